Source: an optimization exercise on an open RTL-to-GDS flow (aim: small area). Production flows keep margins and buffers that such runs may drop. At most, simulation tests tie the RTL to the original design; equivalence was not proved. The runs stand in the order in which they began. Some may have run side by side, so a run need not build on the results above it, and the first need not be the original design. Some runs may be left out. An edit can pass the tests and still lose a function that they never use. The RTL of runs 2 to 4 was laid out without a check of its function. The flow treats the clock pin as an ideal source, which a real chip does not have. Power is estimated from default activity; no workload was simulated.

==> design.v <==
module main_wrapper
   (btn_pin,
    rst,
    seg_cs_pin,
    seg_data_0_pin,
    seg_data_1_pin,
    sw_pin,
    sys_clk_in);
  input [4:0]btn_pin;
  input rst;
  output [7:0]seg_cs_pin;
  output [7:0]seg_data_0_pin;
  output [7:0]seg_data_1_pin;
  input [3:0]sw_pin;
  input sys_clk_in;
  wire clk = sys_clk_in;
  reg [3:0] sw1, sw2, sw3;
  reg [2:0] bt1, bt2, bt3;
  reg [3:0] aim;      
  reg [2:0] btr;      
  wire [3:0] swd = sw1 & sw2 & sw3;
  wire [2:0] btd = bt1 & bt2 & bt3;
  always @(posedge clk)
    if (rst) begin
      sw1 <= 0; sw2 <= 0; sw3 <= 0;
      bt1 <= 0; bt2 <= 0; bt3 <= 0;
      aim <= 0; btr <= 0;
    end else begin
      sw1 <= sw_pin; sw2 <= sw1; sw3 <= sw2;
      bt1 <= btn_pin[2:0]; bt2 <= bt1; bt3 <= bt2;
      aim <= swd; btr <= btd;
    end
  wire test = btr[0];
  wire rf   = btr[1];
  wire mf   = btr[2];
  reg [8:0] q;
  reg [3:0] r;
  always @(posedge clk)
    if (rst || (q == 9'd500 && r == 4'd1)) begin
      q <= 0; r <= 0;
    end else if (r == 4'd9) begin
      q <= q + 9'd1; r <= 0;
    end else
      r <= r + 4'd1;
  reg [2:0] s4;
  reg [3:0] s3, s2, s1, s0;
  reg game;
  wire s_hi = (s4 != 0) || (s3 != 0) || (s2 != 0);
  wire le10 = (s1 == 0) || (s1 == 1 && s0 == 0);
  wire le25 = (s1 < 2) || (s1 == 2 && s0 <= 5);
  wire le35 = (s1 < 3) || (s1 == 3 && s0 <= 5);
  wire le45 = (s1 < 4) || (s1 == 4 && s0 <= 5);
  wire le50 = (s1 < 5) || (s1 == 5 && s0 == 0);
  reg [8:0] qth;   
  always @(*) begin
    qth = 9'd499;
    if (game && !s_hi) begin
      if (le10) qth = 9'd399;
      else if (le25) qth = 9'd299;
      else if (le35) qth = 9'd199;
      else if (le45) qth = 9'd159;
      else if (le50) qth = 9'd99;
    end
  end
  wire hit_nx = rst || (r == 4'd9 && q == qth);
  reg hit;
  always @(posedge clk) hit <= hit_nx;
  reg [63:0] lfsr;
  wire fb = ~(lfsr[63] ^ lfsr[62] ^ lfsr[60] ^ lfsr[59]);
  always @(posedge clk)
    if (rst || btd[1]) lfsr <= 64'd0;
    else lfsr <= {lfsr[62:0], fb};
  reg [3:0] dec;
  wire nib_ok = (lfsr[3:0] != 4'd0) && (lfsr[3:0] <= 4'd9);
  always @(posedge clk)
    if (rst) dec <= 0;
    else if (nib_ok && !hit_nx) dec <= lfsr[3:0];
  reg [27:0] b;
  wire [7:0] nz;
  wire [6:0] top;
  genvar k;
  generate for (k = 0; k < 7; k = k + 1) begin : g_nz
    assign nz[k] = |b[4*k+3:4*k];
  end endgenerate
  assign nz[7] = 1'b0;
  generate for (k = 0; k < 7; k = k + 1) begin : g_top
    assign top[k] = nz[k] & ~nz[k+1];
  end endgenerate
  reg [3:0] lead;
  integer j;
  always @(*) begin
    lead = 4'd0;
    for (j = 0; j < 7; j = j + 1)
      lead = lead | (b[4*j +: 4] & {4{top[j]}});
  end
  wire remove = !rf && mf && game && (r == 4'd0) && (aim == lead);
  wire entry  = !rf && hit && game;
  reg [27:0] brm;
  always @(*)
    for (j = 0; j < 7; j = j + 1)
      brm[4*j +: 4] = b[4*j +: 4] & {4{~(remove & top[j])}};
  wire s_max = (s4 == 3'd6) && (s3 == 4'd5) && (s2 == 4'd5) && (s1 == 4'd3) && (s0 == 4'd5);
  always @(posedge clk)
    if (rst) begin
      b <= 0; game <= 1'b1;
      s4 <= 0; s3 <= 0; s2 <= 0; s1 <= 0; s0 <= 0;
    end else begin
      if (rf || !game) b <= 0;
      else if (entry) b <= {brm[23:0], dec};
      else b <= brm;
      if (rf) game <= 1'b1;
      else if (nz[6]) game <= 1'b0;
      if (rf) begin
        s4 <= 0; s3 <= 0; s2 <= 0; s1 <= 0; s0 <= 0;
      end else if (remove) begin
        if (s_max) begin
          s4 <= 0; s3 <= 0; s2 <= 0; s1 <= 0; s0 <= 0;
        end else if (s0 != 4'd9) s0 <= s0 + 4'd1;
        else begin
          s0 <= 0;
          if (s1 != 4'd9) s1 <= s1 + 4'd1;
          else begin
            s1 <= 0;
            if (s2 != 4'd9) s2 <= s2 + 4'd1;
            else begin
              s2 <= 0;
              if (s3 != 4'd9) s3 <= s3 + 4'd1;
              else begin
                s3 <= 0;
                s4 <= s4 + 3'd1;
              end
            end
          end
        end
      end
    end
  reg [1:0] p;
  always @(posedge clk)
    if (rst) p <= 0;
    else p <= p + 2'd1;
  function [6:0] seg7(input [3:0] v);
    case (v)
      4'd0: seg7 = 7'b0111111;
      4'd1: seg7 = 7'b0000110;
      4'd2: seg7 = 7'b1011011;
      4'd3: seg7 = 7'b1001111;
      4'd4: seg7 = 7'b1100110;
      4'd5: seg7 = 7'b1101101;
      4'd6: seg7 = 7'b1111101;
      4'd7: seg7 = 7'b0000111;
      4'd8: seg7 = 7'b1111111;
      4'd9: seg7 = 7'b1101111;
      default: seg7 = 7'b0000000;
    endcase
  endfunction
  reg [3:0] v1, v2;
  always @(*) begin
    case (p)
      2'd0: v1 = game ? aim : 4'd0;
      2'd1: v1 = 4'd0;
      2'd2: v1 = game ? b[23:20] : 4'd0;
      default: v1 = game ? b[19:16] : {1'b0, s4};
    endcase
    case (p)
      2'd0: v2 = game ? b[15:12] : s3;
      2'd1: v2 = game ? b[11:8] : s2;
      2'd2: v2 = game ? b[7:4] : s1;
      default: v2 = game ? b[3:0] : s0;
    endcase
  end
  reg [7:0] o1, o2;
  always @(*) begin
    o1 = {1'b0, seg7(v1)};
    if (game && v1 == 4'd0) o1 = 8'b00000000;
    if (game && p == 2'd1) o1 = 8'b01001001;
    if (test) o1 = 8'b11111111;
    o2 = {1'b0, seg7(v2)};
    if (game && v2 == 4'd0) o2 = 8'b00000000;
    if (test) o2 = 8'b11111111;
  end
  assign seg_data_0_pin = o1;
  assign seg_data_1_pin = o2;
  wire [3:0] cs = {p == 2'd3, p == 2'd2, p == 2'd1, p == 2'd0};
  assign seg_cs_pin = {cs, cs};
endmodule
==> run.sh <==
#!/bin/bash
# synth_recipe.tcl (not shown) runs the flow's synth.tcl, then flattens the netlist and writes it again
# the make line also repeats each setting of config.mk as NAME=value (left out here)
make -C /OpenROAD-flow-scripts/flow DESIGN_CONFIG=/design/flow/config.mk WORK_HOME=/design/flow/orfs CLKGATE_MAP_FILE= SYNTH_SCRIPT=/design/flow/synth_recipe.tcl finish
==> config.mk <==
export PLATFORM = sky130hd
export DESIGN_NAME = main_wrapper
export DESIGN_NICKNAME = main_wrapper
export VERILOG_FILES = /design/flow/design.v
export SDC_FILE = /design/flow/constraint.sdc
export NUM_CORES = 4
export LEC_CHECK = 0
export CAP_MARGIN = 20
export CORE_MARGIN = 2
export CORE_UTILIZATION = 40
export SLEW_MARGIN = 20
==> constraint.sdc <==
create_clock -name core_clock -period 60.0 [get_ports {sys_clk_in}]
set_input_delay 12.0000 -clock core_clock [delete_from_list [all_inputs] [get_ports {sys_clk_in}]]
set_output_delay 12.0000 -clock core_clock [all_outputs]
set_load 0.01 [all_outputs]
==> results of run 1 <==
## Yosys cell counts, types with 3 or more instances
cell	number
inv_1	28
ha_1	23
o22ai_1	7
xnor2_1	8
nor3_1	12
a222oi_1	8
nor4_1	4
nor4b_1	4
nand2b_1	20
or4_1	7
o211ai_1	3
and3_1	12
buf_4	6
a21o_1	15
nand4_1	10
o21ai_1	10
o21bai_1	4
a31oi_1	5
mux4_2	3
a22oi_1	11
nand2_1	66
a21oi_1	37
or2_2	5
mux2i_1	12
dfxtp_1	160
nor4_4	4
o21ai_0	19
and2_1	69
a211oi_1	6
nor2_1	47
o221a_2	3
nor4bb_1	3
nor2b_1	28
xor2_1	16
or3_1	4
clkbuf_1	37
nand3_1	18
## stage by stage
stage,hold slack (ns),total power [mW],setup slack (ns)
2_1_floorplan,0.406,0.127,45.44
3_3_place_gp,0.411,0.136,44.54
3_5_place_dp,0.412,0.136,44.46
4_1_cts,0.431,0.243,44.01
5_1_grt,0.436,0.251,43.68
6_report,0.428,0.242,44.19
## registers in the layout, summed over array words and instances (netlist names), 4 cells and up
| name | cells |
|---|---|
| sw1 | 4 |
| b | 28 |
| dec | 4 |
| s0 | 4 |
| s3 | 4 |
| s2 | 4 |
| sw3 | 4 |
| sw2 | 4 |
| r | 4 |
| s1 | 4 |
| q | 9 |
| aim | 4 |
| lfsr | 64 |
## path summary, 6_finish.rpt
check                                         end  cells after the start  slack, ns      from
worst min-delay path                     lfsr[49]                      1       0.43  lfsr[48]
worst min register to register           lfsr[49]                      1       0.43  lfsr[48]
worst max register to register              s4[0]                      6      56.71      game
worst max-delay path            seg_data_0_pin[1]                     12      44.19      p[0]
## power by group through the flow
stage / sequential [mW] / clock, mW / combinational [mW]
after CTS: 0.111 / 0.110 / 0.0230
after floorplan: 0.112 / 0 / 0.0156
after detailed placement: 0.113 / 0 / 0.0228
final: 0.111 / 0.108 / 0.0232
after global routing: 0.111 / 0.115 / 0.0256
after global placement: 0.113 / 0 / 0.0224
## cells by family (layout without fill, tap and decap cells)
logic type,after synthesis,after routing,share of synthesized area
AND/OR/NAND/NOR,328,328,0.264
flip-flops,160,160,0.454
AO/OA/AOI/OAI,148,148,0.141
buffers and inverters,74,96,0.0429
XOR/XNOR,24,24,0.0298
adder cells (fa/ha/maj),23,23,0.0408
multiplexers,15,15,0.0266
## final cells by class
type                       instances  area share
multi-input combinational        538       0.439
sequential                       160       0.394
clock buffer                      18      0.0540
timing repair buffer              35      0.0454
tap                              225      0.0346
clock inverter                    14      0.0202
inverter                          29      0.0134
## layer usage
layer | global-route usage | part of all wire | up-vias
met5 | 0 | 0 | -
met4 | 0.0735 | 0.021 | 0
met3 | 0.0333 | 0.053 | 33
met2 | 0.261 | 0.45 | 156
met1 | 0.242 | 0.48 | 2575
li1 | - | - | 2711
## cell usage in the layout, fill, tap and decap left out, types with 11 or more instances in the layout
cell,netlist,routed
nor2b_1,28,28
mux2i_1,12,12
xor2_1,16,16
inv_1,28,28
nand2_1,66,66
nand3_1,18,18
o21ai_0,19,19
nand2b_1,20,20
dfxtp_1,160,160
a21o_1,15,15
ha_1,23,23
clkbuf_16,0,17
nor3_1,12,12
nor2_1,47,47
a22oi_1,11,11
clkdlybuf4s50_1,0,32
a21oi_1,37,37
and3_1,12,12
and2_1,69,69
==> run notes, run 1 <==
status=timing/DRC/antenna clean; area delta synth->final=15.3%; TNS Setup=0 ns; final core occ=0.472; total CTS buffers=17; setup repair bufs after CTS=0; vias in the first global route=5,169; routed vias=5,475; filler instances=1,625; Startpoint Class=register; CP Capture Type=output port; #FFs+latches synth=160; layout cells sized above 1=0.0730; sw frac=0.271; Cell Pwr Density=29.7 mW/mm^2; Unique masters post-synth=66; Starting Density=0.409; CP max stage cell=ha_1; period utilization=0.264; gate count of the mapped netlist=772; DR vias/cell=5.37; syn nets=806; Worst EP arrival=3.81 ns; Switching Power=65.5 uW; wire per inst=14.9 um; Worst VDD drop=0.0253 mV; Ys Warns=1; post-synthesis sequential area ratio=0.454; Max Fanout on Critical Path=13; initial antenna violation count=0; standard-cell row count=48; Post-Syn Area=0.00705 sq mm; CP top delay family=compound AO/OA/AOI/OAI gates; DIE WIDTH=137 um; Clock Skews=0.00858 ns; CTS tree=done; CP cell instances=ha_1 -> clkinv_1 -> o211ai_1 -> o21ai_0 -> inv_1 -> ha_1 -> nor2b_1 -> a21oi_1 -> a21oi_1 -> a21oi_1 -> a21o_1 -> clkdlybuf4s50_1; clock latency on the worst-skew pair=0.43 ns; Area after DPL=0.00748 sq mm; hpwl dp=10,400 um; IO Port Bufs=32; global route total overflow=0; Worst Path Buf+Inv=3; area leader, netlist=dfxtp_1; Slew @ Worst Pin=1.01 ns; DIE AREA=0.0187 sq mm; Multi-input gate area=0.00357 sq mm; area share of the largest cell type after synthesis=0.454; most frequent CP cell=a21oi_1; Synth area leaders=dfxtp_1 (45%), and2_1 (6.1%), ha_1 (4.1%), nand2_1 (3.5%), a21oi_1 (2.6%); final WL=15,200 um; RePlAce Congestion=0.868; nets@finish=815; core box area=0.0172 sq mm; final setup fails=0; leakage power=3.18 nW; unrepaired setup endpoints after global routing=no; Clock Path Buffers=2; final cell count without fillers=1,019; CTS Hold Buffers Added=0; top_reg_cell synth=dfxtp_1; cts repair resizes=0; Flop pwr share=0.459; CTS Sinks=160; FMAX=63.2 MHz; DRC Markers=0; Mapped Avg Cell Area=9.13 sq um; DRT iter0 DRCs=394; post-route cell area=0.00813 sq mm; asr flop ratio synth=0; die height=137 um; gr usage total=0.173; # IOs=35; Reg area=0.00320 sq mm; worst setup path class=register to output port; # H-tree levels=4; clock root cell=clkbuf_16; fin. max-slew vios=0; diode count=0; Clock Power Share=0.446; Pint=176 uW; largest net degree at the start of global routing=65; placed insts=985; Comb pwr share=0.096; EDFF count, synth=0; slew margin rel.=0.327; Final min period=15.81 ns; first-pass GRT wire length=25,600 um; post-route antenna net violation count=0; max-cap viol count=0; min-delay worst type=register to register; clock slew at reported path FFs=0.07 ns; CP max stage delay=0.46 ns; DRT Pass-1 Iters=6; Critical Path RT=48.00 ns; final hold viol count=0
==> run 2: changes to the inputs <==
==> design.v (replaced) <==
module Debounce(
  input clk,
  input rst,
  input [3:0] sw_pin,
  input [2:0] btn_pin,
  output [3:0] aim,    
  output [2:0] btr,    
  output [2:0] btd     
);
  reg [3:0] sws1, swc0, swc1;
  reg [2:0] bts1, btc0, btc1;
  always @(posedge clk) begin
    sws1 <= sw_pin;
    if (rst) begin
      swc0 <= 0; swc1 <= 0;
      bts1 <= 0; btc0 <= 0; btc1 <= 0;
    end else begin
      swc0 <= sws1 & ~swc1;
      swc1 <= sws1 & (swc0 | swc1);
      bts1 <= btn_pin;
      btc0 <= bts1 & ~btc1;
      btc1 <= bts1 & (btc0 | btc1);
    end
  end
  assign aim = swc1 & ~swc0;
  assign btr = btc1 & ~btc0;
  assign btd = bts1 & btc1;
endmodule
module Random_gen(
  input clk,
  input rst,
  input clr_btn,
  input hold,
  output reg [3:0] dec
);
  reg [63:0] ls;
  wire clr = rst | clr_btn;
  wire fb = ~(ls[63] ^ ls[62] ^ ls[60] ^ ls[59]);
  integer j;
  always @(posedge clk) begin
    ls[0] <= ~clr & fb;
    for (j = 1; j < 64; j = j + 1)
      if (j % 2 == 1) ls[j] <= ~(~clr & ls[j-1]);
      else ls[j] <= ~(clr | ls[j-1]);
  end
  wire [3:0] nib = {~ls[3], ls[2], ~ls[1], ls[0]};
  wire nib_ok = (nib != 4'd0) && (nib <= 4'd9);
  always @(posedge clk)
    if (rst) dec <= 0;
    else if (nib_ok && !hold) dec <= nib;
endmodule
module Control(
  input clk,
  input rst,
  input [3:0] aim,
  input rf,             
  input mf,             
  input [3:0] dec,
  output hit_nx,        
  output reg game,
  output [23:0] b,      
  output [18:0] s       
);
  wire r0, r9, wrap;
  wire [8:0] q;
  Counter counter_i (.clk(clk), .rst(rst), .q(q), .r0(r0), .r9(r9));
  wire [1:0] lvl;
  wire remove, entry;
  Score score_i (.clk(clk), .rst(rst), .rf(rf), .inc(remove), .s(s));
  Hit hit_i (.s(s), .game(game), .q(q), .r9(r9), .rst(rst), .hit_nx(hit_nx));
  reg hit;
  always @(posedge clk) hit <= hit_nx;
  wire seven;
  Board board_i (.clk(clk), .rst(rst), .clrb(rf | ~game), .entry(!rf && hit && game),
                 .fire(!rf && mf && game && r0), .aim(aim), .dec(dec), .b(b), .seven(seven),
                 .remove(remove));
  always @(posedge clk)
    if (rst | rf) game <= 1'b1;
    else if (seven) game <= 1'b0;
endmodule
module Counter(input clk, input rst, output reg [8:0] q, output r0, output r9);
  reg [3:0] r;
  always @(posedge clk)
    if (rst || (q == 9'd500 && r == 4'd1)) begin
      q <= 0; r <= 0;
    end else if (r == 4'd9) begin
      q <= q + 9'd1; r <= 0;
    end else
      r <= r + 4'd1;
  assign r0 = (r == 4'd0);
  assign r9 = (r == 4'd9);
endmodule
module Hit(input [18:0] s, input game, input [8:0] q, input r9, input rst, output hit_nx);
  wire [2:0] s4 = s[18:16];
  wire [3:0] s3 = s[15:12], s2 = s[11:8], s1 = s[7:4], s0 = s[3:0];
  wire s_hi = (s4 != 0) || (s3 != 0) || (s2 != 0);
  wire le10 = (s1 == 0) || (s1 == 1 && s0 == 0);
  wire le25 = (s1 < 2) || (s1 == 2 && s0 <= 5);
  wire le35 = (s1 < 3) || (s1 == 3 && s0 <= 5);
  wire le45 = (s1 < 4) || (s1 == 4 && s0 <= 5);
  wire le50 = (s1 < 5) || (s1 == 5 && s0 == 0);
  reg [8:0] qth;   
  always @(*) begin
    qth = 9'd499;
    if (game && !s_hi) begin
      if (le10) qth = 9'd399;
      else if (le25) qth = 9'd299;
      else if (le35) qth = 9'd199;
      else if (le45) qth = 9'd159;
      else if (le50) qth = 9'd99;
    end
  end
  assign hit_nx = rst || (r9 && q == qth);
endmodule
module Score(input clk, input rst, input rf, input inc, output [18:0] s);
  reg [2:0] s4;
  reg [3:0] s3, s2, s1, s0;
  assign s = {s4, s3, s2, s1, s0};
  wire s_max = (s4 == 3'd6) && (s3 == 4'd5) && (s2 == 4'd5) && (s1 == 4'd3) && (s0 == 4'd5);
  always @(posedge clk)
    if (rst || rf || (inc && s_max)) begin
      s4 <= 0; s3 <= 0; s2 <= 0; s1 <= 0; s0 <= 0;
    end else if (inc) begin
      if (s0 != 4'd9) s0 <= s0 + 4'd1;
      else begin
        s0 <= 0;
        if (s1 != 4'd9) s1 <= s1 + 4'd1;
        else begin
          s1 <= 0;
          if (s2 != 4'd9) s2 <= s2 + 4'd1;
          else begin
            s2 <= 0;
            if (s3 != 4'd9) s3 <= s3 + 4'd1;
            else begin
              s3 <= 0;
              s4 <= s4 + 3'd1;
            end
          end
        end
      end
    end
endmodule
module Board(input clk, input rst, input clrb, input entry, input fire, input [3:0] aim,
             input [3:0] dec, output reg [23:0] b, output reg seven, output remove);
  wire [6:0] nz;
  wire [5:0] top;
  genvar k;
  generate for (k = 0; k < 6; k = k + 1) begin : g_nz
    assign nz[k] = |b[4*k+3:4*k];
  end endgenerate
  assign nz[6] = seven;
  generate for (k = 0; k < 6; k = k + 1) begin : g_top
    assign top[k] = nz[k] & ~nz[k+1];
  end endgenerate
  reg [3:0] lead;
  integer j;
  always @(*) begin
    lead = 4'd0;
    for (j = 0; j < 6; j = j + 1)
      lead = lead | (b[4*j +: 4] & {4{top[j]}});
  end
  assign remove = fire && (aim == lead);
  reg [23:0] brm;
  always @(*)
    for (j = 0; j < 6; j = j + 1)
      brm[4*j +: 4] = b[4*j +: 4] & {4{~(remove & top[j])}};
  always @(posedge clk)
    if (rst || clrb) begin
      b <= 0; seven <= 0;
    end else if (entry) begin
      b <= {brm[19:0], dec}; seven <= nz[5] & ~(remove & top[5]);
    end else
      b <= brm;
endmodule
module ssdisplay(
  input clk,
  input rst,
  input [23:0] b,
  input [18:0] s,
  input [3:0] aim,
  input test,
  input game,
  output [7:0] seg_data_0_pin,
  output [7:0] seg_data_1_pin,
  output [7:0] seg_cs_pin
);
  reg [1:0] p;
  always @(posedge clk)
    if (rst) p <= 0;
    else p <= p + 2'd1;
  function [6:0] seg7(input [3:0] v);
    case (v)
      4'd0: seg7 = 7'b0111111;
      4'd1: seg7 = 7'b0000110;
      4'd2: seg7 = 7'b1011011;
      4'd3: seg7 = 7'b1001111;
      4'd4: seg7 = 7'b1100110;
      4'd5: seg7 = 7'b1101101;
      4'd6: seg7 = 7'b1111101;
      4'd7: seg7 = 7'b0000111;
      4'd8: seg7 = 7'b1111111;
      4'd9: seg7 = 7'b1101111;
      default: seg7 = 7'b0000000;
    endcase
  endfunction
  reg [3:0] v1, v2;
  always @(*) begin
    case (p)
      2'd0: v1 = game ? aim : 4'd0;
      2'd1: v1 = 4'd0;
      2'd2: v1 = game ? b[23:20] : 4'd0;
      default: v1 = game ? b[19:16] : {1'b0, s[18:16]};
    endcase
    case (p)
      2'd0: v2 = game ? b[15:12] : s[15:12];
      2'd1: v2 = game ? b[11:8] : s[11:8];
      2'd2: v2 = game ? b[7:4] : s[7:4];
      default: v2 = game ? b[3:0] : s[3:0];
    endcase
  end
  reg [7:0] o1, o2;
  always @(*) begin
    o1 = {1'b0, seg7(v1)};
    if (game && v1 == 4'd0) o1 = 8'b00000000;
    if (game && p == 2'd1) o1 = 8'b01001001;
    if (test) o1 = 8'b11111111;
    o2 = {1'b0, seg7(v2)};
    if (game && v2 == 4'd0) o2 = 8'b00000000;
    if (test) o2 = 8'b11111111;
  end
  assign seg_data_0_pin = o1;
  assign seg_data_1_pin = o2;
  wire [3:0] cs = {p == 2'd3, p == 2'd2, p == 2'd1, p == 2'd0};
  assign seg_cs_pin = {cs, cs};
endmodule
module main_wrapper
   (btn_pin,
    rst,
    seg_cs_pin,
    seg_data_0_pin,
    seg_data_1_pin,
    sw_pin,
    sys_clk_in);
  input [4:0]btn_pin;
  input rst;
  output [7:0]seg_cs_pin;
  output [7:0]seg_data_0_pin;
  output [7:0]seg_data_1_pin;
  input [3:0]sw_pin;
  input sys_clk_in;
  wire [3:0] aim;
  wire [2:0] btr, btd;
  wire [3:0] dec;
  wire hit_nx, game;
  wire [23:0] b;
  wire [18:0] s;
  Debounce debounce_i (.clk(sys_clk_in), .rst(rst), .sw_pin(sw_pin), .btn_pin(btn_pin[2:0]),
                       .aim(aim), .btr(btr), .btd(btd));
  Random_gen random_i (.clk(sys_clk_in), .rst(rst), .clr_btn(btd[1]), .hold(hit_nx), .dec(dec));
  Control control_i (.clk(sys_clk_in), .rst(rst), .aim(aim), .rf(btr[1]), .mf(btr[2]),
                     .dec(dec), .hit_nx(hit_nx), .game(game), .b(b), .s(s));
  ssdisplay display_i (.clk(sys_clk_in), .rst(rst), .b(b), .s(s), .aim(aim), .test(btr[0]),
                       .game(game), .seg_data_0_pin(seg_data_0_pin),
                       .seg_data_1_pin(seg_data_1_pin), .seg_cs_pin(seg_cs_pin));
endmodule
==> flow/run.sh (new file) <==
#!/bin/bash
# Own layout flow: the standard flow, except that synthesis maps the logic
# with an area-oriented ABC script (flow/area_synth.tcl), the port buffers are
# the smallest buffer and CTS inserts no dummy clock loads.
set -euo pipefail
WORK=$(pwd)
export AREA_ABC_SCRIPT=$WORK/flow/area.abc
bash standard.sh synth "SYNTH_SCRIPT=$WORK/flow/area_synth.tcl" > $WORK/1_synth.log 2>&1
bash standard.sh finish \
  "SYNTH_SCRIPT=$WORK/flow/area_synth.tcl" \
  "BUFFER_PORTS_ARGS=-buffer_cell sky130_fd_sc_hd__buf_1" \
  "CTS_ARGS=-sink_clustering_enable -repair_clock_nets -dont_use_dummy_load" \
  > $WORK/2_layout.log 2>&1
==> flow/area.abc (new file) <==
strash
&get -n
&fraig -x
&put
scorr
dc2
strash
&get -n
&deepsyn -T 60
&put
strash
&get -n
&dch -f
&nf
&put
==> flow/area_synth.tcl (new file) <==
# The standard flow's synthesis script (synth_recipe.tcl) with one change: ABC maps the
# logic with flow/area.abc, an area-oriented script, instead of ORFS's speed
# script. Everything before ABC, and so every register and its name, is the
# same as in the standard synthesis.
proc synth {args} { yosys synth -nofsm -noshare {*}$args }
proc abc {args} {
  set i [lsearch -exact $args -script]
  if { $i >= 0 } { lset args [expr {$i + 1}] $::env(AREA_ABC_SCRIPT) }
  yosys abc {*}$args
}
source $::env(SCRIPTS_DIR)/synth.tcl
# left out here: clear keep_hierarchy, flatten, clean up, hide names made inside functions, write 1_2_yosys.v
==> standard.sh (new file) <==
#!/bin/bash
# synth_recipe.tcl (not shown) runs the flow's synth.tcl, then flattens the netlist and writes it again
# the make line also repeats each setting of config.mk as NAME=value (left out here)
make -C /OpenROAD-flow-scripts/flow DESIGN_CONFIG=/design/flow/config.mk WORK_HOME=/design/flow/orfs CLKGATE_MAP_FILE= SYNTH_SCRIPT=/design/flow/synth_recipe.tcl "${@:-finish}"
removed: run.sh
==> run notes, run 2 <==
status=timing/DRC/antenna clean; CTS Hold Buffers Added=0; Switching Power=43.8 uW; DRT iter0 DRCs=358; TNS Setup=0 ns; CP Capture Type=output port; Comb pwr share=0.064; # H-tree levels=4; Worst EP arrival=3.66 ns; hpwl dp=8820 um; clock slew at reported path FFs=0.06 ns; worst setup path class=register to output port; unrepaired setup endpoints after global routing=no; Cell Pwr Density=30.3 mW/mm^2; max-cap viol count=0; RePlAce Congestion=0.899; Slew @ Worst Pin=0.978 ns; final setup fails=0; setup repair bufs after CTS=0; CP top delay family=compound AO/OA/AOI/OAI gates; Clock Path Buffers=2; area delta synth->final=13.4%; Pint=154 uW; #FFs+latches synth=150; commonest non-fill, non-tap cell in the layout=dfxtp_1; routed vias=4,594; Synth area leaders=dfxtp_1 (52%), nor2_1 (5.8%), ha_1 (4.8%), a22o_1 (4.3%), nand2_1 (4.0%); Final min period=15.66 ns; EDFF count, synth=0; final cell count without fillers=850; area leader, netlist=dfxtp_1; diode count=0; Worst VDD drop=0.0270 mV; core box area=0.0140 sq mm; min-delay worst type=register to register; post-route cell area=0.00654 sq mm; Critical Path RT=48.00 ns; max reg flops=64; Clock Power Share=0.419; leakage power=2.45 nW; largest net degree at the start of global routing=34; post-synthesis sequential area ratio=0.521; FMAX=63.8 MHz; slew margin rel.=0.342; first-pass GRT wire length=20,700 um; global route total overflow=0; wire per inst=14.7 um; Unique masters post-synth=46; top_reg_cell synth=dfxtp_1; Area after DPL=0.00611 sq mm; nets@finish=705; area share of the largest cell type after synthesis=0.521; Fin Hold WS=0.356 ns; fin. max-slew vios=0; gr usage total=0.175; CP max stage cell=nor2_1; total CTS buffers=17; cts repair resizes=0; DRT Pass-1 Iters=5; DRC Markers=0; Starting Density=0.412; DIE AREA=0.0154 sq mm; Flop pwr share=0.517; placed insts=833; CTS Sinks=150; CP cell instances=clkinv_1 -> nor2_1 -> nand2_1 -> o211ai_1 -> clkinv_1 -> ha_1 -> a31oi_1 -> nor2_1 -> a21o_1 -> nor2b_1 -> a21o_1 -> a21oi_1 -> buf_1; Largest regs=random_i.ls x64, control_i.board_i.b x24, control_i.counter_i.q x9; standard-cell row count=43; Mapped Avg Cell Area=9.27 sq um; DIE WIDTH=124 um; CTS tree=done; initial antenna violation count=0; Max Fanout on Critical Path=11; most frequent cells in the layout=dfxtp_1 (150), nor2_1 (89), nand2_1 (62); Post-Syn Area=0.00577 sq mm; DR vias/cell=5.40; syn nets=655; Largest Register=random_i.ls; asr flop ratio synth=0; layout cells sized above 1=0.0358; top-count cell post-synth=dfxtp_1; Clock Skews=0.0168 ns; Ys Warns=8; clock root cell=clkbuf_16; gate count of the mapped netlist=622; Startpoint Class=register; Worst Path Buf+Inv=3; vias in the first global route=4,258; clock latency on the worst-skew pair=0.42 ns; synth cell count leaders=dfxtp_1 (150), nor2_1 (89), nand2_1 (62); sw frac=0.221; post-route antenna net violation count=0; die height=124 um; IO Port Bufs=32; period utilization=0.261; # IOs=35; CP max stage delay=0.57 ns; final WL=12,500 um; final hold viol count=0
run 2: kinds of logic after synthesis:
group | share of synthesized area
flip-flops | 0.521
XOR/XNOR | 0.0152
AND/OR/NAND/NOR | 0.215
adder cells (fa/ha/maj) | 0.0477
buffers and inverters | 0.0254
AO/OA/AOI/OAI | 0.174
multiplexers | 0.00174
run 2: routing by layer:
layer / global-route usage / vias up / wire length [um]
met5: 0 / - / 0
met4: 0.0723 / 0 / 196
met3: 0.0440 / 17 / 589
met2: 0.278 / 98 / 5750
met1: 0.225 / 2166 / 5980
li1: - / 2313 / -
run 2: final cells by class:
| cell class | instances | area [sq um] |
|---|---|---|
| timing repair buffer | 37 | 158 |
| fill | 1377 | 7450 |
| inverter | 27 | 101 |
| clock buffer | 17 | 425 |
| multi-input combinational | 439 | 2630 |
| tap | 180 | 225 |
| sequential | 150 | 3000 |
run 2: worst paths after layout:
path / startpoint / slack [ns] / endpoint / cells past startpoint
hold / removal: random_i.ls[8] / 0.36 / random_i.ls[9] / 1
setup / recovery: control_i.game / 44.34 / seg_data_0_pin[3] / 13
hold reg to reg: random_i.ls[8] / 0.36 / random_i.ls[9] / 1
setup reg to reg: control_i.board_i.b[21] / 55.90 / control_i.score_i.s4[1] / 9
run 2: per-stage QoR:
stage                     utilization  setup slack [ns]  total power [mW]
final                           0.468             44.34             0.198
after global routing            0.468             43.95             0.206
after CTS                       0.467             44.34             0.200
after detailed placement        0.437             44.80             0.117
after global placement          0.437             44.88             0.117
after floorplan                     -             45.39             0.113
run 2: worst reg2reg max path, cell delays in order, from the launching register on:
cell and delay [ns]:
dfxtp_1 0.35, nor4_1 0.86, a22oi_1 0.29, nand4_1 0.16, or4b_1 0.49, nor4b_1 0.49, nand4_1 0.19, nor4_2 0.60
nand3_1 0.27, a211oi_1 0.30
run 2: power groups by stage:
stage	combinational, mW	sequential, mW	clock (mW)
5_1_grt	0.0144	0.103	0.0892
3_3_place_gp	0.0123	0.104	0
2_1_floorplan	0.00903	0.104	0
3_5_place_dp	0.0128	0.104	0
4_1_cts	0.0128	0.102	0.0851
6_report	0.0127	0.102	0.0831
==> run 3: changes to the inputs <==
==> flow/run.sh (replaced) <==
#!/bin/bash
# Own layout flow: the standard flow, except that synthesis maps the logic
# with an area-oriented ABC script (flow/area_synth.tcl), the port buffers are
# the smallest buffer and CTS inserts no dummy clock loads.
set -euo pipefail
WORK=$(pwd)
export AREA_ABC_SCRIPT=$WORK/flow/area.abc
bash standard.sh synth ADDER_MAP_FILE= "SYNTH_SCRIPT=$WORK/flow/area_synth.tcl" > $WORK/1_synth.log 2>&1
bash standard.sh finish ADDER_MAP_FILE= \
  "SYNTH_SCRIPT=$WORK/flow/area_synth.tcl" \
  "BUFFER_PORTS_ARGS=-buffer_cell sky130_fd_sc_hd__buf_1" \
  "CTS_ARGS=-sink_clustering_enable -repair_clock_nets -dont_use_dummy_load -buf_list sky130_fd_sc_hd__clkbuf_4 -sink_clustering_size 10 -sink_clustering_max_diameter 50" \
  > $WORK/2_layout.log 2>&1
==> run notes, run 3 <==
status=timing/DRC/antenna clean; largest net degree at the start of global routing=34; area delta synth->final=8.12%; most frequent cells in the layout=dfxtp_1 (150), nor2_1 (78), nand2_1 (60); first-pass GRT wire length=20,000 um; area share of the largest cell type after synthesis=0.545; standard-cell row count=42; clock root cell=clkbuf_4; Critical Path RT=48.00 ns; slew margin rel.=0.331; min-delay worst type=register to register; # H-tree levels=4; final WL=11,800 um; vias in the first global route=4,264; die height=121 um; #FFs+latches synth=150; CP top delay family=simple AND/OR/NAND/NOR gates; post-route antenna net violation count=0; Starting Density=0.413; top_reg_cell synth=dfxtp_1; gr usage total=0.170; CTS Hold Buffers Added=0; diode count=0; final setup fails=0; total power=153 uW; filler instances=1,328; Final min period=15.63 ns; Clock Path Buffers=2; layout cells sized above 1=0.0332; final hold viol count=0; CP cell instances=and2_0 -> a222oi_1 -> and3_1 -> a31oi_1 -> nor2_1 -> and3_1 -> o21ai_0 -> nor2_1 -> nor3_1 -> buf_1; IO Port Bufs=32; Worst VDD drop=0.0189 mV; EDFF count, synth=0; CTS tree=done; wire per inst=14.6 um; CP max stage delay=0.73 ns; Startpoint Class=register; top-count cell post-synth=dfxtp_1; Unique masters post-synth=46; worst setup path class=register to output port; FMAX=64.0 MHz; commonest non-fill, non-tap cell in the layout=dfxtp_1; unrepaired setup endpoints after global routing=no; global route total overflow=0; DIE WIDTH=121 um; Clock Skews=0.0286 ns; Worst EP arrival=3.63 ns; gate count of the mapped netlist=587; CP max stage cell=and2_0; RePlAce Congestion=0.911; Max Fanout on Critical Path=14; Mapped Avg Cell Area=9.39 sq um; DIE AREA=0.0147 sq mm; initial antenna violation count=0; Largest Register=random_i.ls; core box area=0.0133 sq mm; area leader, netlist=dfxtp_1; DRT Pass-1 Iters=6; setup repair bufs after CTS=0; clock latency on the worst-skew pair=0.52 ns; Worst Path Buf+Inv=1; routed vias=4,478; DR vias/cell=5.54; fin. max-slew vios=0; synth cell count leaders=dfxtp_1 (150), nor2_1 (78), nand2_1 (60); total CTS buffers=17; Cell Pwr Density=25.6 mW/mm^2; hpwl dp=8310 um; Post-Syn Area=0.00551 sq mm; DRC Markers=0; CP Capture Type=output port; Slew @ Worst Pin=0.995 ns; syn nets=598; DRT iter0 DRCs=260; period utilization=0.260; asr flop ratio synth=0; max reg flops=64; Largest regs=random_i.ls x64, control_i.board_i.b x24, control_i.counter_i.q x9; post-synthesis sequential area ratio=0.545; nets@finish=645; Ys Warns=8; Synth area leaders=dfxtp_1 (54%), nor2_1 (5.3%), a22o_1 (4.6%), nand2_1 (4.1%), a21oi_1 (4.0%); # IOs=35; TNS Setup=0 ns; max-cap viol count=0; CTS Sinks=150; leakage power=2.19 nW; cts repair resizes=0; clock slew at reported path FFs=0.11 ns
-- run 3: changes by cell type in the layout (fill, tap and decap cells not counted), sizes merged, moves of 8 or more --
| cell | previous run | this run |
|---|---|---|
| ha | 22 | 0 |
| nor3 | 12 | 20 |
| clkinv | 27 | 19 |
| a222oi | 0 | 9 |
| nand3 | 18 | 6 |
| a211oi | 3 | 11 |
| nor2 | 89 | 78 |
| a22oi | 23 | 10 |
-- run 3: per-layer routing --
| metal | share of wire | track usage | wire length (um) | up-vias |
|---|---|---|---|---|
| li1 | - | - | - | 2232 |
| met3 | 0.050 | 0.0484 | 595 | 12 |
| met5 | 0 | 0 | 0 | - |
| met1 | 0.47 | 0.214 | 5550 | 2111 |
| met4 | 0.014 | 0.0625 | 163 | 0 |
| met2 | 0.47 | 0.277 | 5510 | 123 |
-- run 3: worst paths after layout --
kind / startpoint / end / cells after the start / slack [ns]
setup reg to reg: control_i.board_i.b[21] / control_i.score_i.s2[3] / 9 / 56.42
setup / recovery: display_i.p[1] / seg_data_1_pin[3] / 10 / 44.37
hold reg to reg: random_i.ls[56] / random_i.ls[57] / 1 / 0.36
hold / removal: random_i.ls[56] / random_i.ls[57] / 1 / 0.36
-- run 3: per-stage QoR --
stage / setup WS (ns) / area, sq um / utilization / hold WS [ns] / cells
6_report: 44.37 / 5960 / 0.447 / 0.362 / 808
5_1_grt: 44.01 / 5960 / 0.447 / 0.381 / 808
4_1_cts: 44.37 / 5960 / 0.446 / 0.366 / 808
3_5_place_dp: 44.95 / 5830 / 0.437 / 0.347 / 791
3_3_place_gp: 45.08 / 5830 / 0.437 / 0.345 / 791
2_1_floorplan: 45.28 / 5510 / - / 0.343 / 587
-- run 3: power by group --
part / leakage, nW / switching (mW) / total, mW / internal [mW]
registers: 1.22 / 0.00122 / 0.102 / 0.101
logic: 0.894 / 0.00624 / 0.00951 / 0.00327
clock network: 0.0782 / 0.0280 / 0.0410 / 0.0129
-- run 3: worst reg2reg max path: cells and delay by family, from the launching register on --
kind	cells	cell delay, ns
flops	1	0.36
simple gates	5	2.08
compound gates	4	0.99
-- run 3: kinds of logic (layout without fill, tap and decap cells) --
| kind of cell | Yosys count | in the layout | synth area share |
|---|---|---|---|
| AND/OR/NAND/NOR | 252 | 252 | 0.225 |
| AO/OA/AOI/OAI | 150 | 150 | 0.194 |
| flip-flops | 150 | 150 | 0.545 |
| buffers and inverters | 25 | 70 | 0.0211 |
| XOR/XNOR | 9 | 9 | 0.0143 |
| multiplexers | 1 | 1 | 0.00182 |
-- run 3: cell type report --
type	count	area, sq um	area share
Tap cell	176	220	0.0369
Timing Repair Buffer	34	135	0.0227
Multi-Input combinational cell	412	2400	0.403
Clock buffer	17	128	0.0214
Sequential cell	150	3000	0.504
Inverter	19	71.3	0.0120
==> run 4: changes to the inputs <==
--- a/flow/run.sh
+++ b/flow/run.sh
@@ -9,5 +9,5 @@
 bash standard.sh finish ADDER_MAP_FILE= \
   "SYNTH_SCRIPT=$WORK/flow/area_synth.tcl" \
   "BUFFER_PORTS_ARGS=-buffer_cell sky130_fd_sc_hd__buf_1" \
-  "CTS_ARGS=-sink_clustering_enable -repair_clock_nets -dont_use_dummy_load -buf_list sky130_fd_sc_hd__clkbuf_4 -sink_clustering_size 10 -sink_clustering_max_diameter 50" \
+  "CTS_ARGS=-sink_clustering_enable -repair_clock_nets -dont_use_dummy_load -buf_list sky130_fd_sc_hd__clkbuf_8" \
   > $WORK/2_layout.log 2>&1
--- a/config.mk
+++ b/config.mk
@@ -7,5 +7,6 @@
 export LEC_CHECK = 0
 export CAP_MARGIN = 20
 export CORE_MARGIN = 2
-export CORE_UTILIZATION = 40
+export CORE_UTILIZATION = 65
+export PLACE_DENSITY = 0.75
 export SLEW_MARGIN = 20
==> run notes, run 4 <==
status=timing/DRC/antenna clean; final WL=11,600 um; cts repair resizes=0; core box area=0.00822 sq mm; vias in the first global route=4,018; largest net degree at the start of global routing=34; DIE AREA=0.00924 sq mm; max reg flops=64; standard-cell row count=33; gr usage total=0.262; # IOs=35; Startpoint Class=register; final hold viol count=0; final cell count without fillers=737; CTS Sinks=150; hpwl dp=8020 um; Slew @ Worst Pin=1.04 ns; area delta synth->final=8.44%; #FFs+latches synth=150; first-pass GRT wire length=18,800 um; Clock Path Buffers=2; asr flop ratio synth=0; routed vias=4,564; global route total overflow=0; final worst slack=44.40 ns; top_reg_cell synth=dfxtp_1; Worst EP arrival=3.60 ns; FMAX=64.1 MHz; Post-Syn Area=0.00551 sq mm; TNS Setup=0 ns; synth cell count leaders=dfxtp_1 (150), nor2_1 (78), nand2_1 (60); Unique masters post-synth=46; FF-to-FF path depth=9; Critical Path RT=48.00 ns; # H-tree levels=4; CP Capture Type=output port; EDFF count, synth=0; die height=96.1 um; DRT iter0 DRCs=386; RR Startpoint=control_i.board_i.b[4]; post-synthesis sequential area ratio=0.545; CTS Hold Buffers Added=0; DIE WIDTH=96.1 um; commonest non-fill, non-tap cell in the layout=dfxtp_1; DRC Markers=0; area share of the largest cell type after synthesis=0.545; area leader, netlist=dfxtp_1; initial antenna violation count=0; period utilization=0.260; top-count cell post-synth=dfxtp_1; Worst VDD drop=0.0183 mV; reg2reg end=control_i.score_i.s2[3]; RePlAce Congestion=0.858; diode count=0; Synth area leaders=dfxtp_1 (54%), nor2_1 (5.3%), a22o_1 (4.6%), nand2_1 (4.1%), a21oi_1 (4.0%); Ys Warns=8; total CTS buffers=17; flop-to-flop setup slack=56.37 ns; Mapped Avg Cell Area=9.39 sq um; setup repair bufs after CTS=0; leakage power=2.23 nW; crit path to=seg_data_1_pin[3]; Setup crit start=display_i.p[1]; clock latency on the worst-skew pair=0.44 ns; Max Fanout on Critical Path=12; post-route antenna net violation count=0; wire per inst=15.7 um; Starting Density=0.671; filler instances=643; final setup fails=0; syn nets=598; gate count of the mapped netlist=587; min-delay worst type=register to register; DR vias/cell=6.19; nets@finish=645; CTS tree=done; total power=167 uW; layout cells sized above 1=0.0332; DRT Pass-1 Iters=8; worst setup path class=register to output port; unrepaired setup endpoints after global routing=no; slew margin rel.=0.304; Largest Register=random_i.ls; Cell Pwr Density=27.9 mW/mm^2; IO Port Bufs=32; Final min period=15.60 ns; clock root cell=clkbuf_8; Largest regs=random_i.ls x64, control_i.board_i.b x24, control_i.counter_i.q x9; max-cap viol count=0; placed insts=720; Clock Skews=0.0413 ns; DP Worst Slack=44.94 ns; clock slew at reported path FFs=0.11 ns; most frequent cells in the layout=dfxtp_1 (150), nor2_1 (78), nand2_1 (60); fin. max-slew vios=0
run 4: cell count changes in the layout (fill, tap and decap cells not counted):
cell	delta
clkbuf_8	+17
clkbuf_4	-17
run 4: worst min path at each step:
stage / start / endpoint / slack (ns) / cells past startpoint
3_5_place_dp: random_i.ls[24] / random_i.ls[25] / 0.35 / 1
3_3_place_gp: random_i.ls[56] / random_i.ls[57] / 0.34 / 1
4_1_cts: random_i.ls[18] / random_i.ls[19] / 0.34 / 1
2_1_floorplan: random_i.ls[10] / random_i.ls[11] / 0.34 / 1
5_1_grt: random_i.ls[18] / random_i.ls[19] / 0.35 / 1
6_report: random_i.ls[18] / random_i.ls[19] / 0.33 / 1
run 4: area by class of cell:
class | instances | area [sq um] | share of cell area
flip-flops and latches | 150 | 3000 | 0.502
inverters | 19 | 71.3 | 0.0119
repair buffers | 34 | 135 | 0.0226
multi-input cells | 412 | 2400 | 0.402
well taps | 105 | 131 | 0.0220
clock buffers | 17 | 234 | 0.0391
run 4: worst max-delay path: stages (launching register included):
cell and delay [ns]:
dfxtp_1 0.46, nor2b_1 0.87, a222oi_1 0.30, and3_1 0.30, o31ai_1 0.42, clkinv_1 0.13, o21ai_0 0.30, nor2_1 0.11
nor3_1 0.15, buf_1 0.18
run 4: metrics by stage:
stage,hold slack (ns),area [sq um],util
final,0.333,5980,0.728
after floorplan,0.343,5510,-
after global routing,0.353,5980,0.728
after CTS,0.340,5970,0.727
after detailed placement,0.348,5740,0.698
after global placement,0.344,5740,0.698
run 4: power breakdown:
part           internal [mW]  total, mW  switching [mW]  leakage (nW)
logic                0.00326    0.00963         0.00637         0.894
clock network         0.0250     0.0551          0.0301         0.122
registers              0.101      0.102         0.00117          1.22
total                  0.129      0.167          0.0376          2.23
run 4: cells by family (layout without fill, tap and decap cells):
family,count (synthesis),count (layout),synth area share
buffers and inverters,25,70,0.0211
AND/OR/NAND/NOR,252,252,0.225
multiplexers,1,1,0.00182
XOR/XNOR,9,9,0.0143
AO/OA/AOI/OAI,150,150,0.194
flip-flops,150,150,0.545
run 4: layer usage:
layer	global-route usage	vias up	wire length [um]
met5	0	-	0
met4	0.0976	0	262
met3	0.0587	29	746
met2	0.431	184	5390
met1	0.337	2127	5210
li1	-	2224	-
==> run 5: changes to the inputs <==
--- a/design.v
+++ b/design.v
@@ -61,11 +61,10 @@
   output [23:0] b,      
   output [18:0] s       
 );
-  wire r0, r9, wrap;
+  wire r0, r9;
   wire [8:0] q;
   Counter counter_i (.clk(clk), .rst(rst), .q(q), .r0(r0), .r9(r9));
-  wire [1:0] lvl;
-  wire remove, entry;
+  wire remove;
   Score score_i (.clk(clk), .rst(rst), .rf(rf), .inc(remove), .s(s));
   Hit hit_i (.s(s), .game(game), .q(q), .r9(r9), .rst(rst), .hit_nx(hit_nx));
   reg hit;
@@ -79,96 +78,87 @@
     else if (seven) game <= 1'b0;
 endmodule
 module Counter(input clk, input rst, output reg [8:0] q, output r0, output r9);
-  reg [3:0] r;
-  always @(posedge clk)
-    if (rst || (q == 9'd500 && r == 4'd1)) begin
-      q <= 0; r <= 0;
-    end else if (r == 4'd9) begin
-      q <= q + 9'd1; r <= 0;
-    end else
-      r <= r + 4'd1;
-  assign r0 = (r == 4'd0);
-  assign r9 = (r == 4'd9);
+  reg [4:0] r;
+  assign r0 = ~r[4] & ~r[0];
+  assign r9 = r[4] & ~r[3];
+  wire r1 = ~r[1] & r[0];
+  wire wrap = rst || (q == 9'd500 && r1);
+  always @(posedge clk) begin
+    if (wrap) r <= 0;
+    else r <= {r[3:0], ~r[4]};
+    if (wrap) q <= 0;
+    else if (r9) q <= q + 9'd1;
+  end
 endmodule
 module Hit(input [18:0] s, input game, input [8:0] q, input r9, input rst, output hit_nx);
-  wire [2:0] s4 = s[18:16];
-  wire [3:0] s3 = s[15:12], s2 = s[11:8], s1 = s[7:4], s0 = s[3:0];
-  wire s_hi = (s4 != 0) || (s3 != 0) || (s2 != 0);
-  wire le10 = (s1 == 0) || (s1 == 1 && s0 == 0);
-  wire le25 = (s1 < 2) || (s1 == 2 && s0 <= 5);
-  wire le35 = (s1 < 3) || (s1 == 3 && s0 <= 5);
-  wire le45 = (s1 < 4) || (s1 == 4 && s0 <= 5);
-  wire le50 = (s1 < 5) || (s1 == 5 && s0 == 0);
-  reg [8:0] qth;   
-  always @(*) begin
-    qth = 9'd499;
-    if (game && !s_hi) begin
-      if (le10) qth = 9'd399;
-      else if (le25) qth = 9'd299;
-      else if (le35) qth = 9'd199;
-      else if (le45) qth = 9'd159;
-      else if (le50) qth = 9'd99;
-    end
-  end
-  assign hit_nx = rst || (r9 && q == qth);
+  wire [3:0] s1 = s[7:4], s0 = s[3:0];
+  wire s_hi = |s[18:8];
+  wire s0le5 = ~s0[3] & ~(s0[2] & s0[1]);    
+  wire s0z = (s0 == 4'd0);
+  wire l0 = (s1 == 4'd0) | (s1 == 4'd1 & s0z);
+  wire l1 = (s1 == 4'd1 & ~s0z) | (s1 == 4'd2 & s0le5);
+  wire l2 = (s1 == 4'd2 & ~s0le5) | (s1 == 4'd3 & s0le5);
+  wire l3 = (s1 == 4'd3 & ~s0le5) | (s1 == 4'd4 & s0le5);
+  wire l4 = (s1 == 4'd4 & ~s0le5) | (s1 == 4'd5 & s0z);
+  wire low = game & ~s_hi;
+  wire m = low & l0 ? (q == 9'd399) :
+           low & l1 ? (q == 9'd299) :
+           low & l2 ? (q == 9'd199) :
+           low & l3 ? (q == 9'd159) :
+           low & l4 ? (q == 9'd99) : (q == 9'd499);
+  assign hit_nx = rst | (r9 & m);
 endmodule
 module Score(input clk, input rst, input rf, input inc, output [18:0] s);
   reg [2:0] s4;
   reg [3:0] s3, s2, s1, s0;
   assign s = {s4, s3, s2, s1, s0};
-  wire s_max = (s4 == 3'd6) && (s3 == 4'd5) && (s2 == 4'd5) && (s1 == 4'd3) && (s0 == 4'd5);
+  wire s_max = s4[2] & s4[1] & s3[2] & s3[0] & s2[2] & s2[0] & s1[1] & s1[0] & s0[2] & s0[0];
+  function [3:0] binc(input [3:0] d, input c);   
+    binc = {d[3] ^ (c & d[0] & (d[3] | (d[2] & d[1]))),
+            d[2] ^ (c & d[1] & d[0]),
+            d[1] ^ (c & d[0] & ~d[3]),
+            d[0] ^ c};
+  endfunction
+  wire c1 = inc & s0[3] & s0[0];
+  wire c2 = c1 & s1[3] & s1[0];
+  wire c3 = c2 & s2[3] & s2[0];
+  wire c4 = c3 & s3[3] & s3[0];
   always @(posedge clk)
     if (rst || rf || (inc && s_max)) begin
       s4 <= 0; s3 <= 0; s2 <= 0; s1 <= 0; s0 <= 0;
-    end else if (inc) begin
-      if (s0 != 4'd9) s0 <= s0 + 4'd1;
-      else begin
-        s0 <= 0;
-        if (s1 != 4'd9) s1 <= s1 + 4'd1;
-        else begin
-          s1 <= 0;
-          if (s2 != 4'd9) s2 <= s2 + 4'd1;
-          else begin
-            s2 <= 0;
-            if (s3 != 4'd9) s3 <= s3 + 4'd1;
-            else begin
-              s3 <= 0;
-              s4 <= s4 + 3'd1;
-            end
-          end
-        end
-      end
+    end else begin
+      s0 <= binc(s0, inc);
+      s1 <= binc(s1, c1);
+      s2 <= binc(s2, c2);
+      s3 <= binc(s3, c3);
+      s4 <= s4 + {2'b0, c4};
     end
 endmodule
 module Board(input clk, input rst, input clrb, input entry, input fire, input [3:0] aim,
              input [3:0] dec, output reg [23:0] b, output reg seven, output remove);
   wire [6:0] nz;
-  wire [5:0] top;
   genvar k;
   generate for (k = 0; k < 6; k = k + 1) begin : g_nz
     assign nz[k] = |b[4*k+3:4*k];
   end endgenerate
   assign nz[6] = seven;
-  generate for (k = 0; k < 6; k = k + 1) begin : g_top
-    assign top[k] = nz[k] & ~nz[k+1];
-  end endgenerate
   reg [3:0] lead;
   integer j;
   always @(*) begin
     lead = 4'd0;
     for (j = 0; j < 6; j = j + 1)
-      lead = lead | (b[4*j +: 4] & {4{top[j]}});
+      lead = lead | (b[4*j +: 4] & {4{~nz[j+1]}});
   end
   assign remove = fire && (aim == lead);
   reg [23:0] brm;
   always @(*)
     for (j = 0; j < 6; j = j + 1)
-      brm[4*j +: 4] = b[4*j +: 4] & {4{~(remove & top[j])}};
+      brm[4*j +: 4] = b[4*j +: 4] & {4{~(remove & ~nz[j+1])}};
   always @(posedge clk)
     if (rst || clrb) begin
       b <= 0; seven <= 0;
     end else if (entry) begin
-      b <= {brm[19:0], dec}; seven <= nz[5] & ~(remove & top[5]);
+      b <= {brm[19:0], dec}; seven <= nz[5] & ~remove;
     end else
       b <= brm;
 endmodule
@@ -189,19 +179,13 @@
     if (rst) p <= 0;
     else p <= p + 2'd1;
   function [6:0] seg7(input [3:0] v);
-    case (v)
-      4'd0: seg7 = 7'b0111111;
-      4'd1: seg7 = 7'b0000110;
-      4'd2: seg7 = 7'b1011011;
-      4'd3: seg7 = 7'b1001111;
-      4'd4: seg7 = 7'b1100110;
-      4'd5: seg7 = 7'b1101101;
-      4'd6: seg7 = 7'b1111101;
-      4'd7: seg7 = 7'b0000111;
-      4'd8: seg7 = 7'b1111111;
-      4'd9: seg7 = 7'b1101111;
-      default: seg7 = 7'b0000000;
-    endcase
+    seg7 = {v[3] | (v[2] & ~v[1]) | (~v[2] & v[1]) | (v[1] & ~v[0]),
+            v[3] | (~v[1] & ~v[0]) | (v[2] & ~v[1]) | (v[2] & ~v[0]),
+            (~v[2] & ~v[0]) | (v[1] & ~v[0]),
+            v[3] | (~v[2] & ~v[0]) | (v[1] & ~v[0]) | (~v[2] & v[1]) | (v[2] & ~v[1] & v[0]),
+            v[2] | ~v[1] | v[0],
+            ~v[2] | (v[1] & v[0]) | (~v[1] & ~v[0]),
+            v[3] | v[1] | (v[2] & v[0]) | (~v[2] & ~v[0])};
   endfunction
   reg [3:0] v1, v2;
   always @(*) begin
@@ -218,18 +202,11 @@
       default: v2 = game ? b[3:0] : s[3:0];
     endcase
   end
-  reg [7:0] o1, o2;
-  always @(*) begin
-    o1 = {1'b0, seg7(v1)};
-    if (game && v1 == 4'd0) o1 = 8'b00000000;
-    if (game && p == 2'd1) o1 = 8'b01001001;
-    if (test) o1 = 8'b11111111;
-    o2 = {1'b0, seg7(v2)};
-    if (game && v2 == 4'd0) o2 = 8'b00000000;
-    if (test) o2 = 8'b11111111;
-  end
-  assign seg_data_0_pin = o1;
-  assign seg_data_1_pin = o2;
+  wire blank1 = game & ((v1 == 4'd0) | (v1[3] & (v1[2] | v1[1])));
+  wire blank2 = game & (v2 == 4'd0);
+  wire sym = game & (p == 2'd1);
+  assign seg_data_0_pin = test ? 8'hff : sym ? 8'b01001001 : blank1 ? 8'h00 : {1'b0, seg7(v1)};
+  assign seg_data_1_pin = test ? 8'hff : blank2 ? 8'h00 : {1'b0, seg7(v2)};
   wire [3:0] cs = {p == 2'd3, p == 2'd2, p == 2'd1, p == 2'd0};
   assign seg_cs_pin = {cs, cs};
 endmodule
==> flow/run.sh (replaced) <==
#!/bin/bash
# Own layout flow: the standard flow (standard.sh), except that
#  - synthesis maps the logic with an area-oriented ABC script
#    (flow/area_synth.tcl, flow/area.abc) and without Yosys's adder
#    extraction; everything before ABC, so every register and its name, is
#    as in the standard synthesis;
#  - the port buffers are the smallest buffer;
#  - CTS uses small clock buffers and inserts no dummy clock loads.
# Each step's full output goes to a log file in the work folder.
set -euo pipefail
WORK=$(pwd)
export AREA_ABC_SCRIPT=$WORK/flow/area.abc
CTS="-sink_clustering_enable -repair_clock_nets -dont_use_dummy_load -buf_list sky130_fd_sc_hd__clkbuf_8 -sink_clustering_size 20 -sink_clustering_max_diameter 100"
bash standard.sh synth ADDER_MAP_FILE= "SYNTH_SCRIPT=$WORK/flow/area_synth.tcl" \
  > $WORK/1_synth.log 2>&1
bash standard.sh finish ADDER_MAP_FILE= "SYNTH_SCRIPT=$WORK/flow/area_synth.tcl" \
  "BUFFER_PORTS_ARGS=-buffer_cell sky130_fd_sc_hd__buf_1" \
  "CTS_ARGS=$CTS" \
  > $WORK/2_layout.log 2>&1
==> run notes, run 5 <==
hold worst-path end=random_i.ls[5]; FMAX=65.5 MHz; diode count=0; Mapped Avg Cell Area=9.32 sq um; filler instances=656; post-route antenna net violation count=0; largest net degree at the start of global routing=34; period utilization=0.255; DRC Markers=0; hold path depth=1; final setup fails=0; TNS Setup=0 ns; placed insts=723; Worst Min Path Start=random_i.ls[4]; RR Startpoint=control_i.game; DRT iter0 DRCs=320; post-synthesis sequential area ratio=0.550; max-cap viol count=0; area leader, netlist=dfxtp_1; vias in the first global route=4,334; status=timing/DRC/antenna clean; min-delay worst type=register to register; first-pass GRT wire length=19,400 um; clock root cell=clkbuf_8; Unique masters post-synth=52; Worst VDD drop=0.0260 mV; Critical Path RT=48.00 ns; DR vias/cell=6.19; # IOs=35; unrepaired setup endpoints after global routing=no; Max Fanout on Critical Path=10; Post-Syn Area=0.00550 sq mm; clock latency on the worst-skew pair=0.43 ns; hpwl dp=8080 um; commonest non-fill, non-tap cell in the layout=dfxtp_1; Largest Register=random_i.ls; final cell count without fillers=740; core box area=0.00822 sq mm; Ys Warns=7; top_reg_cell synth=dfxtp_1; FF-to-FF path depth=9; Worst EP arrival=3.28 ns; RePlAce Congestion=0.969; Clock Skews=0.0321 ns; flop-to-flop setup slack=55.90 ns; # H-tree levels=4; total power=167 uW; wire per inst=16.0 um; Synth area leaders=dfxtp_1 (55%), nor2_1 (5.5%), nand2_1 (4.7%), a22o_1 (4.3%), a21oi_1 (4.0%); IO Port Bufs=32; EDFF count, synth=0; die height=96.0 um; worst setup path class=register to output port; leakage power=2.18 nW; gr usage total=0.273; CTS tree=done; clock slew at reported path FFs=0.09 ns; Slew @ Worst Pin=1.01 ns; Starting Density=0.669; gate count of the mapped netlist=590; Multi-input gate area=0.00236 sq mm; slew margin rel.=0.318; Clock Path Buffers=2; final hold viol count=0; Cell Pwr Density=27.9 mW/mm^2; total CTS buffers=17; Startpoint Class=register; #FFs+latches synth=151; CTS Hold Buffers Added=0; most frequent cells in the layout=dfxtp_1 (151), nor2_1 (80), nand2_1 (69); syn nets=601; top-count cell post-synth=dfxtp_1; reg2reg end=random_i.dec[0]; CP Capture Type=output port; DIE WIDTH=96.0 um; CTS Sinks=151; final core occ=0.727; nets@finish=648; Reg area=0.00302 sq mm; area delta synth->final=8.72%; initial antenna violation count=0; area share of the largest cell type after synthesis=0.550; cts repair resizes=0; standard-cell row count=33; final WL=11,800 um; Final min period=15.28 ns; DIE AREA=0.00921 sq mm; DRT Pass-1 Iters=5; synth cell count leaders=dfxtp_1 (151), nor2_1 (80), nand2_1 (69); setup repair bufs after CTS=0; layout cells sized above 1=0.0331; routed vias=4,583; Largest regs=random_i.ls x64, control_i.board_i.b x24, control_i.counter_i.q x9; asr flop ratio synth=0; global route total overflow=0; fin. max-slew vios=0; max reg flops=64
[run 5: changes by cell type after synthesis, moves of 4 or more]
cell / before / now
a211oi_1: 11 / 6
nand2_1: 60 / 69
and3_1: 17 / 9
nor3_1: 20 / 15
and4_1: 8 / 3
xor2_1: 5 / 1
o21ai_0: 8 / 12
nand2b_1: 14 / 4
clkinv_1: 19 / 26
a22oi_1: 10 / 17
[run 5: cell type report]
class | instances | area share
multi-input combinational | 407 | 0.394
sequential | 151 | 0.506
inverter | 26 | 0.0163
timing repair buffer | 34 | 0.0226
clock buffer | 17 | 0.0391
tap | 105 | 0.0220
[run 5: kinds of logic (layout without fill, tap and decap cells)]
family	Yosys count	count (layout)	synth area share
AND/OR/NAND/NOR	242	242	0.209
AO/OA/AOI/OAI	159	159	0.206
flip-flops	151	151	0.550
buffers and inverters	32	77	0.0259
XOR/XNOR	5	5	0.00797
multiplexers	1	1	0.00182
[run 5: routing by layer]
layer  wire, um  part of all wire  track usage  up-vias
met2       5750              0.49        0.467      160
met3        632             0.053       0.0783       27
met4        220             0.019        0.108        0
met1       5240              0.44        0.325     2168
met5          0                 0            0        -
li1           -                 -            -     2228
[run 5: critical path: stages (launching register included)]
cell	delay, ns
dfxtp_1	0.38
nor2_1	0.64
nand2_1	0.14
o21ai_0	0.55
nand3_1	0.21
a32oi_1	0.27
nor2b_1	0.10
o221ai_1	0.21
a21oi_1	0.10
o21ai_0	0.09
buf_1	0.17
[run 5: per-stage QoR]
stage	worst slack, ns	cell area (sq um)	hold slack [ns]
after floorplan	45.74	5500	0.343
after global placement	45.46	5730	0.345
after detailed placement	45.26	5730	0.348
after CTS	44.82	5960	0.356
after global routing	44.52	5980	0.363
final	44.72	5980	0.352
[run 5: report_power, final]
part	switching, mW	internal [mW]
sequential	0.00107	0.102
combinational	0.00584	0.00282
clock	0.0302	0.0250
total	0.0371	0.129
[run 5: how the worst max path moves through the flow]
stage / startpoint / endpoint / slack, ns / depth (start not counted)
CTS: display_i.p[0] / seg_data_0_pin[1] / 44.82 / 10
global route: display_i.p[0] / seg_data_0_pin[1] / 44.52 / 10
global placement: display_i.p[0] / seg_data_0_pin[1] / 45.46 / 10
detailed placement: display_i.p[0] / seg_data_0_pin[1] / 45.26 / 10
finish: display_i.p[0] / seg_data_0_pin[1] / 44.72 / 10
floorplan: display_i.p[0] / seg_data_0_pin[1] / 45.74 / 9
==> run 6: changes to the inputs <==
--- a/flow/run.sh
+++ b/flow/run.sh
@@ -10,7 +10,7 @@
 set -euo pipefail
 WORK=$(pwd)
 export AREA_ABC_SCRIPT=$WORK/flow/area.abc
-CTS="-sink_clustering_enable -repair_clock_nets -dont_use_dummy_load -buf_list sky130_fd_sc_hd__clkbuf_8 -sink_clustering_size 20 -sink_clustering_max_diameter 100"
+CTS="-sink_clustering_enable -repair_clock_nets -dont_use_dummy_load -buf_list {sky130_fd_sc_hd__clkbuf_4 sky130_fd_sc_hd__clkbuf_8} -sink_clustering_size 10 -sink_clustering_max_diameter 50"
 bash standard.sh synth ADDER_MAP_FILE= "SYNTH_SCRIPT=$WORK/flow/area_synth.tcl" \
   > $WORK/1_synth.log 2>&1
 bash standard.sh finish ADDER_MAP_FILE= "SYNTH_SCRIPT=$WORK/flow/area_synth.tcl" \
==> flow/area.abc (replaced) <==
strash
&get -n
&fraig -x
&put
scorr
dc2
strash
&get -n
&deepsyn -T 30
&put
strash
&get -n
&dch -f
&nf -R 1000
&put
--- a/config.mk
+++ b/config.mk
@@ -7,6 +7,6 @@
 export LEC_CHECK = 0
 export CAP_MARGIN = 20
 export CORE_MARGIN = 2
-export CORE_UTILIZATION = 65
-export PLACE_DENSITY = 0.75
+export CORE_UTILIZATION = 40
+export PLACE_DENSITY = 0.6
 export SLEW_MARGIN = 20
==> run notes, run 6 <==
slew margin rel.=0.275; placed insts=769; DRT Pass-1 Iters=9; largest net degree at the start of global routing=34; final hold viol count=0; flop-to-flop setup slack=55.86 ns; Post-Syn Area=0.00529 sq mm; DIE WIDTH=119 um; routed vias=4,192; gate count of the mapped netlist=564; CTS tree=done; die height=119 um; reg2reg end=control_i.score_i.s4[1]; min-delay worst type=register to register; layout cells sized above 1=0.0361; CP Capture Type=output port; Max Fanout on Critical Path=12; hold worst-path end=random_i.ls[53]; period utilization=0.261; final cell count without fillers=786; commonest non-fill, non-tap cell in the layout=dfxtp_1; Worst Min Path Start=random_i.ls[52]; initial antenna violation count=0; #FFs+latches synth=151; worst setup path class=register to output port; Worst EP arrival=3.68 ns; area leader, netlist=dfxtp_1; RePlAce Congestion=0.870; FF-to-FF path depth=16; Slew @ Worst Pin=1.08 ns; IO Port Bufs=32; vias in the first global route=3,888; unrepaired setup endpoints after global routing=no; Starting Density=0.404; CP top delay family=compound AO/OA/AOI/OAI gates; Worst VDD drop=0.0181 mV; CP cell instances=clkinv_1 -> nor3_1 -> a22oi_1 -> and3_1 -> a21o_1 -> a32oi_1 -> nor2_1 -> a32oi_1 -> a31o_1 -> a21oi_1 -> o21ai_0 -> buf_1; Cell Pwr Density=28.4 mW/mm^2; DR vias/cell=5.33; CP max stage cell=nor3_1; EDFF count, synth=0; top_reg_cell synth=dfxtp_1; CTS Sinks=151; asr flop ratio synth=0; RR Startpoint=control_i.board_i.b[11]; total CTS buffers=17; Worst Path Buf+Inv=2; area share of the largest cell type after synthesis=0.571; filler instances=1,269; clock root cell=clkbuf_8; post-route antenna net violation count=0; TNS Setup=0 ns; routing usage on met1=0.217; final setup fails=0; FMAX=63.8 MHz; DIE AREA=0.0142 sq mm; CTS Hold Buffers Added=0; hold path depth=1; DRC Markers=0; status=timing/DRC/antenna clean; met2 GRT Util=0.263; gr usage total=0.166; Clock Path Buffers=2; # H-tree levels=4; final WL=11,200 um; CP max stage delay=0.65 ns; max reg flops=64; area delta synth->final=10.5%; global route total overflow=0; clock slew at reported path FFs=0.09 ns; Startpoint Class=register; cts repair resizes=0; Clock Skews=0.0261 ns; met3 GRT Util=0.0426; Ys Warns=7; Synth area leaders=dfxtp_1 (57%), nor2_1 (6.4%), nand2_1 (5.1%), a22o_1 (4.6%), a21oi_1 (3.9%); nets@finish=623; wire per inst=14.3 um; Largest regs=random_i.ls x64, control_i.board_i.b x24, control_i.counter_i.q x9; core box area=0.0131 sq mm; most frequent cells in the layout=dfxtp_1 (151), nor2_1 (90), nand2_1 (71); clock latency on the worst-skew pair=0.44 ns; Unique masters post-synth=43; max-cap viol count=0; most frequent CP cell=a32oi_1; Largest Register=random_i.ls; standard-cell row count=42; leakage power=2.21 nW; hpwl dp=7850 um; DRT iter0 DRCs=294; Critical Path RT=48.00 ns; first-pass GRT wire length=18,900 um; Mapped Avg Cell Area=9.38 sq um; busiest grt layer=met2; # IOs=35; Final min period=15.68 ns; setup repair bufs after CTS=0; post-synthesis sequential area ratio=0.571; synth cell count leaders=dfxtp_1 (151), nor2_1 (90), nand2_1 (72); top-count cell post-synth=dfxtp_1; syn nets=575; fin. max-slew vios=0; diode count=0
==> run 6: worst max path at each step <==
stage,start,end,cells after the start
floorplan,control_i.game,seg_data_0_pin[1],11
global placement,control_i.game,seg_data_0_pin[1],12
detailed placement,control_i.game,seg_data_0_pin[1],12
CTS,control_i.game,seg_data_0_pin[1],12
global route,control_i.game,seg_data_0_pin[1],12
finish,control_i.game,seg_data_0_pin[1],12
==> run 6: kinds of logic after synthesis <==
kind of cell | share of synthesized area
XOR/XNOR | 0.0232
buffers and inverters | 0.0184
AND/OR/NAND/NOR | 0.211
flip-flops | 0.571
AO/OA/AOI/OAI | 0.175
multiplexers | 0.00189
==> run 6: where the power goes <==
part / total (mW) / switching (mW) / leakage (nW) / internal [mW]
sequential: 0.102 / 0.000918 / 1.23 / 0.102
combinational: 0.00810 / 0.00559 / 0.860 / 0.00251
clock: 0.0554 / 0.0304 / 0.122 / 0.0249
==> run 6: worst reg2reg max path, stage by stage (launching register included) <==
cell,delay [ns]
dfxtp_1,0.37
nor4_1,0.94
a22oi_1,0.26
nand2_1,0.11
a221o_1,0.12
xnor2_1,0.11
nand2_1,0.08
nor2_1,0.10
buf_4,0.22
and3_1,0.23
and2_0,0.31
and3_1,0.32
and3_1,0.27
and2_0,0.25
nand2_1,0.13
xor2_1,0.15
nor2_1,0.05
==> run 6: per-layer routing <==
| metal | vias to the layer above | wire, um |
|---|---|---|
| met5 | - | 0 |
| met4 | 0 | 210 |
| met3 | 21 | 510 |
| met2 | 108 | 5140 |
| met1 | 1974 | 5370 |
| li1 | 2089 | - |
==> run 6: stage by stage <==
stage / utilization / area, sq um / worst slack [ns] / power (mW) / hold WS [ns]
finish: 0.447 / 5850 / 44.32 / 0.166 / 0.350
global route: 0.447 / 5850 / 43.90 / 0.173 / 0.360
CTS: 0.447 / 5850 / 44.32 / 0.168 / 0.353
detailed placement: 0.429 / 5610 / 44.78 / 0.113 / 0.348
global placement: 0.429 / 5610 / 44.92 / 0.113 / 0.346
floorplan: - / 5290 / 45.39 / 0.110 / 0.343
==> run 6: layout make-up <==
type | instances | area, sq um | share of cell area
timing repair buffer | 35 | 143 | 0.0244
sequential | 151 | 3020 | 0.517
clock buffer | 17 | 234 | 0.0400
inverter | 14 | 52.6 | 0.00898
multi-input combinational | 393 | 2180 | 0.372
tap | 176 | 220 | 0.0376
==> run 7: changes to the inputs <==
==> flow/run.sh (replaced) <==
#!/bin/bash
# Own layout flow: the standard flow (standard.sh), except that
#  - synthesis maps the logic with an area-oriented ABC script
#    (flow/area_synth.tcl, flow/area.abc) and without Yosys's adder
#    extraction; everything before ABC, so every register and its name, is
#    as in the standard synthesis;
#  - the port buffers, and the buffers synthesis puts between two ports
#    driven by one net, are the smallest buffer;
#  - CTS uses small clock buffers and inserts no dummy clock loads.
# Each step's full output goes to a log file in the work folder.
set -euo pipefail
WORK=$(pwd)
export AREA_ABC_SCRIPT=$WORK/flow/area.abc
CTS="-sink_clustering_enable -repair_clock_nets -dont_use_dummy_load -buf_list sky130_fd_sc_hd__clkbuf_8 -sink_clustering_size 10 -sink_clustering_max_diameter 50"
SYN=(ADDER_MAP_FILE= "SYNTH_SCRIPT=$WORK/flow/area_synth.tcl" \
     "MIN_BUF_CELL_AND_PORTS=sky130_fd_sc_hd__buf_1 A X")
bash standard.sh synth "${SYN[@]}" \
  > $WORK/1_synth.log 2>&1
bash standard.sh finish "${SYN[@]}" \
  "BUFFER_PORTS_ARGS=-buffer_cell sky130_fd_sc_hd__buf_1" \
  "CTS_ARGS=$CTS" \
  > $WORK/2_layout.log 2>&1
--- a/config.mk
+++ b/config.mk
@@ -8,5 +8,4 @@
 export CAP_MARGIN = 20
 export CORE_MARGIN = 2
 export CORE_UTILIZATION = 40
-export PLACE_DENSITY = 0.6
 export SLEW_MARGIN = 20
==> run notes, run 7 <==
status=timing/DRC/antenna clean; area delta synth->final=11.0%; Final min period=15.54 ns; total CTS buffers=17; Clock Path Buffers=2; met2 GRT Util=0.272; standard-cell row count=41; post-synthesis sequential area ratio=0.574; DIE AREA=0.0141 sq mm; max reg flops=64; Mapped Avg Cell Area=9.34 sq um; clock slew at reported path FFs=0.08 ns; DRT Pass-1 Iters=5; cts repair resizes=0; #FFs+latches synth=151; Unique masters post-synth=43; DRC Markers=0; diode count=0; final setup fails=0; busiest grt layer=met2; xor/xnor share of the synthesized area=0.0233; Fin Hold WS=0.356 ns; DIE WIDTH=119 um; routing usage on met1=0.201; Largest Register=random_i.ls; Ys Warns=7; most frequent cells in the layout=dfxtp_1 (151), nor2_1 (90), nand2_1 (72); core box area=0.0127 sq mm; Area after DPL=0.00562 sq mm; simple-gate share of the synthesized area=0.212; CP Capture Type=output port; post-route antenna net violation count=0; clock root cell=clkbuf_8; final worst slack=44.46 ns; asr flop ratio synth=0; TNS Setup=0 ns; CTS Sinks=151; commonest non-fill, non-tap cell in the layout=dfxtp_1; IO Port Bufs=32; largest family of logic cells by synthesized area=simple AND/OR/NAND/NOR gates; syn nets=575; # IOs=35; min-delay worst type=register to register; hpwl dp=7750 um; Clock Skews=0.0222 ns; area share of the largest cell type after synthesis=0.574; Synth Area in Adders=0; Post-Syn Area=0.00527 sq mm; RePlAce Congestion=0.939; met3 GRT Util=0.0483; Startpoint Class=register; slew margin rel.=0.265; post-route cell area=0.00585 sq mm; layout cells sized above 1=0.0360; # H-tree levels=4; final hold viol count=0; Starting Density=0.414; fin. max-slew vios=0; gr usage total=0.164; leakage power=2.21 nW; worst setup path class=register to output port; largest net degree at the start of global routing=34; Worst EP arrival=3.54 ns; Slew @ Worst Pin=1.09 ns; max-cap viol count=0; DRT iter0 DRCs=215; Critical Path RT=48.00 ns; DP Worst Slack=44.93 ns; CTS Hold Buffers Added=0; final WL=11,000 um; gate count of the mapped netlist=564; clock latency on the worst-skew pair=0.43 ns; vias in the first global route=3,876; top-count cell post-synth=dfxtp_1; initial antenna violation count=0; nets@finish=624; post-synthesis compound-gate area fraction=0.175; wire per inst=14.1 um; top_reg_cell synth=dfxtp_1; Synth area leaders=dfxtp_1 (57%), nor2_1 (6.4%), nand2_1 (5.1%), a22o_1 (4.7%), a21oi_1 (3.9%); global route total overflow=0; area leader, netlist=dfxtp_1; die height=119 um; Max Fanout on Critical Path=12; setup repair bufs after CTS=0; routed vias=4,156; proportion of synthesized area in mux cells=0.00190; first-pass GRT wire length=18,500 um; Largest regs=random_i.ls x64, control_i.board_i.b x24, control_i.counter_i.q x9; synth cell count leaders=dfxtp_1 (151), nor2_1 (90), nand2_1 (72); CTS tree=done; FMAX=64.4 MHz; period utilization=0.259; Worst VDD drop=0.0248 mV; Cell Pwr Density=28.2 mW/mm^2; unrepaired setup endpoints after global routing=no; DR vias/cell=5.31; total power=165 uW; EDFF count, synth=0
run 7: area by class of cell:
type	count	area, sq um
flip-flops and latches	151	3020
inverters	14	52.6
well taps	172	215
clock buffers	17	234
repair buffers	36	150
fillers	1261	6870
multi-input cells	393	2170
run 7: routing by layer:
| metal | routed length, um | share of wire | vias up |
|---|---|---|---|
| li1 | - | - | 2095 |
| met1 | 5190 | 0.47 | 1942 |
| met2 | 5170 | 0.47 | 103 |
| met3 | 502 | 0.045 | 16 |
| met4 | 165 | 0.015 | 0 |
| met5 | 0 | 0 | - |
run 7: cell families (layout without fill, tap and decap cells):
family,count (synthesis),after routing
flops,151,151
mux,1,1
compound gates,131,131
xor+xnor,14,14
buf+inv,20,67
simple gates,247,247
run 7: worst paths after layout:
path / start / to / slack [ns] / cells past startpoint
max: control_i.game / seg_data_0_pin[1] / 44.46 / 12
min: random_i.ls[6] / random_i.ls[7] / 0.36 / 1
max reg2reg: control_i.board_i.b[22] / control_i.score_i.s4[1] / 56.12 / 15
min reg2reg: random_i.ls[6] / random_i.ls[7] / 0.36 / 1
run 7: metrics by stage:
step	util	instances
6_report	0.460	783
5_1_grt	0.460	783
4_1_cts	0.460	783
3_5_place_dp	0.441	766
3_3_place_gp	0.441	766
2_1_floorplan	-	564
run 7: report_power, final:
part           internal [mW]  switching (mW)  total [mW]
clock                 0.0249          0.0297      0.0546
combinational        0.00255         0.00552     0.00807
sequential             0.102        0.000912       0.102
total                  0.129          0.0361       0.165
run 7: worst max-delay path, stage by stage, from the launching register on:
cell	delay, ns
dfxtp_1	0.55
clkinv_1	0.33
nor3_1	0.65
a22oi_1	0.18
and3_1	0.28
a21o_1	0.17
a32oi_1	0.23
nor2_1	0.07
a32oi_1	0.20
a31o_1	0.15
a21oi_1	0.06
o21ai_0	0.09
buf_1	0.17
==> run 8: changes to the inputs <==
--- a/flow/run.sh
+++ b/flow/run.sh
@@ -11,7 +11,7 @@
 set -euo pipefail
 WORK=$(pwd)
 export AREA_ABC_SCRIPT=$WORK/flow/area.abc
-CTS="-sink_clustering_enable -repair_clock_nets -dont_use_dummy_load -buf_list sky130_fd_sc_hd__clkbuf_8 -sink_clustering_size 10 -sink_clustering_max_diameter 50"
+CTS="-sink_clustering_enable -repair_clock_nets -dont_use_dummy_load -buf_list sky130_fd_sc_hd__clkbuf_4 -sink_clustering_size 10 -sink_clustering_max_diameter 50 -sink_buffer_max_cap_derate 0.005"
 SYN=(ADDER_MAP_FILE= "SYNTH_SCRIPT=$WORK/flow/area_synth.tcl" \
      "MIN_BUF_CELL_AND_PORTS=sky130_fd_sc_hd__buf_1 A X")
 bash standard.sh synth "${SYN[@]}" \
==> run notes, run 8 <==
top_reg_cell synth=dfxtp_1; leakage power=2.17 nW; syn nets=575; EDFF count, synth=0; Starting Density=0.414; fin. max-slew vios=0; vias in the first global route=3,896; synth cell count leaders=dfxtp_1 (151), nor2_1 (90), nand2_1 (72); Startpoint Class=register; slew margin rel.=0.277; # H-tree levels=4; total CTS buffers=17; initial antenna violation count=0; Slew @ Worst Pin=1.07 ns; Critical Path RT=48.00 ns; DRT iter0 DRCs=228; first-pass GRT wire length=18,500 um; gr usage total=0.163; clock root cell=clkbuf_4; Unique masters post-synth=43; CTS tree=done; hpwl dp=7750 um; Multi-input gate area=0.00217 sq mm; Largest Register=random_i.ls; Worst EP arrival=3.66 ns; placed insts=766; # IOs=35; RePlAce Congestion=0.939; routed vias=4,113; Synth area leaders=dfxtp_1 (57%), nor2_1 (6.4%), nand2_1 (5.1%), a22o_1 (4.7%), a21oi_1 (3.9%); Fin Hold WS=0.352 ns; Clock Path Buffers=2; post-route antenna net violation count=0; Max Fanout on Critical Path=12; post-synthesis sequential area ratio=0.574; routing usage on met1=0.200; Largest regs=random_i.ls x64, control_i.board_i.b x24, control_i.counter_i.q x9; cts repair resizes=0; total power=151 uW; clock latency on the worst-skew pair=0.53 ns; diode count=0; post-route cell area=0.00574 sq mm; DR vias/cell=5.25; area share of the largest cell type after synthesis=0.574; TNS Setup=0 ns; wire per inst=14.1 um; Post-Syn Area=0.00527 sq mm; unrepaired setup endpoints after global routing=no; DIE WIDTH=119 um; area leader, netlist=dfxtp_1; most frequent cells in the layout=dfxtp_1 (151), nor2_1 (90), nand2_1 (72); Mapped Avg Cell Area=9.34 sq um; Cell Pwr Density=26.4 mW/mm^2; standard-cell row count=41; Ys Warns=7; #FFs+latches synth=151; max reg flops=64; Area after DPL=0.00562 sq mm; IO Port Bufs=32; global route total overflow=0; final hold viol count=0; flop-to-flop setup slack=56.12 ns; setup repair bufs after CTS=0; layout cells sized above 1=0.0360; busiest grt layer=met2; commonest non-fill, non-tap cell in the layout=dfxtp_1; die height=119 um; asr flop ratio synth=0; worst setup path class=register to output port; core box area=0.0127 sq mm; area delta synth->final=9.00%; filler instances=1,279; CTS Hold Buffers Added=0; status=timing/DRC/antenna clean; Clock Skews=0.0332 ns; Final min period=15.66 ns; gate count of the mapped netlist=564; Reg area=0.00302 sq mm; final cell count without fillers=783; CP Capture Type=output port; DIE AREA=0.0141 sq mm; FMAX=63.9 MHz; top-count cell post-synth=dfxtp_1; period utilization=0.261; met3 GRT Util=0.0497; CTS Sinks=151; final WL=11,000 um; clock slew at reported path FFs=0.12 ns; min-delay worst type=register to register; largest net degree at the start of global routing=34; met2 GRT Util=0.272; nets@finish=624; Worst VDD drop=0.0209 mV; max-cap viol count=0; DRC Markers=0; final setup fails=0; DRT Pass-1 Iters=5
run 8: cell counts after synthesis:
No cell type changed its count.
run 8: path summary, 6_finish.rpt:
kind,depth (start not counted),startpoint,to
max,12,control_i.game,seg_data_0_pin[1]
min,1,random_i.ls[6],random_i.ls[7]
max reg2reg,15,control_i.board_i.b[22],control_i.score_i.s4[1]
min reg2reg,1,random_i.ls[6],random_i.ls[7]
run 8: stage by stage:
step           setup WS [ns]  utilization
2_1_floorplan          45.39            -
3_3_place_gp           44.99        0.441
3_5_place_dp           44.93        0.441
4_1_cts                44.34        0.451
5_1_grt                43.99        0.451
6_report               44.34        0.451
run 8: power by group:
part / leakage, nW / switching (mW) / total [mW] / internal, mW
Clock: 0.0782 / 0.0280 / 0.0409 / 0.0130
Sequential: 1.23 / 0.000921 / 0.102 / 0.102
Combinational: 0.865 / 0.00551 / 0.00806 / 0.00255
Total: 2.17 / 0.0344 / 0.151 / 0.117
run 8: cells by family after synthesis:
family,count (synthesis),share of synthesized area
AO/OA/AOI/OAI,131,0.175
buffers and inverters,20,0.0142
flip-flops,151,0.574
multiplexers,1,0.00190
AND/OR/NAND/NOR,247,0.212
XOR/XNOR,14,0.0233
run 8: worst max-delay path: stages (launching register included):
cell and delay [ns]:
dfxtp_1 0.56, clkinv_1 0.34, nor3_1 0.66, a22oi_1 0.18, and3_1 0.28, a21o_1 0.17, a32oi_1 0.23, nor2_1 0.07
a32oi_1 0.20, a31o_1 0.15, a21oi_1 0.06, o21ai_0 0.09, buf_1 0.17
run 8: layout make-up:
type	count	share of cell area
well taps	172	0.0375
repair buffers	36	0.0261
flip-flops and latches	151	0.526
inverters	14	0.00915
clock buffers	17	0.0222
multi-input cells	393	0.379
run 8: per-layer routing:
layer,up-vias,part of all wire
li1,2102,-
met1,1914,0.48
met2,86,0.47
met3,11,0.043
met4,0,0.011
met5,-,0
==> run 9: changes to the inputs <==
--- a/design.v
+++ b/design.v
@@ -46,8 +46,7 @@
   wire [3:0] nib = {~ls[3], ls[2], ~ls[1], ls[0]};
   wire nib_ok = (nib != 4'd0) && (nib <= 4'd9);
   always @(posedge clk)
-    if (rst) dec <= 0;
-    else if (nib_ok && !hold) dec <= nib;
+    if (nib_ok && !hold) dec <= nib;
 endmodule
 module Control(
   input clk,
@@ -82,7 +81,7 @@
   assign r0 = ~r[4] & ~r[0];
   assign r9 = r[4] & ~r[3];
   wire r1 = ~r[1] & r[0];
-  wire wrap = rst || (q == 9'd500 && r1);
+  wire wrap = rst || (&q[8:4] && q[2] && r1);    
   always @(posedge clk) begin
     if (wrap) r <= 0;
     else r <= {r[3:0], ~r[4]};
@@ -105,8 +104,8 @@
            low & l1 ? (q == 9'd299) :
            low & l2 ? (q == 9'd199) :
            low & l3 ? (q == 9'd159) :
-           low & l4 ? (q == 9'd99) : (q == 9'd499);
-  assign hit_nx = rst | (r9 & m);
+           low & l4 ? (q == 9'd99) : (&q[8:4] & &q[1:0]);    
+  assign hit_nx = ~rst & r9 & m;
 endmodule
 module Score(input clk, input rst, input rf, input inc, output [18:0] s);
   reg [2:0] s4;
==> flow/run.sh (replaced) <==
#!/bin/bash
# Own layout flow: the standard flow (standard.sh), except that
#  - synthesis maps the logic with area-oriented ABC scripts
#    (flow/area_synth.tcl, flow/area_*.abc) and without Yosys's adder
#    extraction; everything before ABC, so every register and its name, is
#    as in the standard synthesis. Each ABC script is tried in a folder of its
#    own and the smallest netlist is laid out;
#  - the port buffers, and the buffers synthesis puts between two ports
#    driven by one net, are the smallest buffer;
#  - CTS uses small clock buffers and inserts no dummy clock loads.
# Each step's full output goes to a log file in the work folder.
set -euo pipefail
WORK=$(pwd)
R=orfs/results/$FLOW_PLATFORM/main_wrapper/base
CTS="-sink_clustering_enable -repair_clock_nets -dont_use_dummy_load -buf_list sky130_fd_sc_hd__clkbuf_8 -sink_clustering_size 10 -sink_clustering_max_diameter 50"
SYN=(ADDER_MAP_FILE= "SYNTH_SCRIPT=$WORK/flow/area_synth.tcl" \
     "MIN_BUF_CELL_AND_PORTS=sky130_fd_sc_hd__buf_1 A X")

# synthesis with each ABC script, in parallel
for a in flow/area_*.abc; do
  n=$(basename $a .abc)
  sed "s|$WORK/orfs|$WORK/syn_$n|g" standard.sh > $WORK/standard_$n.sh
  AREA_ABC_SCRIPT=$WORK/$a bash $WORK/standard_$n.sh synth "${SYN[@]}" \
    > $WORK/1_synth_$n.log 2>&1 &
done
wait
best=""; bestarea=""
for a in flow/area_*.abc; do
  n=$(basename $a .abc)
  f=$WORK/syn_$n/reports/$FLOW_PLATFORM/main_wrapper/base/synth_stat.txt
  [[ -f $f && -f $WORK/syn_$n/results/$FLOW_PLATFORM/main_wrapper/base/1_2_yosys.v ]] || continue
  area=$(grep "Chip area for module" $f | tail -1 | awk '{print $NF}')
  echo "$n $area" >> $WORK/1_synth_areas.txt
  if [[ -z $best ]] || awk -v a=$area -v b=$bestarea 'BEGIN{exit !(a<b)}'; then
    best=$n; bestarea=$area
  fi
done
echo "best $best $bestarea" >> $WORK/1_synth_areas.txt

# the best synthesis becomes the standard folder's; the rest are removed
rm -rf $WORK/orfs
mv $WORK/syn_$best $WORK/orfs
rm -rf $WORK/syn_*

AREA_ABC_SCRIPT=$WORK/flow/$best.abc bash standard.sh finish "${SYN[@]}" \
  "BUFFER_PORTS_ARGS=-buffer_cell sky130_fd_sc_hd__buf_1" \
  "CTS_ARGS=$CTS" \
  > $WORK/2_layout.log 2>&1
==> flow/area_f1.abc (new file) <==
strash
&get -n
&fraig -x
&put
scorr
dc2
strash
&get -n
&deepsyn -T 30
&put
strash
&get -n
&dch -f
&nf -R 1000
&put
==> flow/area_k1.abc (new file) <==
strash
&get -n
&fraig -x
&put
scorr
dc2
strash
&get -n
&deepsyn -T 30
&put
strash
&get -n
&dch -f
&nf -R 1000
&put
strash
&get -n
&dch -f
&nf -R 1000
&put
==> flow/area_k2.abc (new file) <==
strash
&get -n
&fraig -x
&put
scorr
dc2
strash
&get -n
&deepsyn -T 30
&put
strash
dc2
&get -n
&dch -f
&nf -R 1000
&put
==> flow/area_k3.abc (new file) <==
strash
&get -n
&fraig -x
&put
scorr
dc2
strash
&get -n
&syn2
&deepsyn -T 30
&put
strash
&get -n
&dch -f
&nf -R 1000
&put
removed: flow/area.abc
==> run notes, run 9 <==
gr usage total=0.167; max-cap viol count=0; CTS tree=done; CTS Sinks=151; die height=119 um; Worst EP arrival=3.50 ns; DR vias/cell=5.29; Post-Syn Area=0.00525 sq mm; Comb pwr share=0.051; Mapped Avg Cell Area=9.50 sq um; Slew @ Worst Pin=0.969 ns; #FFs+latches synth=151; placed insts=755; Pint=129 uW; final cell count without fillers=772; gate count of the mapped netlist=552; syn nets=563; Unique masters post-synth=43; most frequent cells in the layout=dfxtp_1 (147), nor2_1 (78), nand2_1 (55); RePlAce Congestion=0.886; Largest regs=random_i.ls x64, control_i.board_i.b x24, control_i.counter_i.q x9; Largest Register=random_i.ls; final hold viol count=0; clock latency on the worst-skew pair=0.45 ns; clock root cell=clkbuf_8; # IOs=35; hpwl dp=7670 um; fin. max-slew vios=0; cts repair resizes=0; unrepaired setup endpoints after global routing=no; IO Port Bufs=32; nets@finish=613; TNS Setup=0 ns; Cell Pwr Density=28.3 mW/mm^2; EDFF count, synth=4; Worst VDD drop=0.0214 mV; met2 routed WL=4950 um; layout cells sized above 1=0.0400; # H-tree levels=4; area leader, netlist=dfxtp_1; post-synthesis sequential area ratio=0.584; asr flop ratio synth=0; DP Worst Slack=45.01 ns; routed vias=4,083; Switching Power=36.0 uW; Clock Skews=0.0316 ns; final worst slack=44.50 ns; standard-cell row count=41; Ys Warns=7; post-route antenna net violation count=0; DRT iter0 DRCs=269; Clock Path Buffers=2; DIE WIDTH=119 um; Synth area leaders=dfxtp_1 (56%), nor2_1 (5.6%), a21oi_1 (4.9%), a22o_1 (4.0%), nand2_1 (3.9%); status=timing/DRC/antenna clean; max reg flops=64; leakage power=2.16 nW; vias in the first global route=3,801; top_reg_cell synth=dfxtp_1; Starting Density=0.412; slew margin rel.=0.348; met3 WL=664 um; M1 wire length=5330 um; CTS Hold Buffers Added=0; period utilization=0.258; Max Fanout on Critical Path=11; top-count cell post-synth=dfxtp_1; core box area=0.0127 sq mm; Flop pwr share=0.620; Clock Power Share=0.328; DRC Markers=0; total power=166 uW; FMAX=64.5 MHz; total CTS buffers=17; first-pass GRT wire length=18,700 um; synth cell count leaders=dfxtp_1 (147), nor2_1 (78), nand2_1 (55); clock slew at reported path FFs=0.08 ns; sw frac=0.218; min-delay worst type=register to register; final setup fails=0; worst setup path class=register to output port; largest net degree at the start of global routing=34; Critical Path RT=48.00 ns; commonest non-fill, non-tap cell in the layout=dfxtp_1; DRT Pass-1 Iters=5; Startpoint Class=register; Final min period=15.50 ns; initial antenna violation count=0; final WL=11,100 um; DIE AREA=0.0140 sq mm; wire per inst=14.4 um; setup repair bufs after CTS=0; area share of the largest cell type after synthesis=0.561; global route total overflow=0; diode count=0; max layer used=met4; CP Capture Type=output port; area delta synth->final=11.3%
==> run 9: cell types whose count changed in the layout (fill, tap and decap cells not counted), moves of 10 or more <==
| cell | before | now |
|---|---|---|
| a21oi_1 | 40 | 50 |
| nand2_1 | 72 | 55 |
| nor2_1 | 90 | 78 |
| nand2b_1 | 1 | 15 |
| clkbuf_8 | 0 | 17 |
| clkbuf_4 | 17 | 0 |
==> run 9: stage by stage <==
step / instance area (sq um) / utilization / hold slack, ns
after floorplan: 5250 / - / 0.343
after global placement: 5610 / 0.441 / 0.346
after detailed placement: 5610 / 0.441 / 0.349
after CTS: 5840 / 0.459 / 0.357
after global routing: 5840 / 0.459 / 0.361
final: 5840 / 0.459 / 0.358
==> run 9: final timing paths <==
| check | startpoint | end | slack (ns) | cells past startpoint |
|---|---|---|---|---|
| worst max register to register | control_i.board_i.b[5] | control_i.score_i.s4[2] | 55.39 | 15 |
| worst min register to register | random_i.ls[52] | random_i.ls[53] | 0.36 | 1 |
| worst max-delay path | display_i.p[0] | seg_data_0_pin[1] | 44.50 | 12 |
| worst min-delay path | random_i.ls[52] | random_i.ls[53] | 0.36 | 1 |
==> run 9: layout make-up <==
cell class              count  area (sq um)
clock buffers              17           234
flip-flops and latches    151          3060
well taps                 172           215
multi-input cells         378          2110
fillers                  1269          6880
repair buffers             37           158
inverters                  17          63.8
==> run 9: power groups by stage <==
stage	Sequential [mW]	Clock [mW]	Combinational, mW
after floorplan	0.105	0	0.00565
after global placement	0.105	0	0.00825
after detailed placement	0.105	0	0.00848
after CTS	0.103	0.0565	0.00853
after global routing	0.103	0.0616	0.00947
final	0.103	0.0544	0.00848
==> run 9: critical path: stages (launching register included) <==
cell and delay [ns]:
dfxtp_1 0.49, or2_0 0.35, clkinv_1 0.40, nand2_1 0.16
a21oi_1 0.07, o21ai_0 0.23, a31oi_1 0.24, a21oi_1 0.28
a21oi_1 0.13, a21oi_1 0.18, a21boi_0 0.17, a22oi_1 0.23
buf_1 0.17
==> run 9: layer usage <==
layer	vias to the layer above	track usage
met5	-	0
li1	2066	-
met3	16	0.0512
met4	0	0.0699
met2	106	0.255
met1	1895	0.218
==> run 9: cells by family after synthesis <==
kind of cell           Yosys count  synth area share
AND/OR/NAND/NOR                227             0.204
flip-flops                     151             0.584
AO/OA/AOI/OAI                  141             0.178
buffers and inverters           23            0.0165
XOR/XNOR                         9            0.0150
multiplexers                     1           0.00215
==> run 10: changes to the inputs <==
--- a/config.mk
+++ b/config.mk
@@ -5,7 +5,7 @@
 export SDC_FILE = /design/flow/constraint.sdc
 export NUM_CORES = 4
 export LEC_CHECK = 0
-export CAP_MARGIN = 20
+export CAP_MARGIN = 0
 export CORE_MARGIN = 2
 export CORE_UTILIZATION = 40
-export SLEW_MARGIN = 20
+export SLEW_MARGIN = 0
==> run notes, run 10 <==
hpwl dp=7670 um; post-route antenna net violation count=0; vias in the first global route=3,801; routed vias=4,083; post-synthesis sequential area ratio=0.584; DP Worst Slack=45.01 ns; Comb pwr share=0.051; core box area=0.0127 sq mm; clock root cell=clkbuf_8; Largest regs=random_i.ls x64, control_i.board_i.b x24, control_i.counter_i.q x9; top_reg_cell synth=dfxtp_1; Worst VDD drop=0.0214 mV; RePlAce Congestion=0.886; DIE AREA=0.0140 sq mm; hold path depth=1; Critical Path RT=48.00 ns; cts repair resizes=0; min-delay worst type=register to register; FF-to-FF path depth=15; max-cap viol count=0; commonest non-fill, non-tap cell in the layout=dfxtp_1; area delta synth->final=11.3%; IO Port Bufs=32; RR Startpoint=control_i.board_i.b[5]; final setup fails=0; total CTS buffers=17; CTS Hold Buffers Added=0; Max Fanout on Critical Path=11; Startpoint Class=register; Post-Syn Area=0.00525 sq mm; period utilization=0.258; Pint=129 uW; initial antenna violation count=0; Starting Density=0.412; CTS tree=done; gate count of the mapped netlist=552; final WL=11,100 um; area leader, netlist=dfxtp_1; DRT Pass-1 Iters=5; clock slew at reported path FFs=0.08 ns; # IOs=35; most frequent cells in the layout=dfxtp_1 (147), nor2_1 (78), nand2_1 (55); DR vias/cell=5.29; diode count=0; Switching Power=36.0 uW; Largest Register=random_i.ls; die height=119 um; syn nets=563; gr usage total=0.167; layout cells sized above 1=0.0400; CP max stage cell=dfxtp_1; unrepaired setup endpoints after global routing=no; Final min period=15.50 ns; FMAX=64.5 MHz; Worst EP arrival=3.50 ns; reg2reg end=control_i.score_i.s4[2]; Synth area leaders=dfxtp_1 (56%), nor2_1 (5.6%), a21oi_1 (4.9%), a22o_1 (4.0%), nand2_1 (3.9%); leakage power=2.16 nW; CP cell instances=or2_0 -> clkinv_1 -> nand2_1 -> a21oi_1 -> o21ai_0 -> a31oi_1 -> a21oi_1 -> a21oi_1 -> a21oi_1 -> a21boi_0 -> a22oi_1 -> buf_1; standard-cell row count=41; Cell Pwr Density=28.3 mW/mm^2; flop-to-flop setup slack=55.39 ns; global route total overflow=0; sw frac=0.218; setup repair bufs after CTS=0; DRT iter0 DRCs=269; area share of the largest cell type after synthesis=0.561; status=timing/DRC/antenna clean; final hold viol count=0; worst setup path class=register to output port; final worst slack=44.50 ns; Clock Path Buffers=2; nets@finish=613; Clock Power Share=0.328; DRC Markers=0; final core occ=0.459; asr flop ratio synth=0; top-count cell post-synth=dfxtp_1; CP max stage delay=0.49 ns; first-pass GRT wire length=18,700 um; Mapped Avg Cell Area=9.50 sq um; EDFF count, synth=4; Unique masters post-synth=43; Slew @ Worst Pin=0.969 ns; wire per inst=14.4 um; max reg flops=64; Worst Min Path Start=random_i.ls[52]; DIE WIDTH=119 um; clock latency on the worst-skew pair=0.45 ns; CP Capture Type=output port; #FFs+latches synth=151; Ys Warns=7; largest net degree at the start of global routing=34; most frequent CP cell=a21oi_1; slew margin rel.=0.348; Flop pwr share=0.620; CTS Sinks=151; TNS Setup=0 ns; Clock Skews=0.0316 ns; synth cell count leaders=dfxtp_1 (147), nor2_1 (78), nand2_1 (55); fin. max-slew vios=0; hold worst-path end=random_i.ls[53]; # H-tree levels=4
-- run 10: cell counts after synthesis --
Identical to the previous run, type by type.
-- run 10: cell type report --
class	instances	area (sq um)
timing repair buffer	37	158
tap	172	215
sequential	151	3060
multi-input combinational	378	2110
fill	1269	6880
clock buffer	17	234
inverter	17	63.8
-- run 10: power groups by stage --
| stage | clock network, mW | registers, mW | logic, mW |
|---|---|---|---|
| 6_report | 0.0544 | 0.103 | 0.00848 |
| 5_1_grt | 0.0616 | 0.103 | 0.00947 |
| 4_1_cts | 0.0565 | 0.103 | 0.00853 |
| 3_5_place_dp | 0 | 0.105 | 0.00848 |
| 3_3_place_gp | 0 | 0.105 | 0.00825 |
| 2_1_floorplan | 0 | 0.105 | 0.00565 |
-- run 10: stage by stage --
stage               area, sq um  power, mW  cells  hold WS (ns)
floorplan                  5250      0.110    552         0.343
global placement           5610      0.113    755         0.346
detailed placement         5610      0.113    755         0.349
CTS                        5840      0.168    772         0.357
global route               5840      0.174    772         0.361
finish                     5840      0.166    772         0.358
-- run 10: cells by family (layout without fill, tap and decap cells) --
kind of cell,after synthesis,count (layout),synth area share
flip-flops,151,151,0.584
AO/OA/AOI/OAI,141,141,0.178
buffers and inverters,23,71,0.0165
XOR/XNOR,9,9,0.0150
AND/OR/NAND/NOR,227,227,0.204
multiplexers,1,1,0.00215
-- run 10: critical path: cells and delay by family (launching register included) --
kind	cells	cell delay [ns]
compound gates	8	1.53
buf+inv	2	0.57
flops	1	0.49
simple gates	2	0.51
-- run 10: per-layer routing --
metal	share of wire	track usage	up-vias
li1	-	-	2066
met1	0.48	0.218	1895
met2	0.44	0.255	106
met3	0.060	0.0512	16
met4	0.016	0.0699	0
met5	0	0	-
-- run 10: how the worst max path moves through the flow --
| stage | from | end | slack [ns] |
|---|---|---|---|
| 2_1_floorplan | display_i.p[0] | seg_data_0_pin[6] | 45.32 |
| 3_3_place_gp | display_i.p[0] | seg_data_0_pin[1] | 45.20 |
| 3_5_place_dp | display_i.p[0] | seg_data_0_pin[1] | 45.01 |
| 4_1_cts | display_i.p[0] | seg_data_0_pin[1] | 44.52 |
| 5_1_grt | display_i.p[0] | seg_data_0_pin[6] | 44.15 |
| 6_report | display_i.p[0] | seg_data_0_pin[1] | 44.50 |
==> run 11: changes to the inputs <==
--- a/flow/run.sh
+++ b/flow/run.sh
@@ -7,12 +7,13 @@
 #    own and the smallest netlist is laid out;
 #  - the port buffers, and the buffers synthesis puts between two ports
 #    driven by one net, are the smallest buffer;
-#  - CTS uses small clock buffers and inserts no dummy clock loads.
+#  - CTS uses small clock buffers and inserts no dummy clock loads; then
+#    the leaves that drive many flip-flops get a stronger buffer.
 # Each step's full output goes to a log file in the work folder.
 set -euo pipefail
 WORK=$(pwd)
 R=orfs/results/$FLOW_PLATFORM/main_wrapper/base
-CTS="-sink_clustering_enable -repair_clock_nets -dont_use_dummy_load -buf_list sky130_fd_sc_hd__clkbuf_8 -sink_clustering_size 10 -sink_clustering_max_diameter 50"
+CTS="-sink_clustering_enable -repair_clock_nets -dont_use_dummy_load -buf_list sky130_fd_sc_hd__clkbuf_4 -sink_clustering_size 10 -sink_clustering_max_diameter 50"
 SYN=(ADDER_MAP_FILE= "SYNTH_SCRIPT=$WORK/flow/area_synth.tcl" \
      "MIN_BUF_CELL_AND_PORTS=sky130_fd_sc_hd__buf_1 A X")
 
@@ -42,7 +43,14 @@
 mv $WORK/syn_$best $WORK/orfs
 rm -rf $WORK/syn_*
 
-AREA_ABC_SCRIPT=$WORK/flow/$best.abc bash standard.sh finish "${SYN[@]}" \
-  "BUFFER_PORTS_ARGS=-buffer_cell sky130_fd_sc_hd__buf_1" \
-  "CTS_ARGS=$CTS" \
-  > $WORK/2_layout.log 2>&1
+LAYOUT=("${SYN[@]}" "BUFFER_PORTS_ARGS=-buffer_cell sky130_fd_sc_hd__buf_1" "CTS_ARGS=$CTS")
+AREA_ABC_SCRIPT=$WORK/flow/$best.abc bash standard.sh cts "${LAYOUT[@]}" > $WORK/2_layout_to_cts.log 2>&1
+
+# stronger buffers for the clock tree's heavily loaded leaves (flow/clk_leaf.tcl)
+LEAF_LIB=$FLOW_HOME/platforms/$FLOW_PLATFORM/lib/sky130_fd_sc_hd__tt_025C_1v80.lib \
+LEAF_RC=$FLOW_HOME/platforms/$FLOW_PLATFORM/setRC.tcl \
+LEAF_DB=$WORK/$R/4_cts.odb LEAF_SDC=$WORK/$R/4_cts.sdc \
+LEAF_BIG=sky130_fd_sc_hd__clkbuf_8 LEAF_MAX_SINKS=10 LEAF_MAX_SLEW_PS=95 \
+  openroad -no_init -exit $WORK/flow/clk_leaf.tcl > $WORK/3_clk_leaf.log 2>&1
+
+AREA_ABC_SCRIPT=$WORK/flow/$best.abc bash standard.sh finish "${LAYOUT[@]}" > $WORK/4_layout_finish.log 2>&1
==> flow/clk_leaf.tcl (new file) <==
# After CTS: a clock buffer that drives many flip-flops, or whose flip-flops'
# estimated clock slew is high, gets a stronger buffer, so that every
# flip-flop's clock slew stays well under the limit; then the placement is
# legalized again.
read_liberty $::env(LEAF_LIB)
read_db $::env(LEAF_DB)
read_sdc $::env(LEAF_SDC)
source $::env(LEAF_RC)
estimate_parasitics -placement
set big [get_lib_cells */$::env(LEAF_BIG)]
set regclk [dict create]
foreach pin [all_registers -clock_pins -edge_triggered] { dict set regclk [get_full_name $pin] 1 }
set n 0
foreach net [get_nets clknet_*] {
  set sinks 0
  set slew 0
  foreach pin [get_pins -of_objects $net -filter "direction == input"] {
    if {[dict exists $regclk [get_full_name $pin]]} {
      incr sinks
      foreach edge {rise fall} {
        set s [expr {1e12 * [sta::time_ui_sta [get_property $pin slew_max_$edge]]}]
        set slew [expr {max($slew, $s)}]
      }
    }
  }
  if {$sinks == 0} { continue }
  set up [expr {$sinks >= $::env(LEAF_MAX_SINKS) || $slew > $::env(LEAF_MAX_SLEW_PS)}]
  foreach drv [get_pins -of_objects $net -filter "direction == output"] {
    set inst [get_cells -of_objects $drv]
    puts "leaf [get_full_name $net] sinks $sinks est. slew [format %.1f $slew] ps: [get_full_name $inst] [get_property $inst ref_name][expr {$up ? " -> $::env(LEAF_BIG)" : ""}]"
    if {$up} { replace_cell $inst $big; incr n }
  }
}
puts "upsized $n clock buffers"
detailed_placement
check_placement -verbose
write_db $::env(LEAF_DB)
--- a/config.mk
+++ b/config.mk
@@ -5,7 +5,8 @@
 export SDC_FILE = /design/flow/constraint.sdc
 export NUM_CORES = 4
 export LEC_CHECK = 0
-export CAP_MARGIN = 0
+export CAP_MARGIN = 20
 export CORE_MARGIN = 2
 export CORE_UTILIZATION = 40
-export SLEW_MARGIN = 0
+export GPL_TIMING_DRIVEN = 0
+export SLEW_MARGIN = 20
==> run notes, run 11 <==
Worst EP arrival=3.54 ns; most frequent cells in the layout=dfxtp_1 (147), nor2_1 (78), nand2_1 (55); most frequent CP cell=a21oi_1; clock latency on the worst-skew pair=0.55 ns; die height=119 um; Post-Syn Area=0.00525 sq mm; DIE WIDTH=119 um; Cell Pwr Density=27.4 mW/mm^2; Clock Path Buffers=2; Slew @ Worst Pin=1.05 ns; Max Fanout on Critical Path=11; worst setup path class=register to output port; CTS Hold Buffers Added=0; gate count of the mapped netlist=552; Startpoint Class=register; hpwl dp=7640 um; CP max stage delay=0.50 ns; CTS Sinks=151; Multi-input gate area=0.00211 sq mm; CTS tree=done; min-delay worst type=register to register; diode count=0; fin. max-slew vios=0; clock slew at reported path FFs=0.09 ns; clock root cell=clkbuf_4; sw frac=0.223; top_reg_cell synth=dfxtp_1; Final min period=15.54 ns; final WL=11,000 um; Switching Power=35.5 uW; Area after DPL=0.00563 sq mm; max-cap viol count=0; total power=159 uW; CP Capture Type=output port; area delta synth->final=10.9%; DRT Pass-1 Iters=8; # H-tree levels=4; Synth area leaders=dfxtp_1 (56%), nor2_1 (5.6%), a21oi_1 (4.9%), a22o_1 (4.0%), nand2_1 (3.9%); Comb pwr share=0.055; nets@finish=616; DR vias/cell=5.30; Reg area=0.00306 sq mm; DRT iter0 DRCs=269; commonest non-fill, non-tap cell in the layout=dfxtp_1; routed vias=4,110; Starting Density=0.412; Ys Warns=7; Largest Register=random_i.ls; layout cells sized above 1=0.0348; #FFs+latches synth=151; post-synthesis sequential area ratio=0.584; max reg flops=64; initial antenna violation count=0; final core occ=0.457; core box area=0.0127 sq mm; # IOs=35; CP max stage cell=dfxtp_1; CP cell instances=or2_0 -> clkinv_1 -> nand2_1 -> a21oi_1 -> o21ai_0 -> a31oi_1 -> a21oi_1 -> a21oi_1 -> a21oi_1 -> o21ai_0 -> nor2_1 -> a22oi_1 -> buf_1; FMAX=64.4 MHz; unrepaired setup endpoints after global routing=no; syn nets=563; area leader, netlist=dfxtp_1; period utilization=0.259; EDFF count, synth=4; Critical Path RT=48.00 ns; area share of the largest cell type after synthesis=0.561; DIE AREA=0.0140 sq mm; Worst VDD drop=0.0201 mV; top-count cell post-synth=dfxtp_1; cts repair resizes=0; slew margin rel.=0.294; Flop pwr share=0.644; status=timing/DRC/antenna clean; leakage power=2.14 nW; Largest regs=random_i.ls x64, control_i.board_i.b x24, control_i.counter_i.q x9; Unique masters post-synth=43; RePlAce Congestion=0.856; Clock Power Share=0.301; IO Port Bufs=32; TNS Setup=0 ns; Mapped Avg Cell Area=9.50 sq um; filler instances=1,271; largest net degree at the start of global routing=32; final hold viol count=0; synth cell count leaders=dfxtp_1 (147), nor2_1 (78), nand2_1 (55); first-pass GRT wire length=18,900 um; post-route antenna net violation count=0; final setup fails=0; asr flop ratio synth=0; post-route cell area=0.00582 sq mm; Pint=124 uW; setup repair bufs after CTS=0; DRC Markers=0; vias in the first global route=3,959; wire per inst=14.2 um; total CTS buffers=17; standard-cell row count=41; Clock Skews=0.0299 ns; global route total overflow=0; gr usage total=0.165
run 11: cells by family after synthesis:
family | share of synthesized area
compound gates | 0.178
xor+xnor | 0.0150
buf+inv | 0.0165
flops | 0.584
mux | 0.00215
simple gates | 0.204
run 11: metal layers:
metal / vias up / global-route usage / wire length [um]
met3: 21 / 0.0434 / 644
met2: 119 / 0.262 / 4900
met1: 1893 / 0.216 / 5220
met4: 0 / 0.0632 / 210
met5: - / 0 / 0
li1: 2077 / - / -
run 11: final timing paths:
check                                  to  depth (start not counted)  slack, ns                    start
setup / recovery        seg_data_0_pin[1]                         13      44.46           display_i.p[0]
hold / removal            random_i.ls[23]                          1       0.36          random_i.ls[22]
setup reg to reg  control_i.score_i.s4[2]                         14      55.23  control_i.board_i.b[20]
hold reg to reg           random_i.ls[23]                          1       0.36          random_i.ls[22]
run 11: per-stage QoR:
stage | hold slack [ns] | setup slack (ns) | cells
floorplan | 0.343 | 45.32 | 552
global placement | 0.346 | 45.09 | 756
detailed placement | 0.348 | 45.06 | 758
CTS | 0.373 | 44.48 | 775
global route | 0.377 | 44.09 | 775
finish | 0.362 | 44.46 | 775
run 11: layout make-up:
class                           instances  share of cell area
Inverter                               17              0.0110
Tap cell                              172              0.0370
Multi-Input combinational cell        378               0.363
Sequential cell                       151               0.527
Buffer                                  6             0.00387
Clock buffer                           17              0.0316
Timing Repair Buffer                   34              0.0267
run 11: worst max-delay path, delay by kind of cell, from the launching register on:
| kind | cells | cell delay [ns] |
|---|---|---|
| and+or+nand+nor | 3 | 0.68 |
| DFF | 1 | 0.50 |
| AOI/OAI and AO/OA | 8 | 1.31 |
| buffers and inverters | 2 | 0.52 |
run 11: power groups by stage:
stage	clock network [mW]	registers (mW)	logic, mW
finish	0.0480	0.103	0.00874
CTS	0.0432	0.103	0.00877
global placement	0	0.105	0.00826
global route	0.0545	0.103	0.00977
floorplan	0	0.105	0.00565
detailed placement	0	0.105	0.00875
==> run 12: changes to the inputs <==
--- a/config.mk
+++ b/config.mk
@@ -8,5 +8,4 @@
 export CAP_MARGIN = 20
 export CORE_MARGIN = 2
 export CORE_UTILIZATION = 40
-export GPL_TIMING_DRIVEN = 0
 export SLEW_MARGIN = 20
==> run notes, run 12 <==
status=timing/DRC/antenna clean; CTS Hold Buffers Added=0; Clock Skews=0.0298 ns; top_reg_cell synth=dfxtp_1; Post-Syn Area=0.00525 sq mm; gr usage total=0.165; final core occ=0.454; filler instances=1,276; DRC Markers=0; Max Fanout on Critical Path=11; final setup fails=0; top-count cell post-synth=dfxtp_1; Slew @ Worst Pin=0.989 ns; fin. max-slew vios=0; CP cell instances=or2_0 -> clkinv_1 -> nand2_1 -> a21oi_1 -> o21ai_0 -> a31oi_1 -> a21oi_1 -> a21oi_1 -> a21oi_1 -> a21boi_0 -> a22oi_1 -> buf_1; Worst VDD drop=0.0216 mV; clock root cell=clkbuf_4; diode count=0; slew margin rel.=0.335; Unique masters post-synth=43; Critical Path RT=48.00 ns; largest net degree at the start of global routing=34; asr flop ratio synth=0; layout cells sized above 1=0.0400; final hold viol count=0; routed vias=4,047; post-synthesis sequential area ratio=0.584; Setup crit start=display_i.p[0]; syn nets=563; Largest regs=random_i.ls x64, control_i.board_i.b x24, control_i.counter_i.q x9; standard-cell row count=41; initial antenna violation count=0; cts repair resizes=0; # H-tree levels=4; TNS Setup=0 ns; wire per inst=14.3 um; first-pass GRT wire length=18,600 um; RR Startpoint=control_i.board_i.b[5]; clock slew at reported path FFs=0.09 ns; max-cap viol count=0; CTS tree=done; CP max stage cell=dfxtp_1; Mapped Avg Cell Area=9.50 sq um; # IOs=35; Final min period=15.60 ns; final cell count without fillers=772; Ys Warns=7; area delta synth->final=10.1%; EDFF count, synth=4; max reg flops=64; Worst EP arrival=3.60 ns; min-delay worst type=register to register; Cell Pwr Density=27.2 mW/mm^2; DRT iter0 DRCs=248; hold worst-path end=random_i.ls[51]; final WL=11,000 um; worst setup path class=register to output port; FF-to-FF path depth=15; DR vias/cell=5.24; most frequent cells in the layout=dfxtp_1 (147), nor2_1 (78), nand2_1 (55); CP max stage delay=0.50 ns; DIE WIDTH=119 um; unrepaired setup endpoints after global routing=no; #FFs+latches synth=151; CTS Sinks=151; Worst Min Path Start=random_i.ls[50]; setup repair bufs after CTS=0; DIE AREA=0.0140 sq mm; area share of the largest cell type after synthesis=0.561; reg2reg end=control_i.score_i.s4[2]; core box area=0.0127 sq mm; hpwl dp=7670 um; Starting Density=0.412; post-route cell area=0.00578 sq mm; die height=119 um; gate count of the mapped netlist=552; DRT Pass-1 Iters=5; period utilization=0.260; area leader, netlist=dfxtp_1; placed insts=755; hold path depth=1; Startpoint Class=register; RePlAce Congestion=0.886; flop-to-flop setup slack=55.43 ns; most frequent CP cell=a21oi_1; Clock Path Buffers=2; total power=157 uW; leakage power=2.13 nW; Area after DPL=0.00561 sq mm; FMAX=64.1 MHz; nets@finish=613; post-route antenna net violation count=0; commonest non-fill, non-tap cell in the layout=dfxtp_1; vias in the first global route=3,767; IO Port Bufs=32; Largest Register=random_i.ls; synth cell count leaders=dfxtp_1 (147), nor2_1 (78), nand2_1 (55); CP Capture Type=output port; Synth area leaders=dfxtp_1 (56%), nor2_1 (5.6%), a21oi_1 (4.9%), a22o_1 (4.0%), nand2_1 (3.9%); clock latency on the worst-skew pair=0.53 ns; global route total overflow=0; total CTS buffers=17
## run 12: how the worst max path moves through the flow
stage | to | slack [ns] | depth (start not counted)
after floorplan | seg_data_0_pin[6] | 45.32 | 12
after global placement | seg_data_0_pin[1] | 45.20 | 12
after detailed placement | seg_data_0_pin[1] | 45.01 | 12
after CTS | seg_data_0_pin[1] | 44.43 | 12
after global routing | seg_data_0_pin[6] | 44.02 | 13
final | seg_data_0_pin[1] | 44.40 | 12
## run 12: power by group
group	internal, mW	switching (mW)	leakage [nW]
combinational	0.00261	0.00585	0.804
sequential	0.102	0.000699	1.23
clock	0.0178	0.0283	0.0963
## run 12: stage by stage
step / setup slack, ns / hold slack (ns)
floorplan: 45.32 / 0.343
global placement: 45.20 / 0.346
detailed placement: 45.01 / 0.349
CTS: 44.43 / 0.343
global route: 44.02 / 0.357
finish: 44.40 / 0.350
## run 12: logic make-up (layout without fill, tap and decap cells)
family | Yosys count | count (layout) | synth area share
simple gates | 227 | 227 | 0.204
flops | 151 | 151 | 0.584
compound gates | 141 | 141 | 0.178
buf+inv | 23 | 71 | 0.0165
xor+xnor | 9 | 9 | 0.0150
mux | 1 | 1 | 0.00215
## run 12: layout make-up
| type | count | area (sq um) | share of cell area |
|---|---|---|---|
| sequential | 151 | 3060 | 0.530 |
| multi-input combinational | 378 | 2110 | 0.365 |
| tap | 172 | 215 | 0.0373 |
| clock buffer | 17 | 171 | 0.0297 |
| timing repair buffer | 37 | 158 | 0.0273 |
| inverter | 17 | 63.8 | 0.0110 |
## run 12: routing by layer
| layer | vias up | GRT usage | routed length [um] |
|---|---|---|---|
| met3 | 14 | 0.0512 | 557 |
| met2 | 100 | 0.253 | 4900 |
| met1 | 1859 | 0.218 | 5380 |
| met5 | - | 0 | 0 |
| met4 | 0 | 0.0595 | 173 |
| li1 | 2074 | - | - |
## run 12: critical path: cells and delay by family (launching register included)
| kind | cells | cell delay [ns] |
|---|---|---|
| AOI/OAI and AO/OA | 8 | 1.52 |
| buffers and inverters | 2 | 0.57 |
| and+or+nand+nor | 2 | 0.51 |
| DFF | 1 | 0.50 |
==> run 13: changes to the inputs <==
--- a/design.v
+++ b/design.v
@@ -69,7 +69,7 @@
   reg hit;
   always @(posedge clk) hit <= hit_nx;
   wire seven;
-  Board board_i (.clk(clk), .rst(rst), .clrb(rf | ~game), .entry(!rf && hit && game),
+  Board board_i (.clk(clk), .rst(rst), .clrb(rf), .entry(!rf && hit && game), .s(s),
                  .fire(!rf && mf && game && r0), .aim(aim), .dec(dec), .b(b), .seven(seven),
                  .remove(remove));
   always @(posedge clk)
@@ -133,7 +133,8 @@
       s4 <= s4 + {2'b0, c4};
     end
 endmodule
-module Board(input clk, input rst, input clrb, input entry, input fire, input [3:0] aim,
+module Board(input clk, input rst, input clrb, input entry, input [18:0] s, input fire,
+             input [3:0] aim,
              input [3:0] dec, output reg [23:0] b, output reg seven, output remove);
   wire [6:0] nz;
   genvar k;
@@ -156,6 +157,8 @@
   always @(posedge clk)
     if (rst || clrb) begin
       b <= 0; seven <= 0;
+    end else if (seven) begin
+      b <= {5'd0, s}; seven <= 0;
     end else if (entry) begin
       b <= {brm[19:0], dec}; seven <= nz[5] & ~remove;
     end else
@@ -164,7 +167,7 @@
 module ssdisplay(
   input clk,
   input rst,
-  input [23:0] b,
+  input [23:0] b,      
   input [18:0] s,
   input [3:0] aim,
   input test,
@@ -191,14 +194,14 @@
     case (p)
       2'd0: v1 = game ? aim : 4'd0;
       2'd1: v1 = 4'd0;
-      2'd2: v1 = game ? b[23:20] : 4'd0;
-      default: v1 = game ? b[19:16] : {1'b0, s[18:16]};
+      2'd2: v1 = b[23:20];
+      default: v1 = b[19:16];
     endcase
     case (p)
-      2'd0: v2 = game ? b[15:12] : s[15:12];
-      2'd1: v2 = game ? b[11:8] : s[11:8];
-      2'd2: v2 = game ? b[7:4] : s[7:4];
-      default: v2 = game ? b[3:0] : s[3:0];
+      2'd0: v2 = b[15:12];
+      2'd1: v2 = b[11:8];
+      2'd2: v2 = b[7:4];
+      default: v2 = b[3:0];
     endcase
   end
   wire blank1 = game & ((v1 == 4'd0) | (v1[3] & (v1[2] | v1[1])));
==> run notes, run 13 <==
CTS tree=done; post-route antenna net violation count=0; final cell count without fillers=769; Final min period=15.40 ns; worst setup path class=register to output port; TNS Setup=0 ns; area leader, netlist=dfxtp_1; Largest regs=random_i.ls x64, control_i.board_i.b x24, control_i.counter_i.q x9; # H-tree levels=4; global route total overflow=0; Worst EP arrival=3.40 ns; RePlAce Congestion=0.919; clock latency on the worst-skew pair=0.56 ns; Reg area=0.00306 sq mm; Synth area leaders=dfxtp_1 (56%), nor2_1 (6.0%), a222oi_1 (5.4%), nand2_1 (4.5%), a21oi_1 (3.4%); largest net degree at the start of global routing=34; Worst VDD drop=0.0211 mV; period utilization=0.257; # IOs=35; DIE AREA=0.0140 sq mm; IO Port Bufs=32; unrepaired setup endpoints after global routing=no; area delta synth->final=10.3%; placed insts=752; final setup fails=0; Largest Register=random_i.ls; #FFs+latches synth=151; Slew @ Worst Pin=0.995 ns; cts repair resizes=0; synth cell count leaders=dfxtp_1 (147), nor2_1 (84), nand2_1 (63); wire per inst=13.9 um; max-cap viol count=0; CP max stage cell=nor2_1; slew margin rel.=0.330; filler instances=1,240; gate count of the mapped netlist=550; DIE WIDTH=118 um; layout cells sized above 1=0.0385; Post-Syn Area=0.00522 sq mm; commonest non-fill, non-tap cell in the layout=dfxtp_1; standard-cell row count=41; Starting Density=0.412; DP Worst Slack=45.29 ns; Mapped Avg Cell Area=9.49 sq um; routed vias=4,119; leakage power=2.12 nW; Ys Warns=7; die height=118 um; EDFF count, synth=4; DRT iter0 DRCs=362; setup repair bufs after CTS=0; CP Capture Type=output port; final WL=10,700 um; final worst slack=44.60 ns; clock root cell=clkbuf_4; Critical Path RT=48.00 ns; initial antenna violation count=0; asr flop ratio synth=0; most frequent cells in the layout=dfxtp_1 (147), nor2_1 (84), nand2_1 (63); CTS Hold Buffers Added=0; CP max stage delay=0.55 ns; top-count cell post-synth=dfxtp_1; core box area=0.0127 sq mm; CP cell instances=nor2_1 -> nand2_1 -> o21ai_0 -> nand2_1 -> o221ai_1 -> a21oi_1 -> o21ai_0 -> a21oi_1 -> a221oi_1 -> a21oi_1 -> o21ai_0 -> buf_1; total CTS buffers=17; syn nets=561; DRT Pass-1 Iters=6; post-route cell area=0.00576 sq mm; Multi-input gate area=0.00202 sq mm; top_reg_cell synth=dfxtp_1; vias in the first global route=3,843; max reg flops=64; area share of the largest cell type after synthesis=0.564; DRC Markers=0; Area after DPL=0.00557 sq mm; Clock Skews=0.0303 ns; status=timing/DRC/antenna clean; first-pass GRT wire length=17,800 um; gr usage total=0.159; DR vias/cell=5.36; Startpoint Class=register; clock slew at reported path FFs=0.09 ns; fin. max-slew vios=0; post-synthesis sequential area ratio=0.587; CTS Sinks=151; FMAX=64.9 MHz; hpwl dp=7370 um; min-delay worst type=register to register; Max Fanout on Critical Path=10; final hold viol count=0; nets@finish=610; Cell Pwr Density=27.2 mW/mm^2; Unique masters post-synth=36; diode count=0; Clock Path Buffers=2
==> run 13: through the flow <==
| stage | total power [mW] | util | hold slack (ns) |
|---|---|---|---|
| 2_1_floorplan | 0.109 | - | 0.343 |
| 3_3_place_gp | 0.111 | 0.440 | 0.345 |
| 3_5_place_dp | 0.111 | 0.440 | 0.349 |
| 4_1_cts | 0.152 | 0.450 | 0.377 |
| 5_1_grt | 0.164 | 0.454 | 0.375 |
| 6_report | 0.157 | 0.454 | 0.352 |
==> run 13: cell type report <==
class / instances / share of cell area
inverters: 32 / 0.0209
well taps: 172 / 0.0374
multi-input cells: 361 / 0.352
repair buffers: 36 / 0.0261
clock buffers: 17 / 0.0320
flip-flops and latches: 151 / 0.532
==> run 13: per-layer routing <==
metal / share of wire / routed length [um] / up-vias / track usage
met5: 0 / 0 / - / 0
met4: 0.015 / 157 / 0 / 0.0753
met3: 0.061 / 647 / 18 / 0.0497
met2: 0.45 / 4840 / 123 / 0.245
met1: 0.47 / 5040 / 1921 / 0.203
li1: - / - / 2057 / -
==> run 13: worst paths after layout <==
path                                              from                       to  slack [ns]  depth (start not counted)
worst min-delay path                    random_i.ls[4]           random_i.ls[5]        0.35                          1
worst max-delay path                    display_i.p[0]        seg_data_0_pin[3]       44.60                         12
worst max register to register  control_i.board_i.b[5]  control_i.score_i.s4[2]       55.87                         16
worst min register to register          random_i.ls[4]           random_i.ls[5]        0.35                          1
==> run 13: cell families after synthesis <==
family,share of synthesized area
xor gates and xnor gates,0.0201
and+or+nand+nor,0.207
DFF,0.587
AOI/OAI and AO/OA,0.158
buffers and inverters,0.0273
==> run 13: where the power goes <==
part / internal, mW / switching, mW
sequential: 0.102 / 0.000625
combinational: 0.00198 / 0.00442
clock: 0.0192 / 0.0288
==> run 13: critical path, delay by kind of cell (launching register included) <==
kind                   cells  cell delay (ns)
AOI/OAI and AO/OA          8             1.48
buffers and inverters      1             0.17
DFF                        1             0.34
and+or+nand+nor            3             0.86
==> run 14: changes to the inputs <==
--- a/config.mk
+++ b/config.mk
@@ -7,5 +7,6 @@
 export LEC_CHECK = 0
 export CAP_MARGIN = 20
 export CORE_MARGIN = 2
-export CORE_UTILIZATION = 40
+export CORE_UTILIZATION = 60
+export PLACE_DENSITY = 0.85
 export SLEW_MARGIN = 20
==> run notes, run 14 <==
worst setup path class=register to output port; DIE AREA=0.00946 sq mm; Switching Power=33.9 uW; die height=97.3 um; setup repair bufs after CTS=0; Starting Density=0.607; Synth area leaders=dfxtp_1 (56%), nor2_1 (6.0%), a222oi_1 (5.4%), nand2_1 (4.5%), a21oi_1 (3.4%); min-delay worst type=register to register; slew margin rel.=0.251; CTS Sinks=151; simple-gate share of the synthesized area=0.207; Flop pwr share=0.656; EDFF count, synth=4; status=timing/DRC/antenna clean; diode count=0; clock slew at reported path FFs=0.09 ns; post-synthesis sequential area ratio=0.587; Cell Pwr Density=27.6 mW/mm^2; DRC Markers=0; proportion of synthesized area in mux cells=0; gr usage total=0.243; IO Port Bufs=32; routed vias=4,226; Mapped Avg Cell Area=9.49 sq um; # H-tree levels=4; largest net degree at the start of global routing=34; Worst Min Path Start=random_i.ls[10]; DRT iter0 DRCs=496; flop-to-flop setup slack=55.81 ns; leakage power=2.11 nW; DR vias/cell=5.99; area delta synth->final=8.66%; RePlAce Congestion=0.907; standard-cell row count=34; TNS Setup=0 ns; Post-Syn Area=0.00522 sq mm; vias in the first global route=4,068; final setup fails=0; xor/xnor share of the synthesized area=0.0201; RR Startpoint=control_i.board_i.b[21]; period utilization=0.256; post-synthesis compound-gate area fraction=0.158; wire per inst=15.4 um; Startpoint Class=register; total power=156 uW; DIE WIDTH=97.3 um; hold worst-path end=random_i.ls[11]; asr flop ratio synth=0; unrepaired setup endpoints after global routing=no; syn nets=561; Synth Area in Adders=0; Fin Hold WS=0.357 ns; # IOs=35; final hold viol count=0; most frequent cells in the layout=dfxtp_1 (147), nor2_1 (84), nand2_1 (63); Pint=122 uW; hpwl dp=7570 um; post-route antenna net violation count=0; global route total overflow=0; Clock Path Buffers=2; final worst slack=44.65 ns; FMAX=65.1 MHz; largest family of logic cells by synthesized area=simple AND/OR/NAND/NOR gates; total CTS buffers=17; clock latency on the worst-skew pair=0.53 ns; FF-to-FF path depth=16; Slew @ Worst Pin=1.11 ns; max-cap viol count=0; commonest non-fill, non-tap cell in the layout=dfxtp_1; Comb pwr share=0.041; CTS Hold Buffers Added=0; Critical Path RT=48.00 ns; first-pass GRT wire length=18,800 um; Reg area=0.00306 sq mm; top_reg_cell synth=dfxtp_1; gate count of the mapped netlist=550; Largest Register=random_i.ls; DP Worst Slack=45.26 ns; sw frac=0.217; filler instances=699; area leader, netlist=dfxtp_1; synth cell count leaders=dfxtp_1 (147), nor2_1 (84), nand2_1 (63); cts repair resizes=0; layout cells sized above 1=0.0385; initial antenna violation count=0; Clock Power Share=0.302; nets@finish=610; core box area=0.00859 sq mm; Unique masters post-synth=36; reg2reg end=control_i.score_i.s4[2]; final WL=10,900 um; area share of the largest cell type after synthesis=0.564; Multi-input gate area=0.00202 sq mm; Final min period=15.35 ns; CTS tree=done; Ys Warns=7; CP Capture Type=output port; Worst EP arrival=3.35 ns; Worst VDD drop=0.0265 mV; clock root cell=clkbuf_4; #FFs+latches synth=151; hold path depth=1; fin. max-slew vios=0; max reg flops=64; Clock Skews=0.0289 ns; Largest regs=random_i.ls x64, control_i.board_i.b x24, control_i.counter_i.q x9; DRT Pass-1 Iters=8; top-count cell post-synth=dfxtp_1; Max Fanout on Critical Path=10
[run 14: cell counts after synthesis]
Identical to the previous run, type by type.
[run 14: layout make-up]
type | count | area share
flip-flops and latches | 151 | 0.540
repair buffers | 36 | 0.0265
multi-input cells | 361 | 0.357
well taps | 108 | 0.0238
inverters | 32 | 0.0212
clock buffers | 17 | 0.0313
[run 14: through the flow]
step,utilization,instance area [sq um],std cells
finish,0.660,5670,705
global route,0.660,5670,705
CTS,0.654,5620,705
detailed placement,0.639,5490,688
global placement,0.639,5490,688
floorplan,-,5220,550
[run 14: worst max-delay path, cell delays in order, from the launching register on]
cell,delay (ns)
dfxtp_1,0.36
nor2b_1,0.67
a221oi_1,0.36
nor2_1,0.18
o221ai_1,0.11
a21oi_1,0.19
o21ai_0,0.14
a21oi_1,0.24
a221oi_1,0.10
a21oi_1,0.21
o21ai_0,0.12
buf_1,0.14
[run 14: how the worst max path moves through the flow]
stage               slack, ns                 to           start
floorplan               45.43  seg_data_0_pin[3]  display_i.p[0]
global placement        45.30  seg_data_0_pin[3]  display_i.p[0]
detailed placement      45.26  seg_data_1_pin[5]  display_i.p[0]
CTS                     44.71  seg_data_1_pin[5]  display_i.p[0]
global route            44.28  seg_data_0_pin[3]  display_i.p[1]
finish                  44.65  seg_data_0_pin[3]  display_i.p[1]
[run 14: cell families (layout without fill, tap and decap cells)]
group           after synthesis  count (layout)
compound gates              113             113
flops                       151             151
xor+xnor                     12              12
buf+inv                      38              85
simple gates                236             236
[run 14: routing by layer]
layer | GRT usage | share of wire | vias up
li1 | - | - | 2067
met2 | 0.415 | 0.49 | 156
met3 | 0.0561 | 0.060 | 28
met4 | 0.103 | 0.022 | 0
met5 | 0 | 0 | -
met1 | 0.296 | 0.42 | 1975
[run 14: power groups by stage]
stage          combinational (mW)  clock [mW]  sequential (mW)
2_1_floorplan             0.00426           0            0.105
3_3_place_gp              0.00623           0            0.105
3_5_place_dp              0.00643           0            0.105
4_1_cts                   0.00647      0.0421            0.103
5_1_grt                   0.00725      0.0519            0.103
6_report                  0.00648      0.0472            0.103
==> run 15: changes to the inputs <==
--- a/config.mk
+++ b/config.mk
@@ -7,6 +7,6 @@
 export LEC_CHECK = 0
 export CAP_MARGIN = 20
 export CORE_MARGIN = 2
-export CORE_UTILIZATION = 60
-export PLACE_DENSITY = 0.85
+export CORE_UTILIZATION = 40
+export PLACE_DENSITY = 0.8
 export SLEW_MARGIN = 20
==> run notes, run 15 <==
DIE AREA=0.0140 sq mm; CTS Sinks=151; min-delay worst type=register to register; Largest Register=random_i.ls; Max Fanout on Critical Path=10; area leader, netlist=dfxtp_1; area share of the largest cell type after synthesis=0.564; core box area=0.0127 sq mm; final WL=11,100 um; CTS tree=done; max-cap viol count=0; nets@finish=611; # H-tree levels=4; Worst EP arrival=3.42 ns; diode count=0; most frequent cells in the layout=dfxtp_1 (147), nor2_1 (84), nand2_1 (63); syn nets=561; Startpoint Class=register; standard-cell row count=41; Synth Area in Adders=0; wire per inst=14.4 um; largest net degree at the start of global routing=34; CP Capture Type=output port; first-pass GRT wire length=19,000 um; status=timing/DRC/antenna clean; Reg area=0.00306 sq mm; routed vias=4,250; Mapped Avg Cell Area=9.49 sq um; hold path depth=1; # IOs=35; DRC Markers=0; post-synthesis sequential area ratio=0.587; TNS Setup=0 ns; gr usage total=0.164; hold worst-path end=random_i.ls[35]; Clock Path Buffers=2; #FFs+latches synth=151; max reg flops=64; Cell Pwr Density=27.1 mW/mm^2; CTS Hold Buffers Added=0; post-route antenna net violation count=0; clock root cell=clkbuf_4; Largest regs=random_i.ls x64, control_i.board_i.b x24, control_i.counter_i.q x9; worst setup path class=register to output port; Worst VDD drop=0.0309 mV; FF-to-FF path depth=15; asr flop ratio synth=0; largest family of logic cells by synthesized area=simple AND/OR/NAND/NOR gates; Unique masters post-synth=36; layout cells sized above 1=0.0435; FMAX=64.9 MHz; reg2reg end=control_i.score_i.s4[2]; setup repair bufs after CTS=0; clock slew at reported path FFs=0.08 ns; post-synthesis compound-gate area fraction=0.158; period utilization=0.257; simple-gate share of the synthesized area=0.207; Critical Path RT=48.00 ns; EDFF count, synth=4; Starting Density=0.412; total power=156 uW; final hold viol count=0; final setup fails=0; final cell count without fillers=770; die height=118 um; filler instances=1,234; fin. max-slew vios=0; flop-to-flop setup slack=55.86 ns; DRT Pass-1 Iters=10; leakage power=2.12 nW; RR Startpoint=control_i.board_i.b[16]; xor/xnor share of the synthesized area=0.0201; DRT iter0 DRCs=432; Synth area leaders=dfxtp_1 (56%), nor2_1 (6.0%), a222oi_1 (5.4%), nand2_1 (4.5%), a21oi_1 (3.4%); global route total overflow=0; DIE WIDTH=118 um; commonest non-fill, non-tap cell in the layout=dfxtp_1; Multi-input gate area=0.00204 sq mm; Worst Min Path Start=random_i.ls[34]; synth cell count leaders=dfxtp_1 (147), nor2_1 (84), nand2_1 (63); gate count of the mapped netlist=550; top_reg_cell synth=dfxtp_1; IO Port Bufs=32; slew margin rel.=0.329; proportion of synthesized area in mux cells=0; Fin Hold WS=0.349 ns; unrepaired setup endpoints after global routing=no; placed insts=753; top-count cell post-synth=dfxtp_1; total CTS buffers=17; RePlAce Congestion=0.884; Post-Syn Area=0.00522 sq mm; Slew @ Worst Pin=0.997 ns; hpwl dp=7700 um; clock latency on the worst-skew pair=0.53 ns; DR vias/cell=5.52; initial antenna violation count=0; vias in the first global route=4,192; cts repair resizes=0; Ys Warns=7; area delta synth->final=10.6%; Clock Skews=0.0294 ns; Final min period=15.42 ns
==> run 15: cell counts after synthesis <==
No cell type changed its count.
==> run 15: power by group <==
group	leakage (nW)	switching, mW	internal, mW
registers	1.23	0.000648	0.102
clock network	0.0989	0.0285	0.0185
logic	0.789	0.00456	0.00198
total	2.12	0.0337	0.122
==> run 15: kinds of logic after synthesis <==
| logic type | after synthesis |
|---|---|
| simple gates | 236 |
| buf+inv | 38 |
| xor+xnor | 12 |
| flops | 151 |
| compound gates | 113 |
==> run 15: per-layer routing <==
| layer | global-route usage | up-vias | routed length [um] |
|---|---|---|---|
| met5 | 0 | - | 0 |
| met3 | 0.0434 | 23 | 735 |
| met1 | 0.205 | 2002 | 4870 |
| li1 | - | 2063 | - |
| met4 | 0.0678 | 0 | 233 |
| met2 | 0.267 | 162 | 5250 |
==> run 15: final cells by class <==
cell class	instances	share of cell area
sequential	151	0.531
multi-input combinational	361	0.353
tap	172	0.0373
clock buffer	17	0.0308
timing repair buffer	37	0.0273
inverter	32	0.0208
==> run 15: metrics by stage <==
| stage | util | area, sq um | worst slack [ns] |
|---|---|---|---|
| 3_5_place_dp | 0.441 | 5590 | 45.22 |
| 6_report | 0.455 | 5770 | 44.58 |
| 4_1_cts | 0.451 | 5710 | 44.63 |
| 2_1_floorplan | - | 5220 | 45.43 |
| 5_1_grt | 0.455 | 5770 | 44.21 |
| 3_3_place_gp | 0.440 | 5580 | 45.38 |
==> run 15: worst max-delay path: stages (launching register included) <==
cell and delay [ns]:
dfxtp_1 0.33, nor2_1 0.57, nand2_1 0.15, o21ai_0 0.44, nand2_1 0.15, o221ai_1 0.19
a21oi_1 0.09, o21ai_0 0.18, a21oi_1 0.13, a221oi_1 0.30, a21oi_1 0.10, o21ai_0 0.10
buf_1 0.17
==> run 15: how the worst max path moves through the flow <==
stage                               from                 to  slack (ns)  cells after the start
after global placement    display_i.p[0]  seg_data_0_pin[3]       45.38                     12
after CTS                 display_i.p[0]  seg_data_0_pin[3]       44.63                     12
after global routing      display_i.p[1]  seg_data_0_pin[3]       44.21                     12
after detailed placement  display_i.p[1]  seg_data_0_pin[3]       45.22                     12
final                     display_i.p[1]  seg_data_0_pin[3]       44.58                     12
after floorplan           display_i.p[0]  seg_data_0_pin[3]       45.43                      8
==> run 16: changes to the inputs <==
==> flow/area_m3.abc (new file) <==
strash
&get -n
&fraig -x
&put
scorr
dc2
strash
&get -n
&deepsyn -T 30
&put
strash
&get -n
&dch -f
&nf -R 1000 -E 100
&put
==> flow/area_m4.abc (new file) <==
strash
&get -n
&fraig -x
&put
scorr
dc2
strash
&get -n
&deepsyn -T 30
&put
strash
&get -n
&dch -f
&nf -R 1000
&put
strash
&get -n
&dch -f
&nf -R 1000
&put
strash
&get -n
&dch -f
&nf -R 1000
&put
--- a/config.mk
+++ b/config.mk
@@ -7,6 +7,6 @@
 export LEC_CHECK = 0
 export CAP_MARGIN = 20
 export CORE_MARGIN = 2
-export CORE_UTILIZATION = 40
-export PLACE_DENSITY = 0.8
+export CORE_UTILIZATION = 60
+export PLACE_DENSITY = 0.85
 export SLEW_MARGIN = 20
==> run notes, run 16 <==
CTS Hold Buffers Added=0; gate count of the mapped netlist=549; Clock Path Buffers=2; leakage power=2.12 nW; final hold viol count=0; Ys Warns=7; filler instances=694; CP Capture Type=output port; largest family of logic cells by synthesized area=simple AND/OR/NAND/NOR gates; Clock Power Share=0.299; Post-Syn Area=0.00521 sq mm; synth cell count leaders=dfxtp_1 (147), nor2_1 (88), nand2_1 (63); setup repair bufs after CTS=0; clock latency on the worst-skew pair=0.53 ns; vias in the first global route=4,008; simple-gate share of the synthesized area=0.207; DRT iter0 DRCs=461; fin. max-slew vios=0; post-synthesis sequential area ratio=0.588; DR vias/cell=5.99; global route total overflow=0; Switching Power=33.9 uW; post-synthesis compound-gate area fraction=0.155; EDFF count, synth=4; DIE WIDTH=97.2 um; slew margin rel.=0.252; Comb pwr share=0.041; status=timing/DRC/antenna clean; area delta synth->final=8.79%; proportion of synthesized area in mux cells=0.00192; routed vias=4,221; syn nets=560; clock root cell=clkbuf_4; # IOs=35; die height=97.2 um; Largest regs=random_i.ls x64, control_i.board_i.b x24, control_i.counter_i.q x9; Cell Pwr Density=27.4 mW/mm^2; Mapped Avg Cell Area=9.49 sq um; DRC Markers=0; first-pass GRT wire length=18,600 um; CP max stage delay=0.72 ns; Synth area leaders=dfxtp_1 (56%), nor2_1 (6.3%), a222oi_1 (5.8%), nand2_1 (4.5%), a21oi_1 (3.3%); TNS Setup=0 ns; post-route antenna net violation count=0; DRT Pass-1 Iters=8; top-count cell post-synth=dfxtp_1; layout cells sized above 1=0.0419; Worst VDD drop=0.0195 mV; placed insts=688; max-cap viol count=0; DIE AREA=0.00945 sq mm; diode count=0; Slew @ Worst Pin=1.11 ns; Max Fanout on Critical Path=11; CTS Sinks=151; largest net degree at the start of global routing=34; Critical Path RT=48.00 ns; initial antenna violation count=0; Synth Area in Adders=0; max reg flops=64; Clock Skews=0.0313 ns; Final min period=15.51 ns; CP max stage cell=nor2b_1; xor/xnor share of the synthesized area=0.0218; min-delay worst type=register to register; asr flop ratio synth=0; final cell count without fillers=705; top_reg_cell synth=dfxtp_1; Largest Register=random_i.ls; total CTS buffers=17; sw frac=0.218; standard-cell row count=34; hpwl dp=7560 um; unrepaired setup endpoints after global routing=no; cts repair resizes=0; period utilization=0.258; Flop pwr share=0.659; RePlAce Congestion=0.965; # H-tree levels=4; wire per inst=15.5 um; Worst EP arrival=3.51 ns; Unique masters post-synth=39; gr usage total=0.241; area leader, netlist=dfxtp_1; commonest non-fill, non-tap cell in the layout=dfxtp_1; core box area=0.00855 sq mm; #FFs+latches synth=151; worst setup path class=register to output port; CTS tree=done; Pint=122 uW; nets@finish=610; IO Port Bufs=32; clock slew at reported path FFs=0.08 ns; Starting Density=0.610; Startpoint Class=register; most frequent cells in the layout=dfxtp_1 (147), nor2_1 (88), nand2_1 (63); final WL=10,900 um; final setup fails=0; FMAX=64.5 MHz; area share of the largest cell type after synthesis=0.565; CP cell instances=nor2b_1 -> a22oi_1 -> o21a_1 -> nand2_1 -> nor2_1 -> or3_1 -> o21bai_1 -> a21oi_1 -> nor2_1 -> a21oi_1 -> o21ai_0 -> buf_1
run 16: through the flow:
stage / worst slack (ns) / cell area [sq um] / power (mW) / hold slack (ns) / util
final: 44.49 / 5670 / 0.156 / 0.359 / 0.663
after floorplan: 45.46 / 5210 / 0.109 / 0.343 / -
after global routing: 44.09 / 5670 / 0.161 / 0.362 / 0.663
after CTS: 44.60 / 5620 / 0.151 / 0.349 / 0.657
after global placement: 45.21 / 5490 / 0.111 / 0.345 / 0.642
after detailed placement: 45.14 / 5490 / 0.111 / 0.347 / 0.642
run 16: final timing paths:
kind | startpoint | endpoint | slack [ns] | cells after the start
setup / recovery | display_i.p[1] | seg_data_0_pin[0] | 44.49 | 12
hold / removal | random_i.ls[57] | random_i.ls[58] | 0.36 | 1
setup reg to reg | control_i.board_i.b[9] | control_i.score_i.s4[1] | 55.82 | 14
hold reg to reg | random_i.ls[57] | random_i.ls[58] | 0.36 | 1
run 16: kinds of logic (layout without fill, tap and decap cells):
kind of cell | count (synthesis) | after routing
AND/OR/NAND/NOR | 238 | 238
multiplexers | 1 | 1
AO/OA/AOI/OAI | 110 | 110
buffers and inverters | 36 | 84
XOR/XNOR | 13 | 13
flip-flops | 151 | 151
run 16: area by class of cell:
cell class / count / area [sq um] / area share
clock buffer: 17 / 171 / 0.0302
multi-input combinational: 362 / 2030 / 0.358
inverter: 30 / 113 / 0.0199
sequential: 151 / 3060 / 0.540
tap: 108 / 135 / 0.0238
timing repair buffer: 37 / 158 / 0.0278
run 16: power groups by stage:
stage	Clock [mW]	Combinational, mW	Sequential [mW]
floorplan	0	0.00431	0.105
global placement	0	0.00622	0.105
detailed placement	0	0.00643	0.105
CTS	0.0419	0.00645	0.103
global route	0.0515	0.00724	0.103
finish	0.0466	0.00643	0.103
run 16: critical path, delay by kind of cell (launching register included):
| family | cells | cell delay [ns] |
|---|---|---|
| buffers and inverters | 1 | 0.15 |
| DFF | 1 | 0.36 |
| AOI/OAI and AO/OA | 6 | 1.10 |
| and+or+nand+nor | 5 | 1.37 |
run 16: per-layer routing:
metal	wire, um	track usage	vias up
li1	-	-	2058
met1	4570	0.302	1969
met2	5400	0.407	174
met3	758	0.0662	20
met4	184	0.0780	0
met5	0	0	-
==> run 17: changes to the inputs <==
--- a/flow/run.sh
+++ b/flow/run.sh
@@ -13,7 +13,7 @@
 set -euo pipefail
 WORK=$(pwd)
 R=orfs/results/$FLOW_PLATFORM/main_wrapper/base
-CTS="-sink_clustering_enable -repair_clock_nets -dont_use_dummy_load -buf_list sky130_fd_sc_hd__clkbuf_4 -sink_clustering_size 10 -sink_clustering_max_diameter 50"
+CTS="-sink_clustering_enable -repair_clock_nets -dont_use_dummy_load -buf_list sky130_fd_sc_hd__clkbuf_4 -sink_clustering_size 10 -sink_clustering_max_diameter 50 -sink_buffer_max_cap_derate 0.05"
 SYN=(ADDER_MAP_FILE= "SYNTH_SCRIPT=$WORK/flow/area_synth.tcl" \
      "MIN_BUF_CELL_AND_PORTS=sky130_fd_sc_hd__buf_1 A X")
 
==> run notes, run 17 <==
status=timing/DRC/antenna clean; DRC Markers=0; CP Capture Type=output port; max layer used=met4; commonest non-fill, non-tap cell in the layout=dfxtp_1; post-synthesis sequential area ratio=0.584; CTS Hold Buffers Added=0; filler instances=680; Mapped Avg Cell Area=9.47 sq um; sw frac=0.219; die height=97.5 um; Largest regs=random_i.ls x64, control_i.board_i.b x24, control_i.counter_i.q x9; # IOs=35; fin. max-slew vios=0; CTS tree=done; Flop pwr share=0.659; Unique masters post-synth=41; Worst VDD drop=0.0241 mV; gate count of the mapped netlist=554; clock root cell=clkbuf_4; leakage power=2.10 nW; TNS Setup=0 ns; area leader, netlist=dfxtp_1; DIE WIDTH=97.5 um; wire per inst=15.1 um; DIE AREA=0.00951 sq mm; routed vias=4,249; synth cell count leaders=dfxtp_1 (147), nor2_1 (95), nand2_1 (59); layout cells sized above 1=0.0351; total CTS buffers=17; Critical Path RT=48.00 ns; CTS Sinks=151; Max Fanout on Critical Path=11; DRT iter0 DRCs=389; vias in the first global route=4,082; EDFF count, synth=4; asr flop ratio synth=0; clock slew at reported path FFs=0.10 ns; setup repair bufs after CTS=0; met2 routed WL=5190 um; largest net degree at the start of global routing=34; syn nets=565; Final min period=15.49 ns; diode count=0; unrepaired setup endpoints after global routing=no; hpwl dp=7430 um; min-delay worst type=register to register; Startpoint Class=register; #FFs+latches synth=151; worst setup path class=register to output port; Post-Syn Area=0.00525 sq mm; Slew @ Worst Pin=0.914 ns; Worst EP arrival=3.49 ns; Comb pwr share=0.041; final hold viol count=0; M1 wire length=4660 um; met3 WL=639 um; Pint=122 uW; global route total overflow=0; Largest Register=random_i.ls; max-cap viol count=0; Cell Pwr Density=27.4 mW/mm^2; IO Port Bufs=32; FMAX=64.6 MHz; Ys Warns=7; Area after DPL=0.00550 sq mm; core box area=0.00859 sq mm; cts repair resizes=0; standard-cell row count=34; final WL=10,700 um; post-route antenna net violation count=0; Clock Path Buffers=2; RePlAce Congestion=0.924; Clock Skews=0.0359 ns; area share of the largest cell type after synthesis=0.561; max reg flops=64; clock latency on the worst-skew pair=0.54 ns; most frequent cells in the layout=dfxtp_1 (147), nor2_1 (94), nand2_1 (59); Switching Power=34.1 uW; top-count cell post-synth=dfxtp_1; # H-tree levels=4; period utilization=0.258; top_reg_cell synth=dfxtp_1; post-route cell area=0.00567 sq mm; Clock Power Share=0.301; final setup fails=0; DRT Pass-1 Iters=8; slew margin rel.=0.391; first-pass GRT wire length=18,300 um; nets@finish=612; Synth area leaders=dfxtp_1 (56%), nor2_1 (6.8%), a222oi_1 (4.8%), nand2_1 (4.2%), a21oi_1 (2.4%); gr usage total=0.236; Starting Density=0.611; DR vias/cell=6.01; area delta synth->final=8.11%; initial antenna violation count=0
## run 17: cells by family after synthesis
logic type / count (synthesis) / share of synthesized area
DFF: 151 / 0.584
xor gates and xnor gates: 11 / 0.0184
and+or+nand+nor: 243 / 0.212
AOI/OAI and AO/OA: 111 / 0.159
buffers and inverters: 38 / 0.0272
## run 17: cell type report
class	count	area, sq um	share of cell area
tap	108	135	0.0238
timing repair buffer	34	135	0.0238
multi-input combinational	365	2050	0.361
sequential	151	3060	0.540
inverter	32	120	0.0212
clock buffer	17	171	0.0302
## run 17: per-stage QoR
step	total power, mW	utilization	instances	hold WS [ns]	setup WS (ns)
2_1_floorplan	0.109	-	554	0.343	45.65
3_3_place_gp	0.111	0.640	690	0.346	45.53
3_5_place_dp	0.111	0.640	690	0.350	45.28
4_1_cts	0.151	0.655	707	0.338	44.71
5_1_grt	0.162	0.660	707	0.383	44.23
6_report	0.156	0.660	707	0.353	44.51
## run 17: layer usage
layer / track usage / up-vias
met5: 0 / -
met4: 0.107 / 0
met3: 0.0676 / 20
met2: 0.385 / 174
met1: 0.291 / 1987
li1: - / 2068
## run 17: critical path, cell delays in order, from the launching register on
cell and delay (ns):
dfxtp_1 0.37, nor2b_1 0.67, a22oi_1 0.25, clkinv_1 0.09, a31oi_1 0.08, nand2_1 0.18, o221ai_1 0.14, nor2_1 0.17
o21ai_0 0.17, a21oi_1 0.28, nor2_1 0.12, a21oi_1 0.17, o21ai_0 0.12, buf_1 0.14
## run 17: final timing paths
check / to / from / depth (start not counted) / slack [ns]
max: seg_data_0_pin[3] / display_i.p[1] / 13 / 44.51
max reg2reg: control_i.score_i.s4[2] / control_i.board_i.b[21] / 13 / 55.93
min reg2reg: random_i.ls[55] / random_i.ls[54] / 1 / 0.35
min: random_i.ls[55] / random_i.ls[54] / 1 / 0.35
## run 17: power groups by stage
| stage | registers [mW] | clock network [mW] | logic, mW |
|---|---|---|---|
| floorplan | 0.105 | 0 | 0.00422 |
| global placement | 0.105 | 0 | 0.00597 |
| finish | 0.103 | 0.0468 | 0.00631 |
| CTS | 0.103 | 0.0422 | 0.00625 |
| detailed placement | 0.105 | 0 | 0.00624 |
| global route | 0.103 | 0.0519 | 0.00694 |
==> run 18: changes to the inputs <==
--- a/flow/run.sh
+++ b/flow/run.sh
@@ -13,7 +13,7 @@
 set -euo pipefail
 WORK=$(pwd)
 R=orfs/results/$FLOW_PLATFORM/main_wrapper/base
-CTS="-sink_clustering_enable -repair_clock_nets -dont_use_dummy_load -buf_list sky130_fd_sc_hd__clkbuf_4 -sink_clustering_size 10 -sink_clustering_max_diameter 50 -sink_buffer_max_cap_derate 0.05"
+CTS="-sink_clustering_enable -repair_clock_nets -dont_use_dummy_load -buf_list sky130_fd_sc_hd__clkbuf_8 -sink_clustering_size 10 -sink_clustering_max_diameter 50 -sink_buffer_max_cap_derate 0.2"
 SYN=(ADDER_MAP_FILE= "SYNTH_SCRIPT=$WORK/flow/area_synth.tcl" \
      "MIN_BUF_CELL_AND_PORTS=sky130_fd_sc_hd__buf_1 A X")
 
==> run notes, run 18 <==
status=timing/DRC/antenna clean; final hold viol count=0; commonest non-fill, non-tap cell in the layout=dfxtp_1; placed insts=681; clock root cell=clkbuf_8; Unique masters post-synth=37; synth cell count leaders=dfxtp_1 (147), nor2_1 (79), nand2_1 (53); FF-to-FF path depth=13; Area after DPL=0.00549 sq mm; setup repair bufs after CTS=0; FMAX=64.4 MHz; final setup fails=0; DIE AREA=0.00947 sq mm; max reg flops=64; Worst EP arrival=3.54 ns; Max Fanout on Critical Path=8; vias in the first global route=4,042; DP Worst Slack=45.04 ns; Starting Density=0.608; TNS Setup=0 ns; Startpoint Class=register; Reg area=0.00306 sq mm; hold path depth=1; syn nets=555; Worst VDD drop=0.0273 mV; proportion of synthesized area in mux cells=0; Critical Path RT=48.00 ns; Synth Area in Adders=0; post-route antenna net violation count=0; leakage power=2.12 nW; CTS Sinks=151; final WL=11,000 um; Clock Path Buffers=2; area leader, netlist=dfxtp_1; simple-gate share of the synthesized area=0.196; Post-Syn Area=0.00522 sq mm; area share of the largest cell type after synthesis=0.563; layout cells sized above 1=0.0390; top_reg_cell synth=dfxtp_1; routed vias=4,209; DR vias/cell=6.03; Largest regs=random_i.ls x64, control_i.board_i.b x24, control_i.counter_i.q x9; IO Port Bufs=32; Fin Hold WS=0.359 ns; final worst slack=44.46 ns; core box area=0.00859 sq mm; clock slew at reported path FFs=0.08 ns; most frequent cells in the layout=dfxtp_1 (147), nor2_1 (78), nand2_1 (53); total power=164 uW; top-count cell post-synth=dfxtp_1; Slew @ Worst Pin=0.969 ns; gr usage total=0.245; gate count of the mapped netlist=544; CTS tree=done; total CTS buffers=17; fin. max-slew vios=0; unrepaired setup endpoints after global routing=no; CP Capture Type=output port; min-delay worst type=register to register; Clock Skews=0.0305 ns; asr flop ratio synth=0; EDFF count, synth=4; Largest Register=random_i.ls; Final min period=15.54 ns; largest family of logic cells by synthesized area=simple AND/OR/NAND/NOR gates; worst setup path class=register to output port; Switching Power=35.4 uW; Flop pwr share=0.625; initial antenna violation count=0; DRT Pass-1 Iters=8; Comb pwr share=0.039; clock latency on the worst-skew pair=0.44 ns; Cell Pwr Density=28.7 mW/mm^2; xor/xnor share of the synthesized area=0.0151; area delta synth->final=9.61%; post-route cell area=0.00572 sq mm; DRC Markers=0; Mapped Avg Cell Area=9.60 sq um; period utilization=0.259; hpwl dp=7580 um; slew margin rel.=0.348; RePlAce Congestion=0.881; largest net degree at the start of global routing=34; # IOs=35; post-synthesis compound-gate area fraction=0.177; first-pass GRT wire length=18,900 um; wire per inst=15.7 um; Pint=129 uW; final core occ=0.666; global route total overflow=0; nets@finish=603; Multi-input gate area=0.00204 sq mm; filler instances=670; Ys Warns=7; DIE WIDTH=97.3 um; cts repair resizes=0; standard-cell row count=34; max-cap viol count=0; diode count=0; sw frac=0.216; die height=97.3 um; Synth area leaders=dfxtp_1 (56%), nor2_1 (5.7%), a222oi_1 (5.0%), nand2_1 (3.8%), a21oi_1 (3.5%); final cell count without fillers=698; post-synthesis sequential area ratio=0.586; # H-tree levels=4; CTS Hold Buffers Added=0; Clock Power Share=0.336; DRT iter0 DRCs=361; #FFs+latches synth=151
-- run 18: cell families after synthesis --
logic type                Yosys count
and+or+nand+nor                   221
xor gates and xnor gates            9
DFF                               151
buffers and inverters              36
AOI/OAI and AO/OA                 127
-- run 18: cell type report --
cell class / instances / share of cell area
well taps: 108 / 0.0236
clock buffers: 17 / 0.0409
repair buffers: 35 / 0.0249
multi-input cells: 357 / 0.356
inverters: 30 / 0.0197
flip-flops and latches: 151 / 0.535
-- run 18: power by group through the flow --
stage / Sequential (mW) / Combinational, mW / Clock (mW)
6_report: 0.103 / 0.00641 / 0.0552
5_1_grt: 0.103 / 0.00717 / 0.0602
4_1_cts: 0.103 / 0.00639 / 0.0560
3_5_place_dp: 0.105 / 0.00636 / 0
3_3_place_gp: 0.105 / 0.00614 / 0
2_1_floorplan: 0.105 / 0.00427 / 0
-- run 18: path summary, 6_finish.rpt --
path | endpoint | slack (ns) | from
max | seg_data_0_pin[3] | 44.46 | display_i.p[1]
min | random_i.ls[21] | 0.36 | random_i.ls[20]
max reg2reg | control_i.score_i.s4[2] | 55.86 | control_i.board_i.b[16]
min reg2reg | random_i.ls[21] | 0.36 | random_i.ls[20]
-- run 18: worst max-delay path, stage by stage, from the launching register on --
cell and delay, ns:
dfxtp_1 0.33, nor2_1 0.56, nand2_1 0.21, o21ai_0 0.64, nor3_1 0.13, nor3_1 0.27, o21ai_0 0.18, a21oi_1 0.27
a21oi_1 0.09, a21oi_1 0.17, o21ai_0 0.11, buf_1 0.16
-- run 18: metal layers --
layer  track usage  vias to the layer above  part of all wire
li1              -                     2067                 -
met1         0.315                     1966              0.43
met2         0.408                      155              0.49
met3        0.0655                       21             0.066
met4        0.0737                        0             0.016
met5             0                        -                 0

## separate check: timing with driven ports
Ports are ideal in the flow. The routed layouts listed here were re-timed in OpenROAD.
Step 1 sets driving cells, clkbuf_16 on the clock port and buf_2 on the other inputs (assumed; they add their load-dependent delay and slew).
Step 2 adds t to the input delays and takes it off the output delays; t is the mean of the earliest and latest rising clock arrival at the registers after step 1. Input paths then give back, and output paths get back, about the clock's delay inside the block.
Slacks: ideal / step 1 / step 2; pairs: ideal / step 1.
| run | t, ns | slack for setup (ns) | worst setup path at the end | worst data-port slew with drivers (ns) |
|---|---|---|---|---|
| run 1 | 0.467 | 44.186 / 44.145 / 44.611 | register to output | 0.03 |
| run 2 | 0.454 | 44.337 / 44.296 / 44.750 | register to output | 0.03 |
| run 3 | 0.548 | 44.373 / 44.341 / 44.889 | register to output | 0.03 |
| run 4 | 0.446 | 44.401 / 44.367 / 44.812 | register to output | 0.03 |
| run 5 | 0.450 | 44.723 / 44.687 / 45.136 | register to output | 0.03 |
| run 6 | 0.460 | 44.317 / 44.284 / 44.744 | register to output | 0.03 |
| run 7 | 0.459 | 44.464 / 44.430 / 44.889 | register to output | 0.04 |
| run 8 | 0.545 | 44.344 / 44.313 / 44.858 | register to output | 0.04 |
| run 9 | 0.460 | 44.501 / 44.465 / 44.925 | register to output | 0.03 |
| run 10 | 0.460 | 44.501 / 44.465 / 44.925 | register to output | 0.03 |
| run 11 | 0.562 | 44.461 / 44.430 / 44.992 | register to output | 0.03 |
| run 12 | 0.552 | 44.398 / 44.365 / 44.918 | register to output | 0.03 |
| run 13 | 0.574 | 44.598 / 44.567 / 45.140 | register to output | 0.03 |
| run 14 | 0.547 | 44.648 / 44.621 / 45.168 | register to output | 0.04 |
| run 15 | 0.549 | 44.582 / 44.551 / 45.100 | register to output | 0.03 |
| run 16 | 0.540 | 44.490 / 44.463 / 45.003 | register to output | 0.03 |
| run 17 | 0.553 | 44.513 / 44.481 / 45.034 | register to output | 0.04 |
| run 18 | 0.455 | 44.461 / 44.430 / 44.884 | register to output | 0.03 |
After both steps every run listed still meets setup and hold.
